This design comes from an exercise in tuning for small area on the open sky130 flow, not from production work. At most, simulation tests tie the RTL to the original design; equivalence was not proved. Runs are listed by start time; runs that overlapped did not see each other's results, and the first one shown may already differ from the original design. Some runs may be left out. An edit can pass the tests and still lose a function that they never use. Only the layout flow was run in runs 4 and 10; the RTL was not checked for function there. Power figures rest on the tool's default switching activity, not on a simulated workload.

`design/flow/design.v`:
```
module reset_synch (
	input clk,     
	input RST_n,   
	output logic rst_n
);
	logic inter_val;
	always_ff @(posedge clk or negedge RST_n) begin : FF1
		if(~RST_n) begin
			inter_val <= 0;
		end else begin
			inter_val <= 1;
		end
	end
	always_ff @(posedge clk or negedge RST_n) begin : FF2
		if(~RST_n) begin
			rst_n <= 0;
		end else begin
			rst_n <= inter_val;
		end
	end
endmodule : reset_synch
module UART_tx (
	input clk, rst_n, trmt,
	input [7:0] tx_data,
	output logic TX,
	output logic tx_done
);
	logic [11:0] baud_cnt;
	logic [8:0] tx_shft_reg, tx_shft_reg_input;
	logic [3:0] bit_cnt;
	logic shift;
	logic init, transmit, set_done, clr_done;  
	typedef enum reg {IDLE, RUNNING} state_t;
	state_t state, nxt_state;
	always_ff @(posedge clk, negedge rst_n)
		if(!rst_n)
			state <= IDLE;
		else
			state <= nxt_state;
	always_comb begin
		init = 0;
		transmit = 0;
		set_done = 0;
		clr_done = 0;
		nxt_state = state;
		case (state)
		RUNNING: begin
			if(bit_cnt == 4'hA) begin
				set_done = 1;
				nxt_state = IDLE;
			end else
				transmit = 1;
		end
		default: begin
			if(trmt) begin
				init = 1;
				clr_done = 1;
				transmit = 1;
				nxt_state = RUNNING;
			end
		end
		endcase
	end 
	always_ff @(posedge clk, negedge rst_n) begin
		if(!rst_n)
			tx_done <= 0;
		else if (init)
			tx_done <= 0;
		else if(set_done)
			tx_done <= 1'b1;
	end
	always_ff @(posedge clk)  
		if(init)
			bit_cnt <= 0;
		else if(shift)
			bit_cnt <= bit_cnt + 1;
	always_ff @(posedge clk)  
		if(init | shift)
			baud_cnt <= 0;
		else if(transmit)
			baud_cnt <= baud_cnt + 1;
	always_ff @(posedge clk) begin  
		if (baud_cnt == 12'hA2C)
			shift <= 1;
		else
			shift <= 0;
	end	
	always_ff @(posedge clk, negedge rst_n)  
		if(!rst_n)
			tx_shft_reg <= 8'hFF;
		else if(init)
			tx_shft_reg <= {tx_data, 1'b0};
		else if(shift)
			tx_shft_reg <= {1'b1, tx_shft_reg[8:1]};
	always_ff @(posedge clk) begin
		TX <= tx_shft_reg[0];
	end	
endmodule
module UART_rx (
	input clk, rst_n, RX, clr_rdy,		 
	output [7:0] rx_data,
	output logic rdy
);
	logic [11:0] baud_cnt;
	logic [11:0] init_baud_cnt;
	logic [8:0] rx_shft_reg;
	logic [3:0] bit_cnt;
	logic shift;
	logic RX_meta, RX_stable;
	logic start, receiving, set_rdy;  
	typedef enum reg {IDLE, RUNNING} state_t;
	state_t state, nxt_state;
	assign rx_data = rx_shft_reg[7:0];
	assign init_baud_cnt = (start) ? 12'h516 : 12'hA2C;
	always_ff @(posedge clk, negedge rst_n) begin  
		if(!rst_n) begin
			RX_meta <= 1;
			RX_stable <= 1;
		end else begin
			RX_meta <= RX;
			RX_stable <= RX_meta;
		end
	end		
	always_ff @(posedge clk) begin  
		if(start)
			bit_cnt <= 0;
		else if(shift)
			bit_cnt <= bit_cnt + 1'b1;
	end
	always_ff @(posedge clk) begin
		if(start | shift)
			baud_cnt <= init_baud_cnt;
		else if(receiving)
			baud_cnt <= baud_cnt - 1'b1;	
	end
	assign shift = (baud_cnt == 0) ? 1 : 0;  
	always_ff @(posedge clk)  
		if(shift)
			rx_shft_reg <= {RX_stable, rx_shft_reg[8:1]};
	always_ff@(posedge clk, negedge rst_n)  
		if(!rst_n)
			state <= IDLE;
		else
			state <= nxt_state;
	always_ff @(posedge clk, negedge rst_n)
		if(!rst_n)
			rdy <= 0;
		else if(clr_rdy)
			rdy <= 0;
		else if(start)
			rdy <= 0;
		else if(set_rdy)
			rdy <= 1;
	always_comb begin
		start = 0;
		receiving = 0;
		set_rdy = 0;
		nxt_state = state;
		case (state) 
			RUNNING: begin
				if(bit_cnt == 4'hA) begin
					set_rdy = 1;
					nxt_state = IDLE;
				end	else
					receiving = 1;
			end
			default: begin
				if(!RX_stable) begin
					start = 1;
					receiving = 1;
					nxt_state = RUNNING;
				end
			end
		endcase
	end
endmodule
module UART(
  input clk, rst_n,		 
  input RX, trmt,		 
  input clr_rx_rdy,		 
  input [7:0] tx_data,		 
  output TX, rx_rdy, tx_done,	 
  output [7:0] rx_data		 
);
UART_tx iTX(.clk(clk), .rst_n(rst_n), .TX(TX), .trmt(trmt),
        .tx_data(tx_data), .tx_done(tx_done));
UART_rx iRX(.clk(clk), .rst_n(rst_n), .RX(RX), .rdy(rx_rdy),
            .clr_rdy(clr_rx_rdy), .rx_data(rx_data));
endmodule
module UART_wrapper(
	input clk, rst_n, RX, trmt,
	input [7:0] resp,
	output logic cmd_rdy, clr_cmd_rdy, tx_done, TX,
	output [15:0] cmd
);
	logic rx_rdy, clr_rx_rdy, store_data;
	logic [7:0] rx_data;
	logic [7:0] high_byte;
	typedef enum reg {IDLE, RUN} state_t;
	state_t state, nstate;
	UART iUART(.clk(clk), .rst_n(rst_n), .RX(RX), .TX(TX), .tx_data(resp), .trmt(trmt),
						.tx_done(tx_done), .rx_data(rx_data), .rx_rdy(rx_rdy), .clr_rx_rdy(clr_rx_rdy));
	always_ff @(posedge clk) begin
		if(store_data)
			high_byte <= rx_data;
	end
	assign cmd = {high_byte, rx_data};
	always_ff @(posedge clk, negedge rst_n)
		if (!rst_n)
			state <= IDLE;
		else
			state <= nstate;
  always_comb begin
	store_data = 0;
	clr_rx_rdy = 0;
	cmd_rdy = 0;
	nstate = state;
	case (state)
		RUN: begin
			if(rx_rdy) begin
				clr_rx_rdy = 1;
				cmd_rdy = 1;
				store_data = 0;
				nstate = IDLE;
			end
		end
		default: begin
			if(rx_rdy) begin
				cmd_rdy = 0;
				clr_rx_rdy = 1;
				store_data = 1;
				nstate = RUN;
			end
		end
	endcase
end
endmodule
module cmd_proc (
	input clk,     
	input rst_n,   
	input [15:0] cmd,
	input cmd_rdy,
	output logic clr_cmd_rdy,
	output logic send_resp,
	output logic strt_cal,
	input cal_done,
	output logic in_cal,
	input sol_cmplt,
	output logic strt_hdng,
	output logic strt_mv,
	output logic stp_lft,
	output logic stp_rght,
	output logic [11:0] dsrd_hdng,
	input mv_cmplt,
	output logic cmd_md
);
logic [11:0] dsrd_hdng_val;
logic stp_lft_ff, stp_rght_ff;
always_ff @(posedge clk, negedge rst_n) begin
	if (!rst_n) begin
		dsrd_hdng <= 12'h000;
	end else if (strt_hdng)
		dsrd_hdng <= dsrd_hdng_val;
end
always_ff @(posedge clk) begin
	if(strt_mv) begin
		stp_lft <= stp_lft_ff;
		stp_rght <= stp_rght_ff;
	end
end
typedef enum logic [2:0] {IDLE, HEADING, CAL, MAZE_SOLVE, MOVE} state_t;
state_t state, nxt_state;
always_ff @(posedge clk or negedge rst_n) begin
	if(~rst_n) 
		state <= IDLE;
	else 
		state <= nxt_state;
end
always_comb begin
	send_resp = 0;
	cmd_md = 1;
	strt_cal = 0;
	clr_cmd_rdy = 0;
	in_cal = 0;
	dsrd_hdng_val = 0;
	strt_hdng = 0;
	strt_mv = 0;
	stp_lft_ff = 0;
	stp_rght_ff = 0;
	nxt_state = state;
	case (state)
		HEADING: begin
			if(mv_cmplt) begin
				send_resp = 1;
				nxt_state = IDLE;
			end
		end
		CAL: begin
			if(cal_done) begin
				send_resp = 1;
				nxt_state = IDLE;
			end
		end
		MOVE: begin
			if(mv_cmplt) begin
				send_resp = 1;
				nxt_state = IDLE;
			end
		end
		MAZE_SOLVE: begin
			if(sol_cmplt) begin
				send_resp = 1;
				nxt_state = IDLE;
			end else
				cmd_md = 0;
		end
		default: begin
			if(cmd_rdy) begin
				clr_cmd_rdy = 1;
				casez (cmd)
					16'b000?????????????: begin
						strt_cal = 1;
						in_cal = 1;
						nxt_state = CAL;
					end 
					16'b001?????????????: begin
						dsrd_hdng_val = cmd[11:0];
						strt_hdng = 1;
						nxt_state = HEADING;
					end
					16'b010?????????????: begin
						strt_mv = 1;
						nxt_state = MOVE;
						if(cmd[1])
							stp_lft_ff = 1;
						if(cmd[0])
							stp_rght_ff = 1;
					end
					16'b011?????????????: begin
						cmd_md = 0;
						nxt_state = MAZE_SOLVE;
					end
				endcase
			end 
		end
	endcase
end
endmodule : cmd_proc
module maze_solve (
	input clk,     
	input rst_n,   
	input cmd_md,
	input cmd0,
	input lft_opn,
	input rght_opn,
	input mv_cmplt,
	input sol_cmplt,
	output logic strt_hdng,
	output logic [11:0] dsrd_hdng,
	output logic strt_mv,
	output logic stp_lft,
	output logic stp_rght
);
logic hdng_en;
logic [11:0] dsrd_hdng_val;
always_ff @(posedge clk or negedge rst_n) begin : dsrd_hdng_register
	if(~rst_n) begin
		dsrd_hdng <= 12'h000;
	end else if (hdng_en) begin
		dsrd_hdng <= dsrd_hdng_val;
	end
end
typedef enum logic [2:0] {IDLE, FRWD, HDNG_WAIT, ROTATE_WAIT, FRWD_WAIT} state_t;
state_t state, nxt_state;
always_ff @(posedge clk or negedge rst_n) begin : state_ff
	if(~rst_n) begin
		state <= IDLE;
	end else begin
		state <= nxt_state;
	end
end
always_comb begin : state_machine
	dsrd_hdng_val = 0;
	strt_mv = 0;
	strt_hdng = 0;
	hdng_en = 0;
	nxt_state = state;
	case (state)
		default : begin
			if(!cmd_md) begin
				strt_mv = 1;
				nxt_state = FRWD;
			end
		end
		FRWD : begin
			if(mv_cmplt && sol_cmplt)
				nxt_state = IDLE;
			else if(mv_cmplt & cmd0) begin  
				if(lft_opn) begin
					case (dsrd_hdng)  
						12'h000: 
							dsrd_hdng_val = 12'h3FF;
						12'h3FF:  	
							dsrd_hdng_val = 12'h7FF;
						12'h7FF: 	
							dsrd_hdng_val = 12'hC00;
						default: 	
							dsrd_hdng_val = 12'h000;
					endcase
				end else if (rght_opn) begin
					case (dsrd_hdng)  
						12'h000: 	
							dsrd_hdng_val = 12'hC00;
						12'h3FF:  	
							dsrd_hdng_val = 12'h000;
						12'h7FF: 	
							dsrd_hdng_val = 12'h3FF;
						default: 	
							dsrd_hdng_val = 12'h7FF;
					endcase
				end else begin
					case (dsrd_hdng)  
						12'h000: 	
							dsrd_hdng_val = 12'h7FF;
						12'h3FF:  	
							dsrd_hdng_val = 12'hC00;
						12'h7FF: 	
							dsrd_hdng_val = 12'h000;
						default: 	
							dsrd_hdng_val = 12'h3FF;
					endcase
				end
				hdng_en = 1;
				nxt_state = HDNG_WAIT;
			end else if(mv_cmplt & !cmd0) begin  
				if(rght_opn) begin
					case (dsrd_hdng)  
						12'h000: 	
							dsrd_hdng_val = 12'hC00;
						12'h3FF:  	
							dsrd_hdng_val = 12'h000;
						12'h7FF: 	
							dsrd_hdng_val = 12'h3FF;
						default: 	
							dsrd_hdng_val = 12'h7FF;
					endcase
				end else if (lft_opn) begin
					case (dsrd_hdng)  
						12'h000: 
							dsrd_hdng_val = 12'h3FF;
						12'h3FF:  	
							dsrd_hdng_val = 12'h7FF;
						12'h7FF: 	
							dsrd_hdng_val = 12'hC00;
						default: 	
							dsrd_hdng_val = 12'h000;
					endcase
				end else begin
					case (dsrd_hdng)  
						12'h000: 	
							dsrd_hdng_val = 12'h7FF;
						12'h3FF:  	
							dsrd_hdng_val = 12'hC00;
						12'h7FF: 	
							dsrd_hdng_val = 12'h000;
						default: 	
							dsrd_hdng_val = 12'h3FF;
					endcase
				end
				hdng_en = 1;
				nxt_state = HDNG_WAIT;
			end
		end
		HDNG_WAIT : begin 
			strt_hdng = 1;
			nxt_state = ROTATE_WAIT;
		end
		ROTATE_WAIT : begin 
			if(mv_cmplt) begin
				nxt_state = FRWD_WAIT;
			end
		end
		FRWD_WAIT : begin
			strt_mv = 1;
			nxt_state = FRWD;
		end
	endcase
end
assign stp_lft = cmd0;
assign stp_rght = ~cmd0;
endmodule : maze_solve
module navigate(clk,rst_n,strt_hdng,strt_mv,stp_lft,stp_rght,mv_cmplt,hdng_rdy,moving,
                en_fusion,at_hdng,lft_opn,rght_opn,frwrd_opn,frwrd_spd);
  parameter FAST_SIM = 1;		 
  input clk,rst_n;					 
  input strt_hdng;					 
  input strt_mv;					 
  input stp_lft;					 
  input stp_rght;					 
  input hdng_rdy;					 
  output logic mv_cmplt;			 
  output logic moving;				 
  output en_fusion;					 
  input at_hdng;					 
  input lft_opn,rght_opn,frwrd_opn;	 
  output reg [10:0] frwrd_spd;		 
  logic lft_opn_rise, lft_ff, rght_opn_rise, rght_ff;
  logic [5:0] frwrd_inc;
  logic init_frwrd;
  logic inc_frwrd;
  logic dec_frwrd;
  logic dec_frwrd_fast;
  typedef enum reg [2:0] {IDLE, HEADING, MOVING, DECELERATE_NORM, DECELERATE_FAST} state_t;
  state_t state, nxt_state;
  localparam MAX_FRWRD = 11'h2A0;		 
  localparam MIN_FRWRD = 11'h0D0;		 
  always_ff @(posedge clk, negedge rst_n)
    if (!rst_n)
	  frwrd_spd <= 11'h000;
	else if (init_frwrd)		 
	  frwrd_spd <= MIN_FRWRD;									 
	else if (hdng_rdy && inc_frwrd && (frwrd_spd<MAX_FRWRD))	 
	  frwrd_spd <= frwrd_spd + {5'h00,frwrd_inc};				 
	else if (hdng_rdy && (frwrd_spd>11'h000) && (dec_frwrd | dec_frwrd_fast))
	  frwrd_spd <= ((dec_frwrd_fast) && (frwrd_spd>{2'h0,frwrd_inc,3'b000})) ? frwrd_spd - {2'h0,frwrd_inc,3'b000} :  
                    (dec_frwrd_fast) ? 11'h000 :	   
	                (frwrd_spd>{4'h0,frwrd_inc,1'b0}) ? frwrd_spd - {4'h0,frwrd_inc,1'b0} :  
					11'h000;
  assign en_fusion = (frwrd_spd > (MAX_FRWRD/2)) ? 1'b1 : 1'b0;
  assign frwrd_inc = (FAST_SIM) ? 6'h18 : 6'h02;
  assign lft_opn_rise = (lft_opn && !lft_ff) ? 1'b1 : 1'b0;
  assign rght_opn_rise = (rght_opn && !rght_ff) ? 1'b1 : 1'b0; 
  always_ff @(posedge clk, negedge rst_n) begin
    if (!rst_n)
      lft_ff <= 0;
    else
      lft_ff <= lft_opn;
  end
  always_ff @(posedge clk, negedge rst_n) begin
    if (!rst_n)
      rght_ff <= 0;
    else
      rght_ff <= rght_opn;
  end	
  always_ff @(posedge clk, negedge rst_n) begin
    if (!rst_n)
      state <= IDLE;
    else
      state <= nxt_state;
  end
  always_comb begin
    moving = 0;
    init_frwrd = 0;
    inc_frwrd = 0;
    dec_frwrd = 0;
    dec_frwrd_fast = 0;
    mv_cmplt = 0;
    nxt_state = state;
    case(state)
      MOVING: begin
        moving = 1;
        inc_frwrd = 1;
        if (!frwrd_opn)
          nxt_state = DECELERATE_FAST;         
        else if ((lft_opn_rise & stp_lft) ||   
                  (rght_opn_rise & stp_rght))  
          nxt_state = DECELERATE_NORM;
      end
      HEADING: begin
        moving = 1;              
        if (at_hdng) begin       
          mv_cmplt = 1;          
          nxt_state = IDLE;
        end 
      end
      DECELERATE_FAST: begin
        moving = 1;              
        dec_frwrd_fast = 1;      
        if (!frwrd_spd) begin    
          mv_cmplt = 1;
          nxt_state = IDLE;
        end
      end
      DECELERATE_NORM: begin
        moving = 1;              
        dec_frwrd = 1;
        if (!frwrd_spd) begin
          mv_cmplt = 1;
          nxt_state = IDLE;
        end
      end
      default: begin            
        if (strt_hdng) begin     
          moving = 1; 
          nxt_state = HEADING;
        end else if (strt_mv) begin
          init_frwrd = 1;
          nxt_state = MOVING;
        end 
      end
    endcase    
  end
endmodule
module SPI_mnrch(
  input clk, rst_n, wrt, MISO,
  input [15:0] wt_data,
  output logic done, SS_n, SCLK, MOSI,
  output [15:0] rd_data
);
logic init, set_done, ld_SCLK, MISO_smpl, done15, shft_imm, shft, smpl;
logic [15:0] shft_reg;
logic [4:0] SCLK_div;
logic [3:0] bit_cnt;
typedef enum reg [2:0] {IDLE, NOT_SHIFT, WORKHORSE, BACKPORCH} state_t;
state_t state, nxt_state;
assign MOSI = shft_reg[15];
assign SCLK = SCLK_div[4];
assign shft_imm = (SCLK_div == 5'b11111) ? 1'b1 : 1'b0;
assign smpl = (SCLK_div == 5'b01111) ? 1'b1 : 1'b0;
assign done15 = &bit_cnt;
assign rd_data = shft_reg;
always_ff @(posedge clk) begin
  if (ld_SCLK)
    SCLK_div <= 5'b10111;
  else
    SCLK_div <= SCLK_div + 1;
end
always_ff @(posedge clk) begin
  if (init)
    bit_cnt <= 4'h0;
  else if (shft)
    bit_cnt <= bit_cnt + 1;
end
always_ff @(posedge clk, negedge rst_n) begin
  if (!rst_n)
    state <= IDLE;
  else
    state <= nxt_state;
end
always_ff @(posedge clk) begin
  if (smpl)
    MISO_smpl <= MISO;
end
always_ff @(posedge clk) begin
  if (init)
    shft_reg <= wt_data;
  else if (shft)
    shft_reg <= {shft_reg[14:0], MISO_smpl};
end
always_ff @(posedge clk, negedge rst_n) begin
  if (!rst_n) begin
    done <= 0;
    SS_n <= 1;
  end else if (init) begin
    done <= 0;
    SS_n <= 0;
  end else if (set_done) begin
    done <= 1;
    SS_n <= 1;
  end
end
always_comb begin
  set_done = 0;
  init = 0;
  ld_SCLK = 0;
  shft = 0;
  nxt_state = state;
  case(state)
    NOT_SHIFT: if (shft_imm)
      nxt_state = WORKHORSE;
    WORKHORSE: if (done15)
      nxt_state = BACKPORCH;
      else if (shft_imm)
      shft = 1;
    BACKPORCH: if (shft_imm) begin
      shft = 1;
      ld_SCLK = 1;
      set_done = 1;
      nxt_state = IDLE;
    end
    default: if (wrt) begin
      init = 1;
      nxt_state = NOT_SHIFT;
      ld_SCLK = 1;
    end
  endcase
end
endmodule
module inertial_integrator(clk,rst_n,strt_cal,cal_done,vld,rdy,yaw_rt,
                           IR_Dtrm,heading,moving,en_fusion);
  parameter FAST_SIM = 1;		 
  input clk, rst_n;
  input strt_cal;						 
  input vld;							 
  input signed [15:0] yaw_rt;			 
  input [8:0] IR_Dtrm;					 
  input moving;							 
  input en_fusion;						 
  output logic cal_done;				 
  output reg rdy;
  output signed [11:0] heading;
  reg signed [18:0] yaw_comp;			 
  reg signed [18:0] yaw_scaled;			 
  reg vld_ff1,vld_ff2;				 
  logic clr_integrator;
  logic clr_smpl_cntr;
  logic en_smpl_cntr;
  logic compensate_offset;
  typedef enum reg[1:0] {IDLE,CALIBRATING,RUNNING} state_t;
  state_t state,nstate;
  reg signed [26:0] yaw_int;						 
  reg signed [18:0] yaw_off;						 
  reg [11:0] smpl_cntr;								 
  wire signed [24:0] prod_rate;		 
  wire enough_smpls;		 
  wire signed [18:0] yaw_fusion;
  always_ff @(posedge clk, negedge rst_n)
    if (!rst_n)
	   state <= IDLE;
	 else
	   state <= nstate;
  always_comb begin
	 cal_done = 0;
	 clr_integrator = 0;
	 clr_smpl_cntr = 0;
	 en_smpl_cntr = 0;
	 compensate_offset = 0;
	 nstate = IDLE;
	 case (state)
	   IDLE : begin
		  if (strt_cal) begin				 
		    clr_integrator = 1;			 
			clr_smpl_cntr = 1;				 
		    nstate = CALIBRATING;			 
		  end else
		    nstate = IDLE;
		end
		CALIBRATING : begin
		  en_smpl_cntr = vld_ff1;			 
		  if (enough_smpls) begin			 
		    cal_done = 1;
			clr_integrator = 1;
			nstate = RUNNING;
		  end else
			nstate = CALIBRATING;
		end
		default : begin		 
		  compensate_offset = 1;
		  if (strt_cal) begin				 
			 clr_smpl_cntr = 1;
			 clr_integrator = 1;
			 nstate = CALIBRATING;
		  end else
		    nstate = RUNNING;
		end
	 endcase
  end
  always_ff @(posedge clk) begin
    yaw_comp <= (compensate_offset) ? {yaw_rt,3'b000}-yaw_off : {{3{yaw_rt[15]}},yaw_rt};
  end
  always_ff @(posedge clk)
    if (vld_ff1)
      yaw_scaled <= yaw_comp;		 
  always @(posedge clk, negedge rst_n)
    if (!rst_n)
	  smpl_cntr <= 0;
	else if (clr_smpl_cntr)
	  smpl_cntr <= 0;
	else if (en_smpl_cntr)
	  smpl_cntr <= smpl_cntr + 1;
  generate if (FAST_SIM)
    assign enough_smpls = (smpl_cntr==12'h008) ? 1'b1 : 1'b0;
  else
    assign enough_smpls = (smpl_cntr==12'h800) ? 1'b1 : 1'b0;
  endgenerate	
  always_ff @(posedge clk, negedge rst_n) begin
    if (!rst_n) begin
      vld_ff1 <= 1'b0;
      vld_ff2 <= 1'b0;
      rdy <= 1'b0;
	  end else begin
      vld_ff1 <= vld;
      vld_ff2 <= vld_ff1;
	    rdy <= vld_ff2;
	  end end
	assign yaw_fusion = (en_fusion) ? -{{3{IR_Dtrm[8]}},IR_Dtrm,7'h00} + {{7{IR_Dtrm[8]}},IR_Dtrm,3'h0} :  
                                      19'h00000;
  always @(posedge clk, negedge rst_n)
    if (!rst_n) begin
	  yaw_int <= 0;
	end else if (clr_integrator) begin
	  yaw_int <= 0;
	end else if ((vld_ff2) && ((!compensate_offset) || (moving))) begin
	  if (FAST_SIM)	 
	    yaw_int  <= yaw_int + {{6{yaw_scaled[18]}},yaw_scaled,2'b00} +
	                          {{7{yaw_fusion[18]}},yaw_fusion,1'b0};
      else							
	    yaw_int  <= yaw_int + {{8{yaw_scaled[18]}},yaw_scaled} + 
	                          {{8{yaw_fusion[18]}},yaw_fusion};
	end
  always @(posedge clk, negedge rst_n)
    if (!rst_n) begin
	  yaw_off <= 19'h00000;
	end else if (cal_done) begin
	  if (FAST_SIM) begin
		yaw_off <= yaw_int[21:0];
      end else begin
		yaw_off <= yaw_int[26:8];
	  end
	end
	assign heading = yaw_int[26:15];
endmodule
module inert_intf(clk,rst_n,strt_cal,cal_done,heading,rdy,IR_Dtrm,
                  SS_n,SCLK,MOSI,MISO,INT,moving,en_fusion);
  parameter FAST_SIM = 1;	 
  input clk, rst_n;
  input MISO;							 
  input INT;							 
  input strt_cal;						 
  input moving;							 
  input en_fusion;						 
  input [8:0] IR_Dtrm;					 
  output cal_done;				 
  output signed [11:0] heading;	 
  output rdy;					 
  output SS_n,SCLK,MOSI;		 
   logic int_ff1, int_ff2;
   logic [15:0] timer, cmd;
  logic vld_pre, wrt, C_Y_L, C_Y_H, vld;
  wire done;
  wire [15:0] inert_data;		 
  wire signed [15:0] yaw_rt;
  logic [7:0] yaw_H, yaw_L;
  assign yaw_rt = {yaw_H, yaw_L};
  always_ff @(posedge clk, negedge rst_n) begin
    if (!rst_n) begin
      yaw_H <= '0;
      yaw_L <= '0;
    end else if (C_Y_H)
      yaw_H <= inert_data[7:0];
    else if (C_Y_L)
      yaw_L <= inert_data[7:0];
   end
  typedef enum reg [3:0] {INIT1, INIT2, INIT3, READING, YAWL, YAWH} state_t;
  state_t state, nxt_state;
  SPI_mnrch iSPI(.clk(clk),.rst_n(rst_n),.SS_n(SS_n),.SCLK(SCLK),
                 .MISO(MISO),.MOSI(MOSI),.wrt(wrt),.done(done),
				 .rd_data(inert_data),.wt_data(cmd));
  inertial_integrator #(FAST_SIM) iINT(.clk(clk), .rst_n(rst_n), .strt_cal(strt_cal),
                        .vld(vld),.rdy(rdy),.cal_done(cal_done), .yaw_rt(yaw_rt),.moving(moving),
						.en_fusion(en_fusion),.IR_Dtrm(IR_Dtrm),.heading(heading));
  always_ff @(posedge clk, negedge rst_n) begin
    if (!rst_n)
      state <= INIT1;
    else
      state <= nxt_state;
  end
  always_comb begin
    wrt = 0;
    C_Y_L = 0;
    C_Y_H = 0;
    vld_pre = 0;
    nxt_state = state;
    cmd = '0;
    case(state)
      default: if (&timer) begin
        wrt = 1;                       
        cmd = 16'h0D02;                
        nxt_state = INIT2;
      end
      INIT2: if (done) begin
        wrt = 1;                       
        cmd = 16'h1160;
        nxt_state = INIT3;
      end
      INIT3: if (done) begin
        wrt = 1;                       
        cmd = 16'h1440;
        nxt_state = READING;
      end
      READING: if (int_ff2) begin
        wrt = 1;                       
        cmd = 16'hA600;
        nxt_state = YAWL;
      end
      YAWL: if (done) begin
        wrt = 1;                       
        C_Y_L = 1;                     
        cmd = 16'hA700;
        nxt_state = YAWH;
      end
      YAWH: if (done) begin
        vld_pre = 1;                   
        C_Y_H = 1;                     
        nxt_state = READING;
      end
    endcase   
  end
  always_ff @(posedge clk) begin 
    if (!rst_n) begin
      int_ff1 <= 0;
      int_ff2 <= 0;
    end else
      int_ff1 <= INT;
      int_ff2 <= int_ff1;
  end
  always_ff @(posedge clk, negedge rst_n) begin
    if (!rst_n)
      timer <= '0;
    else
      timer <= timer + 1;
  end
  always_ff @(posedge clk, negedge rst_n) begin
    if (!rst_n)
      vld <= '0;
    else
      vld <= vld_pre;
  end
endmodule
module A2D_intf(clk,rst_n,strt_cnv,cnv_cmplt,chnnl,res,SS_n,SCLK,MOSI,MISO);
  input clk,rst_n;			 
  input strt_cnv;			 
  input [2:0] chnnl;		 
  input MISO;				 
  output [11:0] res;		 
  output logic cnv_cmplt;	 
  output SS_n;				 
  output SCLK,MOSI;			 
  typedef enum reg[1:0] {IDLE,CMD,WAIT,RSP} state_t;
  state_t state, nxt_state;
  reg [7:0] wait_cnt;
  wire [15:0] rspns;		 
  wire [15:0] cmd;
  wire done;
  logic wrt,clr_cnt;
  assign cmd = {2'b00,chnnl,11'h000};		 
  always_ff @(posedge clk, negedge rst_n)
    if (!rst_n)
	  state <= IDLE;
	else
	  state <= nxt_state;
  always_ff @(posedge clk)
    if (clr_cnt)
	  wait_cnt <= 8'h00;
	else
	  wait_cnt <= wait_cnt + 1;
  always_comb begin
	wrt = 0;
	cnv_cmplt = 1'b0;
	clr_cnt = 0;
	nxt_state = IDLE;
	case (state)
	  IDLE:
	    if (strt_cnv) begin
		  nxt_state = CMD;
		  wrt = 1;
		end
	  CMD: begin
	    if (done) begin
		  clr_cnt = 1;
		  nxt_state = WAIT;
		end else
		  nxt_state = CMD;
	  end
	  WAIT: begin			 
		wrt = 1;
		nxt_state = RSP;
	  end
	  RSP: begin
	    if (done) begin
		  cnv_cmplt = 1;
		  nxt_state = IDLE;
		end else
		  nxt_state = RSP;
	  end
	endcase
  end
  SPI_mnrch iSPI(.clk(clk),.rst_n(rst_n),.SS_n(SS_n),.SCLK(SCLK),.MISO(MISO),.MOSI(MOSI),.wrt(wrt),
                  .done(done),.wt_data(cmd),.rd_data(rspns));
  assign res = rspns[11:0];		 
endmodule
module PWM8(clk,rst_n,duty,PWM_sig);
  input clk,rst_n;		 
  input [7:0] duty;	 
  output reg PWM_sig;
  wire set, reset;
  reg [7:0] cnt;
  always_ff @(posedge clk, negedge rst_n) 
    if (!rst_n)
	  cnt <= 8'h0;
	else
	  cnt <= cnt + 1;
  assign set = ~|cnt;		 
  assign reset = (cnt>=duty) ? 1'b1 : 1'b0;
  always_ff @(posedge clk, negedge rst_n)
    if (!rst_n)
	  PWM_sig <= 1'b0;
	else if (reset)
	  PWM_sig <= 1'b0;
	else if (set)
	  PWM_sig <= 1'b1;
endmodule
module sensor_intf(clk,rst_n,IR_lft_en,IR_cntr_en,IR_rght_en,lft_IR,
                   rght_IR,IR_Dtrm,vbatt,lft_opn,rght_opn,strt_cal,
				   frwrd_opn,batt_low,A2D_SS_n,
				   A2D_SCLK,A2D_MOSI,A2D_MISO,LED);
  parameter FAST_SIM = 1'b1;
  parameter NOM_IR = 12'h900;		 
  input clk,rst_n;					 
  input A2D_MISO;
  input strt_cal;					 
  output IR_lft_en;					 
  output IR_cntr_en;
  output IR_rght_en;
  output reg [11:0] lft_IR;				 
  output reg [11:0] rght_IR;			 
  output reg [8:0] IR_Dtrm;					 
  output [11:0] vbatt;					 
  output lft_opn,frwrd_opn,rght_opn;	 
  output batt_low;						 
  output A2D_SS_n;						 
  output A2D_MOSI, A2D_SCLK;			 
  output [6:0] LED;
  typedef enum reg [2:0] {LFT_STTL,LFT_CPTR,CNTR_STTL,CNTR_CPTR,RGHT_STTL,
                          RGHT_CPTR,BATT_STTL,BATT_CPTR} state_t;
  typedef enum reg {IDLE,CAL} cal_state_t;
  state_t state,nxt_state;
  cal_state_t cal_state, nxt_cal_state;
  wire [11:0] res;
  wire cnv_cmplt;
  wire IR_duty;
  wire signed [8:0] lft_IR_Dtrm,rght_IR_Dtrm;
  wire signed [12:0] lft_IR_diff,rght_IR_diff;
  wire signed [9:0] IR_Dtrm_sum;
  wire sttl_ovr;				 
  wire [13:0] vbatt_accum;		 
  wire [11:0] IR_err;			 
  logic strt_cnv;
  logic capture_batt,capture_rght,capture_lft,capture_cntr;
  logic [2:0] chnnl;
  logic [1:0] IR_sel;
  logic clr_avg_accums;
  logic accum_lft,accum_rght;
  logic ld_offs;
  reg [11:0] cntr_IR;
  reg [15:0] tmr;			 
  reg [11:0] lft_IR_prev1,rght_IR_prev1;	 
  reg [11:0] lft_IR_prev2,rght_IR_prev2;	 
  reg [11:0] lft_IR_prev3,rght_IR_prev3;	 
  reg [11:0] vbatt1,vbatt2,vbatt3,vbatt4;	 
  reg [11:0] lft_off_reg,rght_off_reg;		 
  reg [14:0] lft_accum,rght_accum;			 
  reg [3:0] smpl_cnt;
  localparam OPEN_THRES = 12'hD30;
  localparam OPEN_THRES_FRNT = 12'hDC0;
  localparam HUG = 12'h0E0;			 
  generate if (FAST_SIM)
	assign sttl_ovr = &tmr[10:0];
  else
	assign sttl_ovr = &tmr;
  endgenerate
  always_ff @(posedge clk, negedge rst_n)
    if (!rst_n)
	  tmr <= 16'h0000;
	else
	  tmr <= tmr + 1;
  always_ff @(posedge clk, negedge rst_n)
    if (!rst_n) begin
      vbatt1 <= 12'hC00;
	  vbatt2 <= 12'hC00;
	  vbatt3 <= 12'hC00;
	  vbatt4 <= 12'hC00;
    end else if (capture_batt) begin
      vbatt1 <= res;
	  vbatt2 <= vbatt1;
	  vbatt3 <= vbatt2;
	  vbatt4 <= vbatt3;
	end
  assign vbatt_accum = vbatt1 + vbatt2 + vbatt3 + vbatt4;
  assign vbatt = vbatt_accum[13:2];				 
  assign LED = vbatt[11:5];
  assign batt_low = (vbatt[11:4]<8'hD9)? 1'b1 : 1'b0;	 
  always_ff @(posedge clk, negedge rst_n)
    if (!rst_n)
      cntr_IR <= 12'h0000;
    else if (capture_cntr)
      cntr_IR <= res;
  always_ff @(posedge clk, negedge rst_n)
    if (!rst_n) begin
      rght_IR <= 12'h000;
	  rght_IR_prev1 <= 12'h000;
	  rght_IR_prev2 <= 12'h000;
	  rght_IR_prev3 <= 12'h000;
    end else if (capture_rght) begin
      rght_IR <= res - rght_off_reg;
	  rght_IR_prev1 <= rght_IR;
	  rght_IR_prev2 <= rght_IR_prev1;
	  rght_IR_prev3 <= rght_IR_prev2;
    end
  always_ff @(posedge clk, negedge rst_n)
    if (!rst_n) begin
      lft_IR <= 12'h000;
	  lft_IR_prev1 <= 12'h000;
	  lft_IR_prev2 <= 12'h000;
	  lft_IR_prev3 <= 12'h000;
    end else if (capture_lft) begin
      lft_IR <= res - lft_off_reg;
	  lft_IR_prev1 <= lft_IR;
	  lft_IR_prev2 <= lft_IR_prev1;
	  lft_IR_prev3 <= lft_IR_prev2;
	end
  assign lft_IR_diff = {1'b0,lft_IR} - {1'b0,lft_IR_prev3};
  assign rght_IR_diff = {1'b0,rght_IR} - {1'b0,rght_IR_prev3};
  assign lft_IR_Dtrm = (lft_IR_diff[12] & ~&lft_IR_diff[11:8]) ? 9'h100 :
                       (~lft_IR_diff[12] & |lft_IR_diff[11:8]) ? 9'h0FF :
					   lft_IR_diff[8:0];
  assign rght_IR_Dtrm = (rght_IR_diff[12] & ~&rght_IR_diff[11:8]) ? 9'h100 :
                        (~rght_IR_diff[12] & |rght_IR_diff[11:8]) ? 9'h0FF :
						rght_IR_diff[8:0]; 
  assign IR_Dtrm_sum = {lft_IR_Dtrm[8],lft_IR_Dtrm} - {rght_IR_Dtrm[8],rght_IR_Dtrm};
  always_ff @(posedge clk)
    IR_Dtrm = ((lft_opn) && (rght_opn)) ? 9'h000 :		 
              (lft_opn) ? ~{rght_IR_Dtrm[8],rght_IR_Dtrm[8:1]} :				 
	      (rght_opn) ? {lft_IR_Dtrm[8],lft_IR_Dtrm[8:1]} :				 
	      IR_Dtrm_sum[9:1];
  always_ff @(posedge clk, negedge rst_n)
    if (!rst_n)
      state <= LFT_STTL;
    else
      state <= nxt_state;
  always_comb begin
    strt_cnv = 0;
    capture_batt = 0;
    capture_rght = 0;
    capture_lft = 0;
    capture_cntr = 0;
    chnnl = 3'b000;
    IR_sel = 2'b00;		 
    nxt_state = state;
    case (state)
      LFT_STTL : begin
	    IR_sel = 2'b01;				 
	    if (sttl_ovr) begin
	      chnnl = 3'b101;			 
	      strt_cnv = 1;
	      nxt_state = LFT_CPTR;
		end
	  end
	  LFT_CPTR : begin
	    IR_sel = 2'b01;				 
		if (cnv_cmplt) begin
		  capture_lft = 1;
		  nxt_state = CNTR_STTL;
		end
	  end
      CNTR_STTL : begin
	    IR_sel = 2'b10;				 
	    if (sttl_ovr) begin
	      chnnl = 3'b111;			 
	      strt_cnv = 1;
	      nxt_state = CNTR_CPTR;
		end
	  end	    
	  CNTR_CPTR : begin
	    IR_sel = 2'b10;				 
		if (cnv_cmplt) begin
		  capture_cntr = 1;
		  nxt_state = RGHT_STTL;
		end
	  end
      RGHT_STTL : begin
	    IR_sel = 2'b11;				 
	    if (sttl_ovr) begin
	      chnnl = 3'b010;			 
	      strt_cnv = 1;
	      nxt_state = RGHT_CPTR;
		end
	  end
	  RGHT_CPTR : begin
	    IR_sel = 2'b11;				 
		if (cnv_cmplt) begin
		  capture_rght = 1;
		  nxt_state = BATT_STTL;
		end
	  end
	  BATT_STTL : begin
	    if (sttl_ovr) begin
	      chnnl = 3'b000;			 
	      strt_cnv = 1;
	      nxt_state = BATT_CPTR;
		end
	  end
	  BATT_CPTR : begin
	    if (cnv_cmplt) begin
	      capture_batt = 1;
		  nxt_state = LFT_STTL;
	    end
	  end
    endcase
  end
  assign IR_err = res - NOM_IR - HUG;	 
  always_ff @(posedge clk)
    if (clr_avg_accums)
	  lft_accum <= 15'h0000;
	else if (accum_lft)
	  lft_accum <= lft_accum + {{3{IR_err[11]}},IR_err};
  always_ff @(posedge clk)
    if (clr_avg_accums)
	  rght_accum <= 15'h0000;
	else if (accum_rght)
	  rght_accum <= rght_accum + {{3{IR_err[11]}},IR_err};
  always_ff @(posedge clk)
    if (clr_avg_accums)
	  smpl_cnt <= 4'h0;
	else if (accum_rght)	 
	  smpl_cnt <= smpl_cnt + 1;
  always_ff @(posedge clk, negedge rst_n)
    if (!rst_n) begin
	  lft_off_reg <= 12'h000;
	  rght_off_reg <= 12'h000;
	end else if (clr_avg_accums) begin
	  lft_off_reg <= 12'h000;
	  rght_off_reg <= 12'h000;
	end else if (ld_offs) begin
	  lft_off_reg <= lft_accum[14:3];
	  rght_off_reg <= rght_accum[14:3];
	end
  always_ff @(posedge clk, negedge rst_n)
    if (!rst_n)
      cal_state <= IDLE;
    else
      cal_state <= nxt_cal_state;
  always_comb begin
    clr_avg_accums = 0;
    accum_lft = 0;
	accum_rght = 0;
	ld_offs = 0;
    nxt_cal_state = cal_state;
	case (cal_state)
	  IDLE : begin
	    if (strt_cal) begin
		  clr_avg_accums = 1;
		  nxt_cal_state = CAL;
		end
	  end
	  CAL : begin
	    accum_lft = capture_lft;
		accum_rght = capture_rght;
		if (smpl_cnt == 4'h8) begin
		  ld_offs = 1;
		  nxt_cal_state = IDLE;
		end
	  end
	endcase
  end
  assign lft_opn = (lft_IR>OPEN_THRES) ? 1'b1 : 1'b0;
  assign frwrd_opn = (cntr_IR>OPEN_THRES_FRNT) ? 1'b1 : 1'b0;
  assign rght_opn = (rght_IR>OPEN_THRES) ? 1'b1 : 1'b0;
  A2D_intf iA2D(.clk(clk),.rst_n(rst_n),.strt_cnv(strt_cnv),.cnv_cmplt(cnv_cmplt),
                .chnnl(chnnl),.res(res),.SS_n(A2D_SS_n),.SCLK(A2D_SCLK),.MOSI(A2D_MOSI),
  			    .MISO(A2D_MISO));
  PWM8 iDRV(.clk(clk),.rst_n(rst_n),.duty(8'hC0),.PWM_sig(IR_duty));
  assign IR_lft_en = (IR_sel==2'b01) ? IR_duty : 1'b0;
  assign IR_cntr_en = (IR_sel==2'b10) ? IR_duty : 1'b0;
  assign IR_rght_en = (IR_sel==2'b11) ? IR_duty : 1'b0;
endmodule
module IR_math (clk, rst_n, lft_opn, rght_opn, lft_IR, rght_IR, IR_Dtrm, en_fusion, dsrd_hdng, dsrd_hdng_adj);
parameter NOM_IR = 12'h900;
input lft_opn, rght_opn, clk, rst_n;
input [11:0] lft_IR, rght_IR;
input signed [8:0] IR_Dtrm;
input en_fusion;
input signed [11:0] dsrd_hdng;
output signed [11:0] dsrd_hdng_adj;
logic signed [12:0] IR_diff;
logic signed [11:0] IR_diff_adj;
logic signed [11:0] IR_adj;
logic signed [11:0] lft_IR_only;
logic signed [11:0] rght_IR_only;
logic signed [12:0] calculated_heading;
assign IR_diff = {1'b0, lft_IR} - {1'b0, rght_IR};
assign IR_diff_adj = IR_diff[12:1];
always_ff @(posedge clk) begin : proc_lft_IR_only
	lft_IR_only <= lft_IR - NOM_IR;
end
always_ff @(posedge clk) begin : proc_rght_IR_only
	rght_IR_only <= NOM_IR - rght_IR;
end
assign IR_adj = (lft_opn && rght_opn) ? 12'h000 :
				(lft_opn) ? rght_IR_only :
				(rght_opn) ? lft_IR_only :
				IR_diff_adj;
assign calculated_heading = { {2{IR_Dtrm[8]}}, IR_Dtrm[8:0], 2'b00 } + { {8{IR_adj[11]}}, IR_adj[10:5] };
assign dsrd_hdng_adj = (en_fusion) ? (calculated_heading[12:1] + dsrd_hdng) : dsrd_hdng;
endmodule
module P_term ( 
	input signed [11:0] error,
	output signed [13:0] P_term,
	output [9:0] err_sat
);
localparam signed [3:0] P_COEFF = 4'h3;
logic signed [9:0] saturated_error;
assign saturated_error = (!error[11] && |error[10:9]) ? 10'h1FF :
						 (error[11] && !(&error[10:9])) ? 10'h200 :
						 error[9:0];
assign err_sat = saturated_error;
assign P_term = saturated_error * P_COEFF;
endmodule
module I_term (
input clk,
input rst_n,
input hdng_vld, 
input moving,
input [9:0] err_sat,
output [11:0] I_term
);
logic [15:0] sign_extended_err, sum, nxt_integrator, integrator, hdng_vld_value;
logic ov;
assign sign_extended_err = { {6{err_sat[9]}}, err_sat[9:0] };  
assign sum = sign_extended_err + integrator; 
assign ov = ((sign_extended_err[15] == integrator[15]) && (sum[15] != integrator[15])) ? 1 : 0; 
assign I_term = integrator[15:4];
assign nxt_integrator = (!moving) ? 16'h0000 :
						(hdng_vld & (!ov)) ? sum :
						integrator;
always_ff @(posedge clk, negedge rst_n)
	if(!rst_n)
		integrator <= 16'h0000;
	else
		integrator <= nxt_integrator;
endmodule
module Dterm(clk, rst_n, hdng_vld, err_sat, D_term);
input clk, hdng_vld, rst_n; 
input signed [9:0] err_sat;
output signed [12:0] D_term;
logic signed [9:0] q1, prev_err;
logic signed [7:0] D_diff_saturated;
logic signed [10:0] D_diff_value;
localparam signed [4:0] D_COEFF = 5'h0E;
always_ff @(posedge clk) begin : proc_D_diff_value
	D_diff_value <= err_sat - prev_err;
end
assign D_diff_saturated = (!D_diff_value[10] && |D_diff_value[9:7]) ? 8'h7F :
						  (D_diff_value[10] && !(&D_diff_value[9:7])) ? 8'h80 :
				          D_diff_value[7:0];
assign D_term[12:0] = D_diff_saturated * D_COEFF;
always_ff@(posedge clk, negedge rst_n) begin
	if(!rst_n) begin
		q1 <= 0;
		prev_err <= 0;
	end
	else if(hdng_vld) begin
		q1 <= err_sat;
		prev_err <= q1;
	end
end
endmodule
module PID (clk, rst_n, moving, dsrd_hdng, actl_hdng, hdng_vld, frwrd_spd, at_hdng, lft_spd, rght_spd);
input clk, rst_n, moving;
input signed [11:0] dsrd_hdng;
input signed [11:0] actl_hdng;
input hdng_vld;
input [10:0] frwrd_spd;
output at_hdng;
output logic [11:0] lft_spd;
output logic [11:0] rght_spd;
logic [11:0] error;
logic [13:0] pterm_out;
logic [11:0] iterm_out;
logic [12:0] dterm_out;
logic [14:0] pterm_out_ext, iterm_out_ext, dterm_out_ext;
logic signed [9:0] err_sat;
logic [9:0] abs_err_sat;
logic [14:0] pid_term;
logic [11:0] pid_term_div8;
logic moving_ff;
localparam COMPARE_VAL = 10'd30;
assign error = actl_hdng - dsrd_hdng;
P_term pterm1 (.error(error), .P_term(pterm_out), .err_sat(err_sat));
I_term iterm1 (.clk(clk), .rst_n(rst_n), .hdng_vld(hdng_vld), .moving(moving), .err_sat(err_sat), .I_term(iterm_out));
Dterm dterm1 (.clk(clk), .rst_n(rst_n), .hdng_vld(hdng_vld), .err_sat(err_sat), .D_term(dterm_out));
always_ff @(posedge clk) begin : proc_pterm_out_ext
	pterm_out_ext <= {{1{pterm_out[13]}}, pterm_out[13:0]};
end
always_ff @(posedge clk) begin : proc_iterm_out_ext
	iterm_out_ext <= {{3{iterm_out[11]}}, iterm_out[11:0]}; 
end
always_ff @(posedge clk) begin : proc_dterm_out_ext
	dterm_out_ext <= {{2{dterm_out[12]}}, dterm_out[12:0]}; ;
end
assign abs_err_sat = !err_sat[9] ? err_sat : -err_sat;
assign at_hdng = ((abs_err_sat) < COMPARE_VAL) ? 1 : 0;
assign pid_term = pterm_out_ext + iterm_out_ext + dterm_out_ext;
always_ff @(posedge clk) begin : proc_pid_term_div8
	pid_term_div8 <= pid_term[14:3];
end
always_ff @(posedge clk) begin : proc_moving_ff
	moving_ff <= moving;
end
assign rght_spd = (moving_ff) ? {1'b0, frwrd_spd[10:0]} - pid_term_div8 : 12'h000;
assign lft_spd = (moving_ff) ? {1'b0, frwrd_spd[10:0]} + pid_term_div8 : 12'h000;  
endmodule
module DutyScaleROM(clk,batt_level,scale);
  input clk;
  input [5:0] batt_level;
  output [12:0] scale;
  reg [11:0]scaleMem[0:63];
  reg [11:0] entry;
  assign scale = {1'b0,entry};	 
 always_ff @(posedge clk) begin
   case(batt_level)
     8'h00 : entry <= 12'h91B;
     8'h01 : entry <= 12'h90F;
     8'h02 : entry <= 12'h903;
     8'h03 : entry <= 12'h8F8;
     8'h04 : entry <= 12'h8EC;
     8'h05 : entry <= 12'h8E0;
     8'h06 : entry <= 12'h8D5;
     8'h07 : entry <= 12'h8C9;
     8'h08 : entry <= 12'h8BE;
     8'h09 : entry <= 12'h8B3;
     8'h0A : entry <= 12'h8A8;
     8'h0B : entry <= 12'h89D;
     8'h0C : entry <= 12'h892;
     8'h0D : entry <= 12'h888;
     8'h0E : entry <= 12'h87D;
     8'h0F : entry <= 12'h872;
     8'h10 : entry <= 12'h868;
     8'h11 : entry <= 12'h85E;
     8'h12 : entry <= 12'h854;
     8'h13 : entry <= 12'h849;
     8'h14 : entry <= 12'h83F;
     8'h15 : entry <= 12'h836;
     8'h16 : entry <= 12'h82C;
     8'h17 : entry <= 12'h822;
     8'h18 : entry <= 12'h818;
     8'h19 : entry <= 12'h80F;
     8'h1A : entry <= 12'h805;
     8'h1B : entry <= 12'h7FC;
     8'h1C : entry <= 12'h7F3;
     8'h1D : entry <= 12'h7E9;
     8'h1E : entry <= 12'h7E0;
     8'h1F : entry <= 12'h7D7;
     8'h20 : entry <= 12'h7CE;
     8'h21 : entry <= 12'h7C5;
     8'h22 : entry <= 12'h7BD;
     8'h23 : entry <= 12'h7B4;
     8'h24 : entry <= 12'h7AB;
     8'h25 : entry <= 12'h7A3;
     8'h26 : entry <= 12'h79A;
     8'h27 : entry <= 12'h792;
     8'h28 : entry <= 12'h789;
     8'h29 : entry <= 12'h781;
     8'h2A : entry <= 12'h779;
     8'h2B : entry <= 12'h771;
     8'h2C : entry <= 12'h769;
     8'h2D : entry <= 12'h761;
     8'h2E : entry <= 12'h759;
     8'h2F : entry <= 12'h751;
     8'h30 : entry <= 12'h749;
     8'h31 : entry <= 12'h741;
     8'h32 : entry <= 12'h73A;
     8'h33 : entry <= 12'h732;
     8'h34 : entry <= 12'h72B;
     8'h35 : entry <= 12'h723;
     8'h36 : entry <= 12'h71C;
     8'h37 : entry <= 12'h714;
     8'h38 : entry <= 12'h70D;
     8'h39 : entry <= 12'h706;
     8'h3A : entry <= 12'h6FF;
     8'h3B : entry <= 12'h6F7;
     8'h3C : entry <= 12'h6F0;
     8'h3D : entry <= 12'h6E9;
     8'h3E : entry <= 12'h6E2;
     8'h3F : entry <= 12'h6DB;
   endcase
 end
endmodule
module PWM12(
  input clk, rst_n,  
  input unsigned [11:0] duty, 
  output logic PWM1, PWM2
);
  logic signed [11:0] cnt;
  localparam NONOVERLAP = 12'h02C;
  always_ff @(posedge clk, negedge rst_n) begin
    if (!rst_n)
      cnt <= '0;
    else
      cnt <= cnt + 1;
  end
  always_ff @(posedge clk, negedge rst_n) begin
    if (!rst_n)
      PWM1 <= 1'b0;
    else if (cnt>=duty)
      PWM1 <= 1'b0;
    else if (cnt>=NONOVERLAP)
      PWM1 <= 1'b1;
  end
  always_ff @(posedge clk, negedge rst_n) begin
    if (!rst_n)
      PWM2 <= 1'b0;
    else if (&cnt)
      PWM2 <= 1'b0;
    else if (cnt>=(duty+NONOVERLAP))
      PWM2 <= 1'b1;
  end
endmodule
module MtrDrv(
  input clk, rst_n,
  input signed [11:0] lft_spd, rght_spd, vbatt,
  output lftPWM1, lftPWM2, rghtPWM1, rghtPWM2
);
logic signed [12:0] scale_factor, lft_sat, rght_sat;
logic signed [24:0] lft_prod, rght_prod;
logic signed [11:0] lft_scaled, rght_scaled;
logic signed [11:0] lft_duty, rght_duty;
DutyScaleROM iDUT(.clk(clk), .batt_level(vbatt[9:4]), .scale(scale_factor));
PWM12 iDUTlft(.clk(clk), .rst_n(rst_n), .duty(lft_duty), .PWM1(lftPWM1), .PWM2(lftPWM2));
PWM12 iDUTrght(.clk(clk), .rst_n(rst_n), .duty(rght_duty), .PWM1(rghtPWM1), .PWM2(rghtPWM2));
always_ff @(posedge clk) begin : proc_lft_prod
  lft_prod <= lft_spd*$signed(scale_factor);;
end
always_ff @(posedge clk) begin : proc_rght_prod
  rght_prod <= rght_spd*$signed(scale_factor);
end
assign lft_sat = lft_prod[23:11];
assign rght_sat = rght_prod[23:11];
assign lft_scaled = (~lft_sat[12] && lft_sat[11]) ? 12'h7FF :
                 (lft_sat[12] && ~lft_sat[11]) ? 12'h800 :
                 lft_sat[11:0];
assign rght_scaled = (~rght_sat[12] && rght_sat[11]) ? 12'h7FF :
                 (rght_sat[12] && ~rght_sat[11]) ? 12'h800 :
                 rght_sat[11:0];
always_ff @(posedge clk) begin : proc_lft_duty
  lft_duty <= lft_scaled + $signed(12'h800);
end
always_ff @(posedge clk) begin : proc_rght_duty
  rght_duty <= $signed(12'h800) - rght_scaled;
end
endmodule
module piezo_drv (
	input clk,     
	input rst_n,   
	input batt_low, 
	input fanfare, 
	output logic piezo, 
	output logic piezo_n
);
	parameter FAST_SIM = 1;  
	typedef enum reg [4:0] {IDLE, FF_G6, FF_C7, FF_E7, FF_G7, FF_E7Q, FF_G7H, LOW_G6, LOW_C7, LOW_E7} state_t;
	state_t state, nstate;
	logic strt_frq, strt_dur;
	logic [24:0] SM_duration_tmr;
	logic [15:0] SM_frequency_tmr;
	logic [24:0] duration_tmr, Check_duration_tmr;
	logic [15:0] frequency_tmr, Check_frequency_tmr;
	logic [4:0] cntr;
	logic frq_done, dur_done, dur_done_ff;
	assign cntr = (FAST_SIM) ? 10'd16 : 1'b1;
	always_ff @(posedge clk, negedge rst_n) begin : proc_frequency_tmr
		if (~rst_n) begin
			frequency_tmr <= 0;
		end
		else if(strt_frq || frq_done) begin
			frequency_tmr <= 0;
		end else begin
			frequency_tmr <= frequency_tmr + 1;
		end
	end
	always_ff @(posedge clk, negedge rst_n) begin : proc_duration_tmr
		if (~rst_n) begin
			duration_tmr <= 0;
		end
		else if(strt_dur || dur_done_ff) begin
			duration_tmr <= 0;
		end else begin
			duration_tmr <= duration_tmr + cntr;
		end
	end
	always_ff @(posedge clk) begin : proc_check_frequency
		if (strt_frq || frq_done)
			Check_frequency_tmr <= SM_frequency_tmr;
	end
	always_ff @(posedge clk) begin : proc_check_duration
		if (strt_dur || dur_done_ff)
			Check_duration_tmr <= SM_duration_tmr;
	end
	assign frq_done = (frequency_tmr == Check_frequency_tmr) ? 1'b1 : 1'b0;
	assign dur_done = (duration_tmr == Check_duration_tmr) ? 1'b1 : 1'b0;
	always_ff @(posedge clk, negedge rst_n) begin
		if (~rst_n)
			dur_done_ff <= 0;
		else if (dur_done)
			dur_done_ff <= 1;
		else
			dur_done_ff <= 0;
	end
	always_ff @(posedge clk or negedge rst_n) begin : proc_piezo
		if(~rst_n) begin
			piezo <= 0;
		end else if (frq_done) begin
			piezo <= ~piezo;
		end
	end
	assign piezo_n = ~piezo;
	always_ff @(posedge clk, negedge rst_n) begin : SM_flop
		if (!rst_n)
			state <= IDLE;
		else
			state <= nstate;
	end : SM_flop
  always_comb begin
		strt_dur = 0;
		strt_frq = 0;
		SM_duration_tmr = 0;
		SM_frequency_tmr = 0;
		nstate = state;
		case (state)
			default : begin
				if(batt_low) begin
					nstate = LOW_G6;
					SM_frequency_tmr = 16'h3E48;
					SM_duration_tmr = 25'h0800000;
					strt_dur = 1;
					strt_frq = 1;
				end else if (fanfare) begin
					nstate = FF_G6;
					SM_frequency_tmr = 16'h3E48;
					SM_duration_tmr = 25'h0800000;
					strt_dur = 1;
					strt_frq = 1;
				end
			end
			FF_G6 : begin
				SM_frequency_tmr = 16'h3E48;
				SM_duration_tmr = 25'h0800000;
				if(dur_done) begin
					nstate = FF_C7;
				end
			end
			FF_C7 : begin
				SM_frequency_tmr = 16'h2EA9;
				SM_duration_tmr = 25'h0800000;
				if(dur_done) begin
					nstate = FF_E7;
				end
			end
			FF_E7 : begin
				SM_frequency_tmr = 16'h2508;
				SM_duration_tmr = 25'h0800000;
				if(dur_done) begin
					nstate = FF_G7;
				end
			end
			FF_G7 : begin
				SM_frequency_tmr = 16'h1F24;
				SM_duration_tmr = 25'h0C00000;
				if(dur_done) begin
					nstate = FF_E7Q;
				end
			end
			FF_E7Q : begin
				SM_frequency_tmr = 16'h2508;
				SM_duration_tmr = 25'h0400000;
				if(dur_done) begin
					nstate = FF_G7H;
				end
			end
			FF_G7H : begin
				SM_frequency_tmr = 16'h1F24;
				SM_duration_tmr = 25'h1000000;
				if(dur_done) begin
					nstate = IDLE;
				end
			end
			LOW_G6 : begin
				SM_frequency_tmr = 16'h3E48;
				SM_duration_tmr = 25'h0800000;
				if(dur_done) begin
					nstate = LOW_C7;
				end
			end
			LOW_C7 : begin
				SM_frequency_tmr = 16'h2EA9;
				SM_duration_tmr = 25'h0800000;
				if(dur_done) begin
					nstate = LOW_E7;
				end
			end
			LOW_E7 : begin
				SM_frequency_tmr = 16'h2508;
				SM_duration_tmr = 25'h0800000;
				if(dur_done) begin
					nstate = IDLE;
				end
			end
		endcase
	end
endmodule : piezo_drv
module MazeRunner(
  input clk, RST_n,						 
  output INRT_SS_n,INRT_SCLK,INRT_MOSI,	 
  input INRT_MISO,						 
  input INRT_INT,						 
  output A2D_SS_n,A2D_SCLK,A2D_MOSI,	 
  input A2D_MISO,						 
  output lftPWM1,lftPWM2,				 
  output rghtPWM1,rghtPWM2,				 
  input RX,								 
  input hall_n,							 
  output TX,							 
  output piezo,piezo_n,					 
  output IR_lft_en,						 
  output IR_cntr_en,					 
  output IR_rght_en,					 
  output [7:0] LED
);
  localparam FAST_SIM = 1;
  localparam NOM_IR = 12'h900;			 
  wire rst_n;							 
  wire strt_cal;						 
  wire cal_done;						 
  wire signed [11:0] lft_spd, rght_spd;	 
  wire signed [11:0] actl_hdng;			 
  wire signed [11:0] dsrd_hdng_cmd;		 
  wire signed [11:0] dsrd_hdng_slv;		 
  wire signed [11:0] dsrd_hdng;			 
  wire signed [11:0] dsrd_hdng_adj;		 
  wire strt_hdng_cmd,strt_hdng_slv;		 
  wire strt_mv_cmd,strt_mv_slv;			 
  wire strt_mv,strt_hdng;				 
  wire stp_lft_cmd,stp_rght_cmd;		 
  wire stp_lft_slv,stp_rght_slv;		 
  wire stp_lft,stp_rght;				 
  wire [11:0] lft_IR,rght_IR;			 
  wire [8:0] IR_Dtrm; 					 
  wire [11:0] vbatt;					 
  wire lft_opn,rght_opn,frwrd_opn;		 
  wire hdng_rdy;						 
  wire moving;							 
  wire en_fusion;						 
  wire at_hdng;							 
  wire send_resp;						 
  wire mv_cmplt;						 
  wire sol_cmplt;						 
  wire resp_sent;
  wire [10:0] frwrd_spd;				 
  wire [15:0] cmd;						 
  wire cmd_rdy;							 
  wire clr_cmd_rdy;						 
  wire batt_low;
  wire cmd_md;							 
  assign sol_cmplt = ~hall_n;			 
  reset_synch iRST(.*);
  UART_wrapper iWRAP(.clk(clk), .rst_n(rst_n), .RX(RX), .TX(TX), .resp(8'hA5), 
               .trmt(send_resp), .tx_done(resp_sent),
			   .cmd_rdy(cmd_rdy), .cmd(cmd), .clr_cmd_rdy(clr_cmd_rdy));
  cmd_proc iCMD(.clk(clk),.rst_n(rst_n),.cmd(cmd),.cmd_rdy(cmd_rdy),
           .clr_cmd_rdy(clr_cmd_rdy),.send_resp(send_resp),.strt_cal(strt_cal),
		   .cal_done(cal_done),.cmd_md(cmd_md),.dsrd_hdng(dsrd_hdng_cmd),
		   .strt_hdng(strt_hdng_cmd),.strt_mv(strt_mv_cmd),.stp_lft(stp_lft_cmd),
		   .stp_rght(stp_rght_cmd),.mv_cmplt(mv_cmplt),.sol_cmplt(sol_cmplt),
		   .in_cal(LED[0]));
  maze_solve iSLV(.clk(clk),.rst_n(rst_n),.cmd0(cmd[0]),.cmd_md(cmd_md),
             .lft_opn(lft_opn),.rght_opn(rght_opn),.dsrd_hdng(dsrd_hdng_slv),
			 .strt_hdng(strt_hdng_slv),.strt_mv(strt_mv_slv),
			 .stp_lft(stp_lft_slv),.stp_rght(stp_rght_slv),.mv_cmplt(mv_cmplt)
			 ,.sol_cmplt(sol_cmplt));
  assign dsrd_hdng = (cmd_md) ? dsrd_hdng_cmd : dsrd_hdng_slv;
  assign strt_hdng = (cmd_md) ? strt_hdng_cmd : strt_hdng_slv;
  assign strt_mv = (cmd_md) ? strt_mv_cmd : strt_mv_slv;
  assign stp_lft = (cmd_md) ? stp_lft_cmd : stp_lft_slv;
  assign stp_rght = (cmd_md) ? stp_rght_cmd : stp_rght_slv;
  navigate #(FAST_SIM) iNAV(.clk(clk),.rst_n(rst_n),.strt_hdng(strt_hdng),.strt_mv(strt_mv),
                .stp_lft(stp_lft),.stp_rght(stp_rght),.mv_cmplt(mv_cmplt),.hdng_rdy(hdng_rdy),
				.moving(moving),.en_fusion(en_fusion),.at_hdng(at_hdng),.lft_opn(lft_opn),
				.rght_opn(rght_opn),.frwrd_opn(frwrd_opn),.frwrd_spd(frwrd_spd));
  assign LED[7:1] = 7'h00;	 
  inert_intf #(FAST_SIM) iNEMO(.clk(clk),.rst_n(rst_n),.strt_cal(strt_cal),
             .cal_done(cal_done),.heading(actl_hdng),.rdy(hdng_rdy),.IR_Dtrm(IR_Dtrm),   
			 .SS_n(INRT_SS_n),.SCLK(INRT_SCLK),.MOSI(INRT_MOSI),.MISO(INRT_MISO),
			 .INT(INRT_INT),.moving(moving),.en_fusion(en_fusion));
  IR_math #(NOM_IR) iIR_adj(.clk(clk), .rst_n(rst_n), .lft_opn(lft_opn),.rght_opn(rght_opn),.lft_IR(lft_IR),.rght_IR(rght_IR),
                            .IR_Dtrm(IR_Dtrm),.en_fusion(en_fusion),.dsrd_hdng(dsrd_hdng),
				            .dsrd_hdng_adj(dsrd_hdng_adj));
  PID iCNTRL(.clk(clk),.rst_n(rst_n),.moving(moving),.dsrd_hdng(dsrd_hdng_adj),.actl_hdng(actl_hdng),
             .hdng_vld(hdng_rdy),.at_hdng(at_hdng),.frwrd_spd(frwrd_spd),.lft_spd(lft_spd),
			 .rght_spd(rght_spd));
  MtrDrv iMTR(.clk(clk),.rst_n(rst_n),.lft_spd(lft_spd),.rght_spd(rght_spd),
              .vbatt(vbatt),.lftPWM1(lftPWM1),.lftPWM2(lftPWM2),
				  .rghtPWM1(rghtPWM1),.rghtPWM2(rghtPWM2));
  sensor_intf #(FAST_SIM,NOM_IR) iIR(.clk(clk),.rst_n(rst_n),
                          .IR_lft_en(IR_lft_en),.strt_cal(strt_cal),
                          .IR_cntr_en(IR_cntr_en),.IR_rght_en(IR_rght_en),
						  .lft_IR(lft_IR),.rght_IR(rght_IR),.IR_Dtrm(IR_Dtrm),
						  .vbatt(vbatt),.lft_opn(lft_opn),.rght_opn(rght_opn),
						  .frwrd_opn(frwrd_opn),.batt_low(batt_low),
						  .A2D_SS_n(A2D_SS_n),.A2D_SCLK(A2D_SCLK),
						  .A2D_MOSI(A2D_MOSI),.A2D_MISO(A2D_MISO),.LED());
  piezo_drv #(FAST_SIM) iCHRG(.clk(clk),.rst_n(rst_n),.batt_low(batt_low),.fanfare(sol_cmplt),
                           .piezo(piezo),.piezo_n(piezo_n));
endmodule
```
`design/flow/run.sh`:
```
#!/bin/bash
# synth_recipe.tcl (not shown) runs the flow's synth.tcl, then flattens the netlist and writes it again
# the make line also repeats each setting of config.mk as NAME=value (left out here)
make -C /OpenROAD-flow-scripts/flow DESIGN_CONFIG=/design/flow/config.mk WORK_HOME=/design/flow/orfs CLKGATE_MAP_FILE= SYNTH_SCRIPT=/design/flow/synth_recipe.tcl finish
```
`design/flow/config.mk`:
```
export PLATFORM = sky130hd
export DESIGN_NAME = MazeRunner
export DESIGN_NICKNAME = MazeRunner
export VERILOG_FILES = /design/flow/design.v
export SDC_FILE = /design/flow/constraint.sdc
export NUM_CORES = 4
export LEC_CHECK = 0
export CAP_MARGIN = 20
export CORE_MARGIN = 2
export CORE_UTILIZATION = 40
export SLEW_MARGIN = 20
```
`design/flow/constraint.sdc`:
```
create_clock -name core_clock -period 20.0 [get_ports {clk}]
set_input_delay 4.0000 -clock core_clock [delete_from_list [all_inputs] [get_ports {clk}]]
set_output_delay 4.0000 -clock core_clock [all_outputs]
set_load 0.01 [all_outputs]
```
==> results.json, run 1 <==
{
  "start_kind": "input pin",
  "gp_congestion": 0.8526,
  "drc": 0,
  "root_buffer": "clkbuf_16",
  "tightest_slew_ns": 1.096,
  "max_slew_margin_pct": 26.80,
  "slew_violations": 0,
  "synth_largest_area_cell": "dfrtp_1",
  "dp_hpwl_mm": 86.39,
  "cts.clk_slew.worst_paths_ns": 0.06,
  "cp_max_fo": 23,
  "final_nets": 6699,
  "crit_top_cell": "a21o_1",
  "syn_area_um2": 55050,
  "die-area_um2": 140600,
  "maxCapViolCount": 0,
  "fin_cells": 7750,
  "hp-class": "register to register",
  "dieHeight_um": 375.0,
  "grt_setup_unrepaired": "no",
  "firstDrtPassIters": 5,
  "synth_seq_cells": 800,
  "r2r-start": "iIR.rght_IR[1]$_DFFE_PN0P_",
  "grt_overflow": 0,
  "die_w_um": 375.0,
  "clock_latency_ns": 0.71,
  "status": "no timing/DRC/antenna violations",
  "synth.avg_cell_area_um2": 9.282,
  "start_util_pct": 40.19,
  "synth_top_cells_by_area": "dfrtp_1 (20%), ha_1 (13%), fa_1 (9.6%)",
  "grt_pass1_wl_mm": 198.7,
  "top_register": "iNEMO.iINT.yaw_int",
  "routedWlPerCell_um": 15.16,
  "fin_tns_setup_ns": 0,
  "vias_per_cell": 5.101,
  "cts_setup_buffers": 0,
  "cts_tree": "yes",
  "antenna_cells": 0,
  "reg_top3": "iNEMO.iINT.yaw_int x25, iCHRG.duration_tmr x21",
  "synth_top_area_share_pct": 20.32,
  "slowest_stage": "o21ai_0",
  "grt_util_all_layers_pct": 16.88,
  "cpPeakStageDelay_ns": 0.61,
  "core_area_um2": 137000,
  "synth_ff_type": "dfrtp_1",
  "yosysUniqueCellTypes": 107,
  "clock.fmax_mhz": 76.33,
  "fp-row-count": 136,
  "vias": 39540,
  "portBuffers": 23,
  "yosysSeqAreaShare_pct": 34.87,
  "rrSetupSlack_ns": 8.31,
  "grt_antenna_before_repair": 1,
  "setup_violations": 0,
  "drive_above_1_share_pct": 5.910,
  "synth-edff-count": 82,
  "h-tree-depth": 3,
  "antenna_left": 0,
  "hold_violations": 0,
  "ioPinCount": 31,
  "ctsHoldBuffers": 0,
  "min_period_over_period_pct": 65.50,
  "min_period_ns": 13.10,
  "drt-total-wl_mm": 117.5,
  "yosysMostFrequentCell": "nand2_1",
  "dp_cells": 7575,
  "criticalPathCategory": "input pin to register",
  "grt_max_degree": 154,
  "syn2layout_area_growth_pct": 9.689,
  "grt_pass1_vias": 39800,
  "synth-async-reset-ratio_pct": 58.38,
  "ctsResizeCount": 0,
  "critical_path_required_ns": 20.64,
  "yosys-top-cells-count": "nand2_1 (744), inv_1 (593), ha_1 (551)",
  "yosysWarnings": 21,
  "largest_reg_flops": 25,
  "cts.sinks": 800,
  "cts_buffer_depth": 3,
  "first_iter_violations": 1925,
  "crit_path_end_kind": "register",
  "hold_start": "iNEMO.int_ff1$_SDFF_PN0_",
  "synth_cells": 5931,
  "fill_cells": 13130,
  "cts_buffers": 93,
  "fin_skew_ns": 0.06130,
  "arrival_ns": 13.74,
  "crit_start": "hall_n"
}
## cell type report
class	count	area [um^2]	area share [%]
Clock buffer	129	2708	4.484
Clock inverter	45	664.4	1.100
Inverter	599	2248	3.724
Tap cell	1794	2245	3.717
Multi-Input combinational cell	4327	32830	54.36
Timing Repair Buffer	56	490.5	0.8122
Sequential cell	800	19200	31.80
## logic make-up after synthesis
logic type / after synthesis / synth area share, %
simple gates: 1889 / 15.82
compound gates: 1078 / 12.39
fa+ha+maj: 827 / 22.34
buf+inv: 810 / 5.641
flops: 800 / 34.87
xor+xnor: 399 / 6.409
mux: 126 / 2.509
other cells: 2 / 0.01364
## final timing paths
kind                       depth (start not counted)                                        to
setup / recovery                                  43  iCNTRL.iterm1.integrator[14]$_DFFE_PN0P_
hold / removal                                     0                     iNEMO.int_ff2$_DFF_P_
setup reg to reg                                  50  iCNTRL.iterm1.integrator[14]$_DFFE_PN0P_
hold reg to reg                                    0                     iNEMO.int_ff2$_DFF_P_
max in group asynchronous                          1                      iRST.rst_n$_DFF_PN0_
min in group asynchronous                          0                 iIR.iDRV.cnt[7]$_DFF_PN0_
## stage by stage
stage                     utilization (%)  hold slack [ns]  instance area, um^2  worst slack (ns)
after floorplan                         -           0.3096                55070             6.042
after global placement              41.60           0.3113                56980             6.401
after detailed placement            41.60           0.3184                56980             6.243
after CTS                           44.06           0.3328                60350             6.962
after global routing                44.08           0.3396                60380             6.002
final                               44.08           0.3287                60380             6.899
## cells in the final DEF, fill, tap and decap left out, drive strengths merged, types with 244 or more instances in the layout
cell / n
dfrtp: 447
o21ai: 319
dfxtp: 251
inv: 600
a21oi: 278
xnor2: 244
nand2: 744
ha: 551
fa: 264
nor2: 442
## routing by layer
layer / up-vias / GRT usage (%) / share of wire, %
met5: - / 0 / 0
met1: 19110 / 22.16 / 46
met4: 0 / 3.690 / 1.8
met3: 146 / 2.197 / 3.0
met2: 444 / 29.58 / 49
li1: 19830 / - / -
## critical path, delay by kind of cell
kind | cells | cell delay (ns)
adders and majority gates | 3 | 1.07
buffers and inverters | 5 | 1.57
muxes | 2 | 0.28
AOI/OAI and AO/OA | 20 | 4.53
and+or+nand+nor | 10 | 1.79
xor gates and xnor gates | 3 | 0.43
Power of run 1 is not shown: the default activity estimate is doubtful for this run.
==> inputs of run 2 (changes only) <==
--- a/design/flow/design.v
+++ b/design/flow/design.v
@@ -22,13 +22,11 @@
 module UART_tx (
 	input clk, rst_n, trmt,
-	input [7:0] tx_data,
-	output logic TX,
-	output logic tx_done
+	output logic TX
 );
 	logic [11:0] baud_cnt;
-	logic [8:0] tx_shft_reg, tx_shft_reg_input;
 	logic [3:0] bit_cnt;
 	logic shift;
-	logic init, transmit, set_done, clr_done;  
+	logic init, transmit;
+	logic frame_bit;
 	typedef enum reg {IDLE, RUNNING} state_t;
 	state_t state, nxt_state;
@@ -41,11 +39,8 @@
 		init = 0;
 		transmit = 0;
-		set_done = 0;
-		clr_done = 0;
 		nxt_state = state;
 		case (state)
 		RUNNING: begin
 			if(bit_cnt == 4'hA) begin
-				set_done = 1;
 				nxt_state = IDLE;
 			end else
@@ -55,5 +50,4 @@
 			if(trmt) begin
 				init = 1;
-				clr_done = 1;
 				transmit = 1;
 				nxt_state = RUNNING;
@@ -62,12 +56,4 @@
 		endcase
 	end 
-	always_ff @(posedge clk, negedge rst_n) begin
-		if(!rst_n)
-			tx_done <= 0;
-		else if (init)
-			tx_done <= 0;
-		else if(set_done)
-			tx_done <= 1'b1;
-	end
 	always_ff @(posedge clk)  
 		if(init)
@@ -86,13 +72,18 @@
 			shift <= 0;
 	end	
-	always_ff @(posedge clk, negedge rst_n)  
-		if(!rst_n)
-			tx_shft_reg <= 8'hFF;
-		else if(init)
-			tx_shft_reg <= {tx_data, 1'b0};
-		else if(shift)
-			tx_shft_reg <= {1'b1, tx_shft_reg[8:1]};
+	always_comb
+		case (bit_cnt)
+			4'd0: frame_bit = 1'b0;
+			4'd1: frame_bit = 1'b1;
+			4'd2: frame_bit = 1'b0;
+			4'd3: frame_bit = 1'b1;
+			4'd4: frame_bit = 1'b0;
+			4'd5: frame_bit = 1'b0;
+			4'd6: frame_bit = 1'b1;
+			4'd7: frame_bit = 1'b0;
+			default: frame_bit = 1'b1;
+		endcase
 	always_ff @(posedge clk) begin
-		TX <= tx_shft_reg[0];
+		TX <= (state == IDLE) | frame_bit;
 	end	
 endmodule
@@ -179,10 +170,8 @@
   input RX, trmt,		 
   input clr_rx_rdy,		 
-  input [7:0] tx_data,		 
-  output TX, rx_rdy, tx_done,	 
+  output TX, rx_rdy,		 
   output [7:0] rx_data		 
 );
-UART_tx iTX(.clk(clk), .rst_n(rst_n), .TX(TX), .trmt(trmt),
-        .tx_data(tx_data), .tx_done(tx_done));
+UART_tx iTX(.clk(clk), .rst_n(rst_n), .TX(TX), .trmt(trmt));
 UART_rx iRX(.clk(clk), .rst_n(rst_n), .RX(RX), .rdy(rx_rdy),
             .clr_rdy(clr_rx_rdy), .rx_data(rx_data));
@@ -190,6 +179,5 @@
 module UART_wrapper(
 	input clk, rst_n, RX, trmt,
-	input [7:0] resp,
-	output logic cmd_rdy, clr_cmd_rdy, tx_done, TX,
+	output logic cmd_rdy, clr_cmd_rdy, TX,
 	output [15:0] cmd
 );
@@ -199,6 +187,6 @@
 	typedef enum reg {IDLE, RUN} state_t;
 	state_t state, nstate;
-	UART iUART(.clk(clk), .rst_n(rst_n), .RX(RX), .TX(TX), .tx_data(resp), .trmt(trmt),
-						.tx_done(tx_done), .rx_data(rx_data), .rx_rdy(rx_rdy), .clr_rx_rdy(clr_rx_rdy));
+	UART iUART(.clk(clk), .rst_n(rst_n), .RX(RX), .TX(TX), .trmt(trmt),
+						.rx_data(rx_data), .rx_rdy(rx_rdy), .clr_rx_rdy(clr_rx_rdy));
 	always_ff @(posedge clk) begin
 		if(store_data)
@@ -362,13 +350,15 @@
 	output logic stp_rght
 );
+logic [1:0] hdng_code;
 logic hdng_en;
-logic [11:0] dsrd_hdng_val;
+logic [1:0] hdng_code_val;
 always_ff @(posedge clk or negedge rst_n) begin : dsrd_hdng_register
 	if(~rst_n) begin
-		dsrd_hdng <= 12'h000;
+		hdng_code <= 2'b00;
 	end else if (hdng_en) begin
-		dsrd_hdng <= dsrd_hdng_val;
+		hdng_code <= hdng_code_val;
 	end
 end
+assign dsrd_hdng = {hdng_code[1] & hdng_code[0], hdng_code[1], {10{hdng_code[1] ^ hdng_code[0]}}};
 typedef enum logic [2:0] {IDLE, FRWD, HDNG_WAIT, ROTATE_WAIT, FRWD_WAIT} state_t;
 state_t state, nxt_state;
@@ -381,5 +371,5 @@
 end
 always_comb begin : state_machine
-	dsrd_hdng_val = 0;
+	hdng_code_val = hdng_code;
 	strt_mv = 0;
 	strt_hdng = 0;
@@ -396,76 +386,11 @@
 			if(mv_cmplt && sol_cmplt)
 				nxt_state = IDLE;
-			else if(mv_cmplt & cmd0) begin  
-				if(lft_opn) begin
-					case (dsrd_hdng)  
-						12'h000: 
-							dsrd_hdng_val = 12'h3FF;
-						12'h3FF:  	
-							dsrd_hdng_val = 12'h7FF;
-						12'h7FF: 	
-							dsrd_hdng_val = 12'hC00;
-						default: 	
-							dsrd_hdng_val = 12'h000;
-					endcase
-				end else if (rght_opn) begin
-					case (dsrd_hdng)  
-						12'h000: 	
-							dsrd_hdng_val = 12'hC00;
-						12'h3FF:  	
-							dsrd_hdng_val = 12'h000;
-						12'h7FF: 	
-							dsrd_hdng_val = 12'h3FF;
-						default: 	
-							dsrd_hdng_val = 12'h7FF;
-					endcase
-				end else begin
-					case (dsrd_hdng)  
-						12'h000: 	
-							dsrd_hdng_val = 12'h7FF;
-						12'h3FF:  	
-							dsrd_hdng_val = 12'hC00;
-						12'h7FF: 	
-							dsrd_hdng_val = 12'h000;
-						default: 	
-							dsrd_hdng_val = 12'h3FF;
-					endcase
-				end
-				hdng_en = 1;
-				nxt_state = HDNG_WAIT;
-			end else if(mv_cmplt & !cmd0) begin  
-				if(rght_opn) begin
-					case (dsrd_hdng)  
-						12'h000: 	
-							dsrd_hdng_val = 12'hC00;
-						12'h3FF:  	
-							dsrd_hdng_val = 12'h000;
-						12'h7FF: 	
-							dsrd_hdng_val = 12'h3FF;
-						default: 	
-							dsrd_hdng_val = 12'h7FF;
-					endcase
-				end else if (lft_opn) begin
-					case (dsrd_hdng)  
-						12'h000: 
-							dsrd_hdng_val = 12'h3FF;
-						12'h3FF:  	
-							dsrd_hdng_val = 12'h7FF;
-						12'h7FF: 	
-							dsrd_hdng_val = 12'hC00;
-						default: 	
-							dsrd_hdng_val = 12'h000;
-					endcase
-				end else begin
-					case (dsrd_hdng)  
-						12'h000: 	
-							dsrd_hdng_val = 12'h7FF;
-						12'h3FF:  	
-							dsrd_hdng_val = 12'hC00;
-						12'h7FF: 	
-							dsrd_hdng_val = 12'h000;
-						default: 	
-							dsrd_hdng_val = 12'h3FF;
-					endcase
-				end
+			else if(mv_cmplt) begin
+				if (cmd0 ? lft_opn : rght_opn)		 
+					hdng_code_val = cmd0 ? hdng_code + 2'd1 : hdng_code - 2'd1;
+				else if (cmd0 ? rght_opn : lft_opn)	 
+					hdng_code_val = cmd0 ? hdng_code - 2'd1 : hdng_code + 2'd1;
+				else								 
+					hdng_code_val = hdng_code + 2'd2;
 				hdng_en = 1;
 				nxt_state = HDNG_WAIT;
@@ -504,7 +429,6 @@
   input at_hdng;					 
   input lft_opn,rght_opn,frwrd_opn;	 
-  output reg [10:0] frwrd_spd;		 
+  output [10:0] frwrd_spd;		 
   logic lft_opn_rise, lft_ff, rght_opn_rise, rght_ff;
-  logic [5:0] frwrd_inc;
   logic init_frwrd;
   logic inc_frwrd;
@@ -513,20 +437,19 @@
   typedef enum reg [2:0] {IDLE, HEADING, MOVING, DECELERATE_NORM, DECELERATE_FAST} state_t;
   state_t state, nxt_state;
-  localparam MAX_FRWRD = 11'h2A0;		 
-  localparam MIN_FRWRD = 11'h0D0;		 
+  logic [6:0] fs;
   always_ff @(posedge clk, negedge rst_n)
     if (!rst_n)
-	  frwrd_spd <= 11'h000;
-	else if (init_frwrd)		 
-	  frwrd_spd <= MIN_FRWRD;									 
-	else if (hdng_rdy && inc_frwrd && (frwrd_spd<MAX_FRWRD))	 
-	  frwrd_spd <= frwrd_spd + {5'h00,frwrd_inc};				 
-	else if (hdng_rdy && (frwrd_spd>11'h000) && (dec_frwrd | dec_frwrd_fast))
-	  frwrd_spd <= ((dec_frwrd_fast) && (frwrd_spd>{2'h0,frwrd_inc,3'b000})) ? frwrd_spd - {2'h0,frwrd_inc,3'b000} :  
-                    (dec_frwrd_fast) ? 11'h000 :	   
-	                (frwrd_spd>{4'h0,frwrd_inc,1'b0}) ? frwrd_spd - {4'h0,frwrd_inc,1'b0} :  
-					11'h000;
-  assign en_fusion = (frwrd_spd > (MAX_FRWRD/2)) ? 1'b1 : 1'b0;
-  assign frwrd_inc = (FAST_SIM) ? 6'h18 : 6'h02;
+	  fs <= 7'h00;
+	else if (init_frwrd)
+	  fs <= 7'h1A;									 
+	else if (hdng_rdy && inc_frwrd && (fs<7'h54))	 
+	  fs <= fs + 7'h03;								 
+	else if (hdng_rdy && (fs!=7'h00) && (dec_frwrd | dec_frwrd_fast))
+	  fs <= ((dec_frwrd_fast) && (fs>7'h18)) ? fs - 7'h18 :	 
+                    (dec_frwrd_fast) ? 7'h00 :
+	                (fs>7'h06) ? fs - 7'h06 :			 
+					7'h00;
+  assign frwrd_spd = {1'b0, fs, 3'b000};
+  assign en_fusion = (fs > 7'h2A) ? 1'b1 : 1'b0;	 
   assign lft_opn_rise = (lft_opn && !lft_ff) ? 1'b1 : 1'b0;
   assign rght_opn_rise = (rght_opn && !rght_ff) ? 1'b1 : 1'b0; 
@@ -577,5 +500,5 @@
         moving = 1;              
         dec_frwrd_fast = 1;      
-        if (!frwrd_spd) begin    
+        if (fs == 7'h00) begin    
           mv_cmplt = 1;
           nxt_state = IDLE;
@@ -585,5 +508,5 @@
         moving = 1;              
         dec_frwrd = 1;
-        if (!frwrd_spd) begin
+        if (fs == 7'h00) begin
           mv_cmplt = 1;
           nxt_state = IDLE;
@@ -700,7 +623,6 @@
   output reg rdy;
   output signed [11:0] heading;
-  reg signed [18:0] yaw_comp;			 
-  reg signed [18:0] yaw_scaled;			 
   reg vld_ff1,vld_ff2;				 
+  reg comp_d1, comp_d2;				 
   logic clr_integrator;
   logic clr_smpl_cntr;
@@ -709,10 +631,14 @@
   typedef enum reg[1:0] {IDLE,CALIBRATING,RUNNING} state_t;
   state_t state,nstate;
-  reg signed [26:0] yaw_int;						 
-  reg signed [18:0] yaw_off;						 
-  reg [11:0] smpl_cntr;								 
-  wire signed [24:0] prod_rate;		 
-  wire enough_smpls;		 
+  reg [24:0] yi;						 
+  reg [16:0] yo;						 
+  reg [3:0] smpl_cntr;					 
+  wire enough_smpls;
   wire signed [18:0] yaw_fusion;
+  wire signed [26:0] yaw_int;
+  wire signed [18:0] yaw_off;
+  wire signed [18:0] yaw_scaled;
+  assign yaw_int = {yi, 2'b00};
+  assign yaw_off = {yo, 2'b00};
   always_ff @(posedge clk, negedge rst_n)
     if (!rst_n)
@@ -729,14 +655,14 @@
 	 case (state)
 	   IDLE : begin
-		  if (strt_cal) begin				 
-		    clr_integrator = 1;			 
-			clr_smpl_cntr = 1;				 
-		    nstate = CALIBRATING;			 
+		  if (strt_cal) begin
+		    clr_integrator = 1;
+			clr_smpl_cntr = 1;
+		    nstate = CALIBRATING;
 		  end else
 		    nstate = IDLE;
 		end
 		CALIBRATING : begin
-		  en_smpl_cntr = vld_ff1;			 
-		  if (enough_smpls) begin			 
+		  en_smpl_cntr = vld_ff1;
+		  if (enough_smpls) begin
 		    cal_done = 1;
 			clr_integrator = 1;
@@ -747,5 +673,5 @@
 		default : begin		 
 		  compensate_offset = 1;
-		  if (strt_cal) begin				 
+		  if (strt_cal) begin
 			 clr_smpl_cntr = 1;
 			 clr_integrator = 1;
@@ -757,9 +683,8 @@
   end
   always_ff @(posedge clk) begin
-    yaw_comp <= (compensate_offset) ? {yaw_rt,3'b000}-yaw_off : {{3{yaw_rt[15]}},yaw_rt};
+    comp_d1 <= compensate_offset;
+    comp_d2 <= comp_d1;
   end
-  always_ff @(posedge clk)
-    if (vld_ff1)
-      yaw_scaled <= yaw_comp;		 
+  assign yaw_scaled = (comp_d2) ? {yaw_rt,3'b000}-yaw_off : {{3{yaw_rt[15]}},yaw_rt};
   always @(posedge clk, negedge rst_n)
     if (!rst_n)
@@ -769,9 +694,5 @@
 	else if (en_smpl_cntr)
 	  smpl_cntr <= smpl_cntr + 1;
-  generate if (FAST_SIM)
-    assign enough_smpls = (smpl_cntr==12'h008) ? 1'b1 : 1'b0;
-  else
-    assign enough_smpls = (smpl_cntr==12'h800) ? 1'b1 : 1'b0;
-  endgenerate	
+  assign enough_smpls = (smpl_cntr==4'h8) ? 1'b1 : 1'b0;
   always_ff @(posedge clk, negedge rst_n) begin
     if (!rst_n) begin
@@ -784,33 +705,26 @@
 	    rdy <= vld_ff2;
 	  end end
-	assign yaw_fusion = (en_fusion) ? -{{3{IR_Dtrm[8]}},IR_Dtrm,7'h00} + {{7{IR_Dtrm[8]}},IR_Dtrm,3'h0} :  
+  assign yaw_fusion = (en_fusion) ? -{{3{IR_Dtrm[8]}},IR_Dtrm,7'h00} + {{7{IR_Dtrm[8]}},IR_Dtrm,3'h0} :
                                       19'h00000;
+  wire [26:0] yaw_int_nxt = yaw_int + {{6{yaw_scaled[18]}},yaw_scaled,2'b00} +
+	                          {{7{yaw_fusion[18]}},yaw_fusion,1'b0};
   always @(posedge clk, negedge rst_n)
     if (!rst_n) begin
-	  yaw_int <= 0;
+	  yi <= 0;
 	end else if (clr_integrator) begin
-	  yaw_int <= 0;
+	  yi <= 0;
 	end else if ((vld_ff2) && ((!compensate_offset) || (moving))) begin
-	  if (FAST_SIM)	 
-	    yaw_int  <= yaw_int + {{6{yaw_scaled[18]}},yaw_scaled,2'b00} +
-	                          {{7{yaw_fusion[18]}},yaw_fusion,1'b0};
-      else							
-	    yaw_int  <= yaw_int + {{8{yaw_scaled[18]}},yaw_scaled} + 
-	                          {{8{yaw_fusion[18]}},yaw_fusion};
+	  yi <= yaw_int_nxt[26:2];
 	end
   always @(posedge clk, negedge rst_n)
     if (!rst_n) begin
-	  yaw_off <= 19'h00000;
+	  yo <= 17'h00000;
 	end else if (cal_done) begin
-	  if (FAST_SIM) begin
-		yaw_off <= yaw_int[21:0];
-      end else begin
-		yaw_off <= yaw_int[26:8];
-	  end
+	  yo <= yi[16:0];			 
 	end
 	assign heading = yaw_int[26:15];
 endmodule
 module inert_intf(clk,rst_n,strt_cal,cal_done,heading,rdy,IR_Dtrm,
-                  SS_n,SCLK,MOSI,MISO,INT,moving,en_fusion);
+                  SS_n,SCLK,MOSI,MISO,INT,moving,en_fusion,timer);
   parameter FAST_SIM = 1;	 
   input clk, rst_n;
@@ -821,4 +735,5 @@
   input en_fusion;						 
   input [8:0] IR_Dtrm;					 
+  input [15:0] timer;					 
   output cal_done;				 
   output signed [11:0] heading;	 
@@ -826,5 +741,5 @@
   output SS_n,SCLK,MOSI;		 
    logic int_ff1, int_ff2;
-   logic [15:0] timer, cmd;
+   logic [15:0] cmd;
   logic vld_pre, wrt, C_Y_L, C_Y_H, vld;
   wire done;
@@ -907,10 +822,4 @@
   always_ff @(posedge clk, negedge rst_n) begin
     if (!rst_n)
-      timer <= '0;
-    else
-      timer <= timer + 1;
-  end
-  always_ff @(posedge clk, negedge rst_n) begin
-    if (!rst_n)
       vld <= '0;
     else
@@ -929,10 +838,6 @@
   typedef enum reg[1:0] {IDLE,CMD,WAIT,RSP} state_t;
   state_t state, nxt_state;
-  reg [7:0] wait_cnt;
-  wire [15:0] rspns;		 
-  wire [15:0] cmd;
   wire done;
-  logic wrt,clr_cnt;
-  assign cmd = {2'b00,chnnl,11'h000};		 
+  logic wrt;
   always_ff @(posedge clk, negedge rst_n)
     if (!rst_n)
@@ -940,13 +845,7 @@
 	else
 	  state <= nxt_state;
-  always_ff @(posedge clk)
-    if (clr_cnt)
-	  wait_cnt <= 8'h00;
-	else
-	  wait_cnt <= wait_cnt + 1;
   always_comb begin
 	wrt = 0;
 	cnv_cmplt = 1'b0;
-	clr_cnt = 0;
 	nxt_state = IDLE;
 	case (state)
@@ -958,5 +857,4 @@
 	  CMD: begin
 	    if (done) begin
-		  clr_cnt = 1;
 		  nxt_state = WAIT;
 		end else
@@ -976,38 +874,108 @@
 	endcase
   end
-  SPI_mnrch iSPI(.clk(clk),.rst_n(rst_n),.SS_n(SS_n),.SCLK(SCLK),.MISO(MISO),.MOSI(MOSI),.wrt(wrt),
-                  .done(done),.wt_data(cmd),.rd_data(rspns));
-  assign res = rspns[11:0];		 
+  SPI_a2d iSPI(.clk(clk),.rst_n(rst_n),.SS_n(SS_n),.SCLK(SCLK),.MISO(MISO),.MOSI(MOSI),.wrt(wrt),
+                  .done(done),.chnnl(chnnl),.rd_data(res));
 endmodule
-module PWM8(clk,rst_n,duty,PWM_sig);
-  input clk,rst_n;		 
-  input [7:0] duty;	 
-  output reg PWM_sig;
-  wire set, reset;
-  reg [7:0] cnt;
-  always_ff @(posedge clk, negedge rst_n) 
-    if (!rst_n)
-	  cnt <= 8'h0;
-	else
-	  cnt <= cnt + 1;
-  assign set = ~|cnt;		 
-  assign reset = (cnt>=duty) ? 1'b1 : 1'b0;
-  always_ff @(posedge clk, negedge rst_n)
-    if (!rst_n)
-	  PWM_sig <= 1'b0;
-	else if (reset)
-	  PWM_sig <= 1'b0;
-	else if (set)
-	  PWM_sig <= 1'b1;
+module SPI_a2d(
+  input clk, rst_n, wrt, MISO,
+  input [2:0] chnnl,
+  output logic done, SS_n, SCLK, MOSI,
+  output [11:0] rd_data
+);
+logic init, set_done, ld_SCLK, MISO_smpl, done15, shft_imm, shft, smpl;
+logic [11:0] shft_reg;
+logic [4:0] SCLK_div;
+logic [3:0] bit_cnt;
+typedef enum reg [2:0] {IDLE, NOT_SHIFT, WORKHORSE, BACKPORCH} state_t;
+state_t state, nxt_state;
+assign MOSI = shft_reg[11] & ~(bit_cnt[3] & bit_cnt[2]);
+assign SCLK = SCLK_div[4];
+assign shft_imm = (SCLK_div == 5'b11111) ? 1'b1 : 1'b0;
+assign smpl = (SCLK_div == 5'b01111) ? 1'b1 : 1'b0;
+assign done15 = &bit_cnt;
+assign rd_data = shft_reg;
+always_ff @(posedge clk) begin
+  if (ld_SCLK)
+    SCLK_div <= 5'b10111;
+  else
+    SCLK_div <= SCLK_div + 1;
+end
+always_ff @(posedge clk) begin
+  if (init)
+    bit_cnt <= 4'h0;
+  else if (shft)
+    bit_cnt <= bit_cnt + 1;
+end
+always_ff @(posedge clk, negedge rst_n) begin
+  if (!rst_n)
+    state <= IDLE;
+  else
+    state <= nxt_state;
+end
+always_ff @(posedge clk) begin
+  if (smpl)
+    MISO_smpl <= MISO;
+end
+always_ff @(posedge clk) begin
+  if (init)
+    shft_reg <= {2'b00, chnnl, 7'h00};
+  else if (shft)
+    shft_reg <= {shft_reg[10:0], MISO_smpl};
+end
+always_ff @(posedge clk, negedge rst_n) begin
+  if (!rst_n) begin
+    done <= 0;
+    SS_n <= 1;
+  end else if (init) begin
+    done <= 0;
+    SS_n <= 0;
+  end else if (set_done) begin
+    done <= 1;
+    SS_n <= 1;
+  end
+end
+always_comb begin
+  set_done = 0;
+  init = 0;
+  ld_SCLK = 0;
+  shft = 0;
+  nxt_state = state;
+  case(state)
+    NOT_SHIFT: if (shft_imm)
+      nxt_state = WORKHORSE;
+    WORKHORSE: if (done15)
+      nxt_state = BACKPORCH;
+      else if (shft_imm)
+      shft = 1;
+    BACKPORCH: if (shft_imm) begin
+      shft = 1;
+      ld_SCLK = 1;
+      set_done = 1;
+      nxt_state = IDLE;
+    end
+    default: if (wrt) begin
+      init = 1;
+      nxt_state = NOT_SHIFT;
+      ld_SCLK = 1;
+    end
+  endcase
+end
+endmodule
+module PWM8(cnt,PWM_sig);
+  input [7:0] cnt;
+  output PWM_sig;
+  assign PWM_sig = (cnt != 8'h00) && (cnt <= 8'hC0);
 endmodule
 module sensor_intf(clk,rst_n,IR_lft_en,IR_cntr_en,IR_rght_en,lft_IR,
                    rght_IR,IR_Dtrm,vbatt,lft_opn,rght_opn,strt_cal,
 				   frwrd_opn,batt_low,A2D_SS_n,
-				   A2D_SCLK,A2D_MOSI,A2D_MISO,LED);
-  parameter FAST_SIM = 1'b1;
+				   A2D_SCLK,A2D_MOSI,A2D_MISO,tmr,cnt8);
+  parameter FAST_SIM = 1'b1;		 
   parameter NOM_IR = 12'h900;		 
   input clk,rst_n;					 
   input A2D_MISO;
   input strt_cal;					 
+  input [10:0] tmr;					 
+  input [7:0] cnt8;					 
   output IR_lft_en;					 
   output IR_cntr_en;
@@ -1021,5 +989,4 @@
   output A2D_SS_n;						 
   output A2D_MOSI, A2D_SCLK;			 
-  output [6:0] LED;
   typedef enum reg [2:0] {LFT_STTL,LFT_CPTR,CNTR_STTL,CNTR_CPTR,RGHT_STTL,
                           RGHT_CPTR,BATT_STTL,BATT_CPTR} state_t;
@@ -1030,10 +997,8 @@
   wire cnv_cmplt;
   wire IR_duty;
-  wire signed [8:0] lft_IR_Dtrm,rght_IR_Dtrm;
-  wire signed [12:0] lft_IR_diff,rght_IR_diff;
   wire signed [9:0] IR_Dtrm_sum;
-  wire sttl_ovr;				 
-  wire [13:0] vbatt_accum;		 
-  wire [11:0] IR_err;			 
+  wire sttl_ovr;
+  wire [13:0] vbatt_accum;
+  wire [11:0] IR_err;
   logic strt_cnv;
   logic capture_batt,capture_rght,capture_lft,capture_cntr;
@@ -1043,26 +1008,16 @@
   logic accum_lft,accum_rght;
   logic ld_offs;
-  reg [11:0] cntr_IR;
-  reg [15:0] tmr;			 
-  reg [11:0] lft_IR_prev1,rght_IR_prev1;	 
-  reg [11:0] lft_IR_prev2,rght_IR_prev2;	 
-  reg [11:0] lft_IR_prev3,rght_IR_prev3;	 
-  reg [11:0] vbatt1,vbatt2,vbatt3,vbatt4;	 
-  reg [11:0] lft_off_reg,rght_off_reg;		 
-  reg [14:0] lft_accum,rght_accum;			 
+  reg cntr_opn;
+  reg [11:0] lft_IR_prev1,rght_IR_prev1;
+  reg [11:0] lft_IR_prev2,rght_IR_prev2;
+  reg [8:0] lft_D,rght_D;
+  reg [11:0] vbatt1,vbatt2,vbatt3,vbatt4;
+  reg [11:0] lft_off_reg,rght_off_reg;
+  reg [14:0] lft_accum,rght_accum;
   reg [3:0] smpl_cnt;
   localparam OPEN_THRES = 12'hD30;
   localparam OPEN_THRES_FRNT = 12'hDC0;
-  localparam HUG = 12'h0E0;			 
-  generate if (FAST_SIM)
-	assign sttl_ovr = &tmr[10:0];
-  else
-	assign sttl_ovr = &tmr;
-  endgenerate
-  always_ff @(posedge clk, negedge rst_n)
-    if (!rst_n)
-	  tmr <= 16'h0000;
-	else
-	  tmr <= tmr + 1;
+  localparam HUG = 12'h0E0;
+  assign sttl_ovr = &tmr[10:0];
   always_ff @(posedge clk, negedge rst_n)
     if (!rst_n) begin
@@ -1078,12 +1033,18 @@
 	end
   assign vbatt_accum = vbatt1 + vbatt2 + vbatt3 + vbatt4;
-  assign vbatt = vbatt_accum[13:2];				 
-  assign LED = vbatt[11:5];
-  assign batt_low = (vbatt[11:4]<8'hD9)? 1'b1 : 1'b0;	 
+  assign vbatt = vbatt_accum[13:2];
+  assign batt_low = (vbatt[11:4]<8'hD9)? 1'b1 : 1'b0;
   always_ff @(posedge clk, negedge rst_n)
     if (!rst_n)
-      cntr_IR <= 12'h0000;
+      cntr_opn <= 1'b0;
     else if (capture_cntr)
-      cntr_IR <= res;
+      cntr_opn <= (res>OPEN_THRES_FRNT);
+  wire [11:0] off_sel = capture_lft ? lft_off_reg : rght_off_reg;
+  wire [11:0] prev2_sel = capture_lft ? lft_IR_prev2 : rght_IR_prev2;
+  wire [11:0] IR_new = res - off_sel;
+  wire [12:0] IR_diff = {1'b0,IR_new} - {1'b0,prev2_sel};
+  wire [8:0] D_new = (IR_diff[12] & ~&IR_diff[11:8]) ? 9'h100 :
+                     (~IR_diff[12] & |IR_diff[11:8]) ? 9'h0FF :
+					 IR_diff[8:0];
   always_ff @(posedge clk, negedge rst_n)
     if (!rst_n) begin
@@ -1091,10 +1052,10 @@
 	  rght_IR_prev1 <= 12'h000;
 	  rght_IR_prev2 <= 12'h000;
-	  rght_IR_prev3 <= 12'h000;
+	  rght_D <= 9'h000;
     end else if (capture_rght) begin
-      rght_IR <= res - rght_off_reg;
+      rght_IR <= IR_new;
 	  rght_IR_prev1 <= rght_IR;
 	  rght_IR_prev2 <= rght_IR_prev1;
-	  rght_IR_prev3 <= rght_IR_prev2;
+	  rght_D <= D_new;
     end
   always_ff @(posedge clk, negedge rst_n)
@@ -1103,24 +1064,16 @@
 	  lft_IR_prev1 <= 12'h000;
 	  lft_IR_prev2 <= 12'h000;
-	  lft_IR_prev3 <= 12'h000;
+	  lft_D <= 9'h000;
     end else if (capture_lft) begin
-      lft_IR <= res - lft_off_reg;
+      lft_IR <= IR_new;
 	  lft_IR_prev1 <= lft_IR;
 	  lft_IR_prev2 <= lft_IR_prev1;
-	  lft_IR_prev3 <= lft_IR_prev2;
+	  lft_D <= D_new;
 	end
-  assign lft_IR_diff = {1'b0,lft_IR} - {1'b0,lft_IR_prev3};
-  assign rght_IR_diff = {1'b0,rght_IR} - {1'b0,rght_IR_prev3};
-  assign lft_IR_Dtrm = (lft_IR_diff[12] & ~&lft_IR_diff[11:8]) ? 9'h100 :
-                       (~lft_IR_diff[12] & |lft_IR_diff[11:8]) ? 9'h0FF :
-					   lft_IR_diff[8:0];
-  assign rght_IR_Dtrm = (rght_IR_diff[12] & ~&rght_IR_diff[11:8]) ? 9'h100 :
-                        (~rght_IR_diff[12] & |rght_IR_diff[11:8]) ? 9'h0FF :
-						rght_IR_diff[8:0]; 
-  assign IR_Dtrm_sum = {lft_IR_Dtrm[8],lft_IR_Dtrm} - {rght_IR_Dtrm[8],rght_IR_Dtrm};
+  assign IR_Dtrm_sum = {lft_D[8],lft_D} - {rght_D[8],rght_D};
   always_ff @(posedge clk)
-    IR_Dtrm = ((lft_opn) && (rght_opn)) ? 9'h000 :		 
-              (lft_opn) ? ~{rght_IR_Dtrm[8],rght_IR_Dtrm[8:1]} :				 
-	      (rght_opn) ? {lft_IR_Dtrm[8],lft_IR_Dtrm[8:1]} :				 
+    IR_Dtrm <= ((lft_opn) && (rght_opn)) ? 9'h000 :
+              (lft_opn) ? ~{rght_D[8],rght_D[8:1]} :
+	      (rght_opn) ? {lft_D[8],lft_D[8:1]} :
 	      IR_Dtrm_sum[9:1];
   always_ff @(posedge clk, negedge rst_n)
@@ -1136,11 +1089,11 @@
     capture_cntr = 0;
     chnnl = 3'b000;
-    IR_sel = 2'b00;		 
+    IR_sel = 2'b00;
     nxt_state = state;
     case (state)
       LFT_STTL : begin
-	    IR_sel = 2'b01;				 
+	    IR_sel = 2'b01;
 	    if (sttl_ovr) begin
-	      chnnl = 3'b101;			 
+	      chnnl = 3'b101;
 	      strt_cnv = 1;
 	      nxt_state = LFT_CPTR;
@@ -1148,5 +1101,5 @@
 	  end
 	  LFT_CPTR : begin
-	    IR_sel = 2'b01;				 
+	    IR_sel = 2'b01;
 		if (cnv_cmplt) begin
 		  capture_lft = 1;
@@ -1155,7 +1108,7 @@
 	  end
       CNTR_STTL : begin
-	    IR_sel = 2'b10;				 
+	    IR_sel = 2'b10;
 	    if (sttl_ovr) begin
-	      chnnl = 3'b111;			 
+	      chnnl = 3'b111;
 	      strt_cnv = 1;
 	      nxt_state = CNTR_CPTR;
@@ -1163,5 +1116,5 @@
 	  end	    
 	  CNTR_CPTR : begin
-	    IR_sel = 2'b10;				 
+	    IR_sel = 2'b10;
 		if (cnv_cmplt) begin
 		  capture_cntr = 1;
@@ -1170,7 +1123,7 @@
 	  end
       RGHT_STTL : begin
-	    IR_sel = 2'b11;				 
+	    IR_sel = 2'b11;
 	    if (sttl_ovr) begin
-	      chnnl = 3'b010;			 
+	      chnnl = 3'b010;
 	      strt_cnv = 1;
 	      nxt_state = RGHT_CPTR;
@@ -1178,5 +1131,5 @@
 	  end
 	  RGHT_CPTR : begin
-	    IR_sel = 2'b11;				 
+	    IR_sel = 2'b11;
 		if (cnv_cmplt) begin
 		  capture_rght = 1;
@@ -1186,5 +1139,5 @@
 	  BATT_STTL : begin
 	    if (sttl_ovr) begin
-	      chnnl = 3'b000;			 
+	      chnnl = 3'b000;
 	      strt_cnv = 1;
 	      nxt_state = BATT_CPTR;
@@ -1199,19 +1152,20 @@
     endcase
   end
-  assign IR_err = res - NOM_IR - HUG;	 
+  assign IR_err = res - NOM_IR - HUG;
+  wire [14:0] accum_sum = (accum_lft ? lft_accum : rght_accum) + {{3{IR_err[11]}},IR_err};
   always_ff @(posedge clk)
     if (clr_avg_accums)
 	  lft_accum <= 15'h0000;
 	else if (accum_lft)
-	  lft_accum <= lft_accum + {{3{IR_err[11]}},IR_err};
+	  lft_accum <= accum_sum;
   always_ff @(posedge clk)
     if (clr_avg_accums)
 	  rght_accum <= 15'h0000;
 	else if (accum_rght)
-	  rght_accum <= rght_accum + {{3{IR_err[11]}},IR_err};
+	  rght_accum <= accum_sum;
   always_ff @(posedge clk)
     if (clr_avg_accums)
 	  smpl_cnt <= 4'h0;
-	else if (accum_rght)	 
+	else if (accum_rght)
 	  smpl_cnt <= smpl_cnt + 1;
   always_ff @(posedge clk, negedge rst_n)
@@ -1255,10 +1209,10 @@
   end
   assign lft_opn = (lft_IR>OPEN_THRES) ? 1'b1 : 1'b0;
-  assign frwrd_opn = (cntr_IR>OPEN_THRES_FRNT) ? 1'b1 : 1'b0;
+  assign frwrd_opn = cntr_opn;
   assign rght_opn = (rght_IR>OPEN_THRES) ? 1'b1 : 1'b0;
   A2D_intf iA2D(.clk(clk),.rst_n(rst_n),.strt_cnv(strt_cnv),.cnv_cmplt(cnv_cmplt),
                 .chnnl(chnnl),.res(res),.SS_n(A2D_SS_n),.SCLK(A2D_SCLK),.MOSI(A2D_MOSI),
   			    .MISO(A2D_MISO));
-  PWM8 iDRV(.clk(clk),.rst_n(rst_n),.duty(8'hC0),.PWM_sig(IR_duty));
+  PWM8 iDRV(.cnt(cnt8),.PWM_sig(IR_duty));
   assign IR_lft_en = (IR_sel==2'b01) ? IR_duty : 1'b0;
   assign IR_cntr_en = (IR_sel==2'b10) ? IR_duty : 1'b0;
@@ -1296,14 +1250,9 @@
 module P_term ( 
 	input signed [11:0] error,
-	output signed [13:0] P_term,
 	output [9:0] err_sat
 );
-localparam signed [3:0] P_COEFF = 4'h3;
-logic signed [9:0] saturated_error;
-assign saturated_error = (!error[11] && |error[10:9]) ? 10'h1FF :
-						 (error[11] && !(&error[10:9])) ? 10'h200 :
-						 error[9:0];
-assign err_sat = saturated_error;
-assign P_term = saturated_error * P_COEFF;
+assign err_sat = (!error[11] && |error[10:9]) ? 10'h1FF :
+				 (error[11] && !(&error[10:9])) ? 10'h200 :
+				 error[9:0];
 endmodule
 module I_term (
@@ -1330,19 +1279,16 @@
 		integrator <= nxt_integrator;
 endmodule
-module Dterm(clk, rst_n, hdng_vld, err_sat, D_term);
+module Dterm(clk, rst_n, hdng_vld, err_sat, D_sat);
 input clk, hdng_vld, rst_n; 
 input signed [9:0] err_sat;
-output signed [12:0] D_term;
+output logic signed [7:0] D_sat;		 
 logic signed [9:0] q1, prev_err;
-logic signed [7:0] D_diff_saturated;
 logic signed [10:0] D_diff_value;
-localparam signed [4:0] D_COEFF = 5'h0E;
-always_ff @(posedge clk) begin : proc_D_diff_value
-	D_diff_value <= err_sat - prev_err;
-end
-assign D_diff_saturated = (!D_diff_value[10] && |D_diff_value[9:7]) ? 8'h7F :
-						  (D_diff_value[10] && !(&D_diff_value[9:7])) ? 8'h80 :
-				          D_diff_value[7:0];
-assign D_term[12:0] = D_diff_saturated * D_COEFF;
+assign D_diff_value = err_sat - prev_err;
+always_ff @(posedge clk) begin : proc_D_sat
+	D_sat <= (!D_diff_value[10] && |D_diff_value[9:7]) ? 8'h7F :
+			 (D_diff_value[10] && !(&D_diff_value[9:7])) ? 8'h80 :
+			 D_diff_value[7:0];
+end
 always_ff@(posedge clk, negedge rst_n) begin
 	if(!rst_n) begin
@@ -1366,33 +1312,28 @@
 output logic [11:0] rght_spd;
 logic [11:0] error;
-logic [13:0] pterm_out;
 logic [11:0] iterm_out;
-logic [12:0] dterm_out;
-logic [14:0] pterm_out_ext, iterm_out_ext, dterm_out_ext;
+logic signed [7:0] D_sat;
 logic signed [9:0] err_sat;
 logic [9:0] abs_err_sat;
-logic [14:0] pid_term;
+logic [14:0] pid_sum;
+logic [11:0] pid_sum_div8;		 
 logic [11:0] pid_term_div8;
 logic moving_ff;
 localparam COMPARE_VAL = 10'd30;
 assign error = actl_hdng - dsrd_hdng;
-P_term pterm1 (.error(error), .P_term(pterm_out), .err_sat(err_sat));
+P_term pterm1 (.error(error), .err_sat(err_sat));
 I_term iterm1 (.clk(clk), .rst_n(rst_n), .hdng_vld(hdng_vld), .moving(moving), .err_sat(err_sat), .I_term(iterm_out));
-Dterm dterm1 (.clk(clk), .rst_n(rst_n), .hdng_vld(hdng_vld), .err_sat(err_sat), .D_term(dterm_out));
-always_ff @(posedge clk) begin : proc_pterm_out_ext
-	pterm_out_ext <= {{1{pterm_out[13]}}, pterm_out[13:0]};
-end
-always_ff @(posedge clk) begin : proc_iterm_out_ext
-	iterm_out_ext <= {{3{iterm_out[11]}}, iterm_out[11:0]}; 
+Dterm dterm1 (.clk(clk), .rst_n(rst_n), .hdng_vld(hdng_vld), .err_sat(err_sat), .D_sat(D_sat));
+assign pid_sum = {{3{err_sat[9]}}, err_sat, 2'b00} - {{5{err_sat[9]}}, err_sat}	 
+               + {{3{iterm_out[11]}}, iterm_out}
+               + {{3{D_sat[7]}}, D_sat, 4'b0000} - {{6{D_sat[7]}}, D_sat, 1'b0};	 
+always_ff @(posedge clk) begin : proc_pid_sum
+	pid_sum_div8 <= pid_sum[14:3];
 end
-always_ff @(posedge clk) begin : proc_dterm_out_ext
-	dterm_out_ext <= {{2{dterm_out[12]}}, dterm_out[12:0]}; ;
+always_ff @(posedge clk) begin : proc_pid_term_div8
+	pid_term_div8 <= pid_sum_div8;
 end
 assign abs_err_sat = !err_sat[9] ? err_sat : -err_sat;
 assign at_hdng = ((abs_err_sat) < COMPARE_VAL) ? 1 : 0;
-assign pid_term = pterm_out_ext + iterm_out_ext + dterm_out_ext;
-always_ff @(posedge clk) begin : proc_pid_term_div8
-	pid_term_div8 <= pid_term[14:3];
-end
 always_ff @(posedge clk) begin : proc_moving_ff
 	moving_ff <= moving;
@@ -1401,77 +1342,78 @@
 assign lft_spd = (moving_ff) ? {1'b0, frwrd_spd[10:0]} + pid_term_div8 : 12'h000;  
 endmodule
-module DutyScaleROM(clk,batt_level,scale);
+module DutyScaleROM(clk,batt_level,delta);
   input clk;
   input [5:0] batt_level;
-  output [12:0] scale;
-  reg [11:0]scaleMem[0:63];
-  reg [11:0] entry;
-  assign scale = {1'b0,entry};	 
- always_ff @(posedge clk) begin
-   case(batt_level)
-     8'h00 : entry <= 12'h91B;
-     8'h01 : entry <= 12'h90F;
-     8'h02 : entry <= 12'h903;
-     8'h03 : entry <= 12'h8F8;
-     8'h04 : entry <= 12'h8EC;
-     8'h05 : entry <= 12'h8E0;
-     8'h06 : entry <= 12'h8D5;
-     8'h07 : entry <= 12'h8C9;
-     8'h08 : entry <= 12'h8BE;
-     8'h09 : entry <= 12'h8B3;
-     8'h0A : entry <= 12'h8A8;
-     8'h0B : entry <= 12'h89D;
-     8'h0C : entry <= 12'h892;
-     8'h0D : entry <= 12'h888;
-     8'h0E : entry <= 12'h87D;
-     8'h0F : entry <= 12'h872;
-     8'h10 : entry <= 12'h868;
-     8'h11 : entry <= 12'h85E;
-     8'h12 : entry <= 12'h854;
-     8'h13 : entry <= 12'h849;
-     8'h14 : entry <= 12'h83F;
-     8'h15 : entry <= 12'h836;
-     8'h16 : entry <= 12'h82C;
-     8'h17 : entry <= 12'h822;
-     8'h18 : entry <= 12'h818;
-     8'h19 : entry <= 12'h80F;
-     8'h1A : entry <= 12'h805;
-     8'h1B : entry <= 12'h7FC;
-     8'h1C : entry <= 12'h7F3;
-     8'h1D : entry <= 12'h7E9;
-     8'h1E : entry <= 12'h7E0;
-     8'h1F : entry <= 12'h7D7;
-     8'h20 : entry <= 12'h7CE;
-     8'h21 : entry <= 12'h7C5;
-     8'h22 : entry <= 12'h7BD;
-     8'h23 : entry <= 12'h7B4;
-     8'h24 : entry <= 12'h7AB;
-     8'h25 : entry <= 12'h7A3;
-     8'h26 : entry <= 12'h79A;
-     8'h27 : entry <= 12'h792;
-     8'h28 : entry <= 12'h789;
-     8'h29 : entry <= 12'h781;
-     8'h2A : entry <= 12'h779;
-     8'h2B : entry <= 12'h771;
-     8'h2C : entry <= 12'h769;
-     8'h2D : entry <= 12'h761;
-     8'h2E : entry <= 12'h759;
-     8'h2F : entry <= 12'h751;
-     8'h30 : entry <= 12'h749;
-     8'h31 : entry <= 12'h741;
-     8'h32 : entry <= 12'h73A;
-     8'h33 : entry <= 12'h732;
-     8'h34 : entry <= 12'h72B;
-     8'h35 : entry <= 12'h723;
-     8'h36 : entry <= 12'h71C;
-     8'h37 : entry <= 12'h714;
-     8'h38 : entry <= 12'h70D;
-     8'h39 : entry <= 12'h706;
-     8'h3A : entry <= 12'h6FF;
-     8'h3B : entry <= 12'h6F7;
-     8'h3C : entry <= 12'h6F0;
-     8'h3D : entry <= 12'h6E9;
-     8'h3E : entry <= 12'h6E2;
-     8'h3F : entry <= 12'h6DB;
+  output logic signed [9:0] delta;
+  reg [5:0] level_ff;
+  always_ff @(posedge clk)
+    level_ff <= batt_level;
+ always_comb begin
+   case(level_ff)
+     6'h00 : delta = 10'sd283;
+     6'h01 : delta = 10'sd271;
+     6'h02 : delta = 10'sd259;
+     6'h03 : delta = 10'sd248;
+     6'h04 : delta = 10'sd236;
+     6'h05 : delta = 10'sd224;
+     6'h06 : delta = 10'sd213;
+     6'h07 : delta = 10'sd201;
+     6'h08 : delta = 10'sd190;
+     6'h09 : delta = 10'sd179;
+     6'h0A : delta = 10'sd168;
+     6'h0B : delta = 10'sd157;
+     6'h0C : delta = 10'sd146;
+     6'h0D : delta = 10'sd136;
+     6'h0E : delta = 10'sd125;
+     6'h0F : delta = 10'sd114;
+     6'h10 : delta = 10'sd104;
+     6'h11 : delta = 10'sd94;
+     6'h12 : delta = 10'sd84;
+     6'h13 : delta = 10'sd73;
+     6'h14 : delta = 10'sd63;
+     6'h15 : delta = 10'sd54;
+     6'h16 : delta = 10'sd44;
+     6'h17 : delta = 10'sd34;
+     6'h18 : delta = 10'sd24;
+     6'h19 : delta = 10'sd15;
+     6'h1A : delta = 10'sd5;
+     6'h1B : delta = -10'sd4;
+     6'h1C : delta = -10'sd13;
+     6'h1D : delta = -10'sd23;
+     6'h1E : delta = -10'sd32;
+     6'h1F : delta = -10'sd41;
+     6'h20 : delta = -10'sd50;
+     6'h21 : delta = -10'sd59;
+     6'h22 : delta = -10'sd67;
+     6'h23 : delta = -10'sd76;
+     6'h24 : delta = -10'sd85;
+     6'h25 : delta = -10'sd93;
+     6'h26 : delta = -10'sd102;
+     6'h27 : delta = -10'sd110;
+     6'h28 : delta = -10'sd119;
+     6'h29 : delta = -10'sd127;
+     6'h2A : delta = -10'sd135;
+     6'h2B : delta = -10'sd143;
+     6'h2C : delta = -10'sd151;
+     6'h2D : delta = -10'sd159;
+     6'h2E : delta = -10'sd167;
+     6'h2F : delta = -10'sd175;
+     6'h30 : delta = -10'sd183;
+     6'h31 : delta = -10'sd191;
+     6'h32 : delta = -10'sd198;
+     6'h33 : delta = -10'sd206;
+     6'h34 : delta = -10'sd213;
+     6'h35 : delta = -10'sd221;
+     6'h36 : delta = -10'sd228;
+     6'h37 : delta = -10'sd236;
+     6'h38 : delta = -10'sd243;
+     6'h39 : delta = -10'sd250;
+     6'h3A : delta = -10'sd257;
+     6'h3B : delta = -10'sd265;
+     6'h3C : delta = -10'sd272;
+     6'h3D : delta = -10'sd279;
+     6'h3E : delta = -10'sd286;
+     6'h3F : delta = -10'sd293;
+     default : delta = 10'sd0;
    endcase
  end
@@ -1479,17 +1421,11 @@
 module PWM12(
   input clk, rst_n,  
+  input [11:0] cnt,	 
   input unsigned [11:0] duty, 
   output logic PWM1, PWM2
 );
-  logic signed [11:0] cnt;
   localparam NONOVERLAP = 12'h02C;
   always_ff @(posedge clk, negedge rst_n) begin
     if (!rst_n)
-      cnt <= '0;
-    else
-      cnt <= cnt + 1;
-  end
-  always_ff @(posedge clk, negedge rst_n) begin
-    if (!rst_n)
       PWM1 <= 1'b0;
     else if (cnt>=duty)
@@ -1509,22 +1445,25 @@
 module MtrDrv(
   input clk, rst_n,
+  input [11:0] cnt,				 
   input signed [11:0] lft_spd, rght_spd, vbatt,
   output lftPWM1, lftPWM2, rghtPWM1, rghtPWM2
 );
-logic signed [12:0] scale_factor, lft_sat, rght_sat;
-logic signed [24:0] lft_prod, rght_prod;
+logic signed [9:0] delta;				 
+logic signed [12:0] lft_sat, rght_sat;
+logic signed [21:0] lft_dprod, rght_dprod;
+logic signed [12:0] lft_hi, rght_hi;
 logic signed [11:0] lft_scaled, rght_scaled;
 logic signed [11:0] lft_duty, rght_duty;
-DutyScaleROM iDUT(.clk(clk), .batt_level(vbatt[9:4]), .scale(scale_factor));
-PWM12 iDUTlft(.clk(clk), .rst_n(rst_n), .duty(lft_duty), .PWM1(lftPWM1), .PWM2(lftPWM2));
-PWM12 iDUTrght(.clk(clk), .rst_n(rst_n), .duty(rght_duty), .PWM1(rghtPWM1), .PWM2(rghtPWM2));
+DutyScaleROM iDUT(.clk(clk), .batt_level(vbatt[9:4]), .delta(delta));
+PWM12 iDUTlft(.clk(clk), .rst_n(rst_n), .cnt(cnt), .duty(lft_duty), .PWM1(lftPWM1), .PWM2(lftPWM2));
+PWM12 iDUTrght(.clk(clk), .rst_n(rst_n), .cnt(cnt), .duty(rght_duty), .PWM1(rghtPWM1), .PWM2(rghtPWM2));
+assign lft_dprod = lft_spd * delta;
+assign rght_dprod = rght_spd * delta;
 always_ff @(posedge clk) begin : proc_lft_prod
-  lft_prod <= lft_spd*$signed(scale_factor);;
+  lft_sat <= {lft_spd[11], lft_spd} + {{2{lft_dprod[21]}}, lft_dprod[21:11]};
 end
 always_ff @(posedge clk) begin : proc_rght_prod
-  rght_prod <= rght_spd*$signed(scale_factor);
+  rght_sat <= {rght_spd[11], rght_spd} + {{2{rght_dprod[21]}}, rght_dprod[21:11]};
 end
-assign lft_sat = lft_prod[23:11];
-assign rght_sat = rght_prod[23:11];
 assign lft_scaled = (~lft_sat[12] && lft_sat[11]) ? 12'h7FF :
                  (lft_sat[12] && ~lft_sat[11]) ? 12'h800 :
@@ -1549,14 +1488,17 @@
 );
 	parameter FAST_SIM = 1;  
-	typedef enum reg [4:0] {IDLE, FF_G6, FF_C7, FF_E7, FF_G7, FF_E7Q, FF_G7H, LOW_G6, LOW_C7, LOW_E7} state_t;
+	localparam [2:0] F_0 = 3'd0, F_G6 = 3'd1, F_C7 = 3'd2, F_E7 = 3'd3, F_G7 = 3'd4;
+	localparam [2:0] D_0 = 3'd0, D_THIRD = 3'd1, D_QUARTER = 3'd2, D_SIXTEENTH = 3'd3, D_HALF = 3'd4;
+	typedef enum reg [3:0] {IDLE, FF_G6, FF_C7, FF_E7, FF_G7, FF_E7Q, FF_G7H, LOW_G6, LOW_C7, LOW_E7} state_t;
 	state_t state, nstate;
 	logic strt_frq, strt_dur;
-	logic [24:0] SM_duration_tmr;
-	logic [15:0] SM_frequency_tmr;
-	logic [24:0] duration_tmr, Check_duration_tmr;
-	logic [15:0] frequency_tmr, Check_frequency_tmr;
-	logic [4:0] cntr;
+	logic [2:0] SM_dur_code;
+	logic [2:0] SM_frq_code;
+	logic [20:0] duration_tmr;			 
+	logic [13:0] frequency_tmr;
+	logic [2:0] Check_dur_code, Check_frq_code;
+	logic [20:0] Check_duration_tmr;
+	logic [13:0] Check_frequency_tmr;
 	logic frq_done, dur_done, dur_done_ff;
-	assign cntr = (FAST_SIM) ? 10'd16 : 1'b1;
 	always_ff @(posedge clk, negedge rst_n) begin : proc_frequency_tmr
 		if (~rst_n) begin
@@ -1576,15 +1518,31 @@
 			duration_tmr <= 0;
 		end else begin
-			duration_tmr <= duration_tmr + cntr;
+			duration_tmr <= duration_tmr + 1;
 		end
 	end
 	always_ff @(posedge clk) begin : proc_check_frequency
 		if (strt_frq || frq_done)
-			Check_frequency_tmr <= SM_frequency_tmr;
+			Check_frq_code <= SM_frq_code;
 	end
 	always_ff @(posedge clk) begin : proc_check_duration
 		if (strt_dur || dur_done_ff)
-			Check_duration_tmr <= SM_duration_tmr;
+			Check_dur_code <= SM_dur_code;
 	end
+	always_comb
+		case (Check_frq_code)
+			F_G6: Check_frequency_tmr = 14'h3E48;
+			F_C7: Check_frequency_tmr = 14'h2EA9;
+			F_E7: Check_frequency_tmr = 14'h2508;
+			F_G7: Check_frequency_tmr = 14'h1F24;
+			default: Check_frequency_tmr = 14'h0000;
+		endcase
+	always_comb
+		case (Check_dur_code)
+			D_THIRD: Check_duration_tmr = 21'h080000;
+			D_QUARTER: Check_duration_tmr = 21'h0C0000;
+			D_SIXTEENTH: Check_duration_tmr = 21'h040000;
+			D_HALF: Check_duration_tmr = 21'h100000;
+			default: Check_duration_tmr = 21'h000000;
+		endcase
 	assign frq_done = (frequency_tmr == Check_frequency_tmr) ? 1'b1 : 1'b0;
 	assign dur_done = (duration_tmr == Check_duration_tmr) ? 1'b1 : 1'b0;
@@ -1592,8 +1550,6 @@
 		if (~rst_n)
 			dur_done_ff <= 0;
-		else if (dur_done)
-			dur_done_ff <= 1;
 		else
-			dur_done_ff <= 0;
+			dur_done_ff <= dur_done;
 	end
 	always_ff @(posedge clk or negedge rst_n) begin : proc_piezo
@@ -1614,6 +1570,6 @@
 		strt_dur = 0;
 		strt_frq = 0;
-		SM_duration_tmr = 0;
-		SM_frequency_tmr = 0;
+		SM_dur_code = D_0;
+		SM_frq_code = F_0;
 		nstate = state;
 		case (state)
@@ -1621,12 +1577,12 @@
 				if(batt_low) begin
 					nstate = LOW_G6;
-					SM_frequency_tmr = 16'h3E48;
-					SM_duration_tmr = 25'h0800000;
+					SM_frq_code = F_G6;
+					SM_dur_code = D_THIRD;
 					strt_dur = 1;
 					strt_frq = 1;
 				end else if (fanfare) begin
 					nstate = FF_G6;
-					SM_frequency_tmr = 16'h3E48;
-					SM_duration_tmr = 25'h0800000;
+					SM_frq_code = F_G6;
+					SM_dur_code = D_THIRD;
 					strt_dur = 1;
 					strt_frq = 1;
@@ -1634,65 +1590,47 @@
 			end
 			FF_G6 : begin
-				SM_frequency_tmr = 16'h3E48;
-				SM_duration_tmr = 25'h0800000;
-				if(dur_done) begin
-					nstate = FF_C7;
-				end
+				SM_frq_code = F_G6;
+				SM_dur_code = D_THIRD;
+				if(dur_done) nstate = FF_C7;
 			end
 			FF_C7 : begin
-				SM_frequency_tmr = 16'h2EA9;
-				SM_duration_tmr = 25'h0800000;
-				if(dur_done) begin
-					nstate = FF_E7;
-				end
+				SM_frq_code = F_C7;
+				SM_dur_code = D_THIRD;
+				if(dur_done) nstate = FF_E7;
 			end
 			FF_E7 : begin
-				SM_frequency_tmr = 16'h2508;
-				SM_duration_tmr = 25'h0800000;
-				if(dur_done) begin
-					nstate = FF_G7;
-				end
+				SM_frq_code = F_E7;
+				SM_dur_code = D_THIRD;
+				if(dur_done) nstate = FF_G7;
 			end
 			FF_G7 : begin
-				SM_frequency_tmr = 16'h1F24;
-				SM_duration_tmr = 25'h0C00000;
-				if(dur_done) begin
-					nstate = FF_E7Q;
-				end
+				SM_frq_code = F_G7;
+				SM_dur_code = D_QUARTER;
+				if(dur_done) nstate = FF_E7Q;
 			end
 			FF_E7Q : begin
-				SM_frequency_tmr = 16'h2508;
-				SM_duration_tmr = 25'h0400000;
-				if(dur_done) begin
-					nstate = FF_G7H;
-				end
+				SM_frq_code = F_E7;
+				SM_dur_code = D_SIXTEENTH;
+				if(dur_done) nstate = FF_G7H;
 			end
 			FF_G7H : begin
-				SM_frequency_tmr = 16'h1F24;
-				SM_duration_tmr = 25'h1000000;
-				if(dur_done) begin
-					nstate = IDLE;
-				end
+				SM_frq_code = F_G7;
+				SM_dur_code = D_HALF;
+				if(dur_done) nstate = IDLE;
 			end
 			LOW_G6 : begin
-				SM_frequency_tmr = 16'h3E48;
-				SM_duration_tmr = 25'h0800000;
-				if(dur_done) begin
-					nstate = LOW_C7;
-				end
+				SM_frq_code = F_G6;
+				SM_dur_code = D_THIRD;
+				if(dur_done) nstate = LOW_C7;
 			end
 			LOW_C7 : begin
-				SM_frequency_tmr = 16'h2EA9;
-				SM_duration_tmr = 25'h0800000;
-				if(dur_done) begin
-					nstate = LOW_E7;
-				end
+				SM_frq_code = F_C7;
+				SM_dur_code = D_THIRD;
+				if(dur_done) nstate = LOW_E7;
 			end
 			LOW_E7 : begin
-				SM_frequency_tmr = 16'h2508;
-				SM_duration_tmr = 25'h0800000;
-				if(dur_done) begin
-					nstate = IDLE;
-				end
+				SM_frq_code = F_E7;
+				SM_dur_code = D_THIRD;
+				if(dur_done) nstate = IDLE;
 			end
 		endcase
@@ -1745,5 +1683,4 @@
   wire mv_cmplt;						 
   wire sol_cmplt;						 
-  wire resp_sent;
   wire [10:0] frwrd_spd;				 
   wire [15:0] cmd;						 
@@ -1752,8 +1689,16 @@
   wire batt_low;
   wire cmd_md;							 
+  wire [15:0] tmr;						 
   assign sol_cmplt = ~hall_n;			 
   reset_synch iRST(.*);
-  UART_wrapper iWRAP(.clk(clk), .rst_n(rst_n), .RX(RX), .TX(TX), .resp(8'hA5), 
-               .trmt(send_resp), .tx_done(resp_sent),
+  logic [15:0] tmr_q;
+  always_ff @(posedge clk, negedge rst_n)
+    if (!rst_n)
+      tmr_q <= 16'h0000;
+    else
+      tmr_q <= tmr_q + 1'b1;
+  assign tmr = tmr_q;
+  UART_wrapper iWRAP(.clk(clk), .rst_n(rst_n), .RX(RX), .TX(TX),
+               .trmt(send_resp),
 			   .cmd_rdy(cmd_rdy), .cmd(cmd), .clr_cmd_rdy(clr_cmd_rdy));
   cmd_proc iCMD(.clk(clk),.rst_n(rst_n),.cmd(cmd),.cmd_rdy(cmd_rdy),
@@ -1781,5 +1726,5 @@
              .cal_done(cal_done),.heading(actl_hdng),.rdy(hdng_rdy),.IR_Dtrm(IR_Dtrm),   
 			 .SS_n(INRT_SS_n),.SCLK(INRT_SCLK),.MOSI(INRT_MOSI),.MISO(INRT_MISO),
-			 .INT(INRT_INT),.moving(moving),.en_fusion(en_fusion));
+			 .INT(INRT_INT),.moving(moving),.en_fusion(en_fusion),.timer(tmr));
   IR_math #(NOM_IR) iIR_adj(.clk(clk), .rst_n(rst_n), .lft_opn(lft_opn),.rght_opn(rght_opn),.lft_IR(lft_IR),.rght_IR(rght_IR),
                             .IR_Dtrm(IR_Dtrm),.en_fusion(en_fusion),.dsrd_hdng(dsrd_hdng),
@@ -1788,5 +1733,5 @@
              .hdng_vld(hdng_rdy),.at_hdng(at_hdng),.frwrd_spd(frwrd_spd),.lft_spd(lft_spd),
 			 .rght_spd(rght_spd));
-  MtrDrv iMTR(.clk(clk),.rst_n(rst_n),.lft_spd(lft_spd),.rght_spd(rght_spd),
+  MtrDrv iMTR(.clk(clk),.rst_n(rst_n),.cnt(tmr[11:0]),.lft_spd(lft_spd),.rght_spd(rght_spd),
               .vbatt(vbatt),.lftPWM1(lftPWM1),.lftPWM2(lftPWM2),
 				  .rghtPWM1(rghtPWM1),.rghtPWM2(rghtPWM2));
@@ -1798,5 +1743,5 @@
 						  .frwrd_opn(frwrd_opn),.batt_low(batt_low),
 						  .A2D_SS_n(A2D_SS_n),.A2D_SCLK(A2D_SCLK),
-						  .A2D_MOSI(A2D_MOSI),.A2D_MISO(A2D_MISO),.LED());
+						  .A2D_MOSI(A2D_MOSI),.A2D_MISO(A2D_MISO),.tmr(tmr[10:0]),.cnt8(tmr[7:0]));
   piezo_drv #(FAST_SIM) iCHRG(.clk(clk),.rst_n(rst_n),.batt_low(batt_low),.fanfare(sol_cmplt),
                            .piezo(piezo),.piezo_n(piezo_n));
==> results.json, run 2 <==
{
  "status": "no timing/DRC/antenna violations",
  "start_util_pct": 40.37,
  "cts_buffers": 77,
  "drt-total-wl_mm": 105.8,
  "fin_cells": 6920,
  "grt_overflow": 0,
  "dieHeight_um": 352.2,
  "synth-edff-count": 57,
  "p_leak_nw": 25.51,
  "die_w_um": 352.2,
  "synth.avg_cell_area_um2": 9.171,
  "clock_latency_ns": 0.66,
  "grt_setup_unrepaired": "no",
  "synth_seq_cells": 644,
  "final_nets": 5986,
  "tightest_slew_ns": 1.017,
  "cts_buffer_depth": 3,
  "antenna_left": 0,
  "first_iter_violations": 2099,
  "ir_drop_uv": 53.67,
  "slew_violations": 0,
  "grt_pass1_vias": 35180,
  "synth_ff_type": "dfrtp_1",
  "whs_ns": 0.1767,
  "crit_top_cell": "ha_1",
  "portBuffers": 23,
  "yosysSeqAreaShare_pct": 31.77,
  "cellPowerDensity_nw_per_um2": 54.21,
  "cts.sinks": 644,
  "cts_tree": "yes",
  "layout_setup_ws_ns": 6.695,
  "reg_top3": "iNEMO.iINT.yi x25, iCHRG.duration_tmr x21, iNEMO.iINT.yo x17",
  "top_register": "iNEMO.iINT.yi",
  "cpPeakStageDelay_ns": 0.72,
  "max_slew_margin_pct": 32.18,
  "criticalPathCategory": "input pin to register",
  "gp_congestion": 0.8354,
  "syn2layout_area_growth_pct": 9.489,
  "grt_util_all_layers_pct": 17.11,
  "fin_skew_ns": 0.03580,
  "power_mw": 2.878,
  "cp_max_fo": 23,
  "routedWlPerCell_um": 15.29,
  "synth_mux_area_share_pct": 4.267,
  "yosysMostFrequentCell": "nand2_1",
  "yosysWarnings": 22,
  "dp_cells": 6776,
  "synthAdderAreaFrac_pct": 23.60,
  "layout_commonest_cell": "nand2_1",
  "synth_top_area_share_pct": 19.25,
  "dp_hpwl_mm": 78.67,
  "critical_path_required_ns": 20.52,
  "crit_path_end_kind": "register",
  "maxCapViolCount": 0,
  "placed_area_um2": 50390,
  "synth-compound-area-share_pct": 12.90,
  "min_period_over_period_pct": 66.52,
  "cts_setup_buffers": 0,
  "hp-class": "register to asynchronous set/reset pin",
  "ctsResizeCount": 0,
  "min_period_ns": 13.30,
  "hold_violations": 0,
  "firstDrtPassIters": 5,
  "synth_top_family_by_area": "adder cells",
  "grt_max_degree": 144,
  "yosys-top-cells-count": "nand2_1 (610), inv_1 (598), ha_1 (457)",
  "fin_util_pct": 44.20,
  "drc": 0,
  "yosysUniqueCellTypes": 94,
  "ctsHoldBuffers": 0,
  "synth-async-reset-ratio_pct": 59.78,
  "syn_area_um2": 48500,
  "arrival_ns": 13.83,
  "h-tree-depth": 3,
  "ioPinCount": 31,
  "layout_common_cells": "nand2_1 (610), inv_1 (598), ha_1 (457), dfrtp_1 (372), nor2_1 (359)",
  "grt_antenna_before_repair": 1,
  "synth-xor-area-share_pct": 6.401,
  "synth_largest_area_cell": "dfrtp_1",
  "vias_per_cell": 5.094,
  "die-area_um2": 124000,
  "grt_pass1_wl_mm": 178.4,
  "final_cell_area_um2": 53100,
  "cts.clk_slew.worst_paths_ns": 0.06,
  "clock.fmax_mhz": 75.16,
  "slowest_stage": "xor2_1",
  "core_area_um2": 120100,
  "dp_slack_ns": 6.087,
  "fp-row-count": 127,
  "synth_simple_gate_area_share_pct": 14.73,
  "synth_cells": 5288,
  "largest_reg_flops": 25,
  "start_kind": "input pin",
  "synth_top_cells_by_area": "dfrtp_1 (19%), ha_1 (12%), fa_1 (12%)",
  "antenna_cells": 0,
  "drive_above_1_share_pct": 7.159,
  "root_buffer": "clkbuf_16",
  "fin_tns_setup_ns": 0,
  "setup_violations": 0,
  "vias": 35250
}
## run 2: final cells by class
class                      count  area (um^2)
clock buffer                 106         2272
clock inverter                38        437.9
fill                       11680        67030
inverter                     600         2252
multi-input combinational   3848        30090
sequential                   644        15410
tap                         1612         2017
timing repair buffer          72        614.3
## run 2: final timing paths
kind	slack, ns	end	start	cells past startpoint
max in group asynchronous	16.37	iRST.rst_n$_DFF_PN0_	RST_n	1
max reg2reg	8.32	iCNTRL.pid_sum_div8[8]$_DFF_P_	iIR.rght_IR[1]$_DFFE_PN0P_	47
min reg2reg	0.18	iCHRG.piezo$_DFFE_PN0N_	iRST.rst_n$_DFF_PN0_	0
min	0.18	iCHRG.piezo$_DFFE_PN0N_	iRST.rst_n$_DFF_PN0_	0
max	6.70	iCNTRL.pid_sum_div8[8]$_DFF_P_	hall_n	42
min in group core_clock	0.32	iNEMO.iINT.comp_d2$_DFF_P_	iNEMO.iINT.comp_d1$_DFF_P_	0
## run 2: kinds of logic after synthesis
logic type / count (synthesis)
other: 2
adders and majority gates: 750
and+or+nand+nor: 1547
buffers and inverters: 802
xor gates and xnor gates: 351
AOI/OAI and AO/OA: 1002
muxes: 190
DFF: 644
## run 2: report_power, final
group          internal, mW  switching [mW]
Sequential             1.34          0.0155
Combinational        0.0205          0.0360
Clock                 0.883           0.587
Total                  2.24           0.639
## run 2: worst max-delay path, delay by kind of cell
family                     cells  cell delay (ns)
adders and majority gates      7             2.56
xor gates and xnor gates       4             1.15
and+or+nand+nor               10             1.68
AOI/OAI and AO/OA             16             3.46
buffers and inverters          4             0.87
muxes                          1             0.09
## run 2: per-layer routing
metal	track usage [%]	part of all wire [%]
met5	0	0
met1	24.07	49
met3	2.122	3.2
met4	3.769	1.8
met2	28.11	46
==> inputs of run 3 (changes only) <==
--- a/design/flow/config.mk
+++ b/design/flow/config.mk
@@ -6,4 +6,5 @@
 export NUM_CORES = 4
 export LEC_CHECK = 0
+export ABC_AREA = 1
 export CAP_MARGIN = 20
 export CORE_MARGIN = 2
==> results.json, run 3 <==
{
  "synth_top_cells_by_area": "dfrtp_1 (19%), ha_1 (12%), fa_1 (12%)",
  "yosysUniqueCellTypes": 65,
  "grt_overflow": 0,
  "cts.clk_slew.worst_paths_ns": 0.06,
  "grt_pass1_wl_mm": 185.5,
  "grt_pass1_vias": 37030,
  "combPwrFrac_pct": 2.2,
  "crit_path_end_kind": "register",
  "multi_input_area_um2": 28110,
  "cts_buffer_depth": 3,
  "p_sw_share_pct": 22.95,
  "final_nets": 6686,
  "layout_commonest_cell": "inv_1",
  "yosysSeqAreaShare_pct": 31.95,
  "syn_area_um2": 48220,
  "synth_ff_type": "dfrtp_1",
  "vias": 37320,
  "dp_hpwl_mm": 84.25,
  "ctsHoldBuffers": 0,
  "die_w_um": 351.2,
  "synth_top_area_share_pct": 19.36,
  "synth-async-reset-ratio_pct": 59.78,
  "hold_violations": 0,
  "cts.sinks": 644,
  "setup_violations": 0,
  "drc": 0,
  "drive_above_1_share_pct": 4.246,
  "critical_path_required_ns": 20.48,
  "synth_seq_cells": 644,
  "final_cell_area_um2": 52810,
  "whs_ns": 0.3242,
  "p_leak_nw": 26.98,
  "synth.avg_cell_area_um2": 8.118,
  "criticalPathCategory": "input pin to register",
  "synth_largest_area_cell": "dfrtp_1",
  "routedWlPerCell_um": 14.50,
  "fin_tns_setup_ns": 0,
  "min_period_ns": 11.82,
  "die-area_um2": 123300,
  "crit_top_cell": "a21oi_1",
  "max_slew_margin_pct": 26.97,
  "grt_setup_unrepaired": "no",
  "portBuffers": 23,
  "start_kind": "input pin",
  "pwr-share-clk_pct": 50.4,
  "regArea_um2": 15410,
  "cts_buffers": 75,
  "p_switching_uw": 651.4,
  "drt-total-wl_mm": 110.5,
  "path_buf_inv": 7,
  "top_register": "iNEMO.iINT.yi",
  "yosys-top-cells-count": "inv_1 (1103), nand2_1 (1091), o21ai_0 (463)",
  "synth-edff-count": 57,
  "hp-class": "register to register",
  "crit_family": "compound AO/OA/AOI/OAI gates",
  "core_area_um2": 119800,
  "firstDrtPassIters": 5,
  "vias_per_cell": 4.899,
  "p_seq_share_pct": 47.5,
  "h-tree-depth": 3,
  "layout_common_cells": "inv_1 (1103), nand2_1 (1088), o21ai_0 (463), ha_1 (457), nor2_1 (446)",
  "clock.fmax_mhz": 84.61,
  "status": "no timing/DRC/antenna violations",
  "yosysWarnings": 22,
  "fp-row-count": 127,
  "fin_util_pct": 44.07,
  "syn2layout_area_growth_pct": 9.512,
  "fill_cells": 11970,
  "synth_cells": 5940,
  "reg_top3": "iNEMO.iINT.yi x25, iCHRG.duration_tmr x21, iNEMO.iINT.yo x17",
  "first_iter_violations": 1965,
  "largest_reg_flops": 25,
  "cts_setup_buffers": 0,
  "grt_util_all_layers_pct": 18.39,
  "fin_skew_ns": 0.02585,
  "ir_drop_uv": 51.61,
  "root_buffer": "clkbuf_16",
  "arrival_ns": 12.30,
  "dieHeight_um": 351.2,
  "antenna_left": 0,
  "maxCapViolCount": 0,
  "grt_max_degree": 151,
  "cellPowerDensity_nw_per_um2": 53.75,
  "slowest_stage": "clkdlybuf4s50_1",
  "cpPeakStageDelay_ns": 0.64,
  "ctsResizeCount": 0,
  "start_util_pct": 40.25,
  "p_int_mw": 2.187,
  "antenna_cells": 0,
  "cts_tree": "yes",
  "placed_area_um2": 50220,
  "gp_congestion": 0.8854,
  "ioPinCount": 31,
  "min_period_over_period_pct": 59.10,
  "slew_violations": 0,
  "grt_antenna_before_repair": 0,
  "tightest_slew_ns": 1.094,
  "yosysMostFrequentCell": "inv_1",
  "cp_max_fo": 16,
  "clock_latency_ns": 0.66
}
## run 3: cell types whose count changed after synthesis, moves of 85 or more
cell	before	now
xnor2_1	209	74
nor2_1	362	447
nand3_1	79	165
inv_1	598	1103
nand2_1	610	1091
mux2_2	134	12
o21ai_0	268	463
a21o_1	120	17
## run 3: final timing paths
check / start / to / slack, ns / depth (start not counted)
max: hall_n / iCNTRL.iterm1.integrator[8]$_DFFE_PN0P_ / 8.18 / 44
min: iCNTRL.pid_sum_div8[3]$_DFF_P_ / iCNTRL.pid_term_div8[3]$_DFF_P_ / 0.32 / 0
max reg2reg: iIR.lft_IR[9]$_DFFE_PN0P_ / iCNTRL.iterm1.integrator[8]$_DFFE_PN0P_ / 9.57 / 56
min reg2reg: iCNTRL.pid_sum_div8[3]$_DFF_P_ / iCNTRL.pid_term_div8[3]$_DFF_P_ / 0.32 / 0
max in group asynchronous: RST_n / iRST.rst_n$_DFF_PN0_ / 16.33 / 1
min in group asynchronous: iRST.rst_n$_DFF_PN0_ / iCHRG.duration_tmr[4]$_DFF_PN0_ / 0.40 / 0
## run 3: worst register-to-register path, delay by kind of cell, from the launching register on
family / cells / cell delay, ns
flip-flops: 1 / 0.41
XOR/XNOR: 1 / 0.13
AO/OA/AOI/OAI: 20 / 3.71
AND/OR/NAND/NOR: 20 / 2.66
adder cells (fa/ha/maj): 6 / 1.96
buffers and inverters: 9 / 1.39
## run 3: cell families (layout without fill, tap and decap cells)
kind of cell,Yosys count,after routing,share of synthesized area (%)
AND/OR/NAND/NOR,1928,1928,16.53
buffers and inverters,1254,1314,9.889
AO/OA/AOI/OAI,1062,1062,12.35
adder cells (fa/ha/maj),736,736,23.44
flip-flops,644,644,31.95
XOR/XNOR,281,281,5.104
multiplexers,33,33,0.7162
other,2,8,0.01557
## run 3: per-layer routing
metal  wire length (um)  global-route usage [%]
met1              52290                   24.72
met2              50750                   30.48
met3               4426                   2.644
met4               2983                   5.861
met5                  0                       0
## run 3: layout make-up
type	count	share of cell area (%)
flip-flops and latches	644	29.18
repair buffers	53	0.9098
clock inverters	32	0.6990
clock buffers	108	4.194
well taps	1612	3.819
inverters	1121	7.968
multi-input cells	4048	53.23
## run 3: through the flow
stage	power [mW]	cells	worst slack, ns
detailed placement	1.436	7478	7.261
global route	2.950	7618	7.044
floorplan	1.418	5946	8.476
finish	2.839	7618	8.180
CTS	2.887	7618	7.986
global placement	1.434	7478	7.489
## run 3: power groups by stage
stage | registers (mW) | clock network (mW) | logic, mW
floorplan | 1.38 | 0 | 0.0392
global placement | 1.37 | 0 | 0.0621
detailed placement | 1.37 | 0 | 0.0630
CTS | 1.35 | 1.48 | 0.0633
global route | 1.35 | 1.53 | 0.0730
finish | 1.35 | 1.43 | 0.0618
==> inputs of run 4 (changes only) <==
--- a/design/flow/design.v
+++ b/design/flow/design.v
@@ -1451,6 +1451,4 @@
 logic signed [9:0] delta;				 
 logic signed [12:0] lft_sat, rght_sat;
-logic signed [21:0] lft_dprod, rght_dprod;
-logic signed [12:0] lft_hi, rght_hi;
 logic signed [11:0] lft_scaled, rght_scaled;
 logic signed [11:0] lft_duty, rght_duty;
@@ -1458,11 +1456,12 @@
 PWM12 iDUTlft(.clk(clk), .rst_n(rst_n), .cnt(cnt), .duty(lft_duty), .PWM1(lftPWM1), .PWM2(lftPWM2));
 PWM12 iDUTrght(.clk(clk), .rst_n(rst_n), .cnt(cnt), .duty(rght_duty), .PWM1(rghtPWM1), .PWM2(rghtPWM2));
-assign lft_dprod = lft_spd * delta;
-assign rght_dprod = rght_spd * delta;
+logic [12:0] lft_hi_w, rght_hi_w;
+bmul_hi iLMUL(.spd(lft_spd), .delta(delta), .out(lft_hi_w));
+bmul_hi iRMUL(.spd(rght_spd), .delta(delta), .out(rght_hi_w));
 always_ff @(posedge clk) begin : proc_lft_prod
-  lft_sat <= {lft_spd[11], lft_spd} + {{2{lft_dprod[21]}}, lft_dprod[21:11]};
+  lft_sat <= lft_hi_w;
 end
 always_ff @(posedge clk) begin : proc_rght_prod
-  rght_sat <= {rght_spd[11], rght_spd} + {{2{rght_dprod[21]}}, rght_dprod[21:11]};
+  rght_sat <= rght_hi_w;
 end
 assign lft_scaled = (~lft_sat[12] && lft_sat[11]) ? 12'h7FF :
@@ -1479,4 +1478,212 @@
 end
 endmodule
+module bmul_hi(input signed [11:0] spd, input signed [9:0] delta, output [12:0] out);
+  wire b_one1 = delta[0] ^ 1'b0;
+  wire b_two2 = (delta[1] & ~delta[0] & ~1'b0) | (~delta[1] & delta[0] & 1'b0);
+  wire b_neg3 = delta[1];
+  wire pp4 = b_neg3 ^ ((b_one1 & spd[0]) | (b_two2 & 1'b0));
+  wire pp5 = b_neg3 ^ ((b_one1 & spd[1]) | (b_two2 & spd[0]));
+  wire pp6 = b_neg3 ^ ((b_one1 & spd[2]) | (b_two2 & spd[1]));
+  wire pp7 = b_neg3 ^ ((b_one1 & spd[3]) | (b_two2 & spd[2]));
+  wire pp8 = b_neg3 ^ ((b_one1 & spd[4]) | (b_two2 & spd[3]));
+  wire pp9 = b_neg3 ^ ((b_one1 & spd[5]) | (b_two2 & spd[4]));
+  wire pp10 = b_neg3 ^ ((b_one1 & spd[6]) | (b_two2 & spd[5]));
+  wire pp11 = b_neg3 ^ ((b_one1 & spd[7]) | (b_two2 & spd[6]));
+  wire pp12 = b_neg3 ^ ((b_one1 & spd[8]) | (b_two2 & spd[7]));
+  wire pp13 = b_neg3 ^ ((b_one1 & spd[9]) | (b_two2 & spd[8]));
+  wire pp14 = b_neg3 ^ ((b_one1 & spd[10]) | (b_two2 & spd[9]));
+  wire pp15 = b_neg3 ^ ((b_one1 & spd[11]) | (b_two2 & spd[10]));
+  wire pp16 = b_neg3 ^ ((b_one1 & spd[11]) | (b_two2 & spd[11]));
+  wire b_one17 = delta[2] ^ delta[1];
+  wire b_two18 = (delta[3] & ~delta[2] & ~delta[1]) | (~delta[3] & delta[2] & delta[1]);
+  wire b_neg19 = delta[3];
+  wire pp20 = b_neg19 ^ ((b_one17 & spd[0]) | (b_two18 & 1'b0));
+  wire pp21 = b_neg19 ^ ((b_one17 & spd[1]) | (b_two18 & spd[0]));
+  wire pp22 = b_neg19 ^ ((b_one17 & spd[2]) | (b_two18 & spd[1]));
+  wire pp23 = b_neg19 ^ ((b_one17 & spd[3]) | (b_two18 & spd[2]));
+  wire pp24 = b_neg19 ^ ((b_one17 & spd[4]) | (b_two18 & spd[3]));
+  wire pp25 = b_neg19 ^ ((b_one17 & spd[5]) | (b_two18 & spd[4]));
+  wire pp26 = b_neg19 ^ ((b_one17 & spd[6]) | (b_two18 & spd[5]));
+  wire pp27 = b_neg19 ^ ((b_one17 & spd[7]) | (b_two18 & spd[6]));
+  wire pp28 = b_neg19 ^ ((b_one17 & spd[8]) | (b_two18 & spd[7]));
+  wire pp29 = b_neg19 ^ ((b_one17 & spd[9]) | (b_two18 & spd[8]));
+  wire pp30 = b_neg19 ^ ((b_one17 & spd[10]) | (b_two18 & spd[9]));
+  wire pp31 = b_neg19 ^ ((b_one17 & spd[11]) | (b_two18 & spd[10]));
+  wire pp32 = b_neg19 ^ ((b_one17 & spd[11]) | (b_two18 & spd[11]));
+  wire b_one33 = delta[4] ^ delta[3];
+  wire b_two34 = (delta[5] & ~delta[4] & ~delta[3]) | (~delta[5] & delta[4] & delta[3]);
+  wire b_neg35 = delta[5];
+  wire pp36 = b_neg35 ^ ((b_one33 & spd[0]) | (b_two34 & 1'b0));
+  wire pp37 = b_neg35 ^ ((b_one33 & spd[1]) | (b_two34 & spd[0]));
+  wire pp38 = b_neg35 ^ ((b_one33 & spd[2]) | (b_two34 & spd[1]));
+  wire pp39 = b_neg35 ^ ((b_one33 & spd[3]) | (b_two34 & spd[2]));
+  wire pp40 = b_neg35 ^ ((b_one33 & spd[4]) | (b_two34 & spd[3]));
+  wire pp41 = b_neg35 ^ ((b_one33 & spd[5]) | (b_two34 & spd[4]));
+  wire pp42 = b_neg35 ^ ((b_one33 & spd[6]) | (b_two34 & spd[5]));
+  wire pp43 = b_neg35 ^ ((b_one33 & spd[7]) | (b_two34 & spd[6]));
+  wire pp44 = b_neg35 ^ ((b_one33 & spd[8]) | (b_two34 & spd[7]));
+  wire pp45 = b_neg35 ^ ((b_one33 & spd[9]) | (b_two34 & spd[8]));
+  wire pp46 = b_neg35 ^ ((b_one33 & spd[10]) | (b_two34 & spd[9]));
+  wire pp47 = b_neg35 ^ ((b_one33 & spd[11]) | (b_two34 & spd[10]));
+  wire pp48 = b_neg35 ^ ((b_one33 & spd[11]) | (b_two34 & spd[11]));
+  wire b_one49 = delta[6] ^ delta[5];
+  wire b_two50 = (delta[7] & ~delta[6] & ~delta[5]) | (~delta[7] & delta[6] & delta[5]);
+  wire b_neg51 = delta[7];
+  wire pp52 = b_neg51 ^ ((b_one49 & spd[0]) | (b_two50 & 1'b0));
+  wire pp53 = b_neg51 ^ ((b_one49 & spd[1]) | (b_two50 & spd[0]));
+  wire pp54 = b_neg51 ^ ((b_one49 & spd[2]) | (b_two50 & spd[1]));
+  wire pp55 = b_neg51 ^ ((b_one49 & spd[3]) | (b_two50 & spd[2]));
+  wire pp56 = b_neg51 ^ ((b_one49 & spd[4]) | (b_two50 & spd[3]));
+  wire pp57 = b_neg51 ^ ((b_one49 & spd[5]) | (b_two50 & spd[4]));
+  wire pp58 = b_neg51 ^ ((b_one49 & spd[6]) | (b_two50 & spd[5]));
+  wire pp59 = b_neg51 ^ ((b_one49 & spd[7]) | (b_two50 & spd[6]));
+  wire pp60 = b_neg51 ^ ((b_one49 & spd[8]) | (b_two50 & spd[7]));
+  wire pp61 = b_neg51 ^ ((b_one49 & spd[9]) | (b_two50 & spd[8]));
+  wire pp62 = b_neg51 ^ ((b_one49 & spd[10]) | (b_two50 & spd[9]));
+  wire pp63 = b_neg51 ^ ((b_one49 & spd[11]) | (b_two50 & spd[10]));
+  wire pp64 = b_neg51 ^ ((b_one49 & spd[11]) | (b_two50 & spd[11]));
+  wire b_one65 = delta[8] ^ delta[7];
+  wire b_two66 = (delta[9] & ~delta[8] & ~delta[7]) | (~delta[9] & delta[8] & delta[7]);
+  wire b_neg67 = delta[9];
+  wire pp68 = b_neg67 ^ ((b_one65 & spd[0]) | (b_two66 & 1'b0));
+  wire pp69 = b_neg67 ^ ((b_one65 & spd[1]) | (b_two66 & spd[0]));
+  wire pp70 = b_neg67 ^ ((b_one65 & spd[2]) | (b_two66 & spd[1]));
+  wire pp71 = b_neg67 ^ ((b_one65 & spd[3]) | (b_two66 & spd[2]));
+  wire pp72 = b_neg67 ^ ((b_one65 & spd[4]) | (b_two66 & spd[3]));
+  wire pp73 = b_neg67 ^ ((b_one65 & spd[5]) | (b_two66 & spd[4]));
+  wire pp74 = b_neg67 ^ ((b_one65 & spd[6]) | (b_two66 & spd[5]));
+  wire pp75 = b_neg67 ^ ((b_one65 & spd[7]) | (b_two66 & spd[6]));
+  wire pp76 = b_neg67 ^ ((b_one65 & spd[8]) | (b_two66 & spd[7]));
+  wire pp77 = b_neg67 ^ ((b_one65 & spd[9]) | (b_two66 & spd[8]));
+  wire pp78 = b_neg67 ^ ((b_one65 & spd[10]) | (b_two66 & spd[9]));
+  wire pp79 = b_neg67 ^ ((b_one65 & spd[11]) | (b_two66 & spd[10]));
+  wire pp80 = b_neg67 ^ ((b_one65 & spd[11]) | (b_two66 & spd[11]));
+  wire s81 = pp6 ^ pp20 ^ b_neg19;
+  wire c82 = (pp6 & pp20) | (pp6 & b_neg19) | (pp20 & b_neg19);
+  wire s83 = pp8 ^ pp22 ^ pp36;
+  wire c84 = (pp8 & pp22) | (pp8 & pp36) | (pp22 & pp36);
+  wire s85 = pp9 ^ pp23 ^ pp37;
+  wire c86 = (pp9 & pp23) | (pp9 & pp37) | (pp23 & pp37);
+  wire s87 = pp10 ^ pp24 ^ pp38;
+  wire c88 = (pp10 & pp24) | (pp10 & pp38) | (pp24 & pp38);
+  wire s89 = pp52 ^ b_neg51;
+  wire c90 = pp52 & b_neg51;
+  wire s91 = pp11 ^ pp25 ^ pp39;
+  wire c92 = (pp11 & pp25) | (pp11 & pp39) | (pp25 & pp39);
+  wire s93 = pp12 ^ pp26 ^ pp40;
+  wire c94 = (pp12 & pp26) | (pp12 & pp40) | (pp26 & pp40);
+  wire s95 = pp54 ^ pp68 ^ b_neg67;
+  wire c96 = (pp54 & pp68) | (pp54 & b_neg67) | (pp68 & b_neg67);
+  wire s97 = pp13 ^ pp27 ^ pp41;
+  wire c98 = (pp13 & pp27) | (pp13 & pp41) | (pp27 & pp41);
+  wire s99 = pp55 ^ pp69;
+  wire c100 = pp55 & pp69;
+  wire s101 = pp14 ^ pp28 ^ pp42;
+  wire c102 = (pp14 & pp28) | (pp14 & pp42) | (pp28 & pp42);
+  wire s103 = pp56 ^ pp70;
+  wire c104 = pp56 & pp70;
+  wire s105 = spd[0] ^ pp15 ^ pp29;
+  wire c106 = (spd[0] & pp15) | (spd[0] & pp29) | (pp15 & pp29);
+  wire s107 = pp43 ^ pp57 ^ pp71;
+  wire c108 = (pp43 & pp57) | (pp43 & pp71) | (pp57 & pp71);
+  wire s109 = spd[1] ^ ~pp16 ^ pp30;
+  wire c110 = (spd[1] & ~pp16) | (spd[1] & pp30) | (~pp16 & pp30);
+  wire s111 = pp44 ^ pp58 ^ pp72;
+  wire c112 = (pp44 & pp58) | (pp44 & pp72) | (pp58 & pp72);
+  wire s113 = spd[2] ^ pp31 ^ pp45;
+  wire c114 = (spd[2] & pp31) | (spd[2] & pp45) | (pp31 & pp45);
+  wire s115 = pp59 ^ pp73 ^ 1'b1;
+  wire c116 = (pp59 & pp73) | (pp59 & 1'b1) | (pp73 & 1'b1);
+  wire s117 = spd[3] ^ ~pp32 ^ pp46;
+  wire c118 = (spd[3] & ~pp32) | (spd[3] & pp46) | (~pp32 & pp46);
+  wire s119 = pp60 ^ pp74;
+  wire c120 = pp60 & pp74;
+  wire s121 = spd[4] ^ pp47 ^ pp61;
+  wire c122 = (spd[4] & pp47) | (spd[4] & pp61) | (pp47 & pp61);
+  wire s123 = pp75 ^ 1'b1;
+  wire c124 = pp75 & 1'b1;
+  wire s125 = spd[5] ^ ~pp48 ^ pp62;
+  wire c126 = (spd[5] & ~pp48) | (spd[5] & pp62) | (~pp48 & pp62);
+  wire s127 = spd[6] ^ pp63 ^ pp77;
+  wire c128 = (spd[6] & pp63) | (spd[6] & pp77) | (pp63 & pp77);
+  wire s129 = spd[7] ^ ~pp64 ^ pp78;
+  wire c130 = (spd[7] & ~pp64) | (spd[7] & pp78) | (~pp64 & pp78);
+  wire s131 = spd[8] ^ pp79 ^ 1'b1;
+  wire c132 = (spd[8] & pp79) | (spd[8] & 1'b1) | (pp79 & 1'b1);
+  wire s133 = c82 ^ pp7 ^ pp21;
+  wire c134 = (c82 & pp7) | (c82 & pp21) | (pp7 & pp21);
+  wire s135 = c86 ^ s87 ^ s89;
+  wire c136 = (c86 & s87) | (c86 & s89) | (s87 & s89);
+  wire s137 = c88 ^ c90 ^ s91;
+  wire c138 = (c88 & c90) | (c88 & s91) | (c90 & s91);
+  wire s139 = c92 ^ s93 ^ s95;
+  wire c140 = (c92 & s93) | (c92 & s95) | (s93 & s95);
+  wire s141 = c94 ^ c96 ^ s97;
+  wire c142 = (c94 & c96) | (c94 & s97) | (c96 & s97);
+  wire s143 = c98 ^ c100 ^ s101;
+  wire c144 = (c98 & c100) | (c98 & s101) | (c100 & s101);
+  wire s145 = c102 ^ c104 ^ s105;
+  wire c146 = (c102 & c104) | (c102 & s105) | (c104 & s105);
+  wire s147 = c106 ^ c108 ^ s109;
+  wire c148 = (c106 & c108) | (c106 & s109) | (c108 & s109);
+  wire s149 = s111 ^ 1'b1;
+  wire c150 = s111 & 1'b1;
+  wire s151 = c110 ^ c112 ^ s113;
+  wire c152 = (c110 & c112) | (c110 & s113) | (c112 & s113);
+  wire s153 = c114 ^ c116 ^ s117;
+  wire c154 = (c114 & c116) | (c114 & s117) | (c116 & s117);
+  wire s155 = c118 ^ c120 ^ s121;
+  wire c156 = (c118 & c120) | (c118 & s121) | (c120 & s121);
+  wire s157 = c122 ^ c124 ^ s125;
+  wire c158 = (c122 & c124) | (c122 & s125) | (c124 & s125);
+  wire s159 = c126 ^ s127 ^ 1'b1;
+  wire c160 = (c126 & s127) | (c126 & 1'b1) | (s127 & 1'b1);
+  wire s161 = c132 ^ spd[9] ^ ~pp80;
+  wire c162 = (c132 & spd[9]) | (c132 & ~pp80) | (spd[9] & ~pp80);
+  wire s163 = c134 ^ s83 ^ b_neg35;
+  wire c164 = (c134 & s83) | (c134 & b_neg35) | (s83 & b_neg35);
+  wire s165 = c136 ^ s137 ^ pp53;
+  wire c166 = (c136 & s137) | (c136 & pp53) | (s137 & pp53);
+  wire s167 = c140 ^ s141 ^ s99;
+  wire c168 = (c140 & s141) | (c140 & s99) | (s141 & s99);
+  wire s169 = c142 ^ s143 ^ s103;
+  wire c170 = (c142 & s143) | (c142 & s103) | (s143 & s103);
+  wire s171 = c144 ^ s145 ^ s107;
+  wire c172 = (c144 & s145) | (c144 & s107) | (s145 & s107);
+  wire s173 = c146 ^ s147 ^ s149;
+  wire c174 = (c146 & s147) | (c146 & s149) | (s147 & s149);
+  wire s175 = c148 ^ c150 ^ s151;
+  wire c176 = (c148 & c150) | (c148 & s151) | (c150 & s151);
+  wire s177 = c152 ^ s153 ^ s119;
+  wire c178 = (c152 & s153) | (c152 & s119) | (s153 & s119);
+  wire s179 = c154 ^ s155 ^ s123;
+  wire c180 = (c154 & s155) | (c154 & s123) | (s155 & s123);
+  wire s181 = c156 ^ s157 ^ pp76;
+  wire c182 = (c156 & s157) | (c156 & pp76) | (s157 & pp76);
+  wire s183 = c160 ^ c128 ^ s129;
+  wire c184 = (c160 & c128) | (c160 & s129) | (c128 & s129);
+  wire s185 = c162 ^ spd[10] ^ 1'b1;
+  wire c186 = (c162 & spd[10]) | (c162 & 1'b1) | (spd[10] & 1'b1);
+  wire s187 = c164 ^ c84 ^ s85;
+  wire c188 = (c164 & c84) | (c164 & s85) | (c84 & s85);
+  wire s189 = c166 ^ c138 ^ s139;
+  wire c190 = (c166 & c138) | (c166 & s139) | (c138 & s139);
+  wire s191 = c174 ^ s175 ^ s115;
+  wire c192 = (c174 & s175) | (c174 & s115) | (s175 & s115);
+  wire s193 = c182 ^ c158 ^ s159;
+  wire c194 = (c182 & c158) | (c182 & s159) | (c158 & s159);
+  wire s195 = c184 ^ c130 ^ s131;
+  wire c196 = (c184 & c130) | (c184 & s131) | (c130 & s131);
+  wire s197 = c192 ^ c176 ^ s177;
+  wire c198 = (c192 & c176) | (c192 & s177) | (c176 & s177);
+  wire s199 = c198 ^ c178 ^ s179;
+  wire c200 = (c198 & c178) | (c198 & s179) | (c178 & s179);
+  wire s201 = c200 ^ c180 ^ s181;
+  wire c202 = (c200 & c180) | (c200 & s181) | (c180 & s181);
+  wire [23:0] ra = {1'b1, c186, s185, c196, s195, c194, c202, s201, s199, s197, s191, c172, c170, c168, c190, s189, s165, c188, s187, s163, s133, s81, pp5, pp4};
+  wire [23:0] rb = {1'b0, ~spd[11], 1'b0, s161, 1'b0, s183, s193, 1'b0, 1'b0, 1'b0, 1'b0, s173, s171, s169, s167, 1'b0, 1'b0, s135, 1'b0, 1'b0, 1'b0, 1'b0, 1'b0, b_neg3};
+  wire [23:0] sum = ra + rb;
+  assign out = sum[23:11];
+endmodule
 module piezo_drv (
 	input clk,     
--- a/design/flow/config.mk
+++ b/design/flow/config.mk
@@ -10,3 +10,4 @@
 export CORE_MARGIN = 2
 export CORE_UTILIZATION = 40
+export CTS_BUF_LIST = sky130_fd_sc_hd__clkbuf_2 sky130_fd_sc_hd__clkbuf_4
 export SLEW_MARGIN = 20
==> results.json, run 4 <==
{
  "status": "no timing/DRC/antenna violations",
  "tightest_slew_ns": 0.9932,
  "synth_cells": 5603,
  "max_slew_margin_pct": 33.79,
  "min_period_over_period_pct": 57.21,
  "synth-xor-area-share_pct": 7.059,
  "synth-async-reset-ratio_pct": 59.78,
  "final_nets": 6227,
  "core_area_um2": 111000,
  "synth_simple_gate_area_share_pct": 16.39,
  "gp_congestion": 0.8872,
  "largest_reg_flops": 25,
  "vias_per_cell": 4.938,
  "setup_violations": 0,
  "reg_top3": "iNEMO.iINT.yi x25, iCHRG.duration_tmr x21, iNEMO.iINT.yo x17",
  "yosysMostFrequentCell": "inv_1",
  "dp_hpwl_mm": 76.97,
  "yosysWarnings": 22,
  "synth.avg_cell_area_um2": 8.013,
  "crit_top_cell": "a21oi_1",
  "synth_seq_cells": 644,
  "fin_util_pct": 44.22,
  "layout_common_cells": "inv_1 (960), nand2_1 (945), o21ai_0 (479), nor2_1 (399), dfrtp_1 (372)",
  "yosys-top-cells-count": "inv_1 (960), nand2_1 (946), o21ai_0 (482)",
  "min_period_ns": 11.44,
  "p_leak_nw": 24.43,
  "synth-compound-area-share_pct": 14.59,
  "ir_drop_uv": 44.13,
  "routedWlPerCell_um": 14.32,
  "portBuffers": 23,
  "fin_tns_setup_ns": 0,
  "fin_skew_ns": 0.09509,
  "top_register": "iNEMO.iINT.yi",
  "syn_area_um2": 44900,
  "clock.fmax_mhz": 87.40,
  "firstDrtPassIters": 8,
  "cpPeakStageDelay_ns": 0.56,
  "start_util_pct": 40.46,
  "drc": 0,
  "die_w_um": 339.0,
  "cts_tree": "yes",
  "synth_top_area_share_pct": 20.79,
  "grt_setup_unrepaired": "no",
  "grt_max_degree": 136,
  "ctsHoldBuffers": 0,
  "criticalPathCategory": "input pin to register",
  "cts_buffer_depth": 3,
  "die-area_um2": 114900,
  "clock_latency_ns": 1.08,
  "cts.sinks": 644,
  "synth-edff-count": 57,
  "slowest_stage": "clkdlybuf4s50_1",
  "synth_top_cells_by_area": "dfrtp_1 (21%), ha_1 (10%), dfxtp_1 (9.0%)",
  "critical_path_required_ns": 20.97,
  "grt_antenna_before_repair": 3,
  "synth_top_family_by_area": "adder cells",
  "syn2layout_area_growth_pct": 9.294,
  "cts_buffers": 180,
  "root_buffer": "clkbuf_4",
  "first_iter_violations": 1915,
  "crit_path_end_kind": "register",
  "arrival_ns": 12.41,
  "dieHeight_um": 339.0,
  "fp-row-count": 122,
  "grt_util_all_layers_pct": 18.50,
  "start_kind": "input pin",
  "fin_cells": 7330,
  "grt_pass1_wl_mm": 178.0,
  "drive_above_1_share_pct": 7.892,
  "cp_max_fo": 17,
  "fill_cells": 11220,
  "cellPowerDensity_nw_per_um2": 57.48,
  "synthAdderAreaFrac_pct": 17.47,
  "synth_largest_area_cell": "dfrtp_1",
  "hold_violations": 0,
  "layout_commonest_cell": "inv_1",
  "dp_cells": 6997,
  "hp-class": "register to register",
  "vias": 36200,
  "grt_overflow": 0,
  "slew_violations": 0,
  "cts.clk_slew.worst_paths_ns": 0.07,
  "yosysUniqueCellTypes": 75,
  "h-tree-depth": 4,
  "maxCapViolCount": 0,
  "drt-total-wl_mm": 105.0,
  "yosysSeqAreaShare_pct": 34.31,
  "ioPinCount": 31,
  "grt_pass1_vias": 36080,
  "cts_setup_buffers": 0,
  "ctsResizeCount": 0,
  "antenna_left": 0,
  "synth_ff_type": "dfrtp_1",
  "synth_mux_area_share_pct": 0.4626
}
run 4: cell types whose count changed in the layout (fill, tap and decap cells not counted), moves of 47 or more:
cell,change
inv_1,-143
fa_1,-116
clkbuf_4,+267
clkbuf_16,-78
xor2_1,+94
o22ai_1,+107
ha_1,-91
nand2_1,-143
nor2_1,-47
run 4: cells by family (layout without fill, tap and decap cells):
| kind of cell | Yosys count | count (layout) |
|---|---|---|
| xor gates and xnor gates | 361 | 361 |
| AOI/OAI and AO/OA | 1162 | 1162 |
| and+or+nand+nor | 1743 | 1743 |
| other | 2 | 9 |
| muxes | 20 | 20 |
| buffers and inverters | 1142 | 1374 |
| adders and majority gates | 529 | 529 |
| DFF | 644 | 644 |
run 4: critical path: cells and delay by family:
kind	cells	cell delay, ns
XOR/XNOR	3	0.48
AND/OR/NAND/NOR	13	2.08
buffers and inverters	6	1.09
AO/OA/AOI/OAI	18	2.90
adder cells (fa/ha/maj)	5	1.85
run 4: path summary, 6_finish.rpt:
path / start / end / slack (ns) / depth (start not counted)
hold / removal: iCNTRL.pid_sum_div8[4]$_DFF_P_ / iCNTRL.pid_term_div8[4]$_DFF_P_ / 0.30 / 0
hold reg to reg: iCNTRL.pid_sum_div8[4]$_DFF_P_ / iCNTRL.pid_term_div8[4]$_DFF_P_ / 0.30 / 0
setup reg to reg: iIR.lft_IR[9]$_DFFE_PN0P_ / iCNTRL.pid_sum_div8[8]$_DFF_P_ / 9.70 / 56
setup / recovery: hall_n / iCNTRL.pid_sum_div8[8]$_DFF_P_ / 8.56 / 45
min in group asynchronous: iRST.rst_n$_DFF_PN0_ / iCHRG.frequency_tmr[8]$_DFF_PN0_ / 0.31 / 0
max in group asynchronous: iRST.rst_n$_DFF_PN0_ / iIR.lft_IR_prev2[1]$_DFFE_PN0P_ / 16.29 / 4
run 4: metrics by stage:
step	power, mW	worst slack, ns	hold slack [ns]	instance area [um^2]
CTS	2.879	8.687	0.3082	49060
detailed placement	1.602	7.493	0.3121	46680
finish	2.821	8.558	0.3034	49070
global route	2.984	7.819	0.3319	49070
floorplan	1.555	8.476	0.3096	44920
global placement	1.601	7.828	0.3118	46680
run 4: cell type report:
type / instances / area, um^2 / share of cell area, %
clock inverter: 65 / 379.1 / 0.7726
multi-input combinational: 3823 / 25190 / 51.34
sequential: 644 / 15410 / 31.40
tap: 1488 / 1862 / 3.794
antenna: 1 / 2.502 / 0.005100
clock buffer: 267 / 2004 / 4.085
inverter: 979 / 3677 / 7.494
timing repair buffer: 63 / 543.0 / 1.107
run 4: per-layer routing:
layer	GRT usage [%]	vias up	wire [um]
li1	-	18440	-
met4	6.176	2	2449
met2	30.28	716	47830
met5	0	-	9
met1	24.93	16850	50120
met3	2.843	190	4557
run 4: report_power, final:
group | switching (mW) | total, mW | internal, mW
sequential | 0.0338 | 1.39 | 1.36
clock | 0.592 | 1.25 | 0.655
combinational | 0.122 | 0.184 | 0.0619
total | 0.748 | 2.82 | 2.07
==> inputs of run 5 (changes only) <==
--- a/design/flow/design.v
+++ b/design/flow/design.v
@@ -529,13 +529,17 @@
   input [15:0] wt_data,
   output logic done, SS_n, SCLK, MOSI,
-  output [15:0] rd_data
+  output [7:0] rd_data
 );
 logic init, set_done, ld_SCLK, MISO_smpl, done15, shft_imm, shft, smpl;
-logic [15:0] shft_reg;
+logic [7:0] shft_reg;
+logic lb6, lb5, lb1;
 logic [4:0] SCLK_div;
 logic [3:0] bit_cnt;
 typedef enum reg [2:0] {IDLE, NOT_SHIFT, WORKHORSE, BACKPORCH} state_t;
 state_t state, nxt_state;
-assign MOSI = shft_reg[15];
+assign MOSI = ~bit_cnt[3] ? shft_reg[7] :
+              (bit_cnt == 4'd9) ? lb6 :
+              (bit_cnt == 4'd10) ? lb5 :
+              (bit_cnt == 4'd14) ? lb1 : 1'b0;
 assign SCLK = SCLK_div[4];
 assign shft_imm = (SCLK_div == 5'b11111) ? 1'b1 : 1'b0;
@@ -566,8 +570,15 @@
 end
 always_ff @(posedge clk) begin
+  if (init) begin
+    lb6 <= wt_data[6];
+    lb5 <= wt_data[5];
+    lb1 <= wt_data[1];
+  end
+end
+always_ff @(posedge clk) begin
   if (init)
-    shft_reg <= wt_data;
+    shft_reg <= wt_data[15:8];
   else if (shft)
-    shft_reg <= {shft_reg[14:0], MISO_smpl};
+    shft_reg <= {shft_reg[6:0], MISO_smpl};
 end
 always_ff @(posedge clk, negedge rst_n) begin
@@ -687,8 +698,6 @@
   end
   assign yaw_scaled = (comp_d2) ? {yaw_rt,3'b000}-yaw_off : {{3{yaw_rt[15]}},yaw_rt};
-  always @(posedge clk, negedge rst_n)
-    if (!rst_n)
-	  smpl_cntr <= 0;
-	else if (clr_smpl_cntr)
+  always @(posedge clk)
+    if (clr_smpl_cntr)
 	  smpl_cntr <= 0;
 	else if (en_smpl_cntr)
@@ -717,8 +726,6 @@
 	  yi <= yaw_int_nxt[26:2];
 	end
-  always @(posedge clk, negedge rst_n)
-    if (!rst_n) begin
-	  yo <= 17'h00000;
-	end else if (cal_done) begin
+  always @(posedge clk)
+    if (cal_done) begin
 	  yo <= yi[16:0];			 
 	end
@@ -744,13 +751,10 @@
   logic vld_pre, wrt, C_Y_L, C_Y_H, vld;
   wire done;
-  wire [15:0] inert_data;		 
+  wire [7:0] inert_data;		 
   wire signed [15:0] yaw_rt;
   logic [7:0] yaw_H, yaw_L;
   assign yaw_rt = {yaw_H, yaw_L};
-  always_ff @(posedge clk, negedge rst_n) begin
-    if (!rst_n) begin
-      yaw_H <= '0;
-      yaw_L <= '0;
-    end else if (C_Y_H)
+  always_ff @(posedge clk) begin
+    if (C_Y_H)
       yaw_H <= inert_data[7:0];
     else if (C_Y_L)
@@ -999,5 +1003,4 @@
   wire signed [9:0] IR_Dtrm_sum;
   wire sttl_ovr;
-  wire [13:0] vbatt_accum;
   wire [11:0] IR_err;
   logic strt_cnv;
@@ -1012,5 +1015,5 @@
   reg [11:0] lft_IR_prev2,rght_IR_prev2;
   reg [8:0] lft_D,rght_D;
-  reg [11:0] vbatt1,vbatt2,vbatt3,vbatt4;
+  reg [11:0] vbatt1,vbatt2,vbatt3;
   reg [11:0] lft_off_reg,rght_off_reg;
   reg [14:0] lft_accum,rght_accum;
@@ -1020,4 +1023,6 @@
   localparam HUG = 12'h0E0;
   assign sttl_ovr = &tmr[10:0];
+  wire [13:0] vbatt_nxt = res + vbatt1 + vbatt2 + vbatt3;
+  reg [7:0] vbatt_hi;
   always_ff @(posedge clk, negedge rst_n)
     if (!rst_n) begin
@@ -1025,13 +1030,12 @@
 	  vbatt2 <= 12'hC00;
 	  vbatt3 <= 12'hC00;
-	  vbatt4 <= 12'hC00;
+	  vbatt_hi <= 8'hC0;
     end else if (capture_batt) begin
       vbatt1 <= res;
 	  vbatt2 <= vbatt1;
 	  vbatt3 <= vbatt2;
-	  vbatt4 <= vbatt3;
+	  vbatt_hi <= vbatt_nxt[13:6];
 	end
-  assign vbatt_accum = vbatt1 + vbatt2 + vbatt3 + vbatt4;
-  assign vbatt = vbatt_accum[13:2];
+  assign vbatt = {vbatt_hi, 4'h0};		 
   assign batt_low = (vbatt[11:4]<8'hD9)? 1'b1 : 1'b0;
   always_ff @(posedge clk, negedge rst_n)
@@ -1708,9 +1712,6 @@
 	logic [13:0] Check_frequency_tmr;
 	logic frq_done, dur_done, dur_done_ff;
-	always_ff @(posedge clk, negedge rst_n) begin : proc_frequency_tmr
-		if (~rst_n) begin
-			frequency_tmr <= 0;
-		end
-		else if(strt_frq || frq_done) begin
+	always_ff @(posedge clk) begin : proc_frequency_tmr
+		if(strt_frq || frq_done) begin
 			frequency_tmr <= 0;
 		end else begin
@@ -1718,9 +1719,6 @@
 		end
 	end
-	always_ff @(posedge clk, negedge rst_n) begin : proc_duration_tmr
-		if (~rst_n) begin
-			duration_tmr <= 0;
-		end
-		else if(strt_dur || dur_done_ff) begin
+	always_ff @(posedge clk) begin : proc_duration_tmr
+		if(strt_dur || dur_done_ff) begin
 			duration_tmr <= 0;
 		end else begin
@@ -1754,9 +1752,6 @@
 	assign frq_done = (frequency_tmr == Check_frequency_tmr) ? 1'b1 : 1'b0;
 	assign dur_done = (duration_tmr == Check_duration_tmr) ? 1'b1 : 1'b0;
-	always_ff @(posedge clk, negedge rst_n) begin
-		if (~rst_n)
-			dur_done_ff <= 0;
-		else
-			dur_done_ff <= dur_done;
+	always_ff @(posedge clk) begin
+		dur_done_ff <= dur_done;
 	end
 	always_ff @(posedge clk or negedge rst_n) begin : proc_piezo
--- a/design/flow/config.mk
+++ b/design/flow/config.mk
@@ -10,4 +10,3 @@
 export CORE_MARGIN = 2
 export CORE_UTILIZATION = 40
-export CTS_BUF_LIST = sky130_fd_sc_hd__clkbuf_2 sky130_fd_sc_hd__clkbuf_4
 export SLEW_MARGIN = 20
==> results.json, run 5 <==
{
  "criticalPathCategory": "input pin to register",
  "multi_input_area_um2": 24970,
  "fin_cells": 6945,
  "clock_latency_ns": 0.65,
  "gp_congestion": 0.8794,
  "synth_top_area_share_pct": 16.80,
  "critical_path_required_ns": 20.51,
  "yosysSeqAreaShare_pct": 34.29,
  "syn_area_um2": 44090,
  "synth_cells": 5417,
  "fill_cells": 10720,
  "drt-total-wl_mm": 102.4,
  "cts_buffer_depth": 3,
  "cp_max_fo": 13,
  "grt_setup_unrepaired": "no",
  "min_delay_path_depth": 0,
  "core_area_um2": 109200,
  "status": "no timing/DRC/antenna violations",
  "grt_overflow": 0,
  "layout_common_cells": "nand2_1 (941), inv_1 (893), o21ai_0 (385), ha_1 (367), nor2_1 (348)",
  "fin_tns_setup_ns": 0,
  "crit_top_cell": "nand2_1",
  "cts.sinks": 635,
  "largest_reg_flops": 25,
  "syn2layout_area_growth_pct": 10.12,
  "regArea_um2": 15120,
  "setup_violations": 0,
  "first_iter_violations": 2256,
  "synth_top_cells_by_area": "dfrtp_1 (17%), dfxtp_1 (11%), ha_1 (10%)",
  "yosysMostFrequentCell": "nand2_1",
  "synth.avg_cell_area_um2": 8.140,
  "drive_above_1_share_pct": 5.485,
  "max_slew_margin_pct": 31.65,
  "maxCapViolCount": 0,
  "firstDrtPassIters": 6,
  "yosysUniqueCellTypes": 77,
  "grt_pass1_vias": 33900,
  "ctsHoldBuffers": 0,
  "reg_top3": "iNEMO.iINT.yi x25, iCHRG.duration_tmr x21, iNEMO.iINT.yo x17",
  "synth_seq_cells": 635,
  "vias": 34470,
  "reg2reg_depth": 58,
  "dp_cells": 6808,
  "vias_per_cell": 4.963,
  "fp-row-count": 121,
  "grt_antenna_before_repair": 1,
  "ioPinCount": 31,
  "cts_tree": "yes",
  "cts_buffers": 74,
  "arrival_ns": 12.63,
  "slew_violations": 0,
  "rrSetupSlack_ns": 9.46,
  "hold_violations": 0,
  "layout_commonest_cell": "nand2_1",
  "die-area_um2": 112900,
  "portBuffers": 23,
  "slowest_stage": "clkdlybuf4s50_1",
  "h-tree-depth": 3,
  "yosys-top-cells-count": "nand2_1 (942), inv_1 (893), o21ai_0 (389)",
  "start_util_pct": 40.39,
  "clock.fmax_mhz": 82.54,
  "start_kind": "input pin",
  "crit_path_end_kind": "register",
  "dieHeight_um": 336.0,
  "final_nets": 5945,
  "synth-async-reset-ratio_pct": 48.50,
  "routedWlPerCell_um": 14.74,
  "yosysWarnings": 22,
  "antenna_cells": 0,
  "synth-edff-count": 85,
  "synth_largest_area_cell": "dfrtp_1",
  "antenna_left": 0,
  "min_period_ns": 12.11,
  "grt_max_degree": 132,
  "cts.clk_slew.worst_paths_ns": 0.06,
  "drc": 0,
  "fin_skew_ns": 0.02806,
  "tightest_slew_ns": 1.024,
  "root_buffer": "clkbuf_16",
  "synth_ff_type": "dfrtp_1",
  "cts_setup_buffers": 0,
  "cpPeakStageDelay_ns": 0.60,
  "top_register": "iNEMO.iINT.yi",
  "dp_hpwl_mm": 75.60,
  "die_w_um": 336.0,
  "grt_pass1_wl_mm": 171.9,
  "min_period_over_period_pct": 60.57,
  "hp-class": "register to register",
  "ctsResizeCount": 0,
  "grt_util_all_layers_pct": 18.42
}
[run 5: metrics by stage]
step	util [%]	worst slack [ns]	hold slack (ns)	cell area [um^2]
2_1_floorplan	-	8.943	0.3096	44120
3_5_place_dp	42.07	7.368	0.3121	45920
6_report	44.48	7.885	0.3257	48560
4_1_cts	44.48	8.038	0.3292	48550
3_3_place_gp	42.07	7.419	0.3110	45920
5_1_grt	44.48	6.878	0.3358	48560
[run 5: worst paths after layout]
| path | endpoint | start |
|---|---|---|
| max reg2reg | iCNTRL.pid_sum_div8[11]$_DFF_P_ | iIR.rght_IR[2]$_DFFE_PN0P_ |
| min | iCNTRL.pid_term_div8[6]$_DFF_P_ | iCNTRL.pid_sum_div8[6]$_DFF_P_ |
| max in group asynchronous | iRST.rst_n$_DFF_PN0_ | RST_n |
| min in group asynchronous | iIR.lft_IR_prev2[1]$_DFFE_PN0P_ | iRST.rst_n$_DFF_PN0_ |
| min reg2reg | iCNTRL.pid_term_div8[6]$_DFF_P_ | iCNTRL.pid_sum_div8[6]$_DFF_P_ |
| max | iCNTRL.pid_sum_div8[11]$_DFF_P_ | hall_n |
[run 5: kinds of logic after synthesis]
logic type,after synthesis,share of synthesized area (%)
other,2,0.01703
and+or+nand+nor,1680,16.15
adders and majority gates,530,17.81
xor gates and xnor gates,368,7.344
AOI/OAI and AO/OA,1098,14.36
muxes,33,0.7803
buffers and inverters,1071,9.242
DFF,635,34.29
[run 5: cell type report]
class | count | area share, %
tap | 1476 | 3.803
timing repair buffer | 65 | 1.149
sequential | 635 | 31.15
clock buffer | 91 | 4.136
clock inverter | 46 | 1.276
inverter | 915 | 7.073
multi-input combinational | 3717 | 51.42
[run 5: metal layers]
layer	part of all wire (%)	track usage (%)	vias up	wire (um)
li1	-	-	17670	-
met1	49	25.93	16190	50300
met2	46	30.20	500	46660
met3	3.7	2.134	103	3793
met4	1.6	4.360	2	1596
met5	0.011	0	-	11
[run 5: worst max-delay path, delay by kind of cell]
kind | cells | cell delay [ns]
AO/OA/AOI/OAI | 18 | 3.07
adder cells (fa/ha/maj) | 6 | 2.15
AND/OR/NAND/NOR | 17 | 2.06
buffers and inverters | 6 | 1.20
XOR/XNOR | 1 | 0.15
Power of run 5 is not shown: the default activity estimate is doubtful for this run.
==> inputs of run 6 (changes only) <==
--- a/design/flow/design.v
+++ b/design/flow/design.v
@@ -454,15 +454,9 @@
   assign lft_opn_rise = (lft_opn && !lft_ff) ? 1'b1 : 1'b0;
   assign rght_opn_rise = (rght_opn && !rght_ff) ? 1'b1 : 1'b0; 
-  always_ff @(posedge clk, negedge rst_n) begin
-    if (!rst_n)
-      lft_ff <= 0;
-    else
-      lft_ff <= lft_opn;
+  always_ff @(posedge clk) begin
+    lft_ff <= lft_opn;
   end
-  always_ff @(posedge clk, negedge rst_n) begin
-    if (!rst_n)
-      rght_ff <= 0;
-    else
-      rght_ff <= rght_opn;
+  always_ff @(posedge clk) begin
+    rght_ff <= rght_opn;
   end	
   always_ff @(posedge clk, negedge rst_n) begin
@@ -974,5 +968,6 @@
                    rght_IR,IR_Dtrm,vbatt,lft_opn,rght_opn,strt_cal,
 				   frwrd_opn,batt_low,A2D_SS_n,
-				   A2D_SCLK,A2D_MOSI,A2D_MISO,tmr,cnt8);
+				   A2D_SCLK,A2D_MOSI,A2D_MISO,tmr,cnt8,
+                   lft_IR_prev1,rght_IR_prev1,capture_lft,capture_rght);
   parameter FAST_SIM = 1'b1;		 
   parameter NOM_IR = 12'h900;		 
@@ -1005,5 +1000,6 @@
   wire [11:0] IR_err;
   logic strt_cnv;
-  logic capture_batt,capture_rght,capture_lft,capture_cntr;
+  output logic capture_rght,capture_lft;			 
+  logic capture_batt,capture_cntr;
   logic [2:0] chnnl;
   logic [1:0] IR_sel;
@@ -1012,5 +1008,5 @@
   logic ld_offs;
   reg cntr_opn;
-  reg [11:0] lft_IR_prev1,rght_IR_prev1;
+  output reg [11:0] lft_IR_prev1,rght_IR_prev1;	 
   reg [11:0] lft_IR_prev2,rght_IR_prev2;
   reg [8:0] lft_D,rght_D;
@@ -1039,8 +1035,6 @@
   assign vbatt = {vbatt_hi, 4'h0};		 
   assign batt_low = (vbatt[11:4]<8'hD9)? 1'b1 : 1'b0;
-  always_ff @(posedge clk, negedge rst_n)
-    if (!rst_n)
-      cntr_opn <= 1'b0;
-    else if (capture_cntr)
+  always_ff @(posedge clk)
+    if (capture_cntr)
       cntr_opn <= (res>OPEN_THRES_FRNT);
   wire [11:0] off_sel = capture_lft ? lft_off_reg : rght_off_reg;
@@ -1051,11 +1045,6 @@
                      (~IR_diff[12] & |IR_diff[11:8]) ? 9'h0FF :
 					 IR_diff[8:0];
-  always_ff @(posedge clk, negedge rst_n)
-    if (!rst_n) begin
-      rght_IR <= 12'h000;
-	  rght_IR_prev1 <= 12'h000;
-	  rght_IR_prev2 <= 12'h000;
-	  rght_D <= 9'h000;
-    end else if (capture_rght) begin
+  always_ff @(posedge clk)
+    if (capture_rght) begin
       rght_IR <= IR_new;
 	  rght_IR_prev1 <= rght_IR;
@@ -1063,11 +1052,6 @@
 	  rght_D <= D_new;
     end
-  always_ff @(posedge clk, negedge rst_n)
-    if (!rst_n) begin
-      lft_IR <= 12'h000;
-	  lft_IR_prev1 <= 12'h000;
-	  lft_IR_prev2 <= 12'h000;
-	  lft_D <= 9'h000;
-    end else if (capture_lft) begin
+  always_ff @(posedge clk)
+    if (capture_lft) begin
       lft_IR <= IR_new;
 	  lft_IR_prev1 <= lft_IR;
@@ -1223,8 +1207,11 @@
   assign IR_rght_en = (IR_sel==2'b11) ? IR_duty : 1'b0;
 endmodule
-module IR_math (clk, rst_n, lft_opn, rght_opn, lft_IR, rght_IR, IR_Dtrm, en_fusion, dsrd_hdng, dsrd_hdng_adj);
+module IR_math (clk, rst_n, lft_opn, rght_opn, lft_IR, rght_IR, IR_Dtrm, en_fusion, dsrd_hdng, dsrd_hdng_adj,
+               lft_IR_prev1, rght_IR_prev1, capture_lft, capture_rght);
 parameter NOM_IR = 12'h900;
 input lft_opn, rght_opn, clk, rst_n;
 input [11:0] lft_IR, rght_IR;
+input [11:0] lft_IR_prev1, rght_IR_prev1;	 
+input capture_lft, capture_rght;			 
 input signed [8:0] IR_Dtrm;
 input en_fusion;
@@ -1239,10 +1226,11 @@
 assign IR_diff = {1'b0, lft_IR} - {1'b0, rght_IR};
 assign IR_diff_adj = IR_diff[12:1];
-always_ff @(posedge clk) begin : proc_lft_IR_only
-	lft_IR_only <= lft_IR - NOM_IR;
-end
-always_ff @(posedge clk) begin : proc_rght_IR_only
-	rght_IR_only <= NOM_IR - rght_IR;
+logic cap_lft_d, cap_rght_d;
+always_ff @(posedge clk) begin
+	cap_lft_d <= capture_lft;
+	cap_rght_d <= capture_rght;
 end
+assign lft_IR_only = (cap_lft_d ? lft_IR_prev1 : lft_IR) - NOM_IR;
+assign rght_IR_only = NOM_IR - (cap_rght_d ? rght_IR_prev1 : rght_IR);
 assign IR_adj = (lft_opn && rght_opn) ? 12'h000 :
 				(lft_opn) ? rght_IR_only :
@@ -1277,9 +1265,6 @@
 						(hdng_vld & (!ov)) ? sum :
 						integrator;
-always_ff @(posedge clk, negedge rst_n)
-	if(!rst_n)
-		integrator <= 16'h0000;
-	else
-		integrator <= nxt_integrator;
+always_ff @(posedge clk)
+	integrator <= nxt_integrator;
 endmodule
 module Dterm(clk, rst_n, hdng_vld, err_sat, D_sat);
@@ -1874,5 +1859,7 @@
   wire stp_lft_slv,stp_rght_slv;		 
   wire stp_lft,stp_rght;				 
-  wire [11:0] lft_IR,rght_IR;			 
+  wire [11:0] lft_IR,rght_IR;
+  wire [11:0] lft_IR_prev1,rght_IR_prev1;	 
+  wire capture_lft,capture_rght;			 
   wire [8:0] IR_Dtrm; 					 
   wire [11:0] vbatt;					 
@@ -1931,4 +1918,5 @@
   IR_math #(NOM_IR) iIR_adj(.clk(clk), .rst_n(rst_n), .lft_opn(lft_opn),.rght_opn(rght_opn),.lft_IR(lft_IR),.rght_IR(rght_IR),
                             .IR_Dtrm(IR_Dtrm),.en_fusion(en_fusion),.dsrd_hdng(dsrd_hdng),
+                            .lft_IR_prev1(lft_IR_prev1),.rght_IR_prev1(rght_IR_prev1),.capture_lft(capture_lft),.capture_rght(capture_rght),
 				            .dsrd_hdng_adj(dsrd_hdng_adj));
   PID iCNTRL(.clk(clk),.rst_n(rst_n),.moving(moving),.dsrd_hdng(dsrd_hdng_adj),.actl_hdng(actl_hdng),
@@ -1945,5 +1933,6 @@
 						  .frwrd_opn(frwrd_opn),.batt_low(batt_low),
 						  .A2D_SS_n(A2D_SS_n),.A2D_SCLK(A2D_SCLK),
-						  .A2D_MOSI(A2D_MOSI),.A2D_MISO(A2D_MISO),.tmr(tmr[10:0]),.cnt8(tmr[7:0]));
+						  .A2D_MOSI(A2D_MOSI),.A2D_MISO(A2D_MISO),.tmr(tmr[10:0]),.cnt8(tmr[7:0]),
+                          .lft_IR_prev1(lft_IR_prev1),.rght_IR_prev1(rght_IR_prev1),.capture_lft(capture_lft),.capture_rght(capture_rght));
   piezo_drv #(FAST_SIM) iCHRG(.clk(clk),.rst_n(rst_n),.batt_low(batt_low),.fanfare(sol_cmplt),
                            .piezo(piezo),.piezo_n(piezo_n));
--- a/design/flow/config.mk
+++ b/design/flow/config.mk
@@ -9,4 +9,7 @@
 export CAP_MARGIN = 20
 export CORE_MARGIN = 2
-export CORE_UTILIZATION = 40
+export CORE_UTILIZATION = 60
+export CTS_BUF_LIST = sky130_fd_sc_hd__clkbuf_16
+export CTS_CLUSTER_DIAMETER = 100
+export CTS_CLUSTER_SIZE = 24
 export SLEW_MARGIN = 20
==> results.json, run 6 <==
{
  "drc": 0,
  "p_seq_share_pct": 60.7,
  "top_register": "iNEMO.iINT.yi",
  "antenna_cells": 0,
  "drive_above_1_share_pct": 3.757,
  "vias": 33160,
  "first_iter_violations": 2308,
  "reg2reg_depth": 50,
  "fin_tns_setup_ns": 0,
  "crit_top_cell": "nand2_1",
  "max_slew_margin_pct": 21.53,
  "clock_latency_ns": 0.62,
  "grt_setup_unrepaired": "no",
  "synth-edff-count": 176,
  "min_period_over_period_pct": 60.51,
  "cpPeakStageDelay_ns": 0.60,
  "fp-row-count": 98,
  "syn_area_um2": 43350,
  "dp_hpwl_mm": 72.20,
  "crit_path_end_kind": "register",
  "firstDrtPassIters": 6,
  "synth-async-reset-ratio_pct": 31.84,
  "hold-path-endpoint": "iNEMO.iINT.comp_d2$_DFF_P_",
  "routed.top_layer": "met4",
  "min_period_ns": 12.10,
  "fill_cells": 6316,
  "rrSetupSlack_ns": 9.44,
  "routedWlPerCell_um": 15.48,
  "vias_per_cell": 5.400,
  "reg_top3": "iNEMO.iINT.yi x25, iCHRG.duration_tmr x21, iNEMO.iINT.yo x17",
  "grt_max_degree": 86,
  "start_util_pct": 60.63,
  "synth-compound-area-share_pct": 13.88,
  "core_area_um2": 71490,
  "largest_reg_flops": 25,
  "synth_largest_area_cell": "edfxtp_1",
  "hold_violations": 0,
  "die_w_um": 272.8,
  "synth_top_cells_by_area": "edfxtp_1 (12%), dfxtp_1 (12%), dfrtp_1 (11%)",
  "antenna_left": 0,
  "die-area_um2": 74410,
  "tightest_slew_ns": 1.167,
  "cp_max_fo": 17,
  "multi_input_area_um2": 24030,
  "ctsResizeCount": 0,
  "synth_cells": 5207,
  "setup_violations": 0,
  "grt_antenna_before_repair": 0,
  "h-tree-depth": 2,
  "grt_pass1_wl_mm": 158.1,
  "hold_start": "iNEMO.iINT.comp_d1$_DFF_P_",
  "gp_congestion": 0.9239,
  "status": "no timing/DRC/antenna violations",
  "r2r-end": "iCNTRL.pid_sum_div8[7]$_DFF_P_",
  "r2r-start": "iIR.rght_IR[6]$_DFFE_PP_",
  "p_leak_nw": 22.13,
  "synthAdderAreaFrac_pct": 18.12,
  "yosysMostFrequentCell": "inv_1",
  "slowest_stage": "clkdlybuf4s50_1",
  "grt_util_all_layers_pct": 25.69,
  "placed_area_um2": 44470,
  "p_int_mw": 1.697,
  "root_buffer": "clkbuf_16",
  "drt-total-wl_mm": 95.08,
  "p_sw_share_pct": 23.29,
  "cts_buffer_depth": 3,
  "cellPowerDensity_nw_per_um2": 48.50,
  "yosysWarnings": 22,
  "yosysUniqueCellTypes": 75,
  "layout_commonest_cell": "inv_1",
  "clock.fmax_mhz": 82.64,
  "synth-xor-area-share_pct": 7.496,
  "synth.avg_cell_area_um2": 8.324,
  "whs_ns": 0.3346,
  "cts_setup_buffers": 0,
  "fin_skew_ns": 0.05498,
  "ctsHoldBuffers": 0,
  "synth_simple_gate_area_share_pct": 14.93,
  "combPwrFrac_pct": 3.0,
  "min_delay_path_depth": 0,
  "layout_common_cells": "inv_1 (922), nand2_1 (754), nor2_1 (376), ha_1 (367), o21ai_0 (357)",
  "final_cell_area_um2": 45600,
  "cts_buffers": 35,
  "cts.clk_slew.worst_paths_ns": 0.09,
  "maxCapViolCount": 0,
  "regArea_um2": 15290,
  "yosys-top-cells-count": "inv_1 (907), nand2_1 (754), nor2_1 (379)",
  "synth_top_family_by_area": "adder cells",
  "met1_length_mm": 45.94,
  "yosysSeqAreaShare_pct": 35.26,
  "start_kind": "input pin",
  "dr_wl_met3_mm": 3.419,
  "wl_met2_mm": 44.27,
  "grt_overflow": 0,
  "critical_path_required_ns": 20.46,
  "hp-class": "register to register",
  "criticalPathCategory": "input pin to register",
  "slew_violations": 0,
  "grt_pass1_vias": 32020,
  "arrival_ns": 12.56,
  "ioPinCount": 31,
  "synth_top_area_share_pct": 12.19,
  "cts_tree": "yes",
  "cts.sinks": 625,
  "dieHeight_um": 272.8,
  "portBuffers": 23,
  "synth_ff_type": "dfxtp_1",
  "final_nets": 5701,
  "pwr-share-clk_pct": 36.3,
  "synth_mux_area_share_pct": 0.8458,
  "ir_drop_uv": 79.02,
  "p_switching_uw": 515.0,
  "synth_seq_cells": 625,
  "syn2layout_area_growth_pct": 5.210
}
## run 6: changes by cell type after synthesis, moves of 15 or more
cell and delta:
clkbuf_1 -17, xnor2_1 +20, dfrtp_1 -109, a21oi_1 +18, o21ai_0 -28, xor2_1 -15
edfxtp_1 +91, nand2_1 -188, nor2_1 +28
## run 6: worst max-delay path: cells and delay by family
kind	cells	cell delay [ns]
and+or+nand+nor	15	1.87
buffers and inverters	5	1.04
adders and majority gates	7	2.56
AOI/OAI and AO/OA	15	2.52
xor gates and xnor gates	3	0.53
## run 6: layout make-up
type                       instances  share of cell area [%]
clock inverter                    28                  0.5048
multi-input combinational       3518                   52.69
timing repair buffer              58                   1.081
sequential                       625                   33.52
clock buffer                      36                   1.975
inverter                         926                   7.622
tap                              950                   2.606
## run 6: cell families after synthesis
| family | count (synthesis) |
|---|---|
| and+or+nand+nor | 1522 |
| buffers and inverters | 1070 |
| AOI/OAI and AO/OA | 1051 |
| DFF | 625 |
| adders and majority gates | 530 |
| xor gates and xnor gates | 371 |
| muxes | 36 |
| other | 2 |
## run 6: routing by layer
layer | vias to the layer above | GRT usage (%)
li1 | 16930 | -
met1 | 15570 | 36.76
met2 | 570 | 43.11
met3 | 84 | 2.065
met4 | 0 | 4.786
met5 | - | 0
## run 6: how the worst max path moves through the flow
stage	startpoint	to	slack, ns	depth (start not counted)
floorplan	hall_n	iCNTRL.pid_sum_div8[7]$_DFF_P_	9.17	45
global placement	hall_n	iCNTRL.pid_sum_div8[7]$_DFF_P_	7.64	47
detailed placement	hall_n	iCNTRL.pid_sum_div8[7]$_DFF_P_	7.46	45
CTS	hall_n	iCNTRL.pid_sum_div8[7]$_DFF_P_	8.04	45
global route	hall_n	iCNTRL.pid_sum_div8[7]$_DFF_P_	6.94	45
finish	hall_n	iCNTRL.pid_sum_div8[7]$_DFF_P_	7.90	45
## run 6: power groups by stage
stage | clock network (mW) | registers [mW] | logic [mW]
after floorplan | 0 | 1.37 | 0.0507
after global placement | 0 | 1.37 | 0.0667
after detailed placement | 0 | 1.37 | 0.0681
after CTS | 0.828 | 1.34 | 0.0684
after global routing | 0.870 | 1.35 | 0.0785
final | 0.802 | 1.34 | 0.0674
## run 6: per-stage QoR
stage / total power [mW] / setup WS (ns) / util, % / std cells
after floorplan: 1.420 / 9.165 / - / 5213
after global placement: 1.436 / 7.635 / 62.20 / 6077
after detailed placement: 1.438 / 7.460 / 62.20 / 6077
after CTS: 2.239 / 8.044 / 63.79 / 6141
after global routing: 2.295 / 6.944 / 63.79 / 6141
final: 2.212 / 7.899 / 63.79 / 6141
==> inputs of run 7 (changes only) <==
--- a/design/flow/config.mk
+++ b/design/flow/config.mk
@@ -9,7 +9,7 @@
 export CAP_MARGIN = 20
 export CORE_MARGIN = 2
-export CORE_UTILIZATION = 60
+export CORE_UTILIZATION = 70
 export CTS_BUF_LIST = sky130_fd_sc_hd__clkbuf_16
-export CTS_CLUSTER_DIAMETER = 100
-export CTS_CLUSTER_SIZE = 24
+export CTS_CLUSTER_DIAMETER = 80
+export CTS_CLUSTER_SIZE = 32
 export SLEW_MARGIN = 20
==> results.json, run 7 <==
{
  "status": "no timing/DRC/antenna violations",
  "yosysUniqueCellTypes": 75,
  "p_leak_nw": 22.14,
  "dieHeight_um": 252.8,
  "ir_drop_uv": 85.96,
  "synth.avg_cell_area_um2": 8.324,
  "clock.fmax_mhz": 83.71,
  "synth-edff-count": 176,
  "regArea_um2": 15290,
  "slew_violations": 0,
  "layout_commonest_cell": "inv_1",
  "top_register": "iNEMO.iINT.yi",
  "dp_slack_ns": 7.475,
  "crit_top_cell": "nand2_1",
  "whs_ns": 0.3343,
  "clock_latency_ns": 0.61,
  "gp_congestion": 0.9343,
  "synth_cells": 5207,
  "r2r-start": "iIR.lft_IR[0]$_DFFE_PP_",
  "synth_top_area_share_pct": 12.19,
  "die_w_um": 252.8,
  "fp-row-count": 91,
  "slowest_stage": "clkdlybuf4s50_1",
  "p_sw_share_pct": 24.38,
  "hold_violations": 0,
  "grt_antenna_before_repair": 1,
  "synth_largest_area_cell": "edfxtp_1",
  "synth-async-reset-ratio_pct": 31.84,
  "cts_setup_buffers": 0,
  "synth_top_cells_by_area": "edfxtp_1 (12%), dfxtp_1 (12%), dfrtp_1 (11%)",
  "final_nets": 5699,
  "yosysWarnings": 22,
  "multi_input_area_um2": 24040,
  "cts.clk_slew.worst_paths_ns": 0.11,
  "dp_hpwl_mm": 71.19,
  "grt_setup_unrepaired": "no",
  "criticalPathCategory": "input pin to register",
  "layout_common_cells": "inv_1 (906), nand2_1 (754), nor2_1 (376), ha_1 (367), o21ai_0 (357)",
  "crit_start": "hall_n",
  "arrival_ns": 12.43,
  "yosys-top-cells-count": "inv_1 (907), nand2_1 (754), nor2_1 (379)",
  "setup_violations": 0,
  "layout_setup_ws_ns": 8.054,
  "reg_top3": "iNEMO.iINT.yi x25, iCHRG.duration_tmr x21, iNEMO.iINT.yo x17",
  "syn2layout_area_growth_pct": 5.092,
  "grt_pass1_wl_mm": 157.0,
  "cts_buffer_depth": 3,
  "drive_above_1_share_pct": 3.990,
  "pwr-share-clk_pct": 37.9,
  "hp-class": "register to asynchronous set/reset pin",
  "die-area_um2": 63930,
  "p_switching_uw": 554.5,
  "min_period_over_period_pct": 59.73,
  "ioPinCount": 31,
  "fin_skew_ns": 0.03620,
  "fill_cells": 4813,
  "drc": 0,
  "fin_cells": 5979,
  "root_buffer": "clkbuf_16",
  "h-tree-depth": 2,
  "grt_pass1_vias": 32220,
  "firstDrtPassIters": 6,
  "first_iter_violations": 2699,
  "max_slew_margin_pct": 28.98,
  "synth_seq_cells": 625,
  "routedWlPerCell_um": 15.76,
  "critical_path_required_ns": 20.49,
  "combPwrFrac_pct": 3.0,
  "p_int_mw": 1.720,
  "grt_util_all_layers_pct": 29.90,
  "largest_reg_flops": 25,
  "p_seq_share_pct": 59.0,
  "cts_tree": "yes",
  "cts.sinks": 625,
  "maxCapViolCount": 0,
  "tightest_slew_ns": 1.052,
  "ctsResizeCount": 0,
  "vias": 33630,
  "min_period_ns": 11.95,
  "ctsHoldBuffers": 0,
  "crit_path_end_kind": "register",
  "cellPowerDensity_nw_per_um2": 49.93,
  "fin_tns_setup_ns": 0,
  "start_kind": "input pin",
  "cp_max_fo": 17,
  "portBuffers": 23,
  "grt_overflow": 0,
  "grt_max_degree": 86,
  "yosysMostFrequentCell": "inv_1",
  "vias_per_cell": 5.625,
  "drt-total-wl_mm": 94.25,
  "start_util_pct": 70.50,
  "yosysSeqAreaShare_pct": 35.26,
  "core_area_um2": 61480,
  "antenna_left": 0,
  "synth_ff_type": "dfxtp_1",
  "syn_area_um2": 43350,
  "cpPeakStageDelay_ns": 0.61,
  "dp_cells": 5916,
  "cts_buffers": 34
}
run 7: cell count changes in the layout (fill, tap and decap cells not counted), moves of 2 or more:
cell | previous run | this run
inv_16 | 1 | 3
inv_1 | 922 | 906
clkinvlp_4 | 2 | 0
inv_12 | 3 | 5
clkinv_8 | 2 | 4
inv_8 | 0 | 4
inv_6 | 1 | 5
run 7: kinds of logic after synthesis:
logic type | synth area share, %
muxes | 0.8458
AOI/OAI and AO/OA | 13.88
adders and majority gates | 18.12
DFF | 35.26
other | 0.01733
and+or+nand+nor | 14.93
xor gates and xnor gates | 7.496
buffers and inverters | 9.451
run 7: metrics by stage:
step	utilization [%]	power [mW]	area [um^2]
global placement	71.99	1.436	44260
CTS	74.07	2.296	45540
detailed placement	72.00	1.439	44270
finish	74.09	2.275	45550
floorplan	-	1.420	43370
global route	74.09	2.350	45550
run 7: power by group through the flow:
stage / combinational (mW) / sequential [mW] / clock (mW)
after detailed placement: 0.0697 / 1.37 / 0
final: 0.0691 / 1.34 / 0.863
after global routing: 0.0799 / 1.35 / 0.924
after floorplan: 0.0507 / 1.37 / 0
after global placement: 0.0670 / 1.37 / 0
after CTS: 0.0697 / 1.34 / 0.884
run 7: metal layers:
layer | vias to the layer above | track usage (%) | part of all wire (%)
met4 | 0 | 7.354 | 2.2
met2 | 868 | 50.02 | 47
met5 | - | 0 | 0
met1 | 15690 | 41.60 | 45
li1 | 16960 | - | -
met3 | 118 | 3.608 | 5.8
run 7: path summary, 6_finish.rpt:
check	to	slack, ns	depth (start not counted)
worst max-delay path	iCNTRL.pid_sum_div8[7]$_DFF_P_	8.05	45
worst min-delay path	iCHRG.state[0]$_DFFE_PN0P_	0.33	0
worst max register to register	iCNTRL.pid_sum_div8[7]$_DFF_P_	9.49	45
worst min register to register	iCHRG.state[0]$_DFFE_PN0P_	0.33	0
max in group asynchronous	iRST.rst_n$_DFF_PN0_	16.33	1
min in group core_clock	iCNTRL.pid_term_div8[1]$_DFF_P_	0.34	0
run 7: worst max-delay path, delay by kind of cell:
family / cells / cell delay, ns
AND/OR/NAND/NOR: 15 / 1.84
XOR/XNOR: 3 / 0.50
adder cells (fa/ha/maj): 7 / 2.57
buffers and inverters: 5 / 1.05
AO/OA/AOI/OAI: 15 / 2.46
run 7: final cells by class:
cell class                 instances  area share [%]
inverter                         926           7.630
antenna                            1        0.005493
clock buffer                      36           1.978
timing repair buffer              57           1.066
clock inverter                    26          0.8130
sequential                       625           33.56
tap                              790           2.170
multi-input combinational       3518           52.78
==> inputs of run 8 (changes only) <==
--- a/design/flow/config.mk
+++ b/design/flow/config.mk
@@ -9,7 +9,7 @@
 export CAP_MARGIN = 20
 export CORE_MARGIN = 2
-export CORE_UTILIZATION = 70
-export CTS_BUF_LIST = sky130_fd_sc_hd__clkbuf_16
+export CORE_UTILIZATION = 60
+export CTS_BUF_LIST = sky130_fd_sc_hd__clkbuf_8
 export CTS_CLUSTER_DIAMETER = 80
-export CTS_CLUSTER_SIZE = 32
+export CTS_CLUSTER_SIZE = 16
 export SLEW_MARGIN = 20
==> results.json, run 8 <==
{
  "setup_violations": 0,
  "cpPeakStageDelay_ns": 0.60,
  "slew_violations": 0,
  "yosysMostFrequentCell": "inv_1",
  "grt_pass1_vias": 32070,
  "min_period_ns": 11.96,
  "yosysUniqueCellTypes": 75,
  "cts_buffers": 48,
  "synth_largest_area_cell": "edfxtp_1",
  "synth_seq_cells": 625,
  "die-area_um2": 74410,
  "dp_hpwl_mm": 72.20,
  "cts.sinks": 625,
  "grt_setup_unrepaired": "no",
  "cellPowerDensity_nw_per_um2": 46.55,
  "ctsHoldBuffers": 0,
  "syn_area_um2": 43350,
  "criticalPathCategory": "input pin to register",
  "drive_above_1_share_pct": 3.949,
  "power_mw": 2.115,
  "start_util_pct": 60.63,
  "layout_common_cells": "inv_1 (936), nand2_1 (754), nor2_1 (376), ha_1 (367), o21ai_0 (357)",
  "arrival_ns": 12.52,
  "hold_violations": 0,
  "antenna_left": 0,
  "ctsResizeCount": 0,
  "ioPinCount": 31,
  "fin_tns_setup_ns": 0,
  "grt_util_all_layers_pct": 25.77,
  "synth_top_area_share_pct": 12.19,
  "synth.avg_cell_area_um2": 8.324,
  "hold_start": "iCNTRL.pid_sum_div8[9]$_DFF_P_",
  "maxCapViolCount": 0,
  "whs_ns": 0.3345,
  "yosysSeqAreaShare_pct": 35.26,
  "grt_antenna_before_repair": 1,
  "vias": 33280,
  "routedWlPerCell_um": 15.41,
  "firstDrtPassIters": 6,
  "vias_per_cell": 5.396,
  "grt_overflow": 0,
  "drt-total-wl_mm": 95.03,
  "final_nets": 5714,
  "p_leak_nw": 22.11,
  "tightest_slew_ns": 1.163,
  "clock_latency_ns": 0.73,
  "fin_skew_ns": 0.09369,
  "die_w_um": 272.8,
  "drc": 0,
  "clock.fmax_mhz": 83.58,
  "synth-edff-count": 176,
  "cts.clk_slew.worst_paths_ns": 0.10,
  "fp-row-count": 98,
  "synth_cells": 5207,
  "yosys-top-cells-count": "inv_1 (907), nand2_1 (754), nor2_1 (379)",
  "syn2layout_area_growth_pct": 4.812,
  "cts_setup_buffers": 0,
  "portBuffers": 23,
  "min_period_over_period_pct": 59.82,
  "cts_tree": "yes",
  "fill_cells": 6374,
  "reg_top3": "iNEMO.iINT.yi x25, iCHRG.duration_tmr x21, iNEMO.iINT.yo x17",
  "grt_max_degree": 86,
  "h-tree-depth": 2,
  "status": "no timing/DRC/antenna violations",
  "slowest_stage": "clkdlybuf4s50_1",
  "cp_max_fo": 17,
  "first_iter_violations": 2349,
  "hp-class": "register to register",
  "synth_top_cells_by_area": "edfxtp_1 (12%), dfxtp_1 (12%), dfrtp_1 (11%)",
  "top_register": "iNEMO.iINT.yi",
  "synth-async-reset-ratio_pct": 31.84,
  "root_buffer": "clkbuf_8",
  "dieHeight_um": 272.8,
  "r2r-start": "iIR.rght_IR[6]$_DFFE_PP_",
  "crit_start": "hall_n",
  "crit_top_cell": "nand2_1",
  "yosysWarnings": 22,
  "core_area_um2": 71490,
  "gp_congestion": 0.9239,
  "grt_pass1_wl_mm": 158.3,
  "ir_drop_uv": 58.79,
  "layout_commonest_cell": "inv_1",
  "crit_path_end_kind": "register",
  "start_kind": "input pin",
  "largest_reg_flops": 25,
  "critical_path_required_ns": 20.56,
  "synth_ff_type": "dfxtp_1",
  "max_slew_margin_pct": 21.94,
  "cts_buffer_depth": 3
}
-- run 8: cell count changes in the layout (fill, tap and decap cells not counted), moves of 2 or more --
| cell | before | now |
|---|---|---|
| bufinv_16 | 0 | 2 |
| clkbuf_16 | 36 | 0 |
| clkbuf_8 | 0 | 49 |
| clkinv_16 | 2 | 0 |
| inv_1 | 906 | 936 |
| inv_12 | 5 | 0 |
| inv_16 | 3 | 0 |
| inv_6 | 5 | 1 |
| inv_8 | 4 | 1 |
-- run 8: final timing paths --
check / to / slack, ns / cells after the start
worst min-delay path: iCNTRL.pid_term_div8[9]$_DFF_P_ / 0.33 / 0
worst max-delay path: iCNTRL.pid_sum_div8[7]$_DFF_P_ / 8.04 / 47
max in group asynchronous: iRST.rst_n$_DFF_PN0_ / 16.42 / 1
min in group asynchronous: iIR.vbatt2[2]$_DFFE_PN0P_ / 0.41 / 0
worst max register to register: iCNTRL.pid_sum_div8[7]$_DFF_P_ / 9.46 / 52
worst min register to register: iCNTRL.pid_term_div8[9]$_DFF_P_ / 0.33 / 0
-- run 8: layout make-up --
class / count / area (um^2) / share of cell area [%]
flip-flops and latches: 625 / 15290 / 33.65
diodes: 1 / 2.502 / 0.005508
clock inverters: 40 / 281.5 / 0.6197
multi-input cells: 3518 / 24030 / 52.89
inverters: 926 / 3476 / 7.651
clock buffers: 49 / 674.4 / 1.484
well taps: 950 / 1189 / 2.616
repair buffers: 58 / 493.0 / 1.085
-- run 8: report_power, final --
group,switching (mW),internal (mW),total [mW]
logic,0.0401,0.0272,0.0673
clock network,0.441,0.265,0.705
registers,0.0192,1.32,1.34
total,0.500,1.61,2.11
-- run 8: layer usage --
| layer | track usage (%) | wire, um |
|---|---|---|
| met5 | 0 | 0 |
| met4 | 5.335 | 1644 |
| met3 | 2.267 | 3902 |
| met2 | 43.01 | 43860 |
| met1 | 36.73 | 45620 |
-- run 8: cells by family (layout without fill, tap and decap cells) --
| logic type | Yosys count | in the layout | synth area share [%] |
|---|---|---|---|
| AND/OR/NAND/NOR | 1522 | 1522 | 14.93 |
| buffers and inverters | 1070 | 1073 | 9.451 |
| AO/OA/AOI/OAI | 1051 | 1051 | 13.88 |
| flip-flops | 625 | 625 | 35.26 |
| adder cells (fa/ha/maj) | 530 | 530 | 18.12 |
| XOR/XNOR | 371 | 371 | 7.496 |
| multiplexers | 36 | 36 | 0.8458 |
| other | 2 | 9 | 0.01733 |
-- run 8: per-stage QoR --
stage / utilization [%] / setup WS, ns / area, um^2 / instances
after global routing: 63.55 / 7.072 / 45430 / 6167
after detailed placement: 62.20 / 7.460 / 44470 / 6077
final: 63.55 / 8.035 / 45430 / 6167
after CTS: 63.54 / 8.184 / 45420 / 6166
after floorplan: - / 9.165 / 43370 / 5213
after global placement: 62.20 / 7.635 / 44470 / 6077
-- run 8: critical path, delay by kind of cell --
family / cells / cell delay, ns
AO/OA/AOI/OAI: 14 / 2.36
buffers and inverters: 6 / 1.08
AND/OR/NAND/NOR: 17 / 1.98
adder cells (fa/ha/maj): 7 / 2.56
XOR/XNOR: 3 / 0.53
==> inputs of run 9 (changes only) <==
--- a/design/flow/design.v
+++ b/design/flow/design.v
@@ -1012,6 +1012,6 @@
   reg [8:0] lft_D,rght_D;
   reg [11:0] vbatt1,vbatt2,vbatt3;
-  reg [11:0] lft_off_reg,rght_off_reg;
-  reg [14:0] lft_accum,rght_accum;
+  wire [11:0] lft_off_reg,rght_off_reg;
+  reg [14:0] lft_acc_off,rght_acc_off;
   reg [3:0] smpl_cnt;
   localparam OPEN_THRES = 12'hD30;
@@ -1141,15 +1141,35 @@
   end
   assign IR_err = res - NOM_IR - HUG;
-  wire [14:0] accum_sum = (accum_lft ? lft_accum : rght_accum) + {{3{IR_err[11]}},IR_err};
-  always_ff @(posedge clk)
-    if (clr_avg_accums)
-	  lft_accum <= 15'h0000;
+  wire [14:0] accum_sum = (accum_lft ? lft_acc_off : rght_acc_off) + {{3{IR_err[11]}},IR_err};
+  always_ff @(posedge clk, negedge rst_n)
+    if (!rst_n)
+	  lft_acc_off[11:0] <= 12'h000;
+	else if (clr_avg_accums)
+	  lft_acc_off[11:0] <= 12'h000;
+	else if (ld_offs)
+	  lft_acc_off[11:0] <= lft_acc_off[14:3];
 	else if (accum_lft)
-	  lft_accum <= accum_sum;
+	  lft_acc_off[11:0] <= accum_sum[11:0];
   always_ff @(posedge clk)
     if (clr_avg_accums)
-	  rght_accum <= 15'h0000;
+	  lft_acc_off[14:12] <= 3'h0;
+	else if (accum_lft & ~ld_offs)
+	  lft_acc_off[14:12] <= accum_sum[14:12];
+  always_ff @(posedge clk, negedge rst_n)
+    if (!rst_n)
+	  rght_acc_off[11:0] <= 12'h000;
+	else if (clr_avg_accums)
+	  rght_acc_off[11:0] <= 12'h000;
+	else if (ld_offs)
+	  rght_acc_off[11:0] <= rght_acc_off[14:3];
 	else if (accum_rght)
-	  rght_accum <= accum_sum;
+	  rght_acc_off[11:0] <= accum_sum[11:0];
+  always_ff @(posedge clk)
+    if (clr_avg_accums)
+	  rght_acc_off[14:12] <= 3'h0;
+	else if (accum_rght & ~ld_offs)
+	  rght_acc_off[14:12] <= accum_sum[14:12];
+  assign lft_off_reg = (cal_state == CAL) ? 12'h000 : lft_acc_off[11:0];
+  assign rght_off_reg = (cal_state == CAL) ? 12'h000 : rght_acc_off[11:0];
   always_ff @(posedge clk)
     if (clr_avg_accums)
@@ -1158,15 +1178,4 @@
 	  smpl_cnt <= smpl_cnt + 1;
   always_ff @(posedge clk, negedge rst_n)
-    if (!rst_n) begin
-	  lft_off_reg <= 12'h000;
-	  rght_off_reg <= 12'h000;
-	end else if (clr_avg_accums) begin
-	  lft_off_reg <= 12'h000;
-	  rght_off_reg <= 12'h000;
-	end else if (ld_offs) begin
-	  lft_off_reg <= lft_accum[14:3];
-	  rght_off_reg <= rght_accum[14:3];
-	end
-  always_ff @(posedge clk, negedge rst_n)
     if (!rst_n)
       cal_state <= IDLE;
==> results.json, run 9 <==
{
  "layout_setup_ws_ns": 8.442,
  "yosysWarnings": 22,
  "maxCapViolCount": 0,
  "synth_top_cells_by_area": "edfxtp_1 (12%), dfrtp_1 (11%), ha_1 (11%)",
  "crit_family": "compound AO/OA/AOI/OAI gates",
  "slowest_stage": "clkdlybuf4s50_1",
  "cts_buffers": 46,
  "cpPeakStageDelay_ns": 0.53,
  "die-area_um2": 73470,
  "p_switching_uw": 473.1,
  "grt_pass1_vias": 32450,
  "final_cell_area_um2": 44880,
  "drc": 0,
  "crit_path_end_kind": "register",
  "min_period_ns": 11.56,
  "start_util_pct": 60.89,
  "top_register": "iNEMO.iINT.yi",
  "min_delay_path_depth": 0,
  "dp_slack_ns": 7.752,
  "placed_area_um2": 43980,
  "portBuffers": 23,
  "fin_skew_ns": 0.04116,
  "path_buf_inv": 5,
  "whs_ns": 0.3356,
  "criticalPathCategory": "input pin to register",
  "synth_cells": 5180,
  "pwr-share-clk_pct": 33.5,
  "reg_top3": "iNEMO.iINT.yi x25, iCHRG.duration_tmr x21, iNEMO.iINT.yo x17",
  "synth_largest_area_cell": "edfxtp_1",
  "ctsResizeCount": 0,
  "layout_commonest_cell": "inv_1",
  "grt_max_degree": 142,
  "yosysMostFrequentCell": "inv_1",
  "yosys-top-cells-count": "inv_1 (895), nand2_1 (799), o21ai_0 (383)",
  "h-tree-depth": 2,
  "setup_violations": 0,
  "hold_violations": 0,
  "synth_seq_cells": 601,
  "cts.clk_slew.worst_paths_ns": 0.11,
  "grt_util_all_layers_pct": 26.41,
  "vias": 33290,
  "tightest_slew_ns": 1.015,
  "drive_above_1_share_pct": 4.058,
  "min_period_over_period_pct": 57.79,
  "core_area_um2": 70270,
  "first_iter_violations": 2189,
  "routedWlPerCell_um": 15.58,
  "cellPowerDensity_nw_per_um2": 45.05,
  "yosysSeqAreaShare_pct": 34.60,
  "reg2reg_depth": 55,
  "ioPinCount": 31,
  "synth_ff_type": "dfxtp_1",
  "power_mw": 2.022,
  "arrival_ns": 12.11,
  "cts_setup_buffers": 0,
  "yosysUniqueCellTypes": 74,
  "synth_top_area_share_pct": 12.35,
  "cts_tree": "yes",
  "grt_setup_unrepaired": "no",
  "dp_hpwl_mm": 72.60,
  "slew_violations": 0,
  "dieHeight_um": 271.1,
  "p_leak_nw": 21.55,
  "grt_antenna_before_repair": 2,
  "start_kind": "input pin",
  "p_sw_share_pct": 23.40,
  "clock.fmax_mhz": 86.52,
  "p_int_mw": 1.549,
  "firstDrtPassIters": 5,
  "clock_latency_ns": 0.68,
  "cts.sinks": 601,
  "synth.avg_cell_area_um2": 8.261,
  "syn2layout_area_growth_pct": 4.895,
  "grt_overflow": 0,
  "syn_area_um2": 42790,
  "cp_max_fo": 21,
  "cts_buffer_depth": 3,
  "synth-async-reset-ratio_pct": 33.11,
  "gp_congestion": 0.8927,
  "fp-row-count": 97,
  "critical_path_required_ns": 20.55,
  "antenna_left": 0,
  "final_nets": 5700,
  "drt-total-wl_mm": 95.69,
  "ctsHoldBuffers": 0,
  "fin_tns_setup_ns": 0,
  "max_slew_margin_pct": 32.08,
  "cp.depth": 47,
  "vias_per_cell": 5.420,
  "combPwrFrac_pct": 2.6,
  "crit_top_cell": "nand2_1",
  "largest_reg_flops": 25,
  "synth-edff-count": 176,
  "status": "no timing/DRC/antenna violations",
  "root_buffer": "clkbuf_8",
  "hp-class": "register to register",
  "grt_pass1_wl_mm": 160.5,
  "ir_drop_uv": 66.60,
  "die_w_um": 271.1,
  "p_seq_share_pct": 63.8,
  "layout_common_cells": "inv_1 (920), nand2_1 (799), o21ai_0 (379), ha_1 (368), nor2_1 (361)"
}
[run 9: cell types whose count changed after synthesis, moves of 9 or more]
cell	before	now
nand2_1	754	799
dfxtp_1	250	226
o21ai_0	361	383
a22oi_1	27	6
nor2_1	379	361
mux2i_1	31	14
nor3b_1	8	21
inv_1	907	895
nor3_1	85	73
o211ai_1	23	12
xnor2_1	66	57
[run 9: kinds of logic (layout without fill, tap and decap cells)]
kind of cell	after synthesis	in the layout	share of synthesized area [%]
xor gates and xnor gates	357	357	7.307
AOI/OAI and AO/OA	1064	1064	14.21
muxes	27	27	0.6696
DFF	601	601	34.60
adders and majority gates	531	531	18.39
other	2	10	0.01755
buffers and inverters	1046	1059	9.328
and+or+nand+nor	1552	1552	15.49
[run 9: final timing paths]
path,start,slack [ns],endpoint
worst max-delay path,hall_n,8.44,iCNTRL.iterm1.integrator[14]$_SDFFE_PN0P_
worst min-delay path,iCNTRL.pid_sum_div8[8]$_DFF_P_,0.34,iCNTRL.pid_term_div8[8]$_DFF_P_
worst max register to register,iIR.rght_IR[4]$_DFFE_PP_,9.89,iCNTRL.iterm1.integrator[14]$_SDFFE_PN0P_
worst min register to register,iCNTRL.pid_sum_div8[8]$_DFF_P_,0.34,iCNTRL.pid_term_div8[8]$_DFF_P_
max in group asynchronous,RST_n,16.41,iRST.rst_n$_DFF_PN0_
min in group asynchronous,iRST.rst_n$_DFF_PN0_,0.44,iIR.rght_acc_off[0]$_DFFE_PN0P_
[run 9: metrics by stage]
stage,cells,util (%)
after global placement,6054,62.59
after CTS,6139,63.87
after floorplan,5186,-
final,6141,63.87
after detailed placement,6054,62.59
after global routing,6141,63.87
[run 9: layer usage]
layer  vias up  track usage (%)  share of wire [%]
met2       608            43.80                 46
met4         2            7.866                2.9
met1     15570            36.14                 46
li1      16970                -                  -
met5         -                0              0.014
met3       138            3.435                4.7
[run 9: area by class of cell]
type / instances / area (um^2)
antenna: 2 / 5.005
clock buffer: 48 / 660.6
clock inverter: 37 / 239.0
fill: 6182 / 25390
inverter: 911 / 3420
multi-input combinational: 3539 / 24030
sequential: 601 / 14810
tap: 940 / 1176
timing repair buffer: 63 / 543.0
[run 9: power by group through the flow]
stage / combinational, mW / sequential (mW) / clock, mW
after floorplan: 0.0393 / 1.32 / 0
after global placement: 0.0514 / 1.32 / 0
after detailed placement: 0.0530 / 1.32 / 0
after CTS: 0.0535 / 1.29 / 0.704
after global routing: 0.0611 / 1.29 / 0.745
final: 0.0529 / 1.29 / 0.678
==> inputs of run 10 (changes only) <==
--- a/design/flow/design.v
+++ b/design/flow/design.v
@@ -1315,6 +1315,6 @@
 logic [9:0] abs_err_sat;
 logic [14:0] pid_sum;
-logic [11:0] pid_sum_div8;		 
-logic [11:0] pid_term_div8;
+logic [10:0] pid_sum_div8;		 
+logic [10:0] pid_term_div8;
 logic moving_ff;
 localparam COMPARE_VAL = 10'd30;
@@ -1327,5 +1327,5 @@
                + {{3{D_sat[7]}}, D_sat, 4'b0000} - {{6{D_sat[7]}}, D_sat, 1'b0};	 
 always_ff @(posedge clk) begin : proc_pid_sum
-	pid_sum_div8 <= pid_sum[14:3];
+	pid_sum_div8 <= pid_sum[13:3];
 end
 always_ff @(posedge clk) begin : proc_pid_term_div8
@@ -1337,6 +1337,6 @@
 	moving_ff <= moving;
 end
-assign rght_spd = (moving_ff) ? {1'b0, frwrd_spd[10:0]} - pid_term_div8 : 12'h000;
-assign lft_spd = (moving_ff) ? {1'b0, frwrd_spd[10:0]} + pid_term_div8 : 12'h000;  
+assign rght_spd = (moving_ff) ? {1'b0, frwrd_spd[10:0]} - {pid_term_div8[10], pid_term_div8} : 12'h000;
+assign lft_spd = (moving_ff) ? {1'b0, frwrd_spd[10:0]} + {pid_term_div8[10], pid_term_div8} : 12'h000;  
 endmodule
 module DutyScaleROM(clk,batt_level,delta);
@@ -1448,5 +1448,4 @@
 );
 logic signed [9:0] delta;				 
-logic signed [12:0] lft_sat, rght_sat;
 logic signed [11:0] lft_scaled, rght_scaled;
 logic signed [11:0] lft_duty, rght_duty;
@@ -1454,19 +1453,13 @@
 PWM12 iDUTlft(.clk(clk), .rst_n(rst_n), .cnt(cnt), .duty(lft_duty), .PWM1(lftPWM1), .PWM2(lftPWM2));
 PWM12 iDUTrght(.clk(clk), .rst_n(rst_n), .cnt(cnt), .duty(rght_duty), .PWM1(rghtPWM1), .PWM2(rghtPWM2));
-logic [12:0] lft_hi_w, rght_hi_w;
+logic [11:0] lft_hi_w, rght_hi_w;
 bmul_hi iLMUL(.spd(lft_spd), .delta(delta), .out(lft_hi_w));
 bmul_hi iRMUL(.spd(rght_spd), .delta(delta), .out(rght_hi_w));
 always_ff @(posedge clk) begin : proc_lft_prod
-  lft_sat <= lft_hi_w;
+  lft_scaled <= lft_hi_w;
 end
 always_ff @(posedge clk) begin : proc_rght_prod
-  rght_sat <= rght_hi_w;
+  rght_scaled <= rght_hi_w;
 end
-assign lft_scaled = (~lft_sat[12] && lft_sat[11]) ? 12'h7FF :
-                 (lft_sat[12] && ~lft_sat[11]) ? 12'h800 :
-                 lft_sat[11:0];
-assign rght_scaled = (~rght_sat[12] && rght_sat[11]) ? 12'h7FF :
-                 (rght_sat[12] && ~rght_sat[11]) ? 12'h800 :
-                 rght_sat[11:0];
 always_ff @(posedge clk) begin : proc_lft_duty
   lft_duty <= lft_scaled + $signed(12'h800);
@@ -1476,5 +1469,5 @@
 end
 endmodule
-module bmul_hi(input signed [11:0] spd, input signed [9:0] delta, output [12:0] out);
+module bmul_hi(input signed [11:0] spd, input signed [9:0] delta, output [11:0] out);
   wire b_one1 = delta[0] ^ 1'b0;
   wire b_two2 = (delta[1] & ~delta[0] & ~1'b0) | (~delta[1] & delta[0] & 1'b0);
@@ -1679,8 +1672,8 @@
   wire s201 = c200 ^ c180 ^ s181;
   wire c202 = (c200 & c180) | (c200 & s181) | (c180 & s181);
-  wire [23:0] ra = {1'b1, c186, s185, c196, s195, c194, c202, s201, s199, s197, s191, c172, c170, c168, c190, s189, s165, c188, s187, s163, s133, s81, pp5, pp4};
-  wire [23:0] rb = {1'b0, ~spd[11], 1'b0, s161, 1'b0, s183, s193, 1'b0, 1'b0, 1'b0, 1'b0, s173, s171, s169, s167, 1'b0, 1'b0, s135, 1'b0, 1'b0, 1'b0, 1'b0, 1'b0, b_neg3};
-  wire [23:0] sum = ra + rb;
-  assign out = sum[23:11];
+  wire [22:0] ra = {c186, s185, c196, s195, c194, c202, s201, s199, s197, s191, c172, c170, c168, c190, s189, s165, c188, s187, s163, s133, s81, pp5, pp4};
+  wire [22:0] rb = {~spd[11], 1'b0, s161, 1'b0, s183, s193, 1'b0, 1'b0, 1'b0, 1'b0, s173, s171, s169, s167, 1'b0, 1'b0, s135, 1'b0, 1'b0, 1'b0, 1'b0, 1'b0, b_neg3};
+  wire [22:0] sum = ra + rb;
+  assign out = sum[22:11];
 endmodule
 module piezo_drv (
==> design/flow/flow/run.sh (new file) <==
#!/bin/bash
# The standard layout (standard.sh: standard synthesis, ORFS floorplan to finish),
# with clock tree synthesis told not to add dummy loads for balancing.
set -euo pipefail
export CTS_ARGS="-sink_clustering_enable -repair_clock_nets -sink_clustering_size 16 -sink_clustering_max_diameter 80 -buf_list sky130_fd_sc_hd__clkbuf_8 -dont_use_dummy_load"
bash standard.sh > standard.log 2>&1
==> design/flow/standard.sh (new file) <==
#!/bin/bash
# synth_recipe.tcl (not shown) runs the flow's synth.tcl, then flattens the netlist and writes it again
# the make line also repeats each setting of config.mk as NAME=value (left out here)
make -C /OpenROAD-flow-scripts/flow DESIGN_CONFIG=/design/flow/config.mk WORK_HOME=/design/flow/orfs CLKGATE_MAP_FILE= SYNTH_SCRIPT=/design/flow/synth_recipe.tcl "${@:-finish}"
removed: design/flow/run.sh
==> results.json, run 10 <==
{
  "core_area_um2": 70150,
  "antenna_left": 0,
  "setup_violations": 0,
  "synth_top_cells_by_area": "edfxtp_1 (12%), dfrtp_1 (11%), dfxtp_1 (10%)",
  "top_register": "iNEMO.iINT.yi",
  "ctsHoldBuffers": 0,
  "grt_util_all_layers_pct": 26.73,
  "criticalPathCategory": "input pin to register",
  "grt_pass1_wl_mm": 161.9,
  "cts.sinks": 597,
  "cts_buffer_depth": 3,
  "cts_tree": "yes",
  "reg_top3": "iNEMO.iINT.yi x25, iCHRG.duration_tmr x21, iNEMO.iINT.yo x17",
  "layout_commonest_cell": "inv_1",
  "slowest_stage": "fa_1",
  "placed_area_um2": 43680,
  "portBuffers": 23,
  "drc": 0,
  "gp_congestion": 0.9296,
  "grt_antenna_before_repair": 2,
  "h-tree-depth": 2,
  "cts_buffers": 46,
  "cpPeakStageDelay_ns": 0.61,
  "arrival_ns": 12.57,
  "maxCapViolCount": 0,
  "synth_largest_area_cell": "edfxtp_1",
  "p_leak_nw": 20.86,
  "slew_violations": 0,
  "synth_ff_type": "dfxtp_1",
  "cellPowerDensity_nw_per_um2": 43.57,
  "syn_area_um2": 42550,
  "drive_above_1_share_pct": 4.350,
  "fin_tns_setup_ns": 0,
  "dieHeight_um": 270.3,
  "cp_max_fo": 11,
  "ctsResizeCount": 0,
  "synth_top_area_share_pct": 12.42,
  "clock_latency_ns": 0.70,
  "synth.avg_cell_area_um2": 8.305,
  "final_nets": 5642,
  "regArea_um2": 14730,
  "yosysWarnings": 22,
  "largest_reg_flops": 25,
  "syn2layout_area_growth_pct": 4.176,
  "min_period_ns": 11.98,
  "dp_hpwl_mm": 73.13,
  "hp-class": "register to asynchronous set/reset pin",
  "tightest_slew_ns": 1.083,
  "cts.clk_slew.worst_paths_ns": 0.10,
  "yosysMostFrequentCell": "inv_1",
  "synth-edff-count": 176,
  "synth-async-reset-ratio_pct": 33.33,
  "path_buf_inv": 7,
  "drt-total-wl_mm": 96.06,
  "fp-row-count": 97,
  "die-area_um2": 73060,
  "grt_overflow": 0,
  "whs_ns": 0.2794,
  "firstDrtPassIters": 5,
  "fin_skew_ns": 0.07853,
  "grt_pass1_vias": 32540,
  "cts_setup_buffers": 0,
  "max_slew_margin_pct": 27.77,
  "status": "no timing/DRC/antenna violations",
  "min_period_over_period_pct": 59.90,
  "synth_cells": 5123,
  "die_w_um": 270.3,
  "vias": 32890,
  "fill_cells": 6210,
  "start_kind": "input pin",
  "vias_per_cell": 5.441,
  "hold_violations": 0,
  "start_util_pct": 60.65,
  "routedWlPerCell_um": 15.89,
  "first_iter_violations": 1892,
  "grt_max_degree": 67,
  "ioPinCount": 31,
  "crit_family": "adder cells",
  "synth_seq_cells": 597,
  "root_buffer": "clkbuf_8",
  "fin_util_pct": 63.18,
  "final_cell_area_um2": 44320,
  "critical_path_required_ns": 20.59,
  "grt_setup_unrepaired": "no",
  "yosys-top-cells-count": "inv_1 (887), nand2_1 (764), nor2_1 (409)",
  "yosysUniqueCellTypes": 74,
  "yosysSeqAreaShare_pct": 34.61,
  "layout_common_cells": "inv_1 (887), nand2_1 (764), nor2_1 (406), ha_1 (355), o21ai_0 (348)",
  "multi_input_area_um2": 23860,
  "crit_path_end_kind": "register",
  "clock.fmax_mhz": 83.47,
  "ir_drop_uv": 74.20
}
run 10: worst register-to-register path, delay by kind of cell, from the launching register on:
kind                     cells  cell delay (ns)
AO/OA/AOI/OAI               15             2.59
XOR/XNOR                     3             0.52
adder cells (fa/ha/maj)      8             3.47
buffers and inverters        5             0.29
AND/OR/NAND/NOR             27             2.89
flip-flops                   1             0.45
run 10: per-stage QoR:
stage,total power [mW],worst slack (ns),instances
floorplan,1.348,8.755,5129
global placement,1.362,7.611,5997
detailed placement,1.363,7.385,5997
CTS,1.959,8.101,6043
global route,2.009,7.366,6044
finish,1.931,8.020,6045
run 10: layout make-up:
class                      instances  share of cell area, %
multi-input combinational       3487                  53.83
sequential                       597                  33.23
inverter                         916                  7.757
tap                              940                  2.653
clock buffer                      46                  1.428
timing repair buffer              57                  1.095
antenna                            2                0.01129
run 10: per-layer routing:
metal  share of wire (%)  global-route usage [%]  wire (um)
met1                  46                   36.03      43720
met2                  47                   46.15      45510
met3                 4.5                   2.676       4282
met4                 2.6                   6.993       2529
met5               0.015                       0         14
run 10: power breakdown:
group          internal [mW]  total (mW)  switching [mW]
logic                 0.0208      0.0564          0.0356
registers               1.26        1.28          0.0153
clock network          0.206       0.595           0.389
run 10: final timing paths:
check	from	end	slack, ns	cells after the start
max in group asynchronous	RST_n	iRST.rst_n$_DFF_PN0_	16.37	1
min in group core_clock	iCNTRL.pid_sum_div8[1]$_DFF_P_	iCNTRL.pid_term_div8[1]$_DFF_P_	0.32	0
hold / removal	iRST.rst_n$_DFF_PN0_	iCNTRL.dterm1.prev_err[9]$_DFFE_PN0P_	0.28	0
setup reg to reg	iIR.lft_IR[1]$_DFFE_PP_	iCNTRL.pid_sum_div8[10]$_DFF_P_	9.65	58
hold reg to reg	iRST.rst_n$_DFF_PN0_	iCNTRL.dterm1.prev_err[9]$_DFFE_PN0P_	0.28	0
setup / recovery	hall_n	iCNTRL.pid_sum_div8[10]$_DFF_P_	8.02	44
run 10: cells by family (layout without fill, tap and decap cells):
family | count (synthesis) | in the layout | share of synthesized area, %
compound gates | 1005 | 1005 | 13.58
fa+ha+maj | 530 | 530 | 18.67
xor+xnor | 339 | 339 | 6.978
flops | 597 | 597 | 34.61
mux | 28 | 28 | 0.6940
buf+inv | 1045 | 1019 | 9.437
simple gates | 1577 | 1577 | 16.01
other cells | 2 | 10 | 0.01765
==> inputs of run 11 (changes only) <==
--- a/design/flow/design.v
+++ b/design/flow/design.v
@@ -1247,5 +1247,5 @@
 				IR_diff_adj;
 assign calculated_heading = { {2{IR_Dtrm[8]}}, IR_Dtrm[8:0], 2'b00 } + { {8{IR_adj[11]}}, IR_adj[10:5] };
-assign dsrd_hdng_adj = (en_fusion) ? (calculated_heading[12:1] + dsrd_hdng) : dsrd_hdng;
+assign dsrd_hdng_adj = dsrd_hdng + (en_fusion ? calculated_heading[12:1] : 12'h000);
 endmodule
 module P_term ( 
==> design/flow/run.sh (new file) <==
#!/bin/bash
# synth_recipe.tcl (not shown) runs the flow's synth.tcl, then flattens the netlist and writes it again
# the make line also repeats each setting of config.mk as NAME=value (left out here)
make -C /OpenROAD-flow-scripts/flow DESIGN_CONFIG=/design/flow/config.mk WORK_HOME=/design/flow/orfs CLKGATE_MAP_FILE= SYNTH_SCRIPT=/design/flow/synth_recipe.tcl finish
removed: design/flow/flow/run.sh
removed: design/flow/standard.sh
==> results.json, run 11 <==
{
  "portBuffers": 23,
  "die_w_um": 269.0,
  "fp-row-count": 97,
  "setup_violations": 0,
  "gp_congestion": 0.8979,
  "grt_antenna_before_repair": 1,
  "synth_ff_type": "dfxtp_1",
  "ioPinCount": 31,
  "drt-total-wl_mm": 93.70,
  "fin_cells": 5996,
  "drive_above_1_share_pct": 4.313,
  "synth-edff-count": 176,
  "final_nets": 5557,
  "syn2layout_area_growth_pct": 4.852,
  "ctsResizeCount": 0,
  "r2r-start": "iIR_adj.cap_rght_d$_DFF_P_",
  "status": "no timing/DRC/antenna violations",
  "cts.clk_slew.worst_paths_ns": 0.11,
  "crit_top_cell": "inv_1",
  "routedWlPerCell_um": 15.63,
  "cpPeakStageDelay_ns": 0.56,
  "fin_skew_ns": 0.07470,
  "synth_seq_cells": 597,
  "critical_path_required_ns": 20.64,
  "slowest_stage": "fa_1",
  "grt_max_degree": 71,
  "ir_drop_uv": 98.17,
  "synth_largest_area_cell": "edfxtp_1",
  "cts_tree": "yes",
  "synth_top_area_share_pct": 12.54,
  "synth_top_cells_by_area": "edfxtp_1 (13%), dfrtp_1 (11%), dfxtp_1 (11%)",
  "syn_area_um2": 42140,
  "fin_tns_setup_ns": 0,
  "crit_start": "hall_n",
  "largest_reg_flops": 25,
  "top_register": "iNEMO.iINT.yi",
  "yosys-top-cells-count": "inv_1 (881), nand2_1 (719), nor2_1 (382)",
  "synth_cells": 5037,
  "grt_pass1_wl_mm": 155.0,
  "ctsHoldBuffers": 0,
  "dp_cells": 5911,
  "start_util_pct": 60.38,
  "min_period_ns": 10.88,
  "firstDrtPassIters": 6,
  "criticalPathCategory": "input pin to register",
  "yosysUniqueCellTypes": 71,
  "yosysWarnings": 22,
  "cp_max_fo": 12,
  "start_kind": "input pin",
  "crit_path_end_kind": "register",
  "maxCapViolCount": 0,
  "drc": 0,
  "slew_violations": 0,
  "grt_util_all_layers_pct": 26.30,
  "reg_top3": "iNEMO.iINT.yi x25, iCHRG.duration_tmr x21, iNEMO.iINT.yo x17",
  "cts_buffer_depth": 3,
  "max_slew_margin_pct": 22.34,
  "layout_common_cells": "inv_1 (907), nand2_1 (719), nor2_1 (381), ha_1 (347), o21ai_0 (341)",
  "cts_buffers": 46,
  "dp_hpwl_mm": 70.76,
  "clock.fmax_mhz": 91.94,
  "h-tree-depth": 2,
  "tightest_slew_ns": 1.161,
  "arrival_ns": 11.52,
  "min_period_over_period_pct": 54.38,
  "yosysSeqAreaShare_pct": 34.94,
  "hp-class": "register to asynchronous set/reset pin",
  "vias_per_cell": 5.370,
  "grt_overflow": 0,
  "vias": 32200,
  "core_area_um2": 69790,
  "hold_violations": 0,
  "dieHeight_um": 269.0,
  "first_iter_violations": 2141,
  "antenna_left": 0,
  "synth.avg_cell_area_um2": 8.366,
  "layout_commonest_cell": "inv_1",
  "cts.sinks": 597,
  "p_leak_nw": 21.02,
  "synth-async-reset-ratio_pct": 33.33,
  "root_buffer": "clkbuf_8",
  "grt_setup_unrepaired": "no",
  "cellPowerDensity_nw_per_um2": 45.33,
  "cts_setup_buffers": 0,
  "yosysMostFrequentCell": "inv_1",
  "clock_latency_ns": 0.71,
  "grt_pass1_vias": 30710,
  "die-area_um2": 72370
}
## run 11: cell count changes after synthesis, sizes merged, moves of 6 or more
cell    previous run  this run
fa               175       184
nor4              26        18
or2               30        37
ha               355       347
nor2             416       383
nand2            797       746
nand3            153       168
inv              903       892
clkinv            13         6
a21oi            325       337
o221ai            14         8
o32ai              7         0
o22ai            112       120
## run 11: cell families (layout without fill, tap and decap cells)
kind of cell | count (synthesis) | in the layout | synth area share [%]
adder cells (fa/ha/maj) | 531 | 531 | 19.04
other | 2 | 9 | 0.01782
multiplexers | 27 | 27 | 0.6740
AND/OR/NAND/NOR | 1502 | 1502 | 15.29
XOR/XNOR | 340 | 340 | 7.067
buffers and inverters | 1030 | 1042 | 9.353
AO/OA/AOI/OAI | 1008 | 1008 | 13.61
flip-flops | 597 | 597 | 34.94
## run 11: worst max-delay path, delay by kind of cell
kind	cells	cell delay, ns
simple gates	16	1.98
buf+inv	10	1.22
xor+xnor	1	0.12
compound gates	6	1.11
fa+ha+maj	7	3.08
## run 11: metrics by stage
stage	worst slack, ns	instance area [um^2]	total power [mW]	hold slack (ns)	utilization [%]
final	9.123	44180	2.003	0.2347	63.31
after global routing	8.417	44180	2.080	0.2711	63.31
after CTS	9.197	44180	2.032	0.2495	63.30
after detailed placement	8.447	43300	1.363	0.2385	62.05
after global placement	8.551	43300	1.361	0.2399	62.05
after floorplan	9.557	42160	1.347	0.3096	-
## run 11: layout make-up
class,count,area [um^2]
Antenna cell,1,2.502
Clock buffer,48,660.6
Clock inverter,36,216.5
Fill cell,6209,25600
Inverter,898,3371
Multi-Input combinational cell,3416,23520
Sequential cell,597,14730
Tap cell,940,1176
Timing Repair Buffer,60,508.0
## run 11: power by group
part	internal [mW]	switching (mW)	total (mW)	leakage (nW)
combinational	0.0209	0.0354	0.0564	14.9
clock	0.244	0.424	0.667	0.543
sequential	1.26	0.0148	1.28	5.62
total	1.53	0.474	2.00	21.0
## run 11: per-layer routing
metal  GRT usage, %  part of all wire, %  up-vias  wire length (um)
li1               -                    -    16420                 -
met1          37.80                   49    15120             45860
met2          43.24                   46      543             42720
met3          2.758                  3.8      113              3543
met4          5.465                  1.7        0              1570
met5              0                    0        -                 0
## run 11: worst paths after layout
check	end	slack [ns]	cells after the start
hold reg to reg	iIR.lft_acc_off[0]$_DFFE_PN0P_	0.23	0
setup / recovery	iCNTRL.pid_sum_div8[9]$_DFF_P_	9.12	40
setup reg to reg	iCNTRL.pid_sum_div8[9]$_DFF_P_	9.56	53
hold / removal	iIR.lft_acc_off[0]$_DFFE_PN0P_	0.23	0
max in group asynchronous	iRST.rst_n$_DFF_PN0_	16.35	1
min in group core_clock	iCNTRL.pid_term_div8[6]$_DFF_P_	0.32	0
==> inputs of run 12 (changes only) <==
==> design/flow/flow/run.sh (new file) <==
#!/bin/bash
# The standard layout (standard.sh: standard synthesis, ORFS floorplan to finish),
# with clock tree synthesis told not to add dummy loads for balancing.
set -euo pipefail
export CTS_ARGS="-sink_clustering_enable -repair_clock_nets -sink_clustering_size 16 -sink_clustering_max_diameter 80 -buf_list sky130_fd_sc_hd__clkbuf_8 -dont_use_dummy_load"
bash standard.sh > standard.log 2>&1
==> design/flow/standard.sh (new file) <==
#!/bin/bash
# synth_recipe.tcl (not shown) runs the flow's synth.tcl, then flattens the netlist and writes it again
# the make line also repeats each setting of config.mk as NAME=value (left out here)
make -C /OpenROAD-flow-scripts/flow DESIGN_CONFIG=/design/flow/config.mk WORK_HOME=/design/flow/orfs CLKGATE_MAP_FILE= SYNTH_SCRIPT=/design/flow/synth_recipe.tcl "${@:-finish}"
removed: design/flow/run.sh
==> results.json, run 12 <==
{
  "grt_max_degree": 71,
  "top_register": "iNEMO.iINT.yi",
  "crit_family": "adder cells",
  "gp_congestion": 0.8979,
  "crit_top_cell": "inv_1",
  "p_seq_share_pct": 66.3,
  "drive_above_1_share_pct": 4.126,
  "cts_tree": "yes",
  "whs_ns": 0.2355,
  "synth-edff-count": 176,
  "maxCapViolCount": 0,
  "yosysSeqAreaShare_pct": 34.94,
  "die-area_um2": 72370,
  "power_mw": 1.929,
  "start_kind": "input pin",
  "reg_top3": "iNEMO.iINT.yi x25, iCHRG.duration_tmr x21, iNEMO.iINT.yo x17",
  "max_slew_margin_pct": 25.64,
  "ctsResizeCount": 0,
  "r2r-end": "iCNTRL.pid_sum_div8[9]$_DFF_P_",
  "firstDrtPassIters": 7,
  "p_sw_share_pct": 22.67,
  "synth_ff_type": "dfxtp_1",
  "final_cell_area_um2": 43940,
  "core_area_um2": 69790,
  "cts_buffers": 46,
  "yosysWarnings": 22,
  "fill_cells": 6203,
  "path_buf_inv": 10,
  "synth_top_area_share_pct": 12.54,
  "crit_start": "hall_n",
  "drc": 0,
  "clock_latency_ns": 0.70,
  "cts.sinks": 597,
  "h-tree-depth": 2,
  "routedWlPerCell_um": 15.71,
  "hp-class": "register to asynchronous set/reset pin",
  "synth_top_cells_by_area": "edfxtp_1 (13%), dfrtp_1 (11%), dfxtp_1 (11%)",
  "reg2reg_depth": 53,
  "pwr-share-clk_pct": 30.8,
  "cpPeakStageDelay_ns": 0.56,
  "synth-async-reset-ratio_pct": 33.33,
  "drt-total-wl_mm": 93.59,
  "root_buffer": "clkbuf_8",
  "first_iter_violations": 2126,
  "synth_seq_cells": 597,
  "synth.avg_cell_area_um2": 8.366,
  "p_int_mw": 1.491,
  "cellPowerDensity_nw_per_um2": 43.89,
  "ir_drop_uv": 95.74,
  "die_w_um": 269.0,
  "dieHeight_um": 269.0,
  "grt_setup_unrepaired": "no",
  "slowest_stage": "fa_1",
  "grt_pass1_vias": 30620,
  "syn2layout_area_growth_pct": 4.273,
  "fp-row-count": 97,
  "criticalPathCategory": "input pin to register",
  "cts_setup_buffers": 0,
  "clock.fmax_mhz": 91.90,
  "antenna_left": 0,
  "fin_skew_ns": 0.1254,
  "start_util_pct": 60.38,
  "dp_slack_ns": 8.447,
  "cts.clk_slew.worst_paths_ns": 0.11,
  "ioPinCount": 31,
  "layout_commonest_cell": "inv_1",
  "p_switching_uw": 437.2,
  "ctsHoldBuffers": 0,
  "status": "no timing/DRC/antenna violations",
  "yosys-top-cells-count": "inv_1 (881), nand2_1 (719), nor2_1 (382)",
  "syn_area_um2": 42140,
  "layout_setup_ws_ns": 9.119,
  "slew_violations": 0,
  "synth_cells": 5037,
  "p_leak_nw": 20.80,
  "vias_per_cell": 5.385,
  "dp_cells": 5911,
  "min_period_ns": 10.88,
  "grt_pass1_wl_mm": 154.5,
  "grt_overflow": 0,
  "cp.depth": 40,
  "fin_tns_setup_ns": 0,
  "fin_cells": 5958,
  "critical_path_required_ns": 20.63,
  "cts_buffer_depth": 3,
  "rrSetupSlack_ns": 9.62,
  "final_nets": 5557,
  "vias": 32090,
  "tightest_slew_ns": 1.112,
  "crit_end": "iCNTRL.pid_sum_div8[9]$_DFF_P_",
  "largest_reg_flops": 25,
  "placed_area_um2": 43300,
  "fin_util_pct": 62.96,
  "r2r-start": "iIR_adj.cap_rght_d$_DFF_P_",
  "synth_largest_area_cell": "edfxtp_1",
  "hold_violations": 0,
  "yosysUniqueCellTypes": 71,
  "portBuffers": 23,
  "cp_max_fo": 12,
  "min_period_over_period_pct": 54.40,
  "combPwrFrac_pct": 2.9,
  "grt_antenna_before_repair": 1,
  "setup_violations": 0,
  "dp_hpwl_mm": 70.76,
  "arrival_ns": 11.52,
  "layout_common_cells": "inv_1 (880), nand2_1 (719), nor2_1 (381), ha_1 (347), o21ai_0 (341)",
  "crit_path_end_kind": "register",
  "grt_util_all_layers_pct": 26.22,
  "yosysMostFrequentCell": "inv_1"
}
==> run 12: logic make-up after synthesis <==
group | Yosys count | synth area share [%]
XOR/XNOR | 340 | 7.067
multiplexers | 27 | 0.6740
other | 2 | 0.01782
AO/OA/AOI/OAI | 1008 | 13.61
buffers and inverters | 1030 | 9.353
AND/OR/NAND/NOR | 1502 | 15.29
flip-flops | 597 | 34.94
adder cells (fa/ha/maj) | 531 | 19.04
==> run 12: area by class of cell <==
class                           count  area [um^2]  area share (%)
Clock buffer                       46        633.1           1.441
Multi-Input combinational cell   3416        23520           53.53
Antenna cell                        1        2.502        0.005695
Inverter                          898         3371           7.671
Timing Repair Buffer               60        508.0           1.156
Sequential cell                   597        14730           33.52
Tap cell                          940         1176           2.677
==> run 12: power groups by stage <==
stage / Combinational [mW] / Sequential (mW) / Clock (mW)
4_1_cts: 0.0576 / 1.28 / 0.623
3_3_place_gp: 0.0561 / 1.31 / 0
2_1_floorplan: 0.0406 / 1.31 / 0
5_1_grt: 0.0658 / 1.28 / 0.656
3_5_place_dp: 0.0573 / 1.31 / 0
6_report: 0.0564 / 1.28 / 0.593
==> run 12: worst min path at each step <==
stage,depth (start not counted),to
finish,0,iIR.lft_acc_off[0]$_DFFE_PN0P_
CTS,0,iIR.lft_acc_off[0]$_DFFE_PN0P_
detailed placement,0,iIR.lft_acc_off[0]$_DFFE_PN0P_
global placement,0,iIR.rght_acc_off[0]$_DFFE_PN0P_
floorplan,0,iCNTRL.pid_term_div8[0]$_DFF_P_
global route,0,iIR.rght_acc_off[0]$_DFFE_PN0P_
==> run 12: layer usage <==
metal / vias to the layer above / track usage (%) / wire (um)
li1: 16390 / - / -
met1: 15040 / 37.71 / 45470
met2: 563 / 43.19 / 42870
met3: 96 / 2.685 / 3782
met4: 0 / 5.270 / 1461
met5: - / 0 / 0
==> inputs of run 13 (changes only) <==
==> design/flow/flow/run.sh (replaced) <==
#!/bin/bash
# The standard layout (standard.sh: standard synthesis, ORFS floorplan to finish),
# with clock tree synthesis told not to add dummy loads for balancing, and a power/area
# recovery pass (downsizing on paths with slack) after the placement resizer.
set -euo pipefail
export CTS_ARGS="-sink_clustering_enable -repair_clock_nets -sink_clustering_size 16 -sink_clustering_max_diameter 80 -buf_list sky130_fd_sc_hd__clkbuf_8 -dont_use_dummy_load"
export POST_RESIZE_TCL="$(pwd)/flow/recover.tcl"
bash standard.sh > standard.log 2>&1
==> design/flow/flow/recover.tcl (new file) <==
# After the placement resizer: downsize cells on paths with slack (area/power recovery).
estimate_parasitics -placement
repair_timing -recover_power 100 -verbose
==> results.json, run 13 <==
{
  "cts_buffer_depth": 3,
  "crit_family": "adder cells",
  "ctsResizeCount": 0,
  "grt_pass1_wl_mm": 154.4,
  "min_period_ns": 11.45,
  "reg_top3": "iNEMO.iINT.yi x25, iCHRG.duration_tmr x21, iNEMO.iINT.yo x17",
  "synth-edff-count": 176,
  "synth_seq_cells": 597,
  "syn2layout_area_growth_pct": 4.311,
  "drc": 0,
  "yosysSeqAreaShare_pct": 34.94,
  "final_nets": 5562,
  "criticalPathCategory": "input pin to register",
  "clock_latency_ns": 0.71,
  "largest_reg_flops": 25,
  "grt_setup_unrepaired": "no",
  "yosysMostFrequentCell": "inv_1",
  "ir_drop_uv": 97.29,
  "layout_commonest_cell": "inv_1",
  "synth_ff_type": "dfxtp_1",
  "start_util_pct": 60.38,
  "die-area_um2": 72370,
  "grt_max_degree": 71,
  "synth_top_cells_by_area": "edfxtp_1 (13%), dfrtp_1 (11%), dfxtp_1 (11%)",
  "slowest_stage": "dlygate4sd3_1",
  "tightest_slew_ns": 1.079,
  "cts.sinks": 597,
  "fp-row-count": 97,
  "hp-class": "register to asynchronous set/reset pin",
  "synth_cells": 5037,
  "whs_ns": 0.2393,
  "gp_congestion": 0.8979,
  "maxCapViolCount": 0,
  "rrSetupSlack_ns": 9.26,
  "r2r-end": "iCNTRL.pid_sum_div8[9]$_DFF_P_",
  "arrival_ns": 12.09,
  "yosys-top-cells-count": "inv_1 (881), nand2_1 (719), nor2_1 (382)",
  "crit_top_cell": "inv_1",
  "path_buf_inv": 11,
  "yosysUniqueCellTypes": 71,
  "cts_setup_buffers": 0,
  "setup_violations": 0,
  "ioPinCount": 31,
  "first_iter_violations": 2108,
  "yosysWarnings": 22,
  "min_period_over_period_pct": 57.23,
  "fin_skew_ns": 0.1433,
  "fill_cells": 6256,
  "antenna_left": 0,
  "cts.clk_slew.worst_paths_ns": 0.11,
  "vias": 32200,
  "firstDrtPassIters": 6,
  "clock.fmax_mhz": 87.37,
  "max_slew_margin_pct": 27.83,
  "drt-total-wl_mm": 94.02,
  "slew_violations": 0,
  "hold_violations": 0,
  "grt_pass1_vias": 30640,
  "dp_hpwl_mm": 70.92,
  "syn_area_um2": 42140,
  "h-tree-depth": 2,
  "grt_util_all_layers_pct": 26.34,
  "fin_tns_setup_ns": 0,
  "drive_above_1_share_pct": 3.803,
  "cts_buffers": 46,
  "crit_start": "hall_n",
  "synth_largest_area_cell": "edfxtp_1",
  "core_area_um2": 69790,
  "vias_per_cell": 5.399,
  "power_mw": 1.928,
  "cts_tree": "yes",
  "r2r-start": "iIR_adj.cap_rght_d$_DFF_P_",
  "cellPowerDensity_nw_per_um2": 43.87,
  "routedWlPerCell_um": 15.76,
  "layout_common_cells": "inv_1 (882), nand2_1 (726), nor2_1 (381), o21ai_0 (347), ha_1 (347)",
  "crit_path_end_kind": "register",
  "fin_util_pct": 62.99,
  "die_w_um": 269.0,
  "synth_top_area_share_pct": 12.54,
  "p_leak_nw": 20.84,
  "critical_path_required_ns": 20.65,
  "cp_max_fo": 14,
  "portBuffers": 23,
  "reg2reg_depth": 53,
  "dieHeight_um": 269.0,
  "cpPeakStageDelay_ns": 0.59,
  "synth.avg_cell_area_um2": 8.366,
  "synth-async-reset-ratio_pct": 33.33,
  "start_kind": "input pin",
  "root_buffer": "clkbuf_8",
  "status": "no timing/DRC/antenna violations",
  "top_register": "iNEMO.iINT.yi",
  "ctsHoldBuffers": 0,
  "grt_antenna_before_repair": 3,
  "grt_overflow": 0
}
[run 13: logic make-up after synthesis]
group,count (synthesis),synth area share (%)
XOR/XNOR,340,7.067
buffers and inverters,1030,9.353
multiplexers,27,0.6740
AND/OR/NAND/NOR,1502,15.29
flip-flops,597,34.94
adder cells (fa/ha/maj),531,19.04
other,2,0.01782
AO/OA/AOI/OAI,1008,13.61
[run 13: worst register-to-register path, delay by kind of cell, from the launching register on]
kind	cells	cell delay, ns
adders and majority gates	7	3.18
buffers and inverters	12	1.19
and+or+nand+nor	19	2.25
AOI/OAI and AO/OA	13	3.35
xor gates and xnor gates	2	0.20
DFF	1	0.48
[run 13: power breakdown]
part	total, mW	internal [mW]	switching, mW	leakage [nW]
Sequential	1.28	1.26	0.0144	5.62
Clock	0.592	0.206	0.387	0.331
Combinational	0.0572	0.0217	0.0354	14.9
[run 13: worst max-delay path by stage]
stage,slack (ns),to,cells past startpoint
finish,8.55,iCNTRL.pid_sum_div8[9]$_DFF_P_,41
global route,7.94,iCNTRL.pid_sum_div8[9]$_DFF_P_,41
CTS,8.70,iCNTRL.pid_sum_div8[9]$_DFF_P_,41
detailed placement,7.93,iCNTRL.pid_sum_div8[9]$_DFF_P_,41
global placement,8.55,iCNTRL.pid_sum_div8[9]$_DFF_P_,40
floorplan,9.56,iCNTRL.pid_sum_div8[9]$_DFF_P_,42
[run 13: metrics by stage]
step / setup slack [ns] / cells / instance area [um^2]
4_1_cts: 8.696 / 5957 / 43800
6_report: 8.554 / 5964 / 43960
3_5_place_dp: 7.930 / 5911 / 43160
2_1_floorplan: 9.557 / 5043 / 42160
5_1_grt: 7.940 / 5964 / 43960
3_3_place_gp: 8.551 / 5911 / 43300
[run 13: routing by layer]
metal  part of all wire, %  track usage [%]  vias up
li1                      -                -    16420
met1                    48            37.65    15120
met2                    45            42.89      549
met3                   4.3            3.087      113
met4                   2.1            6.291        2
met5                 0.014                0        -
[run 13: layout make-up]
type	count	area, um^2	share of cell area [%]
flip-flops and latches	597	14730	33.50
inverters	898	3371	7.668
clock buffers	46	633.1	1.440
diodes	2	5.005	0.01139
multi-input cells	3416	23450	53.35
repair buffers	65	596.8	1.358
well taps	940	1176	2.676
==> inputs of run 14 (changes only) <==
==> design/flow/flow/run.sh (replaced) <==
#!/bin/bash
# The standard layout (standard.sh: standard synthesis, ORFS floorplan to finish),
# with clock tree synthesis told not to add dummy loads for balancing.
set -euo pipefail
export CTS_ARGS="-sink_clustering_enable -repair_clock_nets -sink_clustering_size 20 -sink_clustering_max_diameter 70 -buf_list sky130_fd_sc_hd__clkbuf_8 -dont_use_dummy_load"
bash standard.sh > standard.log 2>&1
removed: design/flow/flow/recover.tcl
==> results.json, run 14 <==
{
  "synth.avg_cell_area_um2": 8.366,
  "h-tree-depth": 2,
  "drc": 0,
  "whs_ns": 0.2361,
  "fill_cells": 6206,
  "reg_top3": "iNEMO.iINT.yi x25, iCHRG.duration_tmr x21, iNEMO.iINT.yo x17",
  "clock.fmax_mhz": 91.76,
  "synth_seq_cells": 597,
  "synth_largest_area_cell": "edfxtp_1",
  "syn2layout_area_growth_pct": 4.207,
  "core_area_um2": 69790,
  "layout_commonest_cell": "inv_1",
  "antenna_left": 0,
  "cts_buffer_depth": 3,
  "criticalPathCategory": "input pin to register",
  "cts_tree": "yes",
  "syn_area_um2": 42140,
  "status": "no timing/DRC/antenna violations",
  "cts.clk_slew.worst_paths_ns": 0.11,
  "synth_cells": 5037,
  "cp_max_fo": 12,
  "ir_drop_uv": 87.48,
  "die_w_um": 269.0,
  "hp-class": "register to asynchronous set/reset pin",
  "ctsHoldBuffers": 0,
  "synth_top_area_share_pct": 12.54,
  "dp_slack_ns": 8.447,
  "grt_antenna_before_repair": 1,
  "top_register": "iNEMO.iINT.yi",
  "grt_overflow": 0,
  "yosys-top-cells-count": "inv_1 (881), nand2_1 (719), nor2_1 (382)",
  "cellPowerDensity_nw_per_um2": 43.67,
  "drt-total-wl_mm": 93.48,
  "firstDrtPassIters": 8,
  "fp-row-count": 97,
  "synth_top_cells_by_area": "edfxtp_1 (13%), dfrtp_1 (11%), dfxtp_1 (11%)",
  "cts_buffers": 44,
  "fin_tns_setup_ns": 0,
  "min_period_ns": 10.90,
  "synth-edff-count": 176,
  "grt_max_degree": 71,
  "cpPeakStageDelay_ns": 0.56,
  "root_buffer": "clkbuf_8",
  "die-area_um2": 72370,
  "grt_pass1_vias": 30650,
  "synth_ff_type": "dfxtp_1",
  "p_leak_nw": 20.79,
  "yosysWarnings": 22,
  "start_kind": "input pin",
  "fin_skew_ns": 0.1317,
  "arrival_ns": 11.52,
  "max_slew_margin_pct": 25.18,
  "grt_pass1_wl_mm": 154.5,
  "dieHeight_um": 269.0,
  "grt_util_all_layers_pct": 26.21,
  "rrSetupSlack_ns": 9.57,
  "vias_per_cell": 5.389,
  "routedWlPerCell_um": 15.70,
  "yosysMostFrequentCell": "inv_1",
  "maxCapViolCount": 0,
  "synth-async-reset-ratio_pct": 33.33,
  "ctsResizeCount": 0,
  "dp_hpwl_mm": 70.76,
  "layout_setup_ws_ns": 9.103,
  "grt_setup_unrepaired": "no",
  "crit_top_cell": "inv_1",
  "slew_violations": 0,
  "largest_reg_flops": 25,
  "cts_setup_buffers": 0,
  "hold_violations": 0,
  "cts.sinks": 597,
  "tightest_slew_ns": 1.118,
  "vias": 32100,
  "slowest_stage": "fa_1",
  "yosysUniqueCellTypes": 71,
  "layout_common_cells": "inv_1 (880), nand2_1 (719), nor2_1 (381), ha_1 (347), o21ai_0 (341)",
  "crit_path_end_kind": "register",
  "ioPinCount": 31,
  "setup_violations": 0,
  "start_util_pct": 60.38,
  "gp_congestion": 0.8979,
  "min_period_over_period_pct": 54.49,
  "critical_path_required_ns": 20.62,
  "yosysSeqAreaShare_pct": 34.94,
  "portBuffers": 23,
  "first_iter_violations": 2114,
  "clock_latency_ns": 0.70,
  "final_nets": 5555,
  "drive_above_1_share_pct": 4.088
}
## run 14: cell counts after synthesis
No cell type changed its count.
## run 14: cell type report
type / instances / area, um^2 / share of cell area, %
diodes: 1 / 2.502 / 0.005699
clock buffers: 44 / 605.6 / 1.379
inverters: 898 / 3371 / 7.676
multi-input cells: 3416 / 23520 / 53.56
flip-flops and latches: 597 / 14730 / 33.54
well taps: 940 / 1176 / 2.678
repair buffers: 60 / 508.0 / 1.157
## run 14: path summary, 6_finish.rpt
path | start | endpoint | cells past startpoint
worst max-delay path | hall_n | iCNTRL.pid_sum_div8[9]$_DFF_P_ | 40
worst min register to register | iRST.rst_n$_DFF_PN0_ | iIR.lft_acc_off[0]$_DFFE_PN0P_ | 0
worst max register to register | iIR_adj.cap_rght_d$_DFF_P_ | iCNTRL.pid_sum_div8[9]$_DFF_P_ | 53
max in group asynchronous | RST_n | iRST.rst_n$_DFF_PN0_ | 1
min in group core_clock | iCNTRL.pid_sum_div8[6]$_DFF_P_ | iCNTRL.pid_term_div8[6]$_DFF_P_ | 0
worst min-delay path | iRST.rst_n$_DFF_PN0_ | iIR.lft_acc_off[0]$_DFFE_PN0P_ | 0
## run 14: layer usage
layer	global-route usage [%]	up-vias	routed length, um
li1	-	16380	-
met1	37.73	15040	45670
met5	0	-	0
met4	5.721	0	1755
met2	42.99	559	42510
met3	2.603	120	3550
## run 14: worst max-delay path: cells and delay by family
kind | cells | cell delay (ns)
xor+xnor | 1 | 0.12
buf+inv | 10 | 1.23
compound gates | 6 | 1.10
simple gates | 16 | 1.97
fa+ha+maj | 7 | 3.08
## run 14: stage by stage
stage | cells | util [%] | total power, mW | cell area, um^2
2_1_floorplan | 5043 | - | 1.347 | 42160
3_3_place_gp | 5911 | 62.05 | 1.361 | 43300
3_5_place_dp | 5911 | 62.05 | 1.363 | 43300
4_1_cts | 5955 | 62.91 | 1.944 | 43900
5_1_grt | 5956 | 62.92 | 1.991 | 43910
6_report | 5956 | 62.92 | 1.918 | 43910
## run 14: logic make-up (layout without fill, tap and decap cells)
| family | Yosys count | in the layout | synth area share [%] |
|---|---|---|---|
| flip-flops | 597 | 597 | 34.94 |
| AO/OA/AOI/OAI | 1008 | 1008 | 13.61 |
| buffers and inverters | 1030 | 1002 | 9.353 |
| XOR/XNOR | 340 | 340 | 7.067 |
| AND/OR/NAND/NOR | 1502 | 1502 | 15.29 |
| other | 2 | 9 | 0.01782 |
| multiplexers | 27 | 27 | 0.6740 |
| adder cells (fa/ha/maj) | 531 | 531 | 19.04 |
## run 14: power by group
group / switching, mW / internal, mW
Combinational: 0.0354 / 0.0209
Sequential: 0.0147 / 1.26
Clock: 0.385 / 0.198
Total: 0.435 / 1.48
==> inputs of run 15 (changes only) <==
==> design/flow/flow/run.sh (replaced) <==
#!/bin/bash
# The standard layout (standard.sh: standard synthesis, ORFS floorplan to finish),
# with clock tree synthesis told not to add dummy loads for balancing.
set -euo pipefail
export CTS_ARGS="-sink_clustering_enable -repair_clock_nets -sink_clustering_size 28 -sink_clustering_max_diameter 90 -buf_list sky130_fd_sc_hd__clkbuf_16 -dont_use_dummy_load"
bash standard.sh > standard.log 2>&1
==> results.json, run 15 <==
{
  "synth-async-reset-ratio_pct": 33.33,
  "die-area_um2": 72370,
  "die_w_um": 269.0,
  "first_iter_violations": 2095,
  "slew_violations": 0,
  "firstDrtPassIters": 6,
  "dieHeight_um": 269.0,
  "fin_skew_ns": 0.07319,
  "critical_path_required_ns": 20.49,
  "cpPeakStageDelay_ns": 0.56,
  "vias_per_cell": 5.393,
  "cts.clk_slew.worst_paths_ns": 0.11,
  "cp_max_fo": 12,
  "h-tree-depth": 2,
  "routedWlPerCell_um": 15.70,
  "max_slew_margin_pct": 25.85,
  "drt-total-wl_mm": 93.35,
  "grt_util_all_layers_pct": 26.21,
  "regArea_um2": 14730,
  "fin_cells": 5945,
  "power_mw": 2.032,
  "reg_top3": "iNEMO.iINT.yi x25, iCHRG.duration_tmr x21, iNEMO.iINT.yo x17",
  "layout_commonest_cell": "inv_1",
  "p_leak_nw": 20.89,
  "reg2reg_depth": 53,
  "start_util_pct": 60.38,
  "crit_top_cell": "inv_1",
  "status": "no timing/DRC/antenna violations",
  "fin_tns_setup_ns": 0,
  "cts_buffer_depth": 3,
  "min_period_ns": 10.99,
  "hp-class": "register to asynchronous set/reset pin",
  "dp_hpwl_mm": 70.76,
  "tightest_slew_ns": 1.109,
  "clock.fmax_mhz": 91.01,
  "arrival_ns": 11.48,
  "syn2layout_area_growth_pct": 4.783,
  "grt_overflow": 0,
  "vias": 32060,
  "grt_max_degree": 71,
  "synth_largest_area_cell": "edfxtp_1",
  "hold_violations": 0,
  "gp_congestion": 0.8979,
  "setup_violations": 0,
  "syn_area_um2": 42140,
  "start_kind": "input pin",
  "synth.avg_cell_area_um2": 8.366,
  "drc": 0,
  "grt_antenna_before_repair": 0,
  "maxCapViolCount": 0,
  "fill_cells": 6163,
  "synth_top_area_share_pct": 12.54,
  "cts.sinks": 597,
  "slowest_stage": "fa_1",
  "grt_setup_unrepaired": "no",
  "layout_common_cells": "inv_1 (880), nand2_1 (719), nor2_1 (381), ha_1 (347), o21ai_0 (341)",
  "root_buffer": "clkbuf_16",
  "portBuffers": 23,
  "top_register": "iNEMO.iINT.yi",
  "ctsResizeCount": 0,
  "synth_seq_cells": 597,
  "ir_drop_uv": 93.17,
  "cts_tree": "yes",
  "synth_cells": 5037,
  "multi_input_area_um2": 23520,
  "criticalPathCategory": "input pin to register",
  "synth_top_cells_by_area": "edfxtp_1 (13%), dfrtp_1 (11%), dfxtp_1 (11%)",
  "drive_above_1_share_pct": 3.896,
  "yosys-top-cells-count": "inv_1 (881), nand2_1 (719), nor2_1 (382)",
  "dp_cells": 5911,
  "crit_path_end_kind": "register",
  "cellPowerDensity_nw_per_um2": 46.02,
  "largest_reg_flops": 25,
  "yosysUniqueCellTypes": 71,
  "yosysSeqAreaShare_pct": 34.94,
  "yosysWarnings": 22,
  "yosysMostFrequentCell": "inv_1",
  "grt_pass1_wl_mm": 154.5,
  "cts_setup_buffers": 0,
  "ctsHoldBuffers": 0,
  "core_area_um2": 69790,
  "min_period_over_period_pct": 54.94,
  "final_nets": 5545,
  "antenna_cells": 0,
  "synth-edff-count": 176,
  "clock_latency_ns": 0.60,
  "grt_pass1_vias": 30630,
  "synth_ff_type": "dfxtp_1",
  "ioPinCount": 31,
  "antenna_left": 0,
  "cts_buffers": 34,
  "fp-row-count": 97
}
==> run 15: area by class of cell <==
cell class / count / area share [%]
clock buffers: 34 / 1.927
flip-flops and latches: 597 / 33.36
well taps: 940 / 2.664
repair buffers: 60 / 1.150
inverters: 898 / 7.634
multi-input cells: 3416 / 53.27
==> run 15: path summary, 6_finish.rpt <==
| check | from | to | slack (ns) |
|---|---|---|---|
| setup / recovery | hall_n | iCNTRL.pid_sum_div8[9]$_DFF_P_ | 9.01 |
| min in group core_clock | iMTR.lft_scaled[5]$_DFF_P_ | iMTR.lft_duty[5]$_DFF_P_ | 0.28 |
| hold reg to reg | iRST.rst_n$_DFF_PN0_ | iIR.lft_acc_off[0]$_DFFE_PN0P_ | 0.23 |
| setup reg to reg | iIR_adj.cap_rght_d$_DFF_P_ | iCNTRL.pid_sum_div8[9]$_DFF_P_ | 9.56 |
| hold / removal | iRST.rst_n$_DFF_PN0_ | iIR.lft_acc_off[0]$_DFFE_PN0P_ | 0.23 |
| max in group asynchronous | RST_n | iRST.rst_n$_DFF_PN0_ | 16.24 |
==> run 15: cells by family (layout without fill, tap and decap cells) <==
kind of cell               count (synthesis)  in the layout  share of synthesized area, %
AOI/OAI and AO/OA                       1008           1008                         13.61
xor gates and xnor gates                 340            340                         7.067
adders and majority gates                531            531                         19.04
buffers and inverters                   1030            992                         9.353
DFF                                      597            597                         34.94
muxes                                     27             27                        0.6740
other                                      2              8                       0.01782
and+or+nand+nor                         1502           1502                         15.29
==> run 15: report_power, final <==
part | switching (mW) | leakage [nW] | internal (mW)
Sequential | 0.0147 | 5.62 | 1.26
Clock | 0.392 | 0.419 | 0.305
Combinational | 0.0354 | 14.9 | 0.0209
==> run 15: through the flow <==
step	utilization (%)	hold slack, ns	setup WS, ns	area (um^2)
floorplan	-	0.3096	9.557	42160
global placement	62.05	0.2399	8.551	43300
detailed placement	62.05	0.2385	8.447	43300
CTS	63.26	0.2489	9.036	44150
global route	63.27	0.2708	8.267	44150
finish	63.27	0.2345	9.012	44150
==> run 15: worst max-delay path, delay by kind of cell <==
family                     cells  cell delay (ns)
adders and majority gates      7             3.08
and+or+nand+nor               16             1.94
buffers and inverters         10             1.22
AOI/OAI and AO/OA              6             1.11
xor gates and xnor gates       1             0.12
==> run 15: routing by layer <==
layer / up-vias / wire (um) / global-route usage [%]
li1: 16370 / - / -
met1: 14990 / 45280 / 37.61
met2: 586 / 42510 / 43.17
met3: 113 / 3779 / 2.502
met4: 0 / 1787 / 5.811
met5: - / 0 / 0

-- what the ideal ports hide --
The results above use ideal ports. As a check the final layouts listed here were re-extracted and re-timed, cells and wires unchanged. Step 1 sets driving cells, clkbuf_16 on the clock port and buf_2 on the other inputs (assumed; they add their load-dependent delay and slew). Step 2, shift: input delay + t, output delay - t, t = (earliest + latest rising clock arrival at the registers) / 2. This alone moves slack from input paths to output paths. Three values: ideal ports, drivers, drivers and shift; two values: the first two.
| run | shift t [ns] | setup slack, ns | hold slack, ns | clock arrival spread, ns |
|---|---|---|---|---|
| run 1 | 0.748 | 6.899 / 6.866 / 6.118 | 0.329 / 0.329 / 0.329 | 0.072 / 0.072 |
| run 2 | 0.716 | 6.695 / 6.741 / 6.025 | 0.177 / 0.177 / 0.177 | 0.036 / 0.036 |
| run 3 | 0.712 | 8.180 / 8.202 / 7.490 | 0.324 / 0.324 / 0.324 | 0.027 / 0.027 |
| run 4 | 1.094 | 8.558 / 8.511 / 7.418 | 0.303 / 0.303 / 0.303 | 0.096 / 0.095 |
| run 5 | 0.710 | 7.885 / 7.823 / 7.114 | 0.326 / 0.326 / 0.326 | 0.029 / 0.029 |
| run 6 | 0.655 | 7.899 / 7.875 / 7.221 | 0.335 / 0.335 / 0.335 | 0.057 / 0.057 |
| run 7 | 0.663 | 8.054 / 8.030 / 7.367 | 0.334 / 0.334 / 0.334 | 0.037 / 0.036 |
| run 8 | 0.742 | 8.035 / 8.013 / 7.271 | 0.334 / 0.334 / 0.334 | 0.094 / 0.093 |
| run 9 | 0.723 | 8.442 / 8.473 / 7.750 | 0.336 / 0.336 / 0.336 | 0.054 / 0.054 |
| run 10 | 0.717 | 8.020 / 7.995 / 7.279 | 0.279 / 0.279 / 0.279 | 0.099 / 0.099 |
| run 11 | 0.739 | 9.123 / 9.156 / 8.417 | 0.235 / 0.235 / 0.235 | 0.079 / 0.078 |
| run 12 | 0.708 | 9.119 / 9.153 / 8.445 | 0.236 / 0.236 / 0.236 | 0.136 / 0.136 |
| run 13 | 0.705 | 8.554 / 8.589 / 7.884 | 0.239 / 0.239 / 0.239 | 0.146 / 0.146 |
| run 14 | 0.701 | 9.103 / 9.135 / 8.434 | 0.236 / 0.236 / 0.236 | 0.132 / 0.132 |
| run 15 | 0.628 | 9.012 / 9.049 / 8.421 | 0.235 / 0.235 / 0.235 | 0.081 / 0.082 |
After both steps every run listed still meets setup and hold. The setup slack of run 4, which loses most, moves by -0.047 ns with the drivers and by -1.140 ns with both steps.
